This is an optimization exercise on Yosys and OpenROAD, whose aim is small area and a short achievable clock period, not a production implementation.
Where RTL was checked, it was by simulation tests only, not by an equivalence proof against the original.
The runs stand in the order in which they began. Some may have run side by side, so a run need not build on the results above it, and the first need not be the original design.
Some runs may be left out. An edit can pass the tests and still lose a function that they never use.
Only the layout flow was run in runs 3 to 8 and 10 to 13; the RTL was not checked for function there.
Power and IR drop assume default switching activity.

==> design.v <==
module alu_top (
    input             clk,
    input      [15:0] a,
    input      [15:0] b,
    input      [2:0]  opcode,
    input      [1:0]  mode,
    output reg [31:0] result,
    output reg        eq
);
    reg [15:0] a_q;
    reg [15:0] b_q;
    reg [2:0]  opcode_q;
    reg [1:0]  mode_q;
    wire [31:0] alu_out;
    wire        alu_eq;
    ALU u_alu (.a(a_q), .b(b_q), .opcode(opcode_q), .mode(mode_q),
               .outALU(alu_out), .eq(alu_eq));
    always @(posedge clk) begin
        a_q      <= a;
        b_q      <= b;
        opcode_q <= opcode;
        mode_q   <= mode;
        result   <= alu_out;
        eq       <= alu_eq;
    end
endmodule

`timescale 1ns / 1ps
module logic_unit(a,b,opcode,outlu,eq);
input [15:0] a;
input [15:0] b;
input [2:0] opcode;
output [31:0] outlu;
output eq;
reg [31:0] outlu;
reg eq;
always@(a,b,opcode)
begin
	case(opcode)
	3'b000: outlu = {16'h0000, (a & b)};
	3'b001: outlu = {16'h0000, (a | b)};
	3'b010: outlu = {16'h0000, (a ^ b)};
	3'b011: outlu = {16'h0000, (~ a)};	
	default outlu = 32'h00000000;
	endcase
end
always@(a,b)
begin
	if( a == b) begin
	eq = 1;
	end
	else begin
	eq = 0;
	end
end
endmodule
`timescale 1ns / 1ps
module arith(a,b,opcode,outau);
input [15:0] a;
input [15:0] b;
input [2:0] opcode;
output [31:0] outau;
reg [31:0] outau;
always@(a,b,opcode)
begin
	case(opcode)
	3'b000: outau = {16'h0000, a + b};
	3'b001: outau = a * b;
	3'b010: if (a > b) begin
		outau = a - b;
		end
		else begin
		outau = b - a;
		end
	3'b011: if (a > b) begin
		outau = (b == 16'h0000) ? 32'hFFFFFFFF : a / b;
		end
		else begin
		outau = (a == 16'h0000) ? 32'hFFFFFFFF : b / a;
		end
	3'b100: outau = a + 1;
	3'b101: outau = a - 1;
	default outau = 32'h00000000;
	endcase
end
endmodule
`timescale 1ns / 1ps
module crypto(a,opcode,outcu);
input [15:0] a;
input [2:0] opcode;
output reg [31:0] outcu;
integer i;
always@(a,opcode)
begin
	outcu = 32'h00000000;
	case(opcode)
    3'b000: outcu = (a>>1) ^ a;
    3'b001: begin
        for (i=0; i<16; i=i+1) begin
        outcu[i] = ^(a>>i);  
    end
    end
	default outcu = 32'h00000000;
	endcase
end   
endmodule
`timescale 1ns / 1ps
module ALU( a, b, opcode, mode, outALU, eq);
input [15:0] a;
input [15:0] b;
input [2:0] opcode;
input [1:0] mode;
output [31:0] outALU;
output  eq;
reg [31:0] outALU;
reg eq;
wire [31:0] outau;
wire [31:0] outlu;
wire [31:0] outcu;
wire teq;
arith a1 (.a(a), .b(b), .opcode(opcode), .outau(outau));
logic_unit l1 (.a(a), .b(b), .opcode(opcode), .outlu(outlu), .eq(teq));
crypto d1 (.a(a),.opcode(opcode), .outcu(outcu));
always@(*)
begin
	if(mode == 2'b00) begin
	outALU = outlu;
	end
	else if (mode == 2'b01) begin
	outALU = outau;
	end
	else if (mode == 2'b10) begin
	outALU = outcu;
	end
	else begin
	outALU = 32'h00000000;
	end
	eq = teq;
end
endmodule
==> run.sh <==
#!/bin/bash
# synth_recipe.tcl (not shown) runs the flow's synth.tcl, then flattens the netlist and writes it again
# the make line also repeats each setting of config.mk as NAME=value (left out here)
make -C /OpenROAD-flow-scripts/flow DESIGN_CONFIG=/design/flow/config.mk WORK_HOME=/design/flow/orfs CLKGATE_MAP_FILE= SYNTH_SCRIPT=/design/flow/synth_recipe.tcl finish
==> config.mk <==
export PLATFORM = sky130hd
export DESIGN_NAME = alu_top
export DESIGN_NICKNAME = alu_top
export VERILOG_FILES = /design/flow/design.v
export SDC_FILE = /design/flow/constraint.sdc
export NUM_CORES = 4
export LEC_CHECK = 0
export CAP_MARGIN = 20
export CORE_MARGIN = 2
export CORE_UTILIZATION = 40
export SLEW_MARGIN = 20
==> constraint.sdc <==
create_clock -name core_clock -period 90.0 [get_ports {clk}]
set_input_delay 18.0000 -clock core_clock [delete_from_list [all_inputs] [get_ports {clk}]]
set_output_delay 18.0000 -clock core_clock [all_outputs]
set_load 0.01 [all_outputs]
==> run_results.csv, run 1 <==
group,metric,value,unit
route,drtPass1Iterations,7,
synthesis,async_reset_ff_share,0,%
placed_design,place.gp.congestion,0.981,
clock_tree,clkLatencyLatePin,0.42,ns
grt,antenna_found_initial,14,
placed_design,hpwl,184000,um
final_layout,final_nets,9917,
final_layout,drive_gt1_share,17.9,%
clock_tree,tritoncts,"built",
clock_tree,cts_max_level,3,
floorplan,dieHeight,386,um
sta,maxSlewHeadroom,37.0,%
clock_tree,ctsHoldBuffers,0,
synthesis,ys_seq_area_share,2.40,%
clock_tree,clock_sinks,70,
route,drc,0,
floorplan,initial_utilization,40.2,%
synthesis,synth_ff_type,"dfxtp_1",
synthesis,yosysTopAreaCellShare,21.3,%
synthesis,ys_top_cells_by_area,"ha_1 21%, fa_1 6.8%, o21a_1 5.5%",
sta,drv_slew,0,
route,via_per_inst,6.11,
floorplan,fp.dieArea,149000,um2
placed_design,dp_cells,10400,
synthesis,ys_warn_count,5,
placed_design,dp_slack,-1.74,ns
final_layout,final_cells,10600,
clock_tree,clkTransAtPathRegs,0.09,ns
placed_design,io_buffers,70,
critical_path,path_max_fanout,14,
route,drt-total-wl,234000,um
route,dr_total_vias,64900,
sta,fmax,0.0117,GHz
critical_path,worstPathArrival,85.50,ns
grt,grt_max_degree,58,
floorplan,row_count,140,
critical_path,path_buf_inv,22,
final_layout,fin_area,68900,um2
sta,period_share,94.7,%
synthesis,syn_inst,8059,
route,drt_first_iter_violations,5202,
clock_tree,cts_made_buffers,9,
grt,overflow,0,
route,routedWlPerCell,22.0,um
critical_path,criticalPathCategory,"flop to flop",
sta,finalCriticalPeriod,85.23,ns
sta,worst_slack,4.77,ns
final_layout,fillers,14600,
critical_path,end_kind,"flop",
placed_design,dpl_cell_area,65400,um2
critical_path,cp_slowest_cell,"ha_1",
critical_path,cp_common_cell,"o21a_1",
synthesis,avgSynthCellArea,7.24,um2
sta,worst_pin_slew,0.938,ns
grt,grt_pass1_wl,354000,um
clock_tree,cts-root-buf,"clkbuf_16",
floorplan,ios,71,
critical_path,worstPathRequired,90.27,ns
hold_path,min_path_type,"flop to flop",
synthesis,synth_cell_type_count,139,
sta,setup_viol,0,
grt,grt_usage,30.0,%
grt,grt_pass1_vias,61300,
outcome,status,"timing/DRC/antenna clean",
sta,hold_viol_final,0,
sta,fin_skew,0.0337,ns
floorplan,die_w,386,um
sta,setup_tns,0,ns
critical_path,max_stage_delay,0.51,ns
synthesis,synth_edf_count,0,
critical_path,startpoint_type,"flop",
run,maxCapViolations,0,
synthesis,syn_area,58300,um2
critical_path,reg2reg_slack,4.77,ns
floorplan,coreArea,145000,um2
route,ant_nets,0,
critical_path,cp_top_family,"compound AO/OA/AOI/OAI gates",
synthesis,synth_top_cell_by_area,"ha_1",
synthesis,ys_ff_latch,70,
final_layout,syn_to_final_growth,18.2,%
clock_tree,clock_path_buffers,2,
[area by class of cell]
class                   instances  area [um2]  share of cell area [%]
multi-input cells            7316       56400                    81.8
repair buffers                855        6750                    9.79
well taps                    1917        2400                    3.48
inverters                     435        1660                    2.40
flip-flops and latches         70        1410                    2.05
clock buffers                   9         225                   0.327
clock inverters                 7        82.6                   0.120
diodes                          9        22.5                  0.0327
[flip-flops by register name (all words and copies together) (netlist names)]
name,cells
result,32
eq,1
b_q,16
a_q,16
mode_q,2
opcode_q,3
[worst reg2reg max path, delay by kind of cell (launching register included)]
kind	cells	cell delay (ns)
adder cells (fa/ha/maj)	32	9.50
AND/OR/NAND/NOR	122	18.30
AO/OA/AOI/OAI	267	50.49
buffers and inverters	22	3.03
flip-flops	1	0.36
multiplexers	12	3.36
[cell usage in the layout (no fill, tap or decap), types with 76 or more instances in the layout]
cell	instances
xor2_1	154
a21oi_1	490
o21a_1	425
a31oi_1	76
o211ai_1	76
o31ai_1	191
fa_1	197
xnor2_1	293
nor2_1	705
inv_1	402
nand4_1	97
nand2_1	777
nand3_1	161
nand2b_1	96
nor3_1	436
a21o_1	166
o21ai_0	280
buf_4	761
or2_2	96
ha_1	974
mux2_2	162
[metal layers]
layer / GRT usage [%] / routed length [um] / vias to the layer above
met5: 0 / 45 / -
met4: 9.33 / 8830 / 6
met3: 4.59 / 17400 / 432
met2: 48.6 / 104000 / 2302
met1: 40.7 / 104000 / 31000
li1: - / - / 31100
[cells in the mapped netlist (all sizes together), types with 18 or more instances]
| cell type | number |
|---|---|
| buf | 76 |
| or2 | 105 |
| o221ai | 31 |
| o31a | 24 |
| fa | 197 |
| a211oi | 53 |
| nor4 | 60 |
| nand2 | 801 |
| o22ai | 36 |
| nor2b | 74 |
| o21bai | 60 |
| a21boi | 40 |
| and3 | 67 |
| a221oi | 21 |
| a31oi | 86 |
| and2 | 81 |
| ha | 995 |
| dfxtp | 70 |
| nand2b | 98 |
| and4 | 24 |
| o31ai | 210 |
| xor2 | 155 |
| clkbuf | 183 |
| o21a | 430 |
| inv | 426 |
| or3 | 66 |
| a211o | 32 |
| mux2i | 80 |
| nor2 | 740 |
| o21ai | 368 |
| o2111ai | 24 |
| o211ai | 78 |
| nand3 | 172 |
| a21oi | 573 |
| nor3 | 464 |
| a21o | 169 |
| a221o | 18 |
| xnor2 | 293 |
| nand4 | 100 |
| mux2 | 164 |
[metrics by stage]
stage | hold slack, ns | util (%)
2_1_floorplan | 0.586 | -
3_3_place_gp | 0.907 | 45.0
3_5_place_dp | 0.908 | 45.1
4_1_cts | 0.944 | 45.4
5_1_grt | 0.989 | 47.5
6_report | 0.956 | 47.5
[timing repair]
| action | 4_1_cts | 5_1_grt |
|---|---|---|
| cloned | 4 | 3 |
| hold endpoints to repair | 0 | 0 |
| pin swaps | 9 | 155 |
| setup buffers | 9 | 151 |
| setup endpoints to repair | 1 | 3 |
| gates resized for setup | 32 | 430 |
[worst paths after layout]
kind | endpoint | startpoint | depth (start not counted)
setup reg to reg | result[0] | a_q[1] | 455
setup / recovery | result[0] | a_q[1] | 455
hold reg to reg | result[1] | mode_q[1] | 3
hold / removal | result[1] | mode_q[1] | 3
[kinds of logic after synthesis]
family / Yosys count / synth area share, %
flip-flops: 70 / 2.40
AO/OA/AOI/OAI: 2468 / 28.9
XOR/XNOR: 449 / 6.77
buffers and inverters: 694 / 4.66
AND/OR/NAND/NOR: 2930 / 24.3
adder cells (fa/ha/maj): 1195 / 28.2
multiplexers: 252 / 4.86
other: 1 / 0.00643
Power of run 1 is not shown: default switching activity piles up to over one toggle a cycle in this logic, so the estimate is an artifact.
==> run 2, diff against run 1 <==
==> design.v (replaced) <==
module alu_top (
    input             clk,
    input      [15:0] a,
    input      [15:0] b,
    input      [2:0]  opcode,
    input      [1:0]  mode,
    output reg [31:0] result,
    output reg        eq
);
    reg [15:0] a_q;
    reg [15:0] b_q;
    reg [2:0]  opcode_q;
    reg [1:0]  mode_q;
    wire [31:0] alu_out;
    wire        alu_eq;
    ALU u_alu (.a(a_q), .b(b_q), .opcode(opcode_q), .mode(mode_q),
               .outALU(alu_out), .eq(alu_eq));
    always @(posedge clk) begin
        a_q      <= a;
        b_q      <= b;
        opcode_q <= opcode;
        mode_q   <= mode;
        result   <= alu_out;
        eq       <= alu_eq;
    end
endmodule

module logic_unit(a, b, opcode, outlu, eq);
input  [15:0] a;
input  [15:0] b;
input  [2:0]  opcode;
output reg [15:0] outlu;
output eq;
wire [15:0] x = a ^ b;
assign eq = ~|x;
always @(*) begin
    case (opcode)
    3'b000:  outlu = a & b;
    3'b001:  outlu = a | b;
    3'b010:  outlu = x;
    3'b011:  outlu = ~a;
    default: outlu = 16'h0000;
    endcase
end
endmodule
module arith(a, b, opcode, outau);
input  [15:0] a;
input  [15:0] b;
input  [2:0]  opcode;
output reg [31:0] outau;
wire gt = a > b;
wire absop = (opcode == 3'b010);
wire inc   = (opcode == 3'b100);
wire dec   = (opcode == 3'b101);
wire [15:0] y = a ^ {16{absop & ~gt}};
wire [15:0] x = (b & {16{~(inc | dec)}}) ^ {16{(absop & gt) | dec}};
wire [16:0] s = y + x + (absop | inc);
wire [31:0] prod = a * b;
wire [15:0] q;
wire dz;
divu dv (.a(a), .b(b), .gt(gt), .q(q), .dz(dz));
always @(*) begin
    case (opcode)
    3'b000:  outau = {16'h0000, s[15:0]};
    3'b001:  outau = prod;
    3'b010:  outau = {16'h0000, s[15:0]};
    3'b011:  outau = {{16{dz}}, q};
    3'b100:  outau = {15'h0000, s[16:0]};
    3'b101:  outau = {{16{~s[16]}}, s[15:0]};
    default: outau = 32'h00000000;
    endcase
end
endmodule
module divu(a, b, gt, q, dz);
input  [15:0] a;
input  [15:0] b;
input  gt;
output [15:0] q;
output dz;
wire [15:0] n = gt ? a : b;
wire [15:0] d = gt ? b : a;
wire [16:0] za, zb;
assign za[16] = 1'b1;
assign zb[16] = 1'b1;
genvar k, j;
generate for (k = 15; k >= 0; k = k - 1) begin : zp
    assign za[k] = za[k+1] & ~a[k];
    assign zb[k] = zb[k+1] & ~b[k];
end endgenerate
wire [16:0] hz = za | zb;
assign dz = hz[0];
wire [15:0] r [0:15];
generate for (j = 0; j < 16; j = j + 1) begin : row
    wire [j:0] t;
    if (j == 0) begin : f
        assign t = n[15];
    end else begin : m
        assign t = {r[j-1][j-1:0], n[15-j]};
    end
    wire [j+1:0] df = {1'b0, t} - {1'b0, d[j:0]};
    wire qb = hz[j+1] & ~df[j+1];
    assign q[15-j] = qb;
    if (j < 15) begin : keep
        assign r[j] = qb ? df[j:0] : t;
    end
end endgenerate
endmodule
module crypto(a, opcode, outcu);
input  [15:0] a;
input  [2:0]  opcode;
output reg [15:0] outcu;
wire [15:0] g2b;
assign g2b[15] = a[15];
genvar i;
generate for (i = 14; i >= 0; i = i - 1) begin : pfx
    assign g2b[i] = g2b[i+1] ^ a[i];
end endgenerate
always @(*) begin
    case (opcode)
    3'b000:  outcu = (a >> 1) ^ a;
    3'b001:  outcu = g2b;
    default: outcu = 16'h0000;
    endcase
end
endmodule
module ALU(a, b, opcode, mode, outALU, eq);
input  [15:0] a;
input  [15:0] b;
input  [2:0]  opcode;
input  [1:0]  mode;
output reg [31:0] outALU;
output eq;
wire [31:0] outau;
wire [15:0] outlu;
wire [15:0] outcu;
arith      a1 (.a(a), .b(b), .opcode(opcode), .outau(outau));
logic_unit l1 (.a(a), .b(b), .opcode(opcode), .outlu(outlu), .eq(eq));
crypto     d1 (.a(a), .opcode(opcode), .outcu(outcu));
always @(*) begin
    case (mode)
    2'b00:   outALU = {16'h0000, outlu};
    2'b01:   outALU = outau;
    2'b10:   outALU = {16'h0000, outcu};
    default: outALU = 32'h00000000;
    endcase
end
endmodule
--- a/config.mk
+++ b/config.mk
@@ -5,7 +5,8 @@
 export SDC_FILE = /design/flow/constraint.sdc
 export NUM_CORES = 4
 export LEC_CHECK = 0
+export ABC_AREA = 1
 export CAP_MARGIN = 20
 export CORE_MARGIN = 2
-export CORE_UTILIZATION = 40
+export CORE_UTILIZATION = 55
 export SLEW_MARGIN = 20
==> run_results.csv, run 2 <==
group,metric,value,unit
final_layout,diodes,0,
clock_tree,cts_resized,0,
route,drt_first_iter_violations,1270,
clock_tree,clock_sinks,70,
final_layout,fin_area,21400,um2
route,drt-total-wl,60400,um
grt,grt_pass1_wl,98200,um
power_and_ir_drop,clockPowerShare,8.0,%
critical_path,path_buf_inv,19,
route,drtPass1Iterations,5,
clock_tree,clkLatencyLatePin,0.37,ns
floorplan,die_w,194,um
grt,antenna_found_initial,1,
critical_path,criticalPathCategory,"flop to flop",
floorplan,initial_utilization,55.8,%
sta,hold_viol_final,0,
critical_path,reg2reg_slack,56.25,ns
power_and_ir_drop,p_leak,12.1,nW
sta,rsz0062_at_grt,"false",
grt,grt_max_degree,41,
placed_design,place.gp.congestion,0.995,
critical_path,cp_slowest_cell,"dfxtp_1",
final_layout,largest-register,"result",
critical_path,reg2reg_to,"result[0]",
hold_path,min_path_type,"flop to flop",
sta,period_share,37.5,%
floorplan,row_count,69,
critical_path,cp.depth,197,
route,via_per_inst,5.52,
synthesis,synth_edf_count,0,
sta,setup_tns,0,ns
floorplan,fp.dieArea,37600,um2
run,maxCapViolations,0,
final_layout,layout_common_cells,"636 x nand2_1, 564 x inv_1, 310 x ha_1, 209 x fa_1, 156 x o21ai_0",
grt,overflow,0,
final_layout,drive_gt1_share,5.16,%
final_layout,largestRegisters,"result (32), a_q (16), b_q (16)",
placed_design,io_buffers,70,
critical_path,end_kind,"flop",
synthesis,ys_top_cells_by_area,"fa_1 21%, ha_1 20%, nand2_1 12%",
synthesis,syn_inst,2776,
floorplan,dieHeight,194,um
synthesis,synth.most_common_cell,"nand2_1",
clock_tree,cts_max_level,3,
synthesis,yosys-top-cells-count,"636 x nand2_1, 564 x inv_1, 310 x ha_1",
clock_tree,clkTransAtPathRegs,0.07,ns
synthesis,async_reset_ff_share,0,%
power_and_ir_drop,max-vdd-ir-drop,0.0572,mV
power_and_ir_drop,power_switching,0.000307,W
power_and_ir_drop,switching_share,55.2,%
critical_path,timing.rr.start,"b_q[15]",
synthesis,syn_area,19900,um2
synthesis,synth_cell_type_count,56,
critical_path,cp_top_family,"compound AO/OA/AOI/OAI gates",
clock_tree,cts_made_buffers,9,
floorplan,coreArea,35600,um2
synthesis,ys_warn_count,6,
power_and_ir_drop,p_per_area,26.0,nW/um2
placed_design,dpl_cell_area,21100,um2
sta,worst_pin_slew,1.14,ns
synthesis,synth_ff_type,"dfxtp_1",
outcome,status,"timing/DRC/antenna clean",
critical_path,cp-startpoint,"b_q[15]",
critical_path,path_max_fanout,40,
critical_path,startpoint_type,"flop",
sta,fmax,0.0296,GHz
clock_tree,cts_setup_buffers,0,
power_and_ir_drop,combPwrFrac,85.5,%
clock_tree,clock_path_buffers,2,
placed_design,hpwl,47500,um
floorplan,ios,71,
critical_path,worstSetupEndpoint,"result[0]",
route,dr_total_vias,18000,
critical_path,rr_worst_depth,197,
sta,drv_slew,0,
sta,finalCriticalPeriod,33.75,ns
route,routedWlPerCell,18.5,um
critical_path,worstPathRequired,90.26,ns
final_layout,largest_reg_flops,32,
clock_tree,tritoncts,"built",
power_and_ir_drop,intPower,0.000250,W
clock_tree,cts-root-buf,"clkbuf_16",
synthesis,synth_top_cell_by_area,"fa_1",
sta,fin_skew,0.0127,ns
final_layout,fillers,3415,
sta,maxSlewHeadroom,23.6,%
critical_path,max_stage_delay,0.92,ns
critical_path,worstPathArrival,34.01,ns
route,drc,0,
synthesis,ys_seq_area_share,7.06,%
critical_path,cp_common_cell,"nand2_1",
synthesis,avgSynthCellArea,7.15,um2
final_layout,final_common_cell,"nand2_1",
grt,grt_pass1_vias,18200,
power_and_ir_drop,p_seq_share,6.5,%
route,ant_nets,0,
synthesis,yosysTopAreaCellShare,21.1,%
grt,grt_usage,33.1,%
clock_tree,ctsHoldBuffers,0,
synthesis,ys_ff_latch,70,
final_layout,syn_to_final_growth,7.80,%
final_layout,final_nets,3360,
sta,setup_viol,0,
## run 2: cell types whose count changed after synthesis, sizes merged, moves of 114 or more
cell,change
ha,-685
nor2,-614
nor3,-455
a21oi,-438
o21a,-428
xnor2,-255
o31ai,-200
o21ai,-167
mux2,-164
a21o,-160
nand2,-145
inv,+141
clkbuf,-114
## run 2: worst min-delay path by stage
| stage | from | end | slack, ns | depth (start not counted) |
|---|---|---|---|---|
| 6_report | mode_q[0] | result[0] | 0.70 | 2 |
| 4_1_cts | mode_q[0] | result[0] | 0.71 | 2 |
| 5_1_grt | mode_q[0] | result[0] | 0.74 | 2 |
| 2_1_floorplan | mode_q[1] | result[0] | 0.52 | 1 |
| 3_3_place_gp | mode_q[0] | result[0] | 0.70 | 2 |
| 3_5_place_dp | mode_q[0] | result[0] | 0.69 | 2 |
## run 2: routing by layer
| layer | wire, um | track usage, % | part of all wire, % |
|---|---|---|---|
| met3 | 3980 | 4.63 | 6.6 |
| met5 | 9 | 0 | 0.015 |
| met4 | 2830 | 14.4 | 4.7 |
| met1 | 26000 | 43.3 | 43 |
| met2 | 27500 | 54.6 | 46 |
## run 2: layout make-up
class | count | area [um2] | share of cell area, %
clock buffer | 9 | 225 | 1.05
clock inverter | 7 | 120 | 0.561
inverter | 572 | 2150 | 10.0
multi-input combinational | 2029 | 15900 | 74.1
sequential | 70 | 1400 | 6.55
tap | 461 | 577 | 2.69
timing repair buffer | 121 | 1080 | 5.06
## run 2: metrics by stage
step / total power (W) / hold WS [ns] / util (%) / worst slack (ns) / std cells
6_report: 0.000557 / 0.704 / 60.2 / 56.25 / 3269
5_1_grt: 0.000636 / 0.738 / 60.2 / 52.40 / 3269
4_1_cts: 0.000560 / 0.713 / 60.2 / 56.41 / 3269
3_3_place_gp: 0.000506 / 0.704 / 59.2 / 57.81 / 3253
2_1_floorplan: 0.000394 / 0.517 / - / 62.57 / 2776
3_5_place_dp: 0.000511 / 0.693 / 59.2 / 56.49 / 3253
## run 2: cells by family after synthesis
kind of cell	Yosys count	share of synthesized area [%]
buf+inv	677	13.2
simple gates	908	19.5
fa+ha+maj	519	40.6
mux	5	0.252
compound gates	453	13.0
xor+xnor	144	6.35
flops	70	7.06
## run 2: worst reg2reg max path, delay by kind of cell (launching register included)
kind,cells,cell delay (ns)
buf+inv,19,2.41
simple gates,78,11.32
compound gates,78,11.54
xor+xnor,1,0.16
mux,4,1.30
fa+ha+maj,17,5.95
flops,1,0.92
## run 2: power by group through the flow
stage          logic [W]  registers, W  clock network [W]
6_report        0.000476     0.0000363          0.0000443
5_1_grt         0.000553     0.0000367          0.0000462
4_1_cts         0.000479     0.0000363          0.0000450
3_5_place_dp    0.000474     0.0000370                  0
3_3_place_gp    0.000469     0.0000370                  0
2_1_floorplan   0.000356     0.0000380                  0
==> run 3, diff against run 2 <==
--- a/design.v
+++ b/design.v
@@ -54,24 +54,41 @@
 wire dec   = (opcode == 3'b101);
 wire [15:0] y = a ^ {16{absop & ~gt}};
 wire [15:0] x = (b & {16{~(inc | dec)}}) ^ {16{(absop & gt) | dec}};
-wire [16:0] s = y + x + (absop | inc);
-wire [31:0] prod = a * b;
+wire [15:0] s;
+wire co;
+add16 ad (.a(y), .b(x), .ci(absop | inc), .s(s), .co(co));
+wire [31:0] prod;
+mul16 mu (.a(a), .b(b), .p(prod));
 wire [15:0] q;
 wire dz;
-divu dv (.a(a), .b(b), .gt(gt), .q(q), .dz(dz));
+div16 dv (.a(a), .b(b), .gt(gt), .q(q), .dz(dz));
 always @(*) begin
     case (opcode)
-    3'b000:  outau = {16'h0000, s[15:0]};
+    3'b000:  outau = {16'h0000, s};
     3'b001:  outau = prod;
-    3'b010:  outau = {16'h0000, s[15:0]};
+    3'b010:  outau = {16'h0000, s};
     3'b011:  outau = {{16{dz}}, q};
-    3'b100:  outau = {15'h0000, s[16:0]};
-    3'b101:  outau = {{16{~s[16]}}, s[15:0]};
+    3'b100:  outau = {15'h0000, co, s};
+    3'b101:  outau = {{16{~co}}, s};
     default: outau = 32'h00000000;
     endcase
 end
 endmodule
-module divu(a, b, gt, q, dz);
+module add16(a, b, ci, s, co);
+input  [15:0] a;
+input  [15:0] b;
+input  ci;
+output [15:0] s;
+output co;
+wire [16:0] c;
+assign c[0] = ci;
+genvar k;
+generate for (k = 0; k < 16; k = k + 1) begin : rb
+    fa u (.x(a[k]), .y(b[k]), .z(c[k]), .c(c[k+1]), .s(s[k]));
+end endgenerate
+assign co = c[16];
+endmodule
+module div16(a, b, gt, q, dz);
 input  [15:0] a;
 input  [15:0] b;
 input  gt;
@@ -89,21 +106,106 @@
 end endgenerate
 wire [16:0] hz = za | zb;
 assign dz = hz[0];
-wire [15:0] r [0:15];
-generate for (j = 0; j < 16; j = j + 1) begin : row
-    wire [j:0] t;
+wire [17:0] d3;
+wire [16:0] c3;
+assign d3[0] = d[0];
+assign c3[1] = 1'b0;
+generate for (k = 1; k < 16; k = k + 1) begin : m3
+    fa u (.x(d[k]), .y(d[k-1]), .z(c3[k]), .c(c3[k+1]), .s(d3[k]));
+end endgenerate
+ha m3h (.x(d[15]), .y(c3[16]), .c(d3[17]), .s(d3[16]));
+wire [15:0] r [0:7];
+generate for (j = 0; j < 8; j = j + 1) begin : st
+    localparam W = 2*j + 2;
+    wire h3 = (a <= ((1 << W) - 1) / 3) | (b <= ((1 << W) - 1) / 3);
+    wire [W-1:0] t;
     if (j == 0) begin : f
-        assign t = n[15];
+        assign t = n[15:14];
     end else begin : m
-        assign t = {r[j-1][j-1:0], n[15-j]};
-    end
-    wire [j+1:0] df = {1'b0, t} - {1'b0, d[j:0]};
-    wire qb = hz[j+1] & ~df[j+1];
-    assign q[15-j] = qb;
-    if (j < 15) begin : keep
-        assign r[j] = qb ? df[j:0] : t;
-    end
-end endgenerate
+        assign t = {r[j-1][W-3:0], n[15-2*j:14-2*j]};
+    end
+    wire [1:0] qq;
+    wire [W-1:0] rr;
+    dstep #(.W(W), .LAST(j == 7)) u (.t(t), .d(d[W-1:0]), .d3(d3[W-1:0]),
+        .h1(hz[W]), .h2(hz[W-1]), .h3(h3), .q(qq), .r(rr));
+    assign q[15-2*j:14-2*j] = qq;
+    assign r[j] = rr;
+end endgenerate
+endmodule
+module dstep #(parameter W = 2, parameter LAST = 0) (t, d, d3, h1, h2, h3, q, r);
+input  [W-1:0] t;
+input  [W-1:0] d;
+input  [W-1:0] d3;
+input  h1, h2, h3;
+output [1:0] q;
+output [W-1:0] r;
+wire [W:0] s1 = {1'b0, t} - {1'b0, d};
+wire [W:0] s2 = {1'b0, t} - {1'b0, d[W-2:0], 1'b0};
+wire [W:0] s3 = {1'b0, t} - {1'b0, d3};
+wire ge1 = h1 & ~s1[W];
+wire ge2 = h2 & ~s2[W];
+wire ge3 = h3 & ~s3[W];
+assign q = {ge2, ge3 | (ge1 & ~ge2)};
+generate if (LAST) begin : l
+    assign r = {W{1'b0}};
+end else begin : n
+    assign r = ge3 ? s3[W-1:0] : ge2 ? s2[W-1:0] : ge1 ? s1[W-1:0] : t;
+end endgenerate
+endmodule
+module mul16(a, b, p);
+input  [15:0] a;
+input  [15:0] b;
+output [31:0] p;
+wire [16:0] s [0:15];
+wire [15:0] c [0:15];
+genvar i, k;
+generate
+for (k = 0; k < 16; k = k + 1) begin : r0
+    assign s[0][k] = a[k] & b[0];
+end
+assign s[0][16] = 1'b0;
+for (i = 1; i < 16; i = i + 1) begin : row
+    for (k = 0; k < 16; k = k + 1) begin : col
+        wire x = a[k] & b[i];
+        if (i == 1 && k == 15) begin : n
+            assign s[i][k] = x;
+            assign c[i][k] = 1'b0;
+        end else if (i == 1) begin : h1
+            ha u (.x(x), .y(s[0][k+1]), .c(c[i][k]), .s(s[i][k]));
+        end else if (k == 15) begin : h2
+            ha u (.x(x), .y(c[i-1][k]), .c(c[i][k]), .s(s[i][k]));
+        end else begin : f
+            fa u (.x(x), .y(s[i-1][k+1]), .z(c[i-1][k]), .c(c[i][k]), .s(s[i][k]));
+        end
+    end
+    assign s[i][16] = 1'b0;
+end
+for (i = 0; i < 16; i = i + 1) begin : lo
+    assign p[i] = s[i][0];
+end
+wire [16:0] rc;
+for (k = 0; k < 16; k = k + 1) begin : fin
+    if (k == 0) begin : h
+        ha u (.x(s[15][1]), .y(c[15][0]), .c(rc[1]), .s(p[16]));
+    end else if (k == 15) begin : t
+        assign p[31] = c[15][15] ^ rc[15];
+    end else begin : f
+        fa u (.x(s[15][k+1]), .y(c[15][k]), .z(rc[k]), .c(rc[k+1]), .s(p[16+k]));
+    end
+end
+endgenerate
+endmodule
+module fa(x, y, z, c, s);
+input x, y, z;
+output c, s;
+assign s = x ^ y ^ z;
+assign c = (x & y) | (x & z) | (y & z);
+endmodule
+module ha(x, y, c, s);
+input x, y;
+output c, s;
+assign s = x ^ y;
+assign c = x & y;
 endmodule
 module crypto(a, opcode, outcu);
 input  [15:0] a;
--- a/config.mk
+++ b/config.mk
@@ -8,5 +8,8 @@
 export ABC_AREA = 1
 export CAP_MARGIN = 20
 export CORE_MARGIN = 2
-export CORE_UTILIZATION = 55
+export CORE_UTILIZATION = 70
+export PLACE_DENSITY = 0.8
 export SLEW_MARGIN = 20
+export SYNTH_HIERARCHICAL = 1
+export SYNTH_MINIMUM_KEEP_SIZE = 0
==> run_results.csv, run 3 <==
group,metric,value,unit
critical_path,path_max_fanout,1,
final_layout,largestRegisters,"result (32), a_q (16), b_q (16)",
clock_tree,clock_sinks,70,
critical_path,cp_slowest_cell,"clkdlybuf4s50_1",
floorplan,row_count,71,
clock_tree,cts_setup_buffers,0,
final_layout,layout_common_cells,"1187 x nand2_1, 801 x inv_1, 312 x nand3_1, 281 x ha_1, 275 x fa_1",
final_layout,fillers,3261,
route,via_per_inst,5.47,
sta,worst_pin_slew,1.22,ns
clock_tree,tritoncts,"built",
final_layout,syn_to_final_growth,2.83,%
critical_path,startpoint_type,"flop",
placed_design,place.gp.congestion,0.977,
synthesis,syn_inst,4010,
sta,finalCriticalPeriod,19.21,ns
hold_path,min_path_type,"flop to flop",
placed_design,dp_slack,71.16,ns
route,routedWlPerCell,16.0,um
grt,grt_max_degree,65,
sta,setup_viol,0,
critical_path,cp_cell_sequence,"clkdlybuf4s50_1",
placed_design,hpwl,56100,um
floorplan,dieHeight,198,um
clock_tree,cts_resized,0,
run,maxCapViolations,0,
grt,grt_pass1_wl,118000,um
clock_tree,clock_path_buffers,2,
final_layout,final_nets,4589,
clock_tree,ctsHoldBuffers,0,
sta,hold_viol_final,0,
route,drtPass1Iterations,6,
sta,worst_slack,70.79,ns
final_layout,largest-register,"result",
floorplan,die_w,198,um
sta,fin_skew,0.00769,ns
synthesis,syn_area,26400,um2
critical_path,worstPathArrival,1.21,ns
floorplan,fp.dieArea,39300,um2
sta,drv_slew,0,
critical_path,cp_top_family,"buffers and inverters",
outcome,status,"timing/DRC/antenna clean",
grt,overflow,0,
grt,antenna_found_initial,0,
grt,grt_usage,37.7,%
clock_tree,cts_max_level,3,
critical_path,criticalPathCategory,"flop to output pin",
placed_design,io_buffers,70,
synthesis,avgSynthCellArea,6.59,um2
critical_path,max_stage_delay,0.56,ns
sta,setup_tns,0,ns
critical_path,path_buf_inv,1,
clock_tree,cts-root-buf,"clkbuf_16",
floorplan,coreArea,37400,um2
route,drt-total-wl,72100,um
route,drt_first_iter_violations,1678,
final_layout,diodes,0,
critical_path,worstPathRequired,72.00,ns
route,drc,0,
sta,rsz0062_at_grt,"false",
floorplan,ios,71,
grt,grt_pass1_vias,23900,
clock_tree,clkTransAtPathRegs,0.06,ns
route,ant_nets,0,
floorplan,initial_utilization,70.7,%
final_layout,final_common_cell,"nand2_1",
sta,maxSlewHeadroom,17.9,%
synthesis,ys_warn_count,13,
critical_path,end_kind,"output pin",
clock_tree,clkLatencyLatePin,0.33,ns
route,dr_total_vias,24700,
clock_tree,cts_made_buffers,9,
sta,fmax,0.0521,GHz
sta,period_share,21.3,%
final_layout,drive_gt1_share,7.40,%
final_layout,largest_reg_flops,32,
run 3: changes by cell type in the layout (fill, tap and decap cells not counted), sizes merged, moves of 54 or more:
cell / delta
nand2: +625
nor2: +123
xor2: -54
inv: +272
nand3: +254
o21ai: -87
fa: +66
run 3: final cells by class:
| type | count | area, um2 | area share, % |
|---|---|---|---|
| inverters | 849 | 3210 | 11.8 |
| clock inverters | 7 | 57.6 | 0.212 |
| flip-flops and latches | 70 | 1400 | 5.16 |
| multi-input cells | 2947 | 20600 | 75.7 |
| clock buffers | 9 | 225 | 0.829 |
| repair buffers | 118 | 1070 | 3.93 |
| well taps | 511 | 639 | 2.35 |
run 3: final timing paths:
kind | from | to | slack [ns] | cells after the start
setup / recovery | result[28] | result[28] | 70.79 | 1
hold reg to reg | mode_q[1] | result[8] | 0.96 | 2
hold / removal | mode_q[1] | result[8] | 0.96 | 2
setup reg to reg | a_q[13] | result[0] | 73.75 | 83
run 3: per-stage QoR:
step | instances | utilization (%) | instance area [um2] | hold WS (ns)
detailed placement | 4494 | 71.9 | 26900 | 0.923
CTS | 4510 | 72.6 | 27200 | 0.927
floorplan | 4010 | - | 26400 | 0.603
finish | 4511 | 72.7 | 27200 | 0.961
global placement | 4494 | 71.9 | 26900 | 0.933
global route | 4511 | 72.7 | 27200 | 0.990
run 3: layer usage:
layer | part of all wire, % | vias up | track usage [%]
met4 | 6.1 | 0 | 20.4
met2 | 47 | 915 | 63.9
met1 | 40 | 11300 | 47.0
met3 | 7.3 | 241 | 4.62
li1 | - | 12200 | -
met5 | 0 | - | 0
Power of run 3 is not shown: the default activity estimate is doubtful for this run.
==> run 4, diff against run 3 <==
--- a/config.mk
+++ b/config.mk
@@ -8,8 +8,7 @@
 export ABC_AREA = 1
 export CAP_MARGIN = 20
 export CORE_MARGIN = 2
-export CORE_UTILIZATION = 70
-export PLACE_DENSITY = 0.8
+export CORE_UTILIZATION = 45
 export SLEW_MARGIN = 20
 export SYNTH_HIERARCHICAL = 1
 export SYNTH_MINIMUM_KEEP_SIZE = 0
==> run_results.csv, run 4 <==
group,metric,value,unit
outcome,status,"timing/DRC/antenna clean",
critical_path,cp_cell_sequence,"clkdlybuf4s50_1",
sta,fin_skew,0.0221,ns
synthesis,avgSynthCellArea,6.59,um2
route,routedWlPerCell,16.9,um
final_layout,syn_to_final_growth,4.39,%
clock_tree,cts_made_buffers,9,
floorplan,ios,71,
critical_path,cp-startpoint,"result[20]",
sta,rsz0062_at_grt,"false",
grt,overflow,0,
route,ant_nets,0,
grt,grt_usage,27.3,%
hold_path,min_from,"mode_q[0]",
placed_design,hpwl,63500,um
final_layout,drive_gt1_share,7.58,%
sta,setup_viol,0,
critical_path,startpoint_type,"flop",
clock_tree,clock_path_buffers,2,
floorplan,fp.dieArea,60700,um2
route,via_per_inst,5.09,
run,maxCapViolations,0,
route,drtPass1Iterations,6,
critical_path,max_stage_delay,0.54,ns
floorplan,dieHeight,246,um
placed_design,io_buffers,70,
final_layout,final_common_cell,"nand2_1",
clock_tree,clkLatencyLatePin,0.37,ns
critical_path,path_max_fanout,1,
grt,grt_pass1_vias,23300,
route,drc,0,
critical_path,end_kind,"output pin",
critical_path,cp_top_family,"buffers and inverters",
final_layout,multi_input_area,20600,um2
sta,period_share,21.4,%
final_layout,layout.area.seq,1400,um2
final_layout,largestRegisters,"result (32), a_q (16), b_q (16)",
clock_tree,cts_max_level,3,
floorplan,coreArea,57900,um2
sta,setup_tns,0,ns
critical_path,path_buf_inv,1,
sta,fmax,0.0520,GHz
clock_tree,cts_resized,0,
clock_tree,clkTransAtPathRegs,0.08,ns
route,drt_first_iter_violations,2049,
grt,grt_pass1_wl,130000,um
critical_path,timing.rr.start,"b_q[2]",
sta,maxSlewHeadroom,31.8,%
clock_tree,cts_setup_buffers,0,
sta,finalCriticalPeriod,19.24,ns
grt,antenna_found_initial,0,
critical_path,reg2reg_to,"result[0]",
floorplan,die_w,246,um
clock_tree,tritoncts,"built",
sta,hold_viol_final,0,
final_layout,largest_reg_flops,32,
route,dr_total_vias,24300,
critical_path,worstPathRequired,72.00,ns
critical_path,rr_worst_depth,91,
placed_design,dpl_cell_area,27300,um2
critical_path,reg2reg_slack,73.69,ns
sta,worst_pin_slew,1.01,ns
clock_tree,cts-root-buf,"clkbuf_16",
final_layout,layout_common_cells,"1187 x nand2_1, 801 x inv_1, 312 x nand3_1, 281 x ha_1, 275 x fa_1",
final_layout,final_nets,4597,
grt,grt_max_degree,65,
hold_path,min_to,"result[5]",
route,drt-total-wl,80800,um
hold_path,holdPathStages,3,
hold_path,min_path_type,"flop to flop",
synthesis,syn_area,26400,um2
critical_path,cp_slowest_cell,"clkdlybuf4s50_1",
clock_tree,clock_sinks,70,
floorplan,row_count,88,
critical_path,worstPathArrival,1.24,ns
placed_design,place.gp.congestion,0.909,
sta,drv_slew,0,
synthesis,ys_warn_count,13,
final_layout,largest-register,"result",
synthesis,syn_inst,4010,
critical_path,criticalPathCategory,"flop to output pin",
clock_tree,ctsHoldBuffers,0,
floorplan,initial_utilization,45.6,%
final_layout,fin_area,27600,um2
final_layout,diodes,0,
final_layout,fillers,6195,
run 4: worst max-delay path by stage:
stage / endpoint / slack (ns) / cells after the start
floorplan: eq / 71.67 / 0
global placement: result[5] / 71.16 / 1
detailed placement: result[25] / 71.16 / 1
CTS: result[20] / 70.75 / 1
global route: result[16] / 70.73 / 1
finish: result[20] / 70.76 / 1
run 4: through the flow:
stage               hold WS (ns)  setup WS, ns  std cells  util [%]
floorplan                  0.603         71.67       4010         -
global placement           0.812         71.16       4757      47.1
detailed placement         0.799         71.16       4757      47.1
CTS                        0.819         70.75       4773      47.6
global route               0.851         70.73       4773      47.6
finish                     0.838         70.76       4773      47.6
run 4: cell type report:
cell class / count / share of cell area, %
Multi-Input combinational cell: 2947 / 74.6
Inverter: 849 / 11.6
Sequential cell: 70 / 5.08
Timing Repair Buffer: 126 / 4.06
Tap cell: 765 / 3.47
Clock buffer: 11 / 0.880
Clock inverter: 5 / 0.299
run 4: layer usage:
metal  GRT usage [%]  share of wire (%)  wire length, um  up-vias
li1                -                  -                -    12200
met1            38.6                 46            37200    11300
met2            44.7                 45            36200      710
met3            2.60                6.2             5040      116
met4            6.70                2.9             2360        0
met5               0                  0                0        -
Power of run 4 is not shown: the default activity estimate is doubtful for this run.
==> run 5, diff against run 4 <==
--- a/design.v
+++ b/design.v
@@ -25,54 +25,29 @@
     end
 endmodule
 
-module logic_unit(a, b, opcode, outlu, eq);
-input  [15:0] a;
-input  [15:0] b;
-input  [2:0]  opcode;
-output reg [15:0] outlu;
+module logic_unit(a, b, x, eq);
+input  [15:0] a;
+input  [15:0] b;
+output [15:0] x;
 output eq;
-wire [15:0] x = a ^ b;
+assign x = a ^ b;
 assign eq = ~|x;
-always @(*) begin
-    case (opcode)
-    3'b000:  outlu = a & b;
-    3'b001:  outlu = a | b;
-    3'b010:  outlu = x;
-    3'b011:  outlu = ~a;
-    default: outlu = 16'h0000;
-    endcase
-end
-endmodule
-module arith(a, b, opcode, outau);
-input  [15:0] a;
-input  [15:0] b;
-input  [2:0]  opcode;
-output reg [31:0] outau;
+endmodule
+module arith(a, b, sub, inc, dec, s, co, p, q, dz);
+input  [15:0] a;
+input  [15:0] b;
+input  sub, inc, dec;
+output [15:0] s;
+output co;
+output [31:0] p;
+output [15:0] q;
+output dz;
 wire gt = a > b;
-wire absop = (opcode == 3'b010);
-wire inc   = (opcode == 3'b100);
-wire dec   = (opcode == 3'b101);
-wire [15:0] y = a ^ {16{absop & ~gt}};
-wire [15:0] x = (b & {16{~(inc | dec)}}) ^ {16{(absop & gt) | dec}};
-wire [15:0] s;
-wire co;
-add16 ad (.a(y), .b(x), .ci(absop | inc), .s(s), .co(co));
-wire [31:0] prod;
-mul16 mu (.a(a), .b(b), .p(prod));
-wire [15:0] q;
-wire dz;
+wire [15:0] y = a ^ {16{sub & ~gt}};
+wire [15:0] x = (b & {16{~(inc | dec)}}) ^ {16{(sub & gt) | dec}};
+add16 ad (.a(y), .b(x), .ci(sub | inc), .s(s), .co(co));
+mul16 mu (.a(a), .b(b), .p(p));
 div16 dv (.a(a), .b(b), .gt(gt), .q(q), .dz(dz));
-always @(*) begin
-    case (opcode)
-    3'b000:  outau = {16'h0000, s};
-    3'b001:  outau = prod;
-    3'b010:  outau = {16'h0000, s};
-    3'b011:  outau = {{16{dz}}, q};
-    3'b100:  outau = {15'h0000, co, s};
-    3'b101:  outau = {{16{~co}}, s};
-    default: outau = 32'h00000000;
-    endcase
-end
 endmodule
 module add16(a, b, ci, s, co);
 input  [15:0] a;
@@ -156,17 +131,20 @@
 input  [15:0] a;
 input  [15:0] b;
 output [31:0] p;
+wire [15:0] an = ~a;
+wire [15:0] bn = ~b;
 wire [16:0] s [0:15];
 wire [15:0] c [0:15];
 genvar i, k;
 generate
 for (k = 0; k < 16; k = k + 1) begin : r0
-    assign s[0][k] = a[k] & b[0];
+    nor2 g (.a(an[k]), .b(bn[0]), .y(s[0][k]));
 end
 assign s[0][16] = 1'b0;
 for (i = 1; i < 16; i = i + 1) begin : row
     for (k = 0; k < 16; k = k + 1) begin : col
-        wire x = a[k] & b[i];
+        wire x;
+        nor2 g (.a(an[k]), .b(bn[i]), .y(x));
         if (i == 1 && k == 15) begin : n
             assign s[i][k] = x;
             assign c[i][k] = 1'b0;
@@ -207,43 +185,66 @@
 assign s = x ^ y;
 assign c = x & y;
 endmodule
-module crypto(a, opcode, outcu);
-input  [15:0] a;
-input  [2:0]  opcode;
-output reg [15:0] outcu;
-wire [15:0] g2b;
+module nor2(a, b, y);
+input a, b;
+output y;
+assign y = ~(a | b);
+endmodule
+module crypto(a, g2b);
+input  [15:0] a;
+output [15:0] g2b;
 assign g2b[15] = a[15];
 genvar i;
 generate for (i = 14; i >= 0; i = i - 1) begin : pfx
     assign g2b[i] = g2b[i+1] ^ a[i];
 end endgenerate
-always @(*) begin
-    case (opcode)
-    3'b000:  outcu = (a >> 1) ^ a;
-    3'b001:  outcu = g2b;
-    default: outcu = 16'h0000;
-    endcase
-end
 endmodule
 module ALU(a, b, opcode, mode, outALU, eq);
 input  [15:0] a;
 input  [15:0] b;
 input  [2:0]  opcode;
 input  [1:0]  mode;
-output reg [31:0] outALU;
+output [31:0] outALU;
 output eq;
-wire [31:0] outau;
-wire [15:0] outlu;
-wire [15:0] outcu;
-arith      a1 (.a(a), .b(b), .opcode(opcode), .outau(outau));
-logic_unit l1 (.a(a), .b(b), .opcode(opcode), .outlu(outlu), .eq(eq));
-crypto     d1 (.a(a), .opcode(opcode), .outcu(outcu));
-always @(*) begin
-    case (mode)
-    2'b00:   outALU = {16'h0000, outlu};
-    2'b01:   outALU = outau;
-    2'b10:   outALU = {16'h0000, outcu};
-    default: outALU = 32'h00000000;
-    endcase
-end
-endmodule
+wire [15:0] x;       
+wire [15:0] g2b;     
+logic_unit l1 (.a(a), .b(b), .x(x), .eq(eq));
+crypto     d1 (.a(a), .g2b(g2b));
+wire m0 = (mode == 2'b00);
+wire m1 = (mode == 2'b01);
+wire m2 = (mode == 2'b10);
+wire op_and = m0 & (opcode == 3'b000);
+wire op_or  = m0 & (opcode == 3'b001);
+wire op_xor = m0 & (opcode == 3'b010);
+wire op_not = m0 & (opcode == 3'b011);
+wire op_add = m1 & (opcode == 3'b000);
+wire op_mul = m1 & (opcode == 3'b001);
+wire op_sub = m1 & (opcode == 3'b010);
+wire op_div = m1 & (opcode == 3'b011);
+wire op_inc = m1 & (opcode == 3'b100);
+wire op_dec = m1 & (opcode == 3'b101);
+wire op_gen = m2 & (opcode == 3'b000);
+wire op_gde = m2 & (opcode == 3'b001);
+wire [15:0] s;       
+wire co;
+wire [31:0] p;       
+wire [15:0] q;       
+wire dz;             
+arith a1 (.a(a), .b(b), .sub(op_sub), .inc(op_inc), .dec(op_dec),
+          .s(s), .co(co), .p(p), .q(q), .dz(dz));
+wire sel_s = op_add | op_sub | op_inc | op_dec;
+wire tt0 = op_not;
+wire tt1 = op_or | op_xor | op_not;
+wire tt2 = op_or | op_xor;
+wire tt3 = op_and | op_or;
+wire [15:0] gen = a ^ {1'b0, a[15:1]};
+genvar i;
+generate for (i = 0; i < 16; i = i + 1) begin : lo
+    wire lg = a[i] ? (b[i] ? tt3 : tt2) : (b[i] ? tt1 : tt0);
+    assign outALU[i] = lg | (sel_s & s[i]) | (op_mul & p[i]) | (op_div & q[i])
+                     | (op_gen & gen[i]) | (op_gde & g2b[i]);
+end endgenerate
+wire hi1 = (op_div & dz) | (op_dec & ~co);
+assign outALU[16] = (op_mul & p[16]) | hi1 | (op_inc & co);
+assign outALU[31:17] = ({15{op_mul}} & p[31:17]) | {15{hi1}};
+endmodule
--- a/config.mk
+++ b/config.mk
@@ -5,10 +5,12 @@
 export SDC_FILE = /design/flow/constraint.sdc
 export NUM_CORES = 4
 export LEC_CHECK = 0
-export ABC_AREA = 1
+export ABC_AREA = 0
+export ABC_CLOCK_PERIOD_IN_PS = 20000
 export CAP_MARGIN = 20
 export CORE_MARGIN = 2
-export CORE_UTILIZATION = 45
+export CORE_UTILIZATION = 70
+export PLACE_DENSITY = 0.8
 export SLEW_MARGIN = 20
 export SYNTH_HIERARCHICAL = 1
 export SYNTH_MINIMUM_KEEP_SIZE = 0
==> run_results.csv, run 5 <==
group,metric,value,unit
final_layout,largest_reg_flops,32,
grt,grt_pass1_vias,20100,
floorplan,coreArea,30600,um2
sta,period_share,22.8,%
placed_design,place.gp.congestion,0.964,
route,drtPass1Iterations,6,
route,routedWlPerCell,22.0,um
floorplan,dieHeight,180,um
critical_path,end_kind,"flop",
sta,setup_tns,0,ns
final_layout,largest-register,"result",
route,via_per_inst,6.73,
sta,worst_pin_slew,1.11,ns
clock_tree,cts_max_level,3,
grt,antenna_found_initial,1,
clock_tree,clkTransAtPathRegs,0.06,ns
critical_path,path_max_fanout,33,
synthesis,ys_warn_count,9,
synthesis,avgSynthCellArea,8.70,um2
sta,setup_viol,0,
grt,overflow,0,
route,drt-total-wl,64500,um
clock_tree,clock_path_buffers,2,
clock_tree,ctsHoldBuffers,0,
synthesis,syn_area,21700,um2
clock_tree,clkLatencyLatePin,0.35,ns
clock_tree,cts_made_buffers,9,
grt,grt_max_degree,55,
critical_path,startpoint_type,"flop",
final_layout,final_nets,3090,
final_layout,largestRegisters,"result (32), a_q (16), b_q (16)",
sta,maxSlewHeadroom,25.8,%
sta,hold_viol_final,0,
floorplan,initial_utilization,71.1,%
run,maxCapViolations,0,
sta,fin_skew,0.0103,ns
floorplan,row_count,64,
critical_path,worstPathArrival,20.72,ns
hold_path,min_path_type,"flop to flop",
clock_tree,cts-root-buf,"clkbuf_16",
final_layout,syn_to_final_growth,5.91,%
critical_path,reg2reg_slack,69.50,ns
placed_design,io_buffers,70,
final_layout,diodes,0,
route,drt_first_iter_violations,1544,
clock_tree,clock_sinks,70,
route,ant_nets,0,
grt,grt_usage,40.1,%
placed_design,hpwl,49800,um
final_layout,drive_gt1_share,6.28,%
clock_tree,cts_resized,0,
critical_path,criticalPathCategory,"flop to flop",
sta,finalCriticalPeriod,20.50,ns
floorplan,ios,71,
clock_tree,tritoncts,"built",
floorplan,fp.dieArea,32500,um2
sta,drv_slew,0,
route,drc,0,
floorplan,die_w,180,um
critical_path,cp_common_cell,"ha_1",
critical_path,max_stage_delay,0.94,ns
sta,fmax,0.0488,GHz
critical_path,cp_slowest_cell,"nor4_1",
grt,grt_pass1_wl,105000,um
clock_tree,cts_setup_buffers,0,
sta,rsz0062_at_grt,"false",
critical_path,worstPathRequired,90.23,ns
outcome,status,"timing/DRC/antenna clean",
final_layout,layout_common_cells,"358 x nor2_1, 275 x fa_1, 249 x ha_1, 219 x inv_1, 118 x a21oi_1",
route,dr_total_vias,19700,
synthesis,syn_inst,2498,
final_layout,final_common_cell,"nor2_1",
[run 5: per-layer routing]
layer	up-vias	share of wire, %	GRT usage [%]
li1	8865	-	-
met2	987	48	68.3
met3	261	8.6	6.87
met4	0	5.7	22.2
met1	9607	37	48.5
met5	-	0	0
[run 5: worst max-delay path: cells and delay by family (launching register included)]
family | cells | cell delay, ns
and+or+nand+nor | 16 | 4.12
DFF | 1 | 0.76
adders and majority gates | 10 | 3.99
AOI/OAI and AO/OA | 27 | 7.13
muxes | 8 | 3.17
buffers and inverters | 5 | 1.13
[run 5: metrics by stage]
step / worst slack [ns] / hold slack [ns] / instances / instance area [um2] / utilization (%)
finish: 69.50 / 0.824 / 2928 / 23000 / 75.3
global route: 68.56 / 0.877 / 2928 / 23000 / 75.3
CTS: 69.63 / 0.818 / 2928 / 23000 / 75.2
detailed placement: 69.76 / 0.799 / 2913 / 22700 / 74.2
global placement: 70.18 / 0.815 / 2912 / 22700 / 74.1
floorplan: 71.67 / 0.744 / 2498 / 21700 / -
[run 5: layout make-up]
cell class	instances	area (um2)
fill	2225	7570
sequential	70	1400
timing repair buffer	100	933
multi-input combinational	2126	19000
inverter	221	830
tap	396	495
clock buffer	9	225
clock inverter	6	86.3
[run 5: path summary, 6_finish.rpt]
path,startpoint,to,depth (start not counted)
worst min-delay path,a_q[3],result[2],4
worst max-delay path,b_q[15],result[0],66
worst min register to register,a_q[3],result[2],4
worst max register to register,b_q[15],result[0],66
Power of run 5 is left out: the tool's default activity adds up to more than one toggle a clock period on the data nets, which glitch-free logic cannot reach.
==> run 6, diff against run 5 <==
==> flow/run.sh (new file) <==
#!/bin/bash
# Standard layout, with the resizer's setup repair aimed at a period close to
# what the design's I/O paths allow (the clock and constraints are unchanged).
set -euo pipefail
export SETUP_SLACK_MARGIN=70.6
bash standard.sh > standard_flow.log 2>&1
==> standard.sh (new file) <==
#!/bin/bash
# synth_recipe.tcl (not shown) runs the flow's synth.tcl, then flattens the netlist and writes it again
# the make line also repeats each setting of config.mk as NAME=value (left out here)
make -C /OpenROAD-flow-scripts/flow DESIGN_CONFIG=/design/flow/config.mk WORK_HOME=/design/flow/orfs CLKGATE_MAP_FILE= SYNTH_SCRIPT=/design/flow/synth_recipe.tcl "${@:-finish}"
removed: run.sh
==> run_results.csv, run 6 <==
group,metric,value,unit
route,ant_nets,0,
route,drtPass1Iterations,5,
clock_tree,cts-root-buf,"clkbuf_16",
route,via_per_inst,6.75,
floorplan,fp.dieArea,32500,um2
placed_design,dp_slack,69.76,ns
critical_path,startpoint_type,"flop",
critical_path,cp_slowest_cell,"clkdlybuf4s50_1",
clock_tree,cts_made_buffers,9,
clock_tree,clkTransAtPathRegs,0.06,ns
floorplan,dieHeight,180,um
sta,setup_viol,0,
synthesis,avgSynthCellArea,8.70,um2
hold_path,min_path_type,"flop to flop",
sta,worst_slack,70.77,ns
critical_path,rr_worst_depth,66,
sta,fin_skew,0.00975,ns
critical_path,reg2reg_slack,71.46,ns
grt,grt_max_degree,55,
sta,drv_slew,0,
floorplan,ios,71,
critical_path,worstPathRequired,72.00,ns
floorplan,die_w,180,um
synthesis,ys_warn_count,9,
critical_path,worstPathArrival,1.23,ns
route,drc,0,
clock_tree,clock_sinks,70,
route,routedWlPerCell,22.2,um
sta,setup_tns,0,ns
critical_path,cp_top_family,"buffers and inverters",
hold_path,holdPathStages,4,
sta,worst_pin_slew,1.13,ns
clock_tree,tritoncts,"built",
grt,antenna_found_initial,1,
critical_path,worstSetupEndpoint,"result[12]",
run,maxCapViolations,0,
final_layout,post-route-util,76.1,%
sta,rsz0062_at_grt,"false",
critical_path,cp-startpoint,"result[12]",
critical_path,path_buf_inv,1,
sta,hold_viol_final,0,
final_layout,largest_reg_flops,32,
floorplan,row_count,64,
sta,finalCriticalPeriod,19.23,ns
final_layout,final_common_cell,"nor2_1",
placed_design,dp_cells,2913,
critical_path,reg2reg_to,"result[0]",
final_layout,final_nets,3106,
clock_tree,ctsHoldBuffers,0,
final_layout,diodes,0,
synthesis,syn_area,21700,um2
clock_tree,cts_max_level,3,
critical_path,timing.rr.start,"b_q[15]",
final_layout,layout_common_cells,"358 x nor2_1, 274 x fa_1, 249 x ha_1, 218 x inv_1, 118 x a21oi_1",
placed_design,hpwl,49800,um
placed_design,io_buffers,70,
floorplan,initial_utilization,71.1,%
critical_path,cp_cell_sequence,"clkdlybuf4s50_1",
critical_path,path_max_fanout,1,
sta,period_share,21.4,%
final_layout,final_cells,2944,
route,drt_first_iter_violations,1472,
grt,grt_pass1_wl,105000,um
final_layout,largestRegisters,"result (32), a_q (16), b_q (16)",
synthesis,syn_inst,2498,
final_layout,syn_to_final_growth,7.07,%
critical_path,end_kind,"output pin",
route,dr_total_vias,19900,
floorplan,coreArea,30600,um2
final_layout,largest-register,"result",
final_layout,drive_gt1_share,7.81,%
sta,fmax,0.0520,GHz
grt,grt_usage,40.2,%
outcome,status,"timing/DRC/antenna clean",
critical_path,cp.depth,1,
clock_tree,clock_path_buffers,2,
critical_path,criticalPathCategory,"flop to output pin",
placed_design,place.gp.congestion,0.964,
clock_tree,clkLatencyLatePin,0.35,ns
sta,maxSlewHeadroom,25.0,%
grt,grt_pass1_vias,20100,
grt,overflow,0,
critical_path,max_stage_delay,0.55,ns
route,drt-total-wl,65300,um
-- run 6: worst min-delay path by stage --
stage / startpoint / endpoint / slack (ns)
2_1_floorplan: a_q[8] / result[7] / 0.74
3_3_place_gp: a_q[1] / result[0] / 0.82
3_5_place_dp: a_q[3] / result[2] / 0.80
4_1_cts: a_q[3] / result[2] / 0.82
5_1_grt: a_q[0] / result[0] / 0.86
6_report: a_q[3] / result[2] / 0.83
-- run 6: area by class of cell --
type,instances,area [um2]
tap,396,495
timing repair buffer,115,1050
fill,2211,7320
sequential,70,1420
inverter,221,833
clock buffer,9,225
clock inverter,6,86.3
multi-input combinational,2127,19200
-- run 6: metal layers --
metal / GRT usage [%] / wire length (um) / share of wire [%] / vias to the layer above
met1: 48.5 / 24300 / 37 / 9688
li1: - / - / - / 8905
met5: 0 / 0 / 0 / -
met2: 68.3 / 31500 / 48 / 993
met4: 22.5 / 4020 / 6.2 / 0
met3: 6.83 / 5520 / 8.4 / 283
-- run 6: repair_timing --
action | CTS | global route
endpoints found under the setup margin | 2 | 2
pin swaps | 0 | 4
cloned | 0 | 1
setup buffers | 0 | 15
gates resized for setup | 14 | 22
hold endpoints to repair | 0 | 0
-- run 6: through the flow --
step / cell area, um2 / hold WS (ns)
floorplan: 21700 / 0.744
global placement: 22700 / 0.815
detailed placement: 22700 / 0.799
CTS: 23000 / 0.818
global route: 23300 / 0.859
finish: 23300 / 0.826
Power of run 6 is not shown: the default activity estimate is doubtful for this run.
==> run 7, diff against run 6 <==
==> run.sh (new file) <==
#!/bin/bash
# synth_recipe.tcl (not shown) runs the flow's synth.tcl, then flattens the netlist and writes it again
# the make line also repeats each setting of config.mk as NAME=value (left out here)
make -C /OpenROAD-flow-scripts/flow DESIGN_CONFIG=/design/flow/config.mk WORK_HOME=/design/flow/orfs CLKGATE_MAP_FILE= SYNTH_SCRIPT=/design/flow/synth_recipe.tcl finish
--- a/config.mk
+++ b/config.mk
@@ -7,10 +7,10 @@
 export LEC_CHECK = 0
 export ABC_AREA = 0
 export ABC_CLOCK_PERIOD_IN_PS = 20000
-export CAP_MARGIN = 20
+export CAP_MARGIN = 60
 export CORE_MARGIN = 2
 export CORE_UTILIZATION = 70
 export PLACE_DENSITY = 0.8
-export SLEW_MARGIN = 20
+export SLEW_MARGIN = 70
 export SYNTH_HIERARCHICAL = 1
 export SYNTH_MINIMUM_KEEP_SIZE = 0
removed: flow/run.sh
removed: standard.sh
==> run_results.csv, run 7 <==
group,metric,value,unit
outcome,status,"timing/DRC/antenna clean",
grt,grt_usage,40.9,%
clock_tree,cts_max_level,3,
critical_path,path_max_fanout,1,
critical_path,cp_slowest_cell,"clkdlybuf4s50_1",
run,maxCapViolations,0,
critical_path,path_buf_inv,1,
synthesis,ys_warn_count,9,
floorplan,ios,71,
final_layout,diodes,0,
critical_path,max_stage_delay,0.57,ns
final_layout,largestRegisters,"result (32), a_q (16), b_q (16)",
hold_path,min_path_type,"flop to flop",
hold_path,min_from,"a_q[3]",
sta,fin_skew,0.00988,ns
sta,period_share,21.4,%
sta,maxSlewHeadroom,67.5,%
clock_tree,tritoncts,"built",
critical_path,cp_cell_sequence,"clkdlybuf4s50_1",
clock_tree,cts-root-buf,"clkbuf_16",
synthesis,syn_inst,2498,
placed_design,dp_cells,2928,
clock_tree,cts_setup_buffers,0,
placed_design,place.gp.congestion,0.964,
critical_path,timing.rr.start,"b_q[11]",
grt,grt_pass1_wl,107000,um
route,ant_nets,0,
sta,drv_slew,0,
clock_tree,cts_made_buffers,9,
floorplan,dieHeight,180,um
sta,worst_pin_slew,0.482,ns
critical_path,end_kind,"output pin",
hold_path,holdPathStages,4,
clock_tree,clock_sinks,70,
grt,grt_max_degree,55,
floorplan,row_count,64,
critical_path,cp_top_family,"buffers and inverters",
critical_path,reg2reg_slack,70.90,ns
sta,finalCriticalPeriod,19.24,ns
synthesis,avgSynthCellArea,8.70,um2
critical_path,criticalPathCategory,"flop to output pin",
route,drt_first_iter_violations,1574,
route,via_per_inst,6.76,
critical_path,reg2reg_to,"result[0]",
critical_path,worstPathArrival,1.24,ns
final_layout,layout_common_cells,"356 x nor2_1, 269 x fa_1, 249 x ha_1, 188 x inv_1, 118 x a21oi_1",
final_layout,final_nets,3110,
critical_path,rr_worst_depth,70,
sta,hold_viol_final,0,
clock_tree,clkTransAtPathRegs,0.06,ns
route,drt-total-wl,66000,um
hold_path,min_to,"result[2]",
route,routedWlPerCell,22.4,um
route,drtPass1Iterations,5,
floorplan,fp.dieArea,32500,um2
route,drc,0,
sta,rsz0062_at_grt,"false",
route,dr_total_vias,19900,
grt,antenna_found_initial,2,
clock_tree,clock_path_buffers,2,
placed_design,io_buffers,70,
final_layout,final_cells,2948,
grt,grt_pass1_vias,20500,
synthesis,syn_area,21700,um2
final_layout,fillers,2108,
final_layout,largest_reg_flops,32,
sta,fmax,0.0520,GHz
sta,timing.hold.ws,0.821,ns
clock_tree,ctsHoldBuffers,0,
floorplan,initial_utilization,71.1,%
placed_design,hpwl,50700,um
final_layout,syn_to_final_growth,8.47,%
critical_path,startpoint_type,"flop",
final_layout,largest-register,"result",
critical_path,worstPathRequired,72.00,ns
final_layout,drive_gt1_share,10.7,%
sta,setup_tns,0,ns
sta,setup_viol,0,
floorplan,coreArea,30600,um2
final_layout,post-route-util,77.1,%
grt,overflow,0,
final_layout,final_common_cell,"nor2_1",
clock_tree,clkLatencyLatePin,0.35,ns
clock_tree,cts_resized,0,
floorplan,die_w,180,um
-- run 7: cell types whose count changed in the layout (fill, tap and decap cells not counted), moves of 8 or more --
cell / delta
inv_2: +31
inv_1: -30
buf_4: -10
o21ai_0: -8
-- run 7: final cells by class --
class / count / area (um2) / area share [%]
well taps: 396 / 495 / 2.10
clock inverters: 6 / 87.6 / 0.371
inverters: 221 / 831 / 3.52
flip-flops and latches: 70 / 1420 / 6.03
repair buffers: 120 / 1060 / 4.51
clock buffers: 9 / 225 / 0.955
multi-input cells: 2126 / 19500 / 82.5
-- run 7: worst max-delay path by stage --
stage | from | endpoint | slack, ns | depth (start not counted)
3_3_place_gp | b_q[11] | result[0] | 70.18 | 65
5_1_grt | b_q[11] | result[0] | 70.24 | 70
4_1_cts | result[12] | result[12] | 70.76 | 1
6_report | result[12] | result[12] | 70.76 | 1
2_1_floorplan | eq | eq | 71.67 | 0
3_5_place_dp | b_q[15] | result[0] | 71.03 | 68
-- run 7: metal layers --
layer | routed length [um] | vias up | global-route usage [%] | share of wire, %
met4 | 3760 | 4 | 20.9 | 5.7
li1 | - | 8915 | - | -
met3 | 5240 | 280 | 6.69 | 7.9
met1 | 24900 | 9747 | 49.4 | 38
met5 | 26 | - | 0 | 0.039
met2 | 32100 | 997 | 70.6 | 49
-- run 7: metrics by stage --
step	cell area (um2)	worst slack [ns]
global placement	22700	70.18
global route	23600	70.24
detailed placement	23100	71.03
CTS	23400	70.76
finish	23600	70.76
floorplan	21700	71.67
Power of run 7 is not shown: the default activity estimate is doubtful for this run.
==> run 8, diff against run 7 <==
==> flow/run.sh (new file) <==
#!/bin/bash
# Standard layout with two changes in how it is made (clock and constraints unchanged):
#  - ports are buffered with the smallest buffer, which the resizer upsizes where needed;
#  - the resizer's setup repair aims at a period close to what the I/O paths allow.
set -euo pipefail
export SETUP_SLACK_MARGIN=71.1
export BUFFER_PORTS_ARGS="-buffer_cell sky130_fd_sc_hd__buf_1"
bash standard.sh > standard_flow.log 2>&1
==> standard.sh (new file) <==
#!/bin/bash
# synth_recipe.tcl (not shown) runs the flow's synth.tcl, then flattens the netlist and writes it again
# the make line also repeats each setting of config.mk as NAME=value (left out here)
make -C /OpenROAD-flow-scripts/flow DESIGN_CONFIG=/design/flow/config.mk WORK_HOME=/design/flow/orfs CLKGATE_MAP_FILE= SYNTH_SCRIPT=/design/flow/synth_recipe.tcl "${@:-finish}"
--- a/config.mk
+++ b/config.mk
@@ -7,10 +7,10 @@
 export LEC_CHECK = 0
 export ABC_AREA = 0
 export ABC_CLOCK_PERIOD_IN_PS = 20000
-export CAP_MARGIN = 60
+export CAP_MARGIN = 20
 export CORE_MARGIN = 2
 export CORE_UTILIZATION = 70
 export PLACE_DENSITY = 0.8
-export SLEW_MARGIN = 70
+export SLEW_MARGIN = 20
 export SYNTH_HIERARCHICAL = 1
 export SYNTH_MINIMUM_KEEP_SIZE = 0
removed: run.sh
==> run_results.csv, run 8 <==
group,metric,value,unit
synthesis,avgSynthCellArea,8.70,um2
floorplan,fp.dieArea,32500,um2
synthesis,syn_inst,2498,
floorplan,initial_utilization,71.1,%
route,drc,0,
clock_tree,clkLatencyLatePin,0.37,ns
critical_path,cp_cell_sequence,"buf_1",
sta,drv_slew,0,
critical_path,criticalPathCategory,"flop to output pin",
route,routedWlPerCell,22.2,um
route,via_per_inst,6.72,
grt,antenna_found_initial,3,
final_layout,final_nets,3101,
placed_design,dpl_cell_area,22200,um2
final_layout,layout.area.seq,1420,um2
sta,maxSlewHeadroom,24.3,%
route,ant_nets,0,
critical_path,cp_top_family,"flip-flops",
floorplan,ios,71,
critical_path,worstPathArrival,0.85,ns
clock_tree,clock_sinks,70,
outcome,status,"timing/DRC/antenna clean",
clock_tree,cts_max_level,3,
floorplan,row_count,64,
grt,grt_max_degree,55,
clock_tree,cts_made_buffers,9,
critical_path,cp_slowest_cell,"dfxtp_1",
clock_tree,clkTransAtPathRegs,0.07,ns
grt,grt_usage,40.6,%
clock_tree,tritoncts,"built",
sta,worst_pin_slew,1.13,ns
hold_path,min_path_type,"flop to flop",
route,drt_first_iter_violations,1506,
final_layout,final_common_cell,"nor2_1",
placed_design,place.gp.congestion,0.985,
synthesis,syn_area,21700,um2
floorplan,coreArea,30600,um2
placed_design,hpwl,50500,um
grt,grt_pass1_wl,106000,um
final_layout,largestRegisters,"result (32), a_q (16), b_q (16)",
final_layout,largest-register,"result",
critical_path,max_stage_delay,0.31,ns
sta,finalCriticalPeriod,18.85,ns
critical_path,startpoint_type,"flop",
clock_tree,clock_path_buffers,2,
final_layout,layout_common_cells,"357 x nor2_1, 274 x fa_1, 249 x ha_1, 218 x inv_1, 118 x a21oi_1",
grt,grt_pass1_vias,20300,
clock_tree,cts-root-buf,"clkbuf_16",
floorplan,dieHeight,180,um
sta,fin_skew,0.0233,ns
sta,hold_viol_final,0,
final_layout,largest_reg_flops,32,
final_layout,drive_gt1_share,7.98,%
placed_design,io_buffers,70,
critical_path,worstPathRequired,72.00,ns
synthesis,ys_warn_count,9,
sta,setup_tns,0,ns
route,dr_total_vias,19800,
run,maxCapViolations,0,
sta,period_share,20.9,%
sta,rsz0062_at_grt,"false",
route,drt-total-wl,65300,um
sta,setup_viol,0,
final_layout,fillers,2309,
final_layout,syn_to_final_growth,4.92,%
final_layout,multi_input_area,19200,um2
sta,fmax,0.0530,GHz
route,drtPass1Iterations,8,
critical_path,path_max_fanout,1,
grt,overflow,0,
sta,timing.hold.ws,0.828,ns
critical_path,end_kind,"output pin",
critical_path,path_buf_inv,1,
floorplan,die_w,180,um
final_layout,fin_area,22800,um2
[run 8: worst paths after layout]
path	start	end	slack (ns)	cells past startpoint
max	result[14]	result[14]	71.15	1
min	a_q[15]	result[15]	0.83	3
max reg2reg	b_q[7]	result[0]	71.77	67
min reg2reg	a_q[15]	result[15]	0.83	3
[run 8: repair_timing]
action | 4_1_cts | 5_1_grt
buffers inserted | 0 | 12
hold buffers | 0 | 0
gates cloned | 0 | 1
resized for setup | 25 | 19
pin swaps | 0 | 5
endpoints found under the setup margin | 2 | 3
[run 8: cell type report]
| type | count | share of cell area [%] |
|---|---|---|
| antenna | 1 | 0.0110 |
| clock buffer | 9 | 0.988 |
| clock inverter | 7 | 0.252 |
| inverter | 221 | 3.65 |
| multi-input combinational | 2127 | 84.1 |
| sequential | 70 | 6.24 |
| tap | 396 | 2.17 |
| timing repair buffer | 110 | 2.56 |
[run 8: worst min-delay path: stages, from the launching register on]
cell	delay, ns
dfxtp_1	0.30
buf_4	0.28
a22oi_1	0.14
nand4_1	0.08
[run 8: per-stage QoR]
step	utilization, %	instances	worst slack [ns]
5_1_grt	74.6	2941	71.09
3_3_place_gp	72.7	2911	70.73
2_1_floorplan	-	2498	71.67
4_1_cts	73.8	2927	71.11
3_5_place_dp	72.7	2911	70.09
6_report	74.6	2941	71.15
[run 8: per-layer routing]
metal / part of all wire [%] / global-route usage (%) / up-vias
met1: 38 / 49.4 / 9634
met2: 48 / 69.4 / 961
met3: 7.5 / 5.98 / 254
met5: 0.041 / 0 / -
li1: - / - / 8904
met4: 6.2 / 22.5 / 4
Power of run 8 is not shown: the default activity estimate is doubtful for this run.
==> run 9, diff against run 8 <==
--- a/design.v
+++ b/design.v
@@ -114,12 +114,42 @@
 input  h1, h2, h3;
 output [1:0] q;
 output [W-1:0] r;
-wire [W:0] s1 = {1'b0, t} - {1'b0, d};
-wire [W:0] s2 = {1'b0, t} - {1'b0, d[W-2:0], 1'b0};
-wire [W:0] s3 = {1'b0, t} - {1'b0, d3};
-wire ge1 = h1 & ~s1[W];
-wire ge2 = h2 & ~s2[W];
-wire ge3 = h3 & ~s3[W];
+function [W:0] subbk;
+    input [W-1:0] t;
+    input [W-1:0] d;
+    input integer n;
+    reg [W-1:0] g, p, gg, pp;
+    integer i, l;
+    begin
+        g = t & ~d;
+        p = ~(t ^ d);
+        g[0] = g[0] | p[0];
+        gg = g;
+        pp = p;
+        for (l = 1; l < W; l = l * 2)
+            for (i = 2*l - 1; i < n; i = i + 2*l) begin
+                gg[i] = gg[i] | (pp[i] & gg[i-l]);
+                pp[i] = pp[i] & pp[i-l];
+            end
+        for (l = H; l >= 1; l = l / 2)
+            for (i = 3*l - 1; i < n; i = i + 2*l) begin
+                gg[i] = gg[i] | (pp[i] & gg[i-l]);
+                pp[i] = pp[i] & pp[i-l];
+            end
+        subbk[W] = gg[n-1];
+        subbk[0] = ~p[0];
+        for (i = 1; i < W; i = i + 1)
+            subbk[i] = p[i] ^ gg[i-1];
+    end
+endfunction
+localparam H = (W > 8) ? 8 : (W > 4) ? 4 : (W > 2) ? 2 : 1;
+wire [W:0] s1 = subbk(t, d, W);
+wire [W:0] s2x = subbk({1'b0, t[W-1:1]}, {1'b0, d[W-2:0]}, W - 1);
+wire [W:0] s2 = {s2x[W], s2x[W-2:0], t[0]};
+wire [W:0] s3 = subbk(t, d3, W);
+wire ge1 = h1 & s1[W];
+wire ge2 = h2 & s2[W];
+wire ge3 = h3 & s3[W];
 assign q = {ge2, ge3 | (ge1 & ~ge2)};
 generate if (LAST) begin : l
     assign r = {W{1'b0}};
==> run_results.csv, run 9 <==
group,metric,value,unit
grt,antenna_found_initial,2,
floorplan,coreArea,29600,um2
placed_design,io_buffers,70,
clock_tree,ctsHoldBuffers,0,
grt,grt_pass1_wl,99100,um
synthesis,ys_warn_count,17,
sta,fmax,0.0530,GHz
floorplan,dieHeight,177,um
clock_tree,tritoncts,"built",
synthesis,avgSynthCellArea,9.38,um2
final_layout,final_common_cell,"fa_1",
critical_path,end_kind,"output pin",
critical_path,criticalPathCategory,"flop to output pin",
run,maxCapViolations,0,
clock_tree,clkLatencyLatePin,0.34,ns
grt,grt_max_degree,55,
synthesis,syn_inst,2240,
grt,grt_usage,40.8,%
critical_path,path_buf_inv,1,
grt,use_met2,69.0,%
critical_path,worstPathRequired,72.00,ns
critical_path,cp_top_family,"flip-flops",
final_layout,layout_common_cells,"336 x fa_1, 321 x nor2_1, 240 x inv_1, 223 x ha_1, 82 x nand2_1",
final_layout,syn_to_final_growth,8.21,%
route,ant_nets,0,
clock_tree,clkTransAtPathRegs,0.06,ns
floorplan,ios,71,
critical_path,startpoint_type,"flop",
grt,overflow,0,
clock_tree,cts_max_level,3,
route,dr_total_vias,17700,
sta,maxSlewHeadroom,19.9,%
sta,finalCriticalPeriod,18.85,ns
sta,setup_viol,0,
critical_path,cp_cell_sequence,"buf_1",
final_layout,largestRegisters,"result (32), a_q (16), b_q (16)",
sta,drv_slew,0,
sta,fin_skew,0.00569,ns
critical_path,cp_slowest_cell,"dfxtp_1",
final_layout,largest-register,"result",
floorplan,row_count,63,
floorplan,die_w,177,um
critical_path,worstPathArrival,0.85,ns
route,drc,0,
final_layout,largest_reg_flops,32,
route,drt_first_iter_violations,1478,
critical_path,max_stage_delay,0.31,ns
floorplan,fp.dieArea,31400,um2
final_layout,final_nets,2912,
final_layout,fillers,2095,
route,drtPass1Iterations,6,
clock_tree,clock_sinks,70,
sta,setup_tns,0,ns
hold_path,min_path_type,"flop to flop",
clock_tree,cts_made_buffers,9,
critical_path,path_max_fanout,1,
grt,grtUsageMet3,7.97,%
route,via_per_inst,6.53,
sta,period_share,20.9,%
clock_tree,cts-root-buf,"clkbuf_16",
sta,worst_pin_slew,1.19,ns
placed_design,hpwl,47800,um
clock_tree,clock_path_buffers,2,
route,routedWlPerCell,23.0,um
sta,rsz0062_at_grt,"false",
outcome,status,"timing/DRC/antenna clean",
grt,use_met1,49.6,%
sta,hold_viol_final,0,
route,drt-total-wl,62300,um
grt,grt_busiest_layer,"met2",
grt,grt_pass1_vias,18400,
placed_design,place.gp.congestion,0.966,
floorplan,initial_utilization,71.0,%
final_layout,drive_gt1_share,12.8,%
synthesis,syn_area,21000,um2
## run 9: layer usage
metal / vias up / wire length (um)
met1: 8875 / 23200
met5: - / 0
met2: 774 / 30500
met4: 0 / 3680
met3: 224 / 4970
li1: 7821 / -
## run 9: timing repair
item	CTS	global route
resized for setup	43	58
pin swaps	10	18
hold endpoints to repair	0	0
buffers inserted	11	41
gates cloned	2	2
setup endpoints to repair	4	2
## run 9: path summary, 6_finish.rpt
kind / startpoint / endpoint / slack [ns] / cells after the start
setup / recovery: result[14] / result[14] / 71.15 / 1
hold / removal: b_q[15] / result[15] / 0.71 / 3
setup reg to reg: b_q[6] / result[0] / 71.85 / 82
hold reg to reg: b_q[15] / result[15] / 0.71 / 3
## run 9: area by class of cell
cell class              instances  area [um2]  share of cell area, %
clock inverters                 6        92.6                  0.407
clock buffers                  10         229                   1.01
diodes                          2        5.00                 0.0220
repair buffers                142         842                   3.71
inverters                     248         951                   4.18
flip-flops and latches         70        1500                   6.58
repair inverters                1        6.26                 0.0275
well taps                     390         488                   2.15
multi-input cells            1839       18600                   81.9
## run 9: tightest hold or removal path, stage by stage (launching register included)
cell and delay (ns):
dfxtp_4 0.37, maj3_1 0.16, o21ai_0 0.07, nand4_1 0.09
## run 9: per-stage QoR
stage                     cell area, um2  instances  setup slack [ns]  util, %  hold slack, ns
after global routing               22700       2708             71.03     76.9           0.753
after detailed placement           21500       2634             68.69     72.7           0.778
after CTS                          22100       2663             71.12     74.9           0.749
after global placement             21500       2633             69.40     72.7           0.777
final                              22700       2708             71.15     76.9           0.714
after floorplan                    21100       2240             71.10        -           0.680
Power of run 9 is not shown: the default activity estimate is doubtful for this run.
==> run 10, diff against run 9 <==
--- a/design.v
+++ b/design.v
@@ -63,7 +63,7 @@
 end endgenerate
 assign co = c[16];
 endmodule
-module div16(a, b, gt, q, dz);
+module div16 #(parameter [15:0] PLAN = 16'h4155) (a, b, gt, q, dz);
 input  [15:0] a;
 input  [15:0] b;
 input  gt;
@@ -89,22 +89,40 @@
     fa u (.x(d[k]), .y(d[k-1]), .z(c3[k]), .c(c3[k+1]), .s(d3[k]));
 end endgenerate
 ha m3h (.x(d[15]), .y(c3[16]), .c(d3[17]), .s(d3[16]));
-wire [15:0] r [0:7];
-generate for (j = 0; j < 8; j = j + 1) begin : st
-    localparam W = 2*j + 2;
-    wire h3 = (a <= ((1 << W) - 1) / 3) | (b <= ((1 << W) - 1) / 3);
-    wire [W-1:0] t;
-    if (j == 0) begin : f
-        assign t = n[15:14];
-    end else begin : m
-        assign t = {r[j-1][W-3:0], n[15-2*j:14-2*j]};
+localparam [15:0] R4 = PLAN;
+wire [15:0] r [0:15];
+generate for (j = 0; j < 16; j = j + 1) begin : row
+    if (R4[j]) begin : s4
+        localparam W = j + 2;
+        wire h3 = (a <= ((1 << W) - 1) / 3) | (b <= ((1 << W) - 1) / 3);
+        wire [W-1:0] t;
+        if (j == 0) begin : f
+            assign t = n[15:14];
+        end else begin : m
+            assign t = {r[j-1][W-3:0], n[15-j:14-j]};
+        end
+        wire [1:0] qq;
+        wire [W-1:0] rr;
+        dstep #(.W(W), .LAST(j == 14)) u (.t(t), .d(d[W-1:0]), .d3(d3[W-1:0]),
+            .h1(hz[W]), .h2(hz[W-1]), .h3(h3), .q(qq), .r(rr));
+        assign q[15-j:14-j] = qq;
+        assign r[j] = rr;
+    end else if (j > 0 && R4[j-1]) begin : s4b
+        assign r[j] = r[j-1];
+    end else begin : s2
+        localparam W = j + 1;
+        wire [W-1:0] t;
+        if (j == 0) begin : f
+            assign t = n[15];
+        end else begin : m
+            assign t = {r[j-1][W-2:0], n[15-j]};
+        end
+        wire qq;
+        wire [W-1:0] rr;
+        rstep #(.W(W), .LAST(j == 15)) u (.t(t), .d(d[W-1:0]), .h(hz[W]), .q(qq), .r(rr));
+        assign q[15-j] = qq;
+        assign r[j] = rr;
     end
-    wire [1:0] qq;
-    wire [W-1:0] rr;
-    dstep #(.W(W), .LAST(j == 7)) u (.t(t), .d(d[W-1:0]), .d3(d3[W-1:0]),
-        .h1(hz[W]), .h2(hz[W-1]), .h3(h3), .q(qq), .r(rr));
-    assign q[15-2*j:14-2*j] = qq;
-    assign r[j] = rr;
 end endgenerate
 endmodule
 module dstep #(parameter W = 2, parameter LAST = 0) (t, d, d3, h1, h2, h3, q, r);
@@ -220,6 +238,49 @@
 output y;
 assign y = ~(a | b);
 endmodule
+module rstep #(parameter W = 2, parameter LAST = 0) (t, d, h, q, r);
+input  [W-1:0] t;
+input  [W-1:0] d;
+input  h;
+output q;
+output [W-1:0] r;
+function [W:0] subbk;
+    input [W-1:0] t;
+    input [W-1:0] d;
+    input integer n;
+    reg [W-1:0] g, p, gg, pp;
+    integer i, l;
+    begin
+        g = t & ~d;
+        p = ~(t ^ d);
+        g[0] = g[0] | p[0];
+        gg = g;
+        pp = p;
+        for (l = 1; l < W; l = l * 2)
+            for (i = 2*l - 1; i < n; i = i + 2*l) begin
+                gg[i] = gg[i] | (pp[i] & gg[i-l]);
+                pp[i] = pp[i] & pp[i-l];
+            end
+        for (l = H; l >= 1; l = l / 2)
+            for (i = 3*l - 1; i < n; i = i + 2*l) begin
+                gg[i] = gg[i] | (pp[i] & gg[i-l]);
+                pp[i] = pp[i] & pp[i-l];
+            end
+        subbk[W] = gg[n-1];
+        subbk[0] = ~p[0];
+        for (i = 1; i < W; i = i + 1)
+            subbk[i] = p[i] ^ gg[i-1];
+    end
+endfunction
+localparam H = (W > 8) ? 8 : (W > 4) ? 4 : (W > 2) ? 2 : 1;
+wire [W:0] s1 = subbk(t, d, W);
+assign q = h & s1[W];
+generate if (LAST) begin : l
+    assign r = {W{1'b0}};
+end else begin : n
+    assign r = q ? s1[W-1:0] : t;
+end endgenerate
+endmodule
 module crypto(a, g2b);
 input  [15:0] a;
 output [15:0] g2b;
==> run_results.csv, run 10 <==
group,metric,value,unit
critical_path,cp_slowest_cell,"fa_2",
final_layout,multi_input_area,18100,um2
grt,grt_pass1_wl,95500,um
sta,worst_pin_slew,1.00,ns
clock_tree,clkTransAtPathRegs,0.06,ns
clock_tree,cts_max_level,3,
sta,setup_tns,0,ns
critical_path,startpoint_type,"flop",
synthesis,syn_inst,2081,
final_layout,syn_to_final_growth,15.8,%
sta,hold_viol_final,0,
sta,fin_skew,0.00747,ns
grt,grt_usage,42.3,%
outcome,status,"timing/DRC/antenna clean",
hold_path,min_path_type,"flop to flop",
critical_path,cp_common_cell,"fa_2",
final_layout,largest_reg_flops,32,
placed_design,io_buffers,70,
critical_path,worstPathArrival,19.86,ns
floorplan,dieHeight,172,um
floorplan,fp.dieArea,29400,um2
run,maxCapViolations,0,
sta,fmax,0.0509,GHz
route,drtPass1Iterations,6,
route,ant_nets,0,
sta,period_share,21.8,%
route,via_per_inst,6.67,
clock_tree,ctsHoldBuffers,0,
final_layout,final_common_cell,"fa_1",
critical_path,criticalPathCategory,"flop to flop",
floorplan,initial_utilization,71.0,%
grt,overflow,0,
synthesis,avgSynthCellArea,9.45,um2
sta,maxSlewHeadroom,32.5,%
final_layout,final_nets,2794,
route,drt_first_iter_violations,1709,
clock_tree,clock_sinks,70,
final_layout,layout_common_cells,"305 x fa_1, 301 x nor2_1, 214 x inv_1, 163 x ha_1, 131 x buf_4",
placed_design,place.gp.congestion,0.984,
sta,drv_slew,0,
critical_path,max_stage_delay,0.57,ns
critical_path,end_kind,"flop",
grt,antenna_found_initial,1,
grt,grt_pass1_vias,17900,
floorplan,row_count,61,
final_layout,largest-register,"result",
clock_tree,cts-root-buf,"clkbuf_16",
placed_design,hpwl,43100,um
clock_tree,tritoncts,"built",
clock_tree,clkLatencyLatePin,0.35,ns
final_layout,drive_gt1_share,21.9,%
synthesis,syn_area,19700,um2
clock_tree,cts_made_buffers,9,
sta,setup_viol,0,
route,routedWlPerCell,23.9,um
floorplan,coreArea,27700,um2
final_layout,layout.area.seq,1520,um2
clock_tree,clock_path_buffers,2,
floorplan,ios,71,
sta,finalCriticalPeriod,19.64,ns
final_layout,largestRegisters,"result (32), a_q (16), b_q (16)",
route,drc,0,
floorplan,die_w,172,um
final_layout,fillers,1673,
route,drt-total-wl,62500,um
route,dr_total_vias,17400,
critical_path,path_max_fanout,17,
synthesis,ys_warn_count,19,
critical_path,worstPathRequired,90.23,ns
sta,rsz0062_at_grt,"true",
grt,grt_max_degree,55,
==> run 10: cell types whose count changed in the layout (fill, tap and decap cells not counted), sizes merged, moves of 10 or more <==
cell,before,now
o21ai,49,60
mux2i,59,41
inv,248,235
nor2,326,307
a21o,55,44
ha,225,201
a221oi,15,5
fa,338,325
nand2b,24,34
xor2,79,66
mux2,42,71
buf,141,209
nor3,40,26
o221ai,20,7
==> run 10: layout make-up <==
cell class              instances  share of cell area (%)
diodes                          1                  0.0110
clock buffers                   9                   0.989
clock inverters                 7                   0.462
inverters                     234                    3.91
multi-input cells            1704                    79.7
flip-flops and latches         70                    6.67
well taps                     378                    2.08
repair buffers                211                    6.20
==> run 10: layer usage <==
layer | routed length, um | global-route usage [%]
met1 | 22400 | 51.4
met5 | 0 | 0
met3 | 5790 | 8.21
met2 | 29600 | 69.3
met4 | 4750 | 27.1
==> run 10: timing repair <==
item | CTS | global route
pin swaps | 45 | 35
setup buffers | 88 | 34
cloned | 7 | 2
gates resized for setup | 95 | 50
setup endpoints to repair | 3 | 3
==> run 10: worst max-delay path: cells and delay by family (launching register included) <==
| family | cells | cell delay [ns] |
|---|---|---|
| AND/OR/NAND/NOR | 23 | 3.87 |
| AO/OA/AOI/OAI | 33 | 6.31 |
| flip-flops | 1 | 0.42 |
| multiplexers | 4 | 1.17 |
| adder cells (fa/ha/maj) | 19 | 6.10 |
| buffers and inverters | 14 | 1.56 |
==> run 10: path summary, 6_finish.rpt <==
kind	slack, ns	start	end	depth (start not counted)
worst max-delay path	70.36	a_q[6]	result[0]	93
worst min-delay path	0.79	a_q[2]	result[2]	3
worst max register to register	70.36	a_q[6]	result[0]	93
worst min register to register	0.79	a_q[2]	result[2]	3
==> run 10: through the flow <==
stage | cells | instance area, um2 | utilization (%) | hold slack [ns] | setup slack [ns]
2_1_floorplan | 2081 | 20400 | - | 0.674 | 70.74
3_3_place_gp | 2466 | 20700 | 74.6 | 0.773 | 69.00
3_5_place_dp | 2466 | 20700 | 74.6 | 0.767 | 68.39
4_1_cts | 2577 | 22200 | 80.2 | 0.772 | 70.82
5_1_grt | 2614 | 22800 | 82.2 | 0.823 | 69.65
6_report | 2614 | 22800 | 82.2 | 0.788 | 70.36
Power of run 10 is not shown: the default activity estimate is doubtful for this run.
==> run 11, diff against run 10 <==
--- a/design.v
+++ b/design.v
@@ -33,20 +33,20 @@
 assign x = a ^ b;
 assign eq = ~|x;
 endmodule
-module arith(a, b, sub, inc, dec, s, co, p, q, dz);
+module arith(a, b, sub, inc, dec, mul, s, co, p, q, dz);
 input  [15:0] a;
 input  [15:0] b;
-input  sub, inc, dec;
+input  sub, inc, dec, mul;
 output [15:0] s;
 output co;
-output [31:0] p;
+output [31:0] p;       
 output [15:0] q;
 output dz;
 wire gt = a > b;
 wire [15:0] y = a ^ {16{sub & ~gt}};
 wire [15:0] x = (b & {16{~(inc | dec)}}) ^ {16{(sub & gt) | dec}};
 add16 ad (.a(y), .b(x), .ci(sub | inc), .s(s), .co(co));
-mul16 mu (.a(a), .b(b), .p(p));
+mul16 mu (.a(a), .b(b), .en(mul), .p(p));
 div16 dv (.a(a), .b(b), .gt(gt), .q(q), .dz(dz));
 endmodule
 module add16(a, b, ci, s, co);
@@ -63,7 +63,7 @@
 end endgenerate
 assign co = c[16];
 endmodule
-module div16 #(parameter [15:0] PLAN = 16'h4155) (a, b, gt, q, dz);
+module div16 #(parameter [15:0] PLAN = 16'h5555) (a, b, gt, q, dz);
 input  [15:0] a;
 input  [15:0] b;
 input  gt;
@@ -89,12 +89,22 @@
     fa u (.x(d[k]), .y(d[k-1]), .z(c3[k]), .c(c3[k+1]), .s(d3[k]));
 end endgenerate
 ha m3h (.x(d[15]), .y(c3[16]), .c(d3[17]), .s(d3[16]));
+wire [8:0] l3;
+assign l3[0] = 1'b1;
+generate for (k = 1; k <= 8; k = k + 1) begin : l3c
+    assign l3[k] = ~d[2*k-1] & (~d[2*k-2] | l3[k-1]);
+end endgenerate
 localparam [15:0] R4 = PLAN;
 wire [15:0] r [0:15];
 generate for (j = 0; j < 16; j = j + 1) begin : row
     if (R4[j]) begin : s4
         localparam W = j + 2;
-        wire h3 = (a <= ((1 << W) - 1) / 3) | (b <= ((1 << W) - 1) / 3);
+        wire h3;
+        if (W % 2 == 0) begin : e
+            assign h3 = hz[W] & l3[W/2];
+        end else begin : o
+            assign h3 = (a <= ((1 << W) - 1) / 3) | (b <= ((1 << W) - 1) / 3);
+        end
         wire [W-1:0] t;
         if (j == 0) begin : f
             assign t = n[15:14];
@@ -175,12 +185,13 @@
     assign r = ge3 ? s3[W-1:0] : ge2 ? s2[W-1:0] : ge1 ? s1[W-1:0] : t;
 end endgenerate
 endmodule
-module mul16(a, b, p);
+module mul16(a, b, en, p);
 input  [15:0] a;
 input  [15:0] b;
+input  en;
 output [31:0] p;
 wire [15:0] an = ~a;
-wire [15:0] bn = ~b;
+wire [15:0] bn = ~(b & {16{en}});
 wire [16:0] s [0:15];
 wire [15:0] c [0:15];
 genvar i, k;
@@ -321,7 +332,7 @@
 wire [31:0] p;       
 wire [15:0] q;       
 wire dz;             
-arith a1 (.a(a), .b(b), .sub(op_sub), .inc(op_inc), .dec(op_dec),
+arith a1 (.a(a), .b(b), .sub(op_sub), .inc(op_inc), .dec(op_dec), .mul(op_mul),
           .s(s), .co(co), .p(p), .q(q), .dz(dz));
 wire sel_s = op_add | op_sub | op_inc | op_dec;
 wire tt0 = op_not;
@@ -332,10 +343,10 @@
 genvar i;
 generate for (i = 0; i < 16; i = i + 1) begin : lo
     wire lg = a[i] ? (b[i] ? tt3 : tt2) : (b[i] ? tt1 : tt0);
-    assign outALU[i] = lg | (sel_s & s[i]) | (op_mul & p[i]) | (op_div & q[i])
+    assign outALU[i] = lg | (sel_s & s[i]) | p[i] | (op_div & q[i])
                      | (op_gen & gen[i]) | (op_gde & g2b[i]);
 end endgenerate
 wire hi1 = (op_div & dz) | (op_dec & ~co);
-assign outALU[16] = (op_mul & p[16]) | hi1 | (op_inc & co);
-assign outALU[31:17] = ({15{op_mul}} & p[31:17]) | {15{hi1}};
+assign outALU[16] = p[16] | hi1 | (op_inc & co);
+assign outALU[31:17] = p[31:17] | {15{hi1}};
 endmodule
==> run_results.csv, run 11 <==
group,metric,value,unit
outcome,status,"timing/DRC/antenna clean",
power_and_ir_drop,power,0.000380,W
floorplan,ios,71,
floorplan,dieHeight,176,um
power_and_ir_drop,p_per_area,16.9,nW/um2
clock_tree,clkTransAtPathRegs,0.06,ns
grt,grt_max_degree,70,
power_and_ir_drop,p_leak,11.1,nW
route,drc,0,
sta,fin_skew,0.00789,ns
power_and_ir_drop,max-vdd-ir-drop,0.0136,mV
final_layout,layout.area.seq,1500,um2
placed_design,dp_slack,68.48,ns
sta,worst_slack,71.12,ns
critical_path,criticalPathCategory,"flop to output pin",
grt,overflow,0,
placed_design,place.gp.congestion,1.05,
critical_path,cp_cell_sequence,"buf_1",
sta,drv_slew,0,
clock_tree,clkLatencyLatePin,0.34,ns
synthesis,ys_warn_count,17,
floorplan,initial_utilization,71.6,%
final_layout,multi_input_area,18400,um2
grt,grt_usage,39.7,%
sta,setup_viol,0,
floorplan,coreArea,28900,um2
power_and_ir_drop,combPwrFrac,81.4,%
hold_path,min_to,"result[15]",
critical_path,end_kind,"output pin",
clock_tree,cts-root-buf,"clkbuf_16",
synthesis,syn_area,20700,um2
route,drtPass1Iterations,6,
sta,fmax,0.0530,GHz
final_layout,layout_common_cells,"336 x fa_1, 330 x nor2_1, 225 x inv_1, 224 x ha_1",
clock_tree,cts_made_buffers,9,
power_and_ir_drop,switching_share,51.7,%
power_and_ir_drop,clockPowerShare,8.9,%
clock_tree,cts_max_level,3,
sta,rsz0062_at_grt,"false",
clock_tree,tritoncts,"built",
clock_tree,clock_path_buffers,2,
critical_path,worstPathRequired,72.00,ns
sta,period_share,21.0,%
hold_path,holdPathStages,2,
synthesis,avgSynthCellArea,9.37,um2
final_layout,drive_gt1_share,13.9,%
final_layout,largest-register,"result",
final_layout,fillers,1991,
critical_path,cp_slowest_cell,"dfxtp_1",
floorplan,fp.dieArea,30900,um2
critical_path,cp_top_family,"flip-flops",
power_and_ir_drop,intPower,0.000183,W
placed_design,io_buffers,70,
critical_path,reg2reg_slack,71.81,ns
critical_path,startpoint_type,"flop",
run,maxCapViolations,0,
route,via_per_inst,6.57,
floorplan,die_w,176,um
placed_design,hpwl,47500,um
grt,grt_pass1_vias,17900,
route,routedWlPerCell,22.9,um
critical_path,path_buf_inv,1,
critical_path,timing.rr.start,"b_q[1]",
critical_path,rr_worst_depth,83,
synthesis,syn_inst,2207,
hold_path,min_path_type,"flop to flop",
final_layout,largestRegisters,"result (32), a_q (16), b_q (16)",
final_layout,largest_reg_flops,32,
final_layout,final_nets,2896,
route,ant_nets,0,
grt,grt_pass1_wl,95300,um
sta,maxSlewHeadroom,32.1,%
final_layout,syn_to_final_growth,8.67,%
route,dr_total_vias,17600,
final_layout,final_common_cell,"fa_1",
clock_tree,clock_sinks,70,
sta,setup_tns,0,ns
hold_path,min_from,"a_q[15]",
sta,finalCriticalPeriod,18.88,ns
critical_path,path_max_fanout,1,
route,drt-total-wl,61500,um
sta,hold_viol_final,0,
critical_path,max_stage_delay,0.35,ns
grt,antenna_found_initial,1,
route,drt_first_iter_violations,1528,
critical_path,worstPathArrival,0.88,ns
sta,worst_pin_slew,1.02,ns
floorplan,row_count,62,
critical_path,reg2reg_to,"result[0]",
power_and_ir_drop,p_seq_share,9.7,%
power_and_ir_drop,power_switching,0.000196,W
## run 11: cell count changes in the layout (fill, tap and decap cells not counted), sizes merged, moves of 18 or more
| cell | before | now |
|---|---|---|
| a21oi | 83 | 101 |
| a22oi | 33 | 2 |
| nor2 | 307 | 335 |
| xnor2 | 47 | 65 |
| buf | 209 | 152 |
| mux2 | 71 | 46 |
| nand2 | 80 | 98 |
| ha | 201 | 225 |
| a221oi | 5 | 31 |
## run 11: what timing repair did
item	CTS	global route
setup buffers	17	51
hold buffers	0	0
endpoints found under the hold margin	0	0
resized for setup	32	70
endpoints found under the setup margin	4	3
pin swaps	13	17
cloned	2	2
## run 11: per-stage QoR
step                      hold slack, ns  cells  cell area (um2)  utilization, %
final                              0.691   2685            22500            77.9
after detailed placement           0.689   2596            21200            73.5
after global placement             0.669   2596            21200            73.5
after CTS                          0.699   2631            21800            75.4
after floorplan                    0.614   2207            20800               -
after global routing               0.694   2684            22500            77.9
## run 11: power groups by stage
stage	combinational, W	sequential [W]	clock [W]
after global routing	0.000340	0.0000371	0.0000348
after floorplan	0.000213	0.0000379	0
after global placement	0.000275	0.0000380	0
final	0.000309	0.0000369	0.0000337
after detailed placement	0.000283	0.0000381	0
after CTS	0.000291	0.0000375	0.0000337
## run 11: cell type report
| class | instances | area share, % |
|---|---|---|
| inverters | 233 | 3.94 |
| flip-flops and latches | 70 | 6.69 |
| diodes | 1 | 0.0111 |
| repair buffers | 155 | 4.28 |
| clock buffers | 11 | 1.08 |
| multi-input cells | 1826 | 81.7 |
| clock inverters | 5 | 0.145 |
| well taps | 384 | 2.14 |
## run 11: per-layer routing
| metal | GRT usage [%] | up-vias | share of wire (%) |
|---|---|---|---|
| met5 | 0 | - | 0 |
| met4 | 23.3 | 0 | 7.6 |
| met3 | 6.67 | 293 | 8.0 |
| met2 | 66.5 | 879 | 48 |
| met1 | 48.5 | 8752 | 37 |
| li1 | - | 7722 | - |
## run 11: worst max path at each step
stage	cells past startpoint	from	slack, ns	endpoint
CTS	86	b_q[15]	71.10	result[0]
floorplan	93	b_q[1]	71.12	result[0]
finish	1	result[0]	71.12	result[0]
detailed placement	81	a_q[2]	68.48	result[0]
global route	90	b_q[1]	70.98	result[0]
global placement	85	b_q[6]	69.27	result[0]
==> run 12, diff against run 11 <==
--- a/design.v
+++ b/design.v
@@ -335,14 +335,12 @@
 arith a1 (.a(a), .b(b), .sub(op_sub), .inc(op_inc), .dec(op_dec), .mul(op_mul),
           .s(s), .co(co), .p(p), .q(q), .dz(dz));
 wire sel_s = op_add | op_sub | op_inc | op_dec;
-wire tt0 = op_not;
-wire tt1 = op_or | op_xor | op_not;
-wire tt2 = op_or | op_xor;
-wire tt3 = op_and | op_or;
+wire t_ab = op_and | op_or;
+wire t_x  = op_or | op_xor;
 wire [15:0] gen = a ^ {1'b0, a[15:1]};
 genvar i;
 generate for (i = 0; i < 16; i = i + 1) begin : lo
-    wire lg = a[i] ? (b[i] ? tt3 : tt2) : (b[i] ? tt1 : tt0);
+    wire lg = (t_ab & a[i] & b[i]) | (t_x & x[i]) | (op_not & ~a[i]);
     assign outALU[i] = lg | (sel_s & s[i]) | p[i] | (op_div & q[i])
                      | (op_gen & gen[i]) | (op_gde & g2b[i]);
 end endgenerate
==> run_results.csv, run 12 <==
group,metric,value,unit
clock_tree,cts_max_level,3,
grt,overflow,0,
power_and_ir_drop,switching_share,51.7,%
power_and_ir_drop,intPower,0.000178,W
route,dr_total_vias,17400,
power_and_ir_drop,clockPowerShare,10.0,%
placed_design,hpwl,48200,um
critical_path,max_stage_delay,0.37,ns
floorplan,initial_utilization,71.3,%
sta,drv_slew,0,
sta,hold_viol_final,0,
critical_path,end_kind,"output pin",
floorplan,die_w,175,um
clock_tree,ctsHoldBuffers,0,
sta,fmax,0.0530,GHz
sta,finalCriticalPeriod,18.87,ns
critical_path,rr_worst_depth,89,
synthesis,avgSynthCellArea,9.33,um2
outcome,status,"timing/DRC/antenna clean",
power_and_ir_drop,max-vdd-ir-drop,0.0142,mV
sta,worst_pin_slew,1.16,ns
sta,fin_skew,0.0131,ns
critical_path,reg2reg_to,"result[0]",
run,maxCapViolations,0,
power_and_ir_drop,p_leak,11.0,nW
route,drc,0,
final_layout,largestRegisters,"result (32), a_q (16), b_q (16)",
floorplan,dieHeight,175,um
route,ant_nets,0,
critical_path,cp_slowest_cell,"dfxtp_2",
clock_tree,cts_made_buffers,9,
power_and_ir_drop,p_seq_share,10.1,%
clock_tree,clkLatencyLatePin,0.34,ns
power_and_ir_drop,combPwrFrac,79.9,%
sta,setup_viol,0,
hold_path,min_from,"b_q[1]",
final_layout,layout_common_cells,"332 x fa_1, 305 x nor2_1, 225 x inv_1, 224 x ha_1, 126 x nand2_1",
clock_tree,clock_sinks,70,
sta,timing.hold.ws,0.577,ns
power_and_ir_drop,power_switching,0.000191,W
synthesis,ys_warn_count,17,
floorplan,coreArea,28800,um2
clock_tree,tritoncts,"built",
sta,period_share,21.0,%
sta,maxSlewHeadroom,22.1,%
grt,grt_pass1_vias,18200,
clock_tree,clkTransAtPathRegs,0.07,ns
hold_path,holdPathStages,2,
hold_path,min_to,"result[1]",
route,drtPass1Iterations,7,
critical_path,timing.rr.start,"b_q[1]",
final_layout,final_nets,2882,
critical_path,reg2reg_slack,71.50,ns
floorplan,row_count,62,
final_layout,largest_reg_flops,32,
placed_design,dp_slack,68.16,ns
floorplan,ios,71,
route,drt_first_iter_violations,1518,
sta,rsz0062_at_grt,"false",
power_and_ir_drop,power,0.000368,W
critical_path,cp_cell_sequence,"buf_1",
clock_tree,cts-root-buf,"clkbuf_16",
final_layout,drive_gt1_share,14.1,%
critical_path,criticalPathCategory,"flop to output pin",
hold_path,min_path_type,"flop to flop",
power_and_ir_drop,p_per_area,16.5,nW/um2
critical_path,path_max_fanout,1,
final_layout,syn_to_final_growth,9.10,%
floorplan,fp.dieArea,30700,um2
critical_path,cp_top_family,"flip-flops",
synthesis,syn_area,20500,um2
grt,grt_max_degree,39,
route,routedWlPerCell,23.3,um
critical_path,path_buf_inv,1,
grt,grt_usage,40.7,%
grt,grt_pass1_wl,97200,um
clock_tree,clock_path_buffers,2,
route,via_per_inst,6.50,
route,drt-total-wl,62100,um
final_layout,final_common_cell,"fa_1",
critical_path,startpoint_type,"flop",
sta,setup_tns,0,ns
grt,antenna_found_initial,0,
placed_design,place.gp.congestion,1.00,
placed_design,io_buffers,70,
final_layout,largest-register,"result",
critical_path,worstPathArrival,0.87,ns
synthesis,syn_inst,2200,
critical_path,worstPathRequired,72.00,ns
sta,worst_slack,71.13,ns
[run 12: per-layer routing]
layer	wire (um)	track usage, %	vias up
met5	0	0	-
met3	5030	6.40	224
met1	23700	51.9	8636
met4	3230	18.3	0
li1	-	-	7619
met2	30200	68.5	872
[run 12: tightest hold or removal path: stages, from the launching register on]
cell	delay (ns)
dfxtp_4	0.36
a32oi_1	0.10
nand3_1	0.08
[run 12: stage by stage]
stage / std cells / cell area (um2) / util (%)
4_1_cts: 2625 / 21800 / 75.7
3_3_place_gp: 2588 / 21000 / 73.0
5_1_grt: 2670 / 22400 / 77.8
6_report: 2671 / 22400 / 77.8
2_1_floorplan: 2200 / 20700 / -
3_5_place_dp: 2589 / 21000 / 73.0
[run 12: area by class of cell]
class                   count  area (um2)
multi-input cells        1819       18300
fillers                  1959        6390
flip-flops and latches     70        1480
inverters                 236         896
repair buffers            145         876
well taps                 384         480
clock buffers               9         225
clock inverters             7        81.3
diodes                      1        2.50
[run 12: how the worst max path moves through the flow]
stage | from | to | slack [ns] | cells past startpoint
after global routing | b_q[4] | result[0] | 70.85 | 91
after CTS | b_q[1] | result[0] | 71.10 | 89
final | result[0] | result[0] | 71.13 | 1
after floorplan | b_q[1] | result[0] | 71.12 | 96
after detailed placement | b_q[14] | result[0] | 68.16 | 87
after global placement | b_q[14] | result[0] | 68.85 | 85
[run 12: what timing repair did]
action / 4_1_cts / 5_1_grt
pin swaps: 11 / 30
setup endpoints to repair: 5 / 2
resized for setup: 76 / 60
buffers inserted: 18 / 42
cloned: 2 / 1
[run 12: power groups by stage]
| stage | clock, W | sequential (W) | combinational [W] |
|---|---|---|---|
| 6_report | 0.0000368 | 0.0000372 | 0.000294 |
| 5_1_grt | 0.0000381 | 0.0000374 | 0.000322 |
| 4_1_cts | 0.0000367 | 0.0000373 | 0.000277 |
| 3_5_place_dp | 0 | 0.0000380 | 0.000266 |
| 3_3_place_gp | 0 | 0.0000378 | 0.000257 |
| 2_1_floorplan | 0 | 0.0000376 | 0.000198 |
==> run 13, diff against run 12 <==
--- a/design.v
+++ b/design.v
@@ -63,7 +63,7 @@
 end endgenerate
 assign co = c[16];
 endmodule
-module div16 #(parameter [15:0] PLAN = 16'h5555) (a, b, gt, q, dz);
+module div16 #(parameter [15:0] PLAN = 16'h4555) (a, b, gt, q, dz);
 input  [15:0] a;
 input  [15:0] b;
 input  gt;
@@ -71,6 +71,7 @@
 output dz;
 wire [15:0] n = gt ? a : b;
 wire [15:0] d = gt ? b : a;
+wire [15:0] dn = ~d;
 wire [16:0] za, zb;
 assign za[16] = 1'b1;
 assign zb[16] = 1'b1;
@@ -89,6 +90,7 @@
     fa u (.x(d[k]), .y(d[k-1]), .z(c3[k]), .c(c3[k+1]), .s(d3[k]));
 end endgenerate
 ha m3h (.x(d[15]), .y(c3[16]), .c(d3[17]), .s(d3[16]));
+wire [17:0] d3n = ~d3;
 wire [8:0] l3;
 assign l3[0] = 1'b1;
 generate for (k = 1; k <= 8; k = k + 1) begin : l3c
@@ -113,7 +115,7 @@
         end
         wire [1:0] qq;
         wire [W-1:0] rr;
-        dstep #(.W(W), .LAST(j == 14)) u (.t(t), .d(d[W-1:0]), .d3(d3[W-1:0]),
+        dstep #(.W(W), .LAST(j == 14)) u (.t(t), .dn(dn[W-1:0]), .d3n(d3n[W-1:0]),
             .h1(hz[W]), .h2(hz[W-1]), .h3(h3), .q(qq), .r(rr));
         assign q[15-j:14-j] = qq;
         assign r[j] = rr;
@@ -129,28 +131,28 @@
         end
         wire qq;
         wire [W-1:0] rr;
-        rstep #(.W(W), .LAST(j == 15)) u (.t(t), .d(d[W-1:0]), .h(hz[W]), .q(qq), .r(rr));
+        rstep #(.W(W), .LAST(j == 15)) u (.t(t), .dn(dn[W-1:0]), .h(hz[W]), .q(qq), .r(rr));
         assign q[15-j] = qq;
         assign r[j] = rr;
     end
 end endgenerate
 endmodule
-module dstep #(parameter W = 2, parameter LAST = 0) (t, d, d3, h1, h2, h3, q, r);
+module dstep #(parameter W = 2, parameter LAST = 0) (t, dn, d3n, h1, h2, h3, q, r);
 input  [W-1:0] t;
-input  [W-1:0] d;
-input  [W-1:0] d3;
+input  [W-1:0] dn;      
+input  [W-1:0] d3n;     
 input  h1, h2, h3;
 output [1:0] q;
 output [W-1:0] r;
 function [W:0] subbk;
     input [W-1:0] t;
-    input [W-1:0] d;
+    input [W-1:0] dn;
     input integer n;
     reg [W-1:0] g, p, gg, pp;
     integer i, l;
     begin
-        g = t & ~d;
-        p = ~(t ^ d);
+        g = t & dn;
+        p = t ^ dn;
         g[0] = g[0] | p[0];
         gg = g;
         pp = p;
@@ -171,10 +173,10 @@
     end
 endfunction
 localparam H = (W > 8) ? 8 : (W > 4) ? 4 : (W > 2) ? 2 : 1;
-wire [W:0] s1 = subbk(t, d, W);
-wire [W:0] s2x = subbk({1'b0, t[W-1:1]}, {1'b0, d[W-2:0]}, W - 1);
+wire [W:0] s1 = subbk(t, dn, W);
+wire [W:0] s2x = subbk({1'b0, t[W-1:1]}, {1'b1, dn[W-2:0]}, W - 1);
 wire [W:0] s2 = {s2x[W], s2x[W-2:0], t[0]};
-wire [W:0] s3 = subbk(t, d3, W);
+wire [W:0] s3 = subbk(t, d3n, W);
 wire ge1 = h1 & s1[W];
 wire ge2 = h2 & s2[W];
 wire ge3 = h3 & s3[W];
@@ -249,21 +251,21 @@
 output y;
 assign y = ~(a | b);
 endmodule
-module rstep #(parameter W = 2, parameter LAST = 0) (t, d, h, q, r);
+module rstep #(parameter W = 2, parameter LAST = 0) (t, dn, h, q, r);
 input  [W-1:0] t;
-input  [W-1:0] d;
+input  [W-1:0] dn;      
 input  h;
 output q;
 output [W-1:0] r;
 function [W:0] subbk;
     input [W-1:0] t;
-    input [W-1:0] d;
+    input [W-1:0] dn;
     input integer n;
     reg [W-1:0] g, p, gg, pp;
     integer i, l;
     begin
-        g = t & ~d;
-        p = ~(t ^ d);
+        g = t & dn;
+        p = t ^ dn;
         g[0] = g[0] | p[0];
         gg = g;
         pp = p;
@@ -284,7 +286,7 @@
     end
 endfunction
 localparam H = (W > 8) ? 8 : (W > 4) ? 4 : (W > 2) ? 2 : 1;
-wire [W:0] s1 = subbk(t, d, W);
+wire [W:0] s1 = subbk(t, dn, W);
 assign q = h & s1[W];
 generate if (LAST) begin : l
     assign r = {W{1'b0}};
==> run_results.csv, run 13 <==
group,metric,value,unit
route,dr_total_vias,17600,
critical_path,worstSetupEndpoint,"result[21]",
power_and_ir_drop,power_switching,0.000192,W
route,drtPass1Iterations,8,
clock_tree,ctsHoldBuffers,0,
grt,grt_max_degree,39,
hold_path,min_path_type,"flop to flop",
final_layout,largest-register,"result",
critical_path,startpoint_type,"flop",
critical_path,criticalPathCategory,"flop to output pin",
sta,setup_tns,0,ns
critical_path,end_kind,"output pin",
grt,grt_pass1_wl,94400,um
floorplan,coreArea,27900,um2
final_layout,final_nets,2870,
route,ant_nets,0,
hold_path,min_from,"b_q[2]",
final_layout,diodes,0,
final_layout,syn_to_final_growth,13.5,%
final_layout,largest_reg_flops,32,
critical_path,reg2reg_to,"result[0]",
synthesis,syn_inst,2127,
final_layout,drive_gt1_share,20.0,%
route,routedWlPerCell,22.6,um
route,drc,0,
placed_design,place.gp.congestion,1.02,
floorplan,dieHeight,173,um
sta,fin_skew,0.00981,ns
outcome,status,"timing/DRC/antenna clean",
power_and_ir_drop,combPwrFrac,81.7,%
sta,finalCriticalPeriod,18.87,ns
final_layout,layout.area.seq,1520,um2
critical_path,max_stage_delay,0.33,ns
clock_tree,cts_max_level,3,
sta,setup_viol,0,
critical_path,rr_worst_depth,80,
critical_path,worstPathRequired,72.00,ns
critical_path,reg2reg_slack,71.16,ns
floorplan,fp.dieArea,29800,um2
final_layout,fillers,1723,
sta,period_share,21.0,%
critical_path,cp_slowest_cell,"dfxtp_1",
placed_design,dpl_cell_area,20400,um2
final_layout,multi_input_area,18000,um2
grt,grt_usage,39.7,%
final_layout,final_cells,2672,
grt,grt_pass1_vias,18200,
placed_design,io_buffers,70,
power_and_ir_drop,p_leak,10.8,nW
final_layout,layout_common_cells,"315 x fa_1, 287 x nor2_1, 199 x inv_1, 194 x ha_1, 139 x buf_4",
critical_path,cp_top_family,"flip-flops",
clock_tree,cts-root-buf,"clkbuf_16",
final_layout,fin_area,22600,um2
clock_tree,clkTransAtPathRegs,0.06,ns
grt,overflow,0,
final_layout,largestRegisters,"result (32), a_q (16), b_q (16)",
sta,fmax,0.0530,GHz
power_and_ir_drop,intPower,0.000188,W
clock_tree,clock_sinks,70,
synthesis,syn_area,19900,um2
sta,hold_viol_final,0,
clock_tree,cts_made_buffers,9,
sta,maxSlewHeadroom,9.53,%
power_and_ir_drop,clockPowerShare,8.8,%
floorplan,die_w,173,um
sta,rsz0062_at_grt,"true",
power_and_ir_drop,switching_share,50.5,%
synthesis,ys_warn_count,18,
floorplan,ios,71,
clock_tree,tritoncts,"built",
route,drt-total-wl,60300,um
critical_path,cp.depth,1,
final_layout,final_common_cell,"fa_1",
route,via_per_inst,6.60,
critical_path,worstPathArrival,0.87,ns
power_and_ir_drop,p_seq_share,9.5,%
critical_path,cp_cell_sequence,"buf_1",
placed_design,hpwl,43900,um
run,maxCapViolations,0,
critical_path,path_buf_inv,1,
critical_path,cp-startpoint,"result[21]",
floorplan,row_count,61,
placed_design,dp_cells,2522,
route,drt_first_iter_violations,1589,
synthesis,avgSynthCellArea,9.35,um2
power_and_ir_drop,p_per_area,16.8,nW/um2
grt,antenna_found_initial,0,
clock_tree,clock_path_buffers,2,
clock_tree,clkLatencyLatePin,0.34,ns
floorplan,initial_utilization,71.4,%
sta,worst_pin_slew,1.34,ns
critical_path,path_max_fanout,1,
critical_path,timing.rr.start,"b_q[9]",
power_and_ir_drop,max-vdd-ir-drop,0.0170,mV
sta,drv_slew,0,
power_and_ir_drop,power,0.000380,W
[run 13: how the worst min path moves through the flow]
stage / to / slack [ns] / cells after the start
final: result[2] / 0.61 / 2
after global routing: result[2] / 0.62 / 2
after detailed placement: result[5] / 0.65 / 2
after CTS: result[5] / 0.62 / 2
after floorplan: result[5] / 0.56 / 2
after global placement: result[5] / 0.64 / 2
[run 13: through the flow]
stage / hold slack, ns / setup WS (ns) / util, %
floorplan: 0.555 / 71.11 / -
global placement: 0.639 / 69.23 / 73.1
detailed placement: 0.650 / 68.35 / 73.1
CTS: 0.621 / 71.10 / 77.8
global route: 0.616 / 70.60 / 81.0
finish: 0.612 / 71.13 / 81.0
[run 13: power by group through the flow]
stage | clock network [W] | logic [W] | registers (W)
after floorplan | 0 | 0.000196 | 0.0000377
final | 0.0000332 | 0.000310 | 0.0000361
after global placement | 0 | 0.000246 | 0.0000383
after global routing | 0.0000348 | 0.000339 | 0.0000362
after detailed placement | 0 | 0.000255 | 0.0000383
after CTS | 0.0000334 | 0.000279 | 0.0000362
[run 13: layout make-up]
| cell class | instances | area share, % |
|---|---|---|
| Inverter | 210 | 3.57 |
| Sequential cell | 70 | 6.72 |
| Clock buffer | 11 | 1.08 |
| Tap cell | 378 | 2.10 |
| Timing Repair Buffer | 218 | 6.41 |
| Clock inverter | 5 | 0.155 |
| Multi-Input combinational cell | 1780 | 80.0 |
[run 13: repair_timing]
action                     4_1_cts  5_1_grt
cloned                           4        3
setup endpoints to repair        3        2
resized for setup              114       90
pin swaps                       48       72
buffers inserted                73       54
[run 13: per-layer routing]
| metal | vias up | track usage, % | routed length [um] |
|---|---|---|---|
| met4 | 0 | 22.5 | 4250 |
| li1 | 7576 | - | - |
| met1 | 8699 | 48.7 | 22100 |
| met5 | - | 0 | 0 |
| met3 | 316 | 6.27 | 4880 |
| met2 | 1047 | 67.0 | 29100 |
==> run 14, diff against run 13 <==
--- a/design.v
+++ b/design.v
@@ -63,7 +63,7 @@
 end endgenerate
 assign co = c[16];
 endmodule
-module div16 #(parameter [15:0] PLAN = 16'h4555) (a, b, gt, q, dz);
+module div16 #(parameter [15:0] PLAN = 16'h5555) (a, b, gt, q, dz);
 input  [15:0] a;
 input  [15:0] b;
 input  gt;
==> run_results.csv, run 14 <==
group,metric,value,unit
outcome,status,"timing/DRC/antenna clean",
critical_path,cp_slowest_cell,"dfxtp_1",
floorplan,row_count,62,
critical_path,path_max_fanout,1,
route,routedWlPerCell,22.1,um
clock_tree,cts_max_level,3,
sta,worst_pin_slew,1.06,ns
sta,rsz0062_at_grt,"false",
sta,drv_slew,0,
final_layout,diodes,0,
critical_path,cp_cell_sequence,"buf_2",
route,drt_first_iter_violations,1494,
clock_tree,clock_sinks,70,
final_layout,drive_gt1_share,13.9,%
critical_path,startpoint_type,"flop",
critical_path,cp_top_family,"flip-flops",
critical_path,worstPathRequired,72.00,ns
critical_path,criticalPathCategory,"flop to output pin",
floorplan,initial_utilization,70.9,%
synthesis,syn_inst,2162,
clock_tree,ctsHoldBuffers,0,
final_layout,layout_common_cells,"330 x fa_1, 305 x nor2_1, 223 x ha_1, 204 x inv_1, 114 x nand2_1",
sta,period_share,21.0,%
sta,maxSlewHeadroom,28.8,%
clock_tree,tritoncts,"built",
power_and_ir_drop,p_leak,10.7,nW
sta,fin_skew,0.00863,ns
clock_tree,clkLatencyLatePin,0.35,ns
grt,overflow,0,
floorplan,die_w,175,um
route,ant_nets,0,
sta,finalCriticalPeriod,18.88,ns
sta,hold_viol_final,0,
grt,grt_pass1_vias,17600,
final_layout,syn_to_final_growth,8.40,%
route,drt-total-wl,58500,um
final_layout,largestRegisters,"result (32), a_q (16), b_q (16)",
final_layout,final_nets,2860,
route,dr_total_vias,17300,
grt,grt_max_degree,39,
power_and_ir_drop,max-vdd-ir-drop,0.0127,mV
final_layout,final_common_cell,"fa_1",
run,maxCapViolations,0,
synthesis,ys_warn_count,17,
grt,grt_pass1_wl,92800,um
grt,antenna_found_initial,0,
grt,grt_usage,38.6,%
critical_path,worstPathArrival,0.88,ns
final_layout,largest_reg_flops,32,
route,drtPass1Iterations,5,
critical_path,path_buf_inv,1,
route,drc,0,
placed_design,place.gp.congestion,0.972,
power_and_ir_drop,p_per_area,16.7,nW/um2
sta,fmax,0.0530,GHz
floorplan,coreArea,28700,um2
sta,setup_viol,0,
clock_tree,cts-root-buf,"clkbuf_16",
sta,timing.hold.ws,0.637,ns
clock_tree,clkTransAtPathRegs,0.07,ns
sta,setup_tns,0,ns
route,via_per_inst,6.55,
synthesis,avgSynthCellArea,9.42,um2
final_layout,largest-register,"result",
floorplan,fp.dieArea,30500,um2
floorplan,dieHeight,175,um
placed_design,hpwl,44700,um
synthesis,syn_area,20400,um2
floorplan,ios,71,
hold_path,min_path_type,"flop to flop",
clock_tree,clock_path_buffers,2,
placed_design,io_buffers,70,
clock_tree,cts_made_buffers,9,
critical_path,max_stage_delay,0.38,ns
critical_path,end_kind,"output pin",
[run 14: area by class of cell]
class | count | area, um2
Fill cell | 2034 | 6640
Timing Repair Buffer | 156 | 971
Sequential cell | 70 | 1470
Inverter | 212 | 808
Clock inverter | 7 | 106
Clock buffer | 9 | 225
Multi-Input combinational cell | 1810 | 18000
Tap cell | 384 | 480
[run 14: layer usage]
metal | global-route usage (%) | wire (um) | vias to the layer above
met5 | 0 | 0 | -
met4 | 14.5 | 2640 | 0
met3 | 5.49 | 4410 | 212
met2 | 65.1 | 28800 | 841
met1 | 51.0 | 22700 | 8689
li1 | - | - | 7604
[run 14: per-stage QoR]
stage                     std cells  utilization (%)  cell area (um2)  setup WS, ns  total power (W)
after floorplan                2162                -            20400         71.11         0.000238
final                          2648             76.9            22100         71.12         0.000369
after detailed placement       2572             72.5            20800         68.83         0.000303
after global placement         2572             72.5            20800         69.50         0.000295
after global routing           2648             76.9            22100         70.87         0.000400
after CTS                      2605             74.8            21500         71.10         0.000352
[run 14: path summary, 6_finish.rpt]
kind / from / to / slack [ns] / cells after the start
setup / recovery: result[0] / result[0] / 71.12 / 1
hold / removal: b_q[11] / result[11] / 0.64 / 2
hold reg to reg: b_q[11] / result[11] / 0.64 / 2
setup reg to reg: b_q[14] / result[0] / 71.63 / 89
[run 14: repair_timing]
action	4_1_cts	5_1_grt
pin swaps	7	28
endpoints found under the setup margin	5	2
setup buffers	16	43
resized for setup	54	63
cloned	1	0
[run 14: where the power goes]
group | internal (W) | leakage [nW] | switching [W]
clock | 0.0000247 | 0.162 | 0.0000159
sequential | 0.0000334 | 0.588 | 0.00000292
combinational | 0.000122 | 9.98 | 0.000170
[run 14: worst min-delay path, delay by kind of cell (launching register included)]
kind	cells	cell delay (ns)
AOI/OAI and AO/OA	1	0.10
DFF	1	0.38
and+or+nand+nor	1	0.12
==> run 15, diff against run 14 <==
--- a/flow/run.sh
+++ b/flow/run.sh
@@ -3,6 +3,6 @@
 #  - ports are buffered with the smallest buffer, which the resizer upsizes where needed;
 #  - the resizer's setup repair aims at a period close to what the I/O paths allow.
 set -euo pipefail
-export SETUP_SLACK_MARGIN=71.1
+export SETUP_SLACK_MARGIN=71.3
 export BUFFER_PORTS_ARGS="-buffer_cell sky130_fd_sc_hd__buf_1"
 bash standard.sh > standard_flow.log 2>&1
==> run_results.csv, run 15 <==
group,metric,value,unit
route,dr_total_vias,17500,
final_layout,layout_common_cells,"328 x fa_1, 305 x nor2_1, 221 x ha_1, 204 x inv_1, 114 x nand2_1",
critical_path,path_max_fanout,1,
sta,worst_slack,71.16,ns
hold_path,min_from,"a_q[15]",
clock_tree,clkLatencyLatePin,0.35,ns
route,drt-total-wl,60400,um
final_layout,drive_gt1_share,17.1,%
critical_path,reg2reg_slack,71.78,ns
final_layout,largest_reg_flops,32,
floorplan,initial_utilization,70.9,%
synthesis,avgSynthCellArea,9.42,um2
critical_path,end_kind,"output pin",
power_and_ir_drop,p_per_area,16.6,nW/um2
power_and_ir_drop,max-vdd-ir-drop,0.0144,mV
sta,rsz0062_at_grt,"true",
route,ant_nets,0,
critical_path,worstPathArrival,0.84,ns
placed_design,io_buffers,70,
sta,maxSlewHeadroom,19.9,%
clock_tree,clock_sinks,70,
sta,drv_slew,0,
final_layout,syn_to_final_growth,10.1,%
critical_path,rr_worst_depth,90,
critical_path,startpoint_type,"flop",
synthesis,syn_area,20400,um2
outcome,status,"timing/DRC/antenna clean",
critical_path,cp_slowest_cell,"dfxtp_2",
route,drtPass1Iterations,5,
route,via_per_inst,6.58,
power_and_ir_drop,p_leak,10.9,nW
final_layout,fin_area,22400,um2
clock_tree,clkTransAtPathRegs,0.07,ns
critical_path,max_stage_delay,0.37,ns
floorplan,row_count,62,
grt,antenna_found_initial,0,
sta,fin_skew,0.00642,ns
hold_path,min_to,"result[15]",
critical_path,criticalPathCategory,"flop to output pin",
clock_tree,clock_path_buffers,2,
clock_tree,cts-root-buf,"clkbuf_16",
floorplan,fp.dieArea,30500,um2
sta,setup_tns,0,ns
final_layout,diodes,0,
sta,timing.hold.ws,0.553,ns
sta,finalCriticalPeriod,18.84,ns
final_layout,final_nets,2866,
placed_design,dp_slack,69.16,ns
sta,worst_pin_slew,1.19,ns
critical_path,cp_top_family,"flip-flops",
grt,grt_pass1_wl,94800,um
clock_tree,ctsHoldBuffers,0,
placed_design,hpwl,45700,um
final_layout,largestRegisters,"result (32), a_q (16), b_q (16)",
critical_path,path_buf_inv,1,
power_and_ir_drop,power,0.000372,W
clock_tree,cts_max_level,3,
floorplan,coreArea,28700,um2
sta,period_share,20.9,%
route,drt_first_iter_violations,1468,
critical_path,timing.rr.start,"b_q[11]",
sta,fmax,0.0531,GHz
floorplan,ios,71,
placed_design,place.gp.congestion,0.977,
grt,overflow,0,
critical_path,cp_cell_sequence,"buf_6",
sta,setup_viol,0,
clock_tree,tritoncts,"built",
floorplan,die_w,175,um
grt,grt_pass1_vias,17900,
final_layout,largest-register,"result",
critical_path,worstPathRequired,72.00,ns
sta,hold_viol_final,0,
grt,grt_max_degree,39,
synthesis,ys_warn_count,17,
route,routedWlPerCell,22.7,um
critical_path,reg2reg_to,"result[0]",
placed_design,dpl_cell_area,20800,um2
run,maxCapViolations,0,
hold_path,holdPathStages,2,
route,drc,0,
hold_path,min_path_type,"flop to flop",
clock_tree,cts_made_buffers,9,
floorplan,dieHeight,175,um
synthesis,syn_inst,2162,
final_layout,final_common_cell,"fa_1",
grt,grt_usage,39.6,%
[run 15: cell types whose count changed in the layout (fill, tap and decap cells not counted), sizes merged]
cell,delta
buf,+6
inv,+4
bufinv,-2
clkinv,-2
[run 15: power breakdown]
group | total [W] | internal [W] | switching, W
sequential | 0.0000371 | 0.0000335 | 0.00000355
clock | 0.0000365 | 0.0000197 | 0.0000168
combinational | 0.000299 | 0.000126 | 0.000172
[run 15: what timing repair did]
item	4_1_cts	5_1_grt
pin swaps	6	50
setup endpoints to repair	37	36
cloned	1	0
gates resized for setup	94	119
setup buffers	16	51
[run 15: area by class of cell]
cell class / instances / area [um2]
Clock buffer: 9 / 225
Inverter: 212 / 811
Sequential cell: 70 / 1510
Clock inverter: 7 / 71.3
Tap cell: 384 / 480
Fill cell: 1970 / 6290
Timing Repair Buffer: 162 / 1160
Multi-Input combinational cell: 1810 / 18100
[run 15: routing by layer]
metal / global-route usage [%] / wire [um] / vias up
li1: - / - / 7628
met1: 50.8 / 22800 / 8715
met2: 66.2 / 29300 / 871
met3: 6.50 / 5000 / 250
met4: 18.0 / 3300 / 0
met5: 0 / 0 / -
[run 15: through the flow]
stage	cells	util, %
6_report	2654	78.1
3_3_place_gp	2570	72.5
2_1_floorplan	2162	-
5_1_grt	2654	78.1
3_5_place_dp	2570	72.5
4_1_cts	2603	75.1
[run 15: worst max path at each step]
stage | startpoint | to | slack, ns | cells after the start
2_1_floorplan | b_q[13] | result[0] | 71.31 | 96
3_3_place_gp | a_q[10] | result[0] | 69.84 | 91
3_5_place_dp | a_q[11] | result[0] | 69.16 | 91
4_1_cts | result[0] | result[0] | 71.17 | 1
5_1_grt | b_q[14] | result[0] | 70.99 | 91
6_report | result[0] | result[0] | 71.16 | 1
==> run 16, diff against run 15 <==
--- a/flow/run.sh
+++ b/flow/run.sh
@@ -3,6 +3,6 @@
 #  - ports are buffered with the smallest buffer, which the resizer upsizes where needed;
 #  - the resizer's setup repair aims at a period close to what the I/O paths allow.
 set -euo pipefail
-export SETUP_SLACK_MARGIN=71.3
+export SETUP_SLACK_MARGIN=70.9
 export BUFFER_PORTS_ARGS="-buffer_cell sky130_fd_sc_hd__buf_1"
 bash standard.sh > standard_flow.log 2>&1
==> run_results.csv, run 16 <==
group,metric,value,unit
floorplan,coreArea,28700,um2
clock_tree,clock_path_buffers,2,
sta,fmax,0.0529,GHz
grt,grt_pass1_wl,94000,um
placed_design,dpl_cell_area,20800,um2
sta,fin_skew,0.00805,ns
placed_design,dp_cells,2573,
final_layout,final_nets,2848,
critical_path,timing.rr.start,"b_q[14]",
placed_design,hpwl,45000,um
route,ant_nets,0,
synthesis,syn_area,20400,um2
final_layout,largestRegisters,"result (32), a_q (16), b_q (16)",
hold_path,min_from,"b_q[13]",
final_layout,largest-register,"result",
critical_path,criticalPathCategory,"flop to output pin",
route,drt-total-wl,57800,um
floorplan,ios,71,
floorplan,fp.dieArea,30500,um2
clock_tree,cts_max_level,3,
critical_path,end_kind,"output pin",
final_layout,layout_common_cells,"330 x fa_1, 305 x nor2_1, 224 x ha_1, 204 x inv_1, 114 x nand2_1",
final_layout,syn_to_final_growth,7.84,%
floorplan,row_count,62,
critical_path,max_stage_delay,0.37,ns
sta,finalCriticalPeriod,18.89,ns
sta,maxSlewHeadroom,26.7,%
final_layout,post-route-util,76.5,%
placed_design,io_buffers,70,
grt,antenna_found_initial,2,
sta,setup_tns,0,ns
floorplan,initial_utilization,70.9,%
final_layout,largest_reg_flops,32,
run,maxCapViolations,0,
hold_path,min_path_type,"flop to flop",
route,drt_first_iter_violations,1508,
critical_path,cp_slowest_cell,"dfxtp_1",
power_and_ir_drop,max-vdd-ir-drop,0.0131,mV
sta,setup_viol,0,
critical_path,worstPathRequired,72.00,ns
grt,grt_usage,38.9,%
route,via_per_inst,6.53,
critical_path,cp_cell_sequence,"buf_1",
clock_tree,tritoncts,"built",
synthesis,syn_inst,2162,
sta,rsz0062_at_grt,"false",
final_layout,fillers,2036,
sta,timing.hold.ws,0.633,ns
sta,drv_slew,0,
synthesis,avgSynthCellArea,9.42,um2
grt,grt_pass1_vias,17800,
floorplan,die_w,175,um
final_layout,fin_area,22000,um2
critical_path,cp-startpoint,"result[0]",
clock_tree,clkLatencyLatePin,0.35,ns
sta,worst_pin_slew,1.09,ns
critical_path,startpoint_type,"flop",
power_and_ir_drop,p_leak,10.6,nW
clock_tree,cts_made_buffers,9,
outcome,status,"timing/DRC/antenna clean",
critical_path,path_buf_inv,1,
power_and_ir_drop,p_per_area,16.6,nW/um2
route,drc,0,
route,routedWlPerCell,21.9,um
sta,period_share,21.0,%
critical_path,path_max_fanout,1,
sta,hold_viol_final,0,
route,dr_total_vias,17200,
route,drtPass1Iterations,8,
grt,grt_max_degree,39,
synthesis,ys_warn_count,17,
grt,overflow,0,
final_layout,drive_gt1_share,13.4,%
placed_design,place.gp.congestion,0.971,
clock_tree,clkTransAtPathRegs,0.07,ns
clock_tree,ctsHoldBuffers,0,
critical_path,cp_top_family,"flip-flops",
final_layout,final_cells,2638,
floorplan,dieHeight,175,um
clock_tree,cts-root-buf,"clkbuf_16",
clock_tree,clock_sinks,70,
critical_path,worstPathArrival,0.89,ns
final_layout,final_common_cell,"fa_1",
## run 16: timing repair
item,in CTS,in global routing
buffers inserted,16,29
gates cloned,1,1
pin swaps,4,28
gates resized for setup,52,68
setup endpoints to repair,4,2
## run 16: layout make-up
| cell class | count | area, um2 | area share [%] |
|---|---|---|---|
| clock buffer | 9 | 225 | 1.03 |
| timing repair buffer | 143 | 877 | 4.00 |
| inverter | 212 | 811 | 3.69 |
| antenna | 2 | 5.00 | 0.0228 |
| tap | 384 | 480 | 2.19 |
| multi-input combinational | 1811 | 18000 | 82.2 |
| clock inverter | 7 | 61.3 | 0.279 |
| sequential | 70 | 1450 | 6.62 |
## run 16: stage by stage
step	total power, W	worst slack, ns
global route	0.000396	70.68
finish	0.000365	71.11
floorplan	0.000238	70.94
CTS	0.000346	70.92
detailed placement	0.000303	68.47
global placement	0.000293	69.42
## run 16: path summary, 6_finish.rpt
path                                    to  slack, ns  cells after the start
worst min register to register  result[13]       0.63                      2
worst min-delay path            result[13]       0.63                      2
worst max register to register   result[0]      71.40                     92
worst max-delay path             result[0]      71.11                      1
## run 16: layer usage
metal  share of wire, %  vias to the layer above  GRT usage (%)
met5                  0                        -              0
met1                 39                     8588           50.9
met4                5.1                        0           15.7
met2                 48                      816           65.3
met3                8.0                      215           5.71
li1                   -                     7603              -
## run 16: power breakdown
part	total [W]	switching [W]	leakage, nW	internal [W]
logic	0.000294	0.000171	9.92	0.000123
clock network	0.0000349	0.0000157	0.135	0.0000192
registers	0.0000364	0.00000296	0.587	0.0000334
total	0.000365	0.000190	10.6	0.000175
## run 16: worst reg2reg max path, delay by kind of cell, from the launching register on
family	cells	cell delay (ns)
flops	1	0.41
buf+inv	9	0.89
fa+ha+maj	16	5.84
mux	4	1.12
simple gates	24	2.97
compound gates	39	7.24
==> run 17, diff against run 16 <==
--- a/flow/run.sh
+++ b/flow/run.sh
@@ -3,6 +3,6 @@
 #  - ports are buffered with the smallest buffer, which the resizer upsizes where needed;
 #  - the resizer's setup repair aims at a period close to what the I/O paths allow.
 set -euo pipefail
-export SETUP_SLACK_MARGIN=70.9
+export SETUP_SLACK_MARGIN=70.75
 export BUFFER_PORTS_ARGS="-buffer_cell sky130_fd_sc_hd__buf_1"
 bash standard.sh > standard_flow.log 2>&1
==> run_results.csv, run 17 <==
group,metric,value,unit
route,drc,0,
floorplan,ios,71,
final_layout,syn_to_final_growth,7.95,%
critical_path,end_kind,"output pin",
placed_design,place.gp.congestion,0.987,
synthesis,ys_warn_count,17,
critical_path,reg2reg_to,"result[0]",
critical_path,worstPathArrival,0.92,ns
critical_path,startpoint_type,"flop",
outcome,status,"timing/DRC/antenna clean",
clock_tree,cts_max_level,3,
grt,antenna_found_initial,2,
sta,setup_viol,0,
final_layout,layout.area.seq,1460,um2
synthesis,avgSynthCellArea,9.42,um2
final_layout,multi_input_area,18000,um2
floorplan,coreArea,28700,um2
final_layout,final_common_cell,"fa_1",
final_layout,final_nets,2847,
power_and_ir_drop,max-vdd-ir-drop,0.0145,mV
final_layout,largest-register,"result",
critical_path,cp-startpoint,"result[0]",
power_and_ir_drop,p_per_area,16.7,nW/um2
critical_path,timing.rr.start,"b_q[13]",
critical_path,worstSetupEndpoint,"result[0]",
power_and_ir_drop,p_leak,10.7,nW
placed_design,io_buffers,70,
critical_path,criticalPathCategory,"flop to output pin",
clock_tree,clock_sinks,70,
final_layout,drive_gt1_share,13.4,%
route,via_per_inst,6.59,
route,dr_total_vias,17400,
synthesis,syn_inst,2162,
grt,overflow,0,
route,drt_first_iter_violations,1854,
route,routedWlPerCell,22.0,um
critical_path,cp_slowest_cell,"dfxtp_1",
clock_tree,tritoncts,"built",
final_layout,largestRegisters,"result (32), a_q (16), b_q (16)",
sta,fin_skew,0.00853,ns
grt,grt_usage,38.5,%
grt,grt_pass1_wl,93100,um
clock_tree,cts_made_buffers,9,
clock_tree,cts-root-buf,"clkbuf_16",
placed_design,hpwl,44800,um
clock_tree,clock_path_buffers,2,
critical_path,cp_top_family,"flip-flops",
sta,rsz0062_at_grt,"false",
sta,fmax,0.0528,GHz
route,drt-total-wl,57900,um
final_layout,layout_common_cells,"331 x fa_1, 305 x nor2_1, 222 x ha_1, 204 x inv_1, 114 x nand2_1",
critical_path,rr_worst_depth,87,
critical_path,reg2reg_slack,71.29,ns
floorplan,initial_utilization,70.9,%
sta,drv_slew,0,
floorplan,fp.dieArea,30500,um2
clock_tree,clkTransAtPathRegs,0.06,ns
synthesis,syn_area,20400,um2
critical_path,cp.depth,1,
clock_tree,ctsHoldBuffers,0,
grt,grt_max_degree,39,
sta,period_share,21.0,%
critical_path,cp_cell_sequence,"buf_1",
floorplan,row_count,62,
sta,setup_tns,0,ns
critical_path,max_stage_delay,0.39,ns
sta,hold_viol_final,0,
final_layout,largest_reg_flops,32,
final_layout,fillers,2052,
hold_path,min_path_type,"flop to flop",
sta,worst_pin_slew,1.11,ns
route,ant_nets,0,
floorplan,dieHeight,175,um
sta,timing.hold.ws,0.653,ns
floorplan,die_w,175,um
clock_tree,clkLatencyLatePin,0.34,ns
critical_path,path_buf_inv,1,
critical_path,worstPathRequired,72.00,ns
route,drtPass1Iterations,8,
run,maxCapViolations,0,
sta,maxSlewHeadroom,25.7,%
grt,grt_pass1_vias,17800,
sta,finalCriticalPeriod,18.92,ns
critical_path,path_max_fanout,1,
[run 17: repair_timing]
action / CTS / global route
pin swaps: 3 / 23
setup buffers: 10 / 33
cloned: 1 / 1
setup endpoints to repair: 4 / 2
gates resized for setup: 45 / 72
[run 17: cell type report]
class,count,area share (%)
Antenna cell,1,0.0114
Clock buffer,10,1.09
Clock inverter,6,0.427
Inverter,212,3.68
Multi-Input combinational cell,1811,82.0
Sequential cell,70,6.62
Tap cell,384,2.19
Timing Repair Buffer,142,3.96
[run 17: worst min-delay path by stage]
stage,from,to,cells after the start
finish,b_q[13],result[13],2
global route,b_q[1],result[1],2
CTS,b_q[14],result[14],2
detailed placement,a_q[15],result[15],2
global placement,a_q[15],result[15],2
floorplan,b_q[8],result[8],2
[run 17: worst min-delay path: stages, from the launching register on]
cell and delay, ns:
dfxtp_2 0.41, a32oi_1 0.12, nand3_1 0.09
[run 17: power breakdown]
group | switching, W | internal [W]
sequential | 0.00000315 | 0.0000334
clock | 0.0000145 | 0.0000252
combinational | 0.000168 | 0.000122
total | 0.000186 | 0.000180
[run 17: per-stage QoR]
stage	util, %	cells	worst slack [ns]	power, W	area [um2]
5_1_grt	76.6	2635	70.50	0.000397	22000
6_report	76.6	2636	71.08	0.000367	22000
3_3_place_gp	72.5	2574	69.31	0.000292	20800
3_5_place_dp	72.5	2574	68.48	0.000301	20800
2_1_floorplan	-	2162	70.76	0.000237	20400
4_1_cts	74.5	2601	70.76	0.000347	21400
[run 17: routing by layer]
| layer | track usage, % | vias up | wire [um] |
|---|---|---|---|
| met5 | 0 | - | 11 |
| met4 | 14.7 | 2 | 2490 |
| met3 | 6.56 | 214 | 5110 |
| met2 | 65.4 | 869 | 28500 |
| met1 | 49.6 | 8690 | 21700 |
| li1 | - | 7592 | - |
==> run 18, diff against run 17 <==
--- a/flow/run.sh
+++ b/flow/run.sh
@@ -3,6 +3,6 @@
 #  - ports are buffered with the smallest buffer, which the resizer upsizes where needed;
 #  - the resizer's setup repair aims at a period close to what the I/O paths allow.
 set -euo pipefail
-export SETUP_SLACK_MARGIN=70.75
+export SETUP_SLACK_MARGIN=70.6
 export BUFFER_PORTS_ARGS="-buffer_cell sky130_fd_sc_hd__buf_1"
 bash standard.sh > standard_flow.log 2>&1
==> run_results.csv, run 18 <==
group,metric,value,unit
outcome,status,"timing/DRC/antenna clean",
route,via_per_inst,6.55,
grt,antenna_found_initial,0,
critical_path,path_max_fanout,1,
final_layout,post-route-util,75.7,%
final_layout,final_nets,2834,
sta,finalCriticalPeriod,18.96,ns
route,routedWlPerCell,22.2,um
sta,hold_viol_final,0,
placed_design,place.gp.congestion,0.926,
hold_path,min_path_type,"flop to flop",
grt,grt_max_degree,39,
route,dr_total_vias,17200,
sta,fmax,0.0527,GHz
final_layout,final_common_cell,"fa_1",
clock_tree,clock_path_buffers,2,
route,drc,0,
final_layout,layout_common_cells,"331 x fa_1, 305 x nor2_1, 225 x ha_1, 205 x inv_1, 114 x nand2_1",
clock_tree,tritoncts,"built",
clock_tree,ctsHoldBuffers,0,
floorplan,die_w,175,um
floorplan,initial_utilization,70.9,%
grt,grt_busiest_layer,"met2",
route,drt_first_iter_violations,1644,
clock_tree,clkLatencyLatePin,0.36,ns
grt,grtUsageMet3,6.28,%
grt,use_met2,65.1,%
critical_path,cp.depth,1,
critical_path,cp_top_family,"flip-flops",
placed_design,dp_cells,2571,
final_layout,diodes,0,
power_and_ir_drop,p_leak,10.6,nW
critical_path,max_stage_delay,0.43,ns
final_layout,largest_reg_flops,32,
critical_path,worstPathArrival,0.96,ns
floorplan,dieHeight,175,um
sta,setup_tns,0,ns
sta,fin_skew,0.0124,ns
critical_path,cp_cell_sequence,"buf_1",
route,drtPass1Iterations,5,
synthesis,syn_inst,2162,
grt,overflow,0,
critical_path,path_buf_inv,1,
critical_path,end_kind,"output pin",
route,drt-total-wl,58200,um
final_layout,largest-register,"result",
grt,grt_pass1_vias,17600,
grt,grt_usage,39.1,%
floorplan,row_count,62,
critical_path,worstPathRequired,72.00,ns
sta,drv_slew,0,
floorplan,fp.dieArea,30500,um2
sta,rsz0062_at_grt,"false",
critical_path,cp_slowest_cell,"dfxtp_1",
clock_tree,clock_sinks,70,
floorplan,ios,71,
grt,use_met1,51.0,%
sta,setup_viol,0,
synthesis,syn_area,20400,um2
clock_tree,cts_made_buffers,9,
floorplan,coreArea,28700,um2
power_and_ir_drop,max-vdd-ir-drop,0.0146,mV
run,maxCapViolations,0,
clock_tree,cts-root-buf,"clkbuf_16",
final_layout,drive_gt1_share,12.5,%
critical_path,criticalPathCategory,"flop to output pin",
power_and_ir_drop,p_per_area,16.5,nW/um2
grt,grt_pass1_wl,93900,um
placed_design,io_buffers,70,
clock_tree,cts_max_level,3,
final_layout,final_cells,2622,
route,ant_nets,0,
clock_tree,clkTransAtPathRegs,0.07,ns
final_layout,largestRegisters,"result (32), a_q (16), b_q (16)",
synthesis,ys_warn_count,17,
hold_path,holdPathStages,2,
critical_path,rr_worst_depth,91,
sta,maxSlewHeadroom,23.4,%
synthesis,avgSynthCellArea,9.42,um2
sta,worst_pin_slew,1.14,ns
critical_path,startpoint_type,"flop",
final_layout,syn_to_final_growth,6.79,%
sta,period_share,21.1,%
placed_design,hpwl,45100,um
run 18: per-layer routing:
layer	vias to the layer above	part of all wire (%)
met4	0	4.7
met2	805	48
met3	191	8.1
li1	7561	-
met5	-	0
met1	8608	39
run 18: per-stage QoR:
step / hold slack (ns) / setup slack, ns / area [um2] / total power (W)
6_report: 0.619 / 71.04 / 21700 / 0.000360
5_1_grt: 0.649 / 70.45 / 21700 / 0.000390
4_1_cts: 0.641 / 70.63 / 21300 / 0.000345
3_5_place_dp: 0.711 / 68.23 / 20800 / 0.000301
3_3_place_gp: 0.700 / 69.06 / 20800 / 0.000293
2_1_floorplan: 0.595 / 70.63 / 20400 / 0.000237
run 18: final timing paths:
path	start	endpoint	slack (ns)
max	result[0]	result[0]	71.04
min	b_q[13]	result[13]	0.62
max reg2reg	b_q[7]	result[0]	71.25
min reg2reg	b_q[13]	result[13]	0.62
run 18: repair_timing:
item,in CTS,in global routing
setup endpoints to repair,4,2
gates resized for setup,44,59
pin swaps,4,16
setup buffers,12,20
cloned,1,2
run 18: final cells by class:
class	count	area (um2)
clock buffers	9	225
well taps	384	480
clock inverters	7	73.8
flip-flops and latches	70	1460
fillers	2077	6970
repair buffers	128	739
inverters	212	810
multi-input cells	1812	17900
run 18: report_power, final:
group / switching [W] / leakage (nW) / total, W / internal, W
Clock: 0.0000173 / 0.148 / 0.0000370 / 0.0000197
Combinational: 0.000167 / 9.82 / 0.000286 / 0.000119
Sequential: 0.00000329 / 0.588 / 0.0000367 / 0.0000334

## port drivers added, routing unchanged
In the flow no input, the clock included, has a driving cell. The finished layouts below were timed again as built, in two steps.
Step 1 (the two cells are an assumption about what drives the block):
set clk [get_ports {clk}]
set_driving_cell -lib_cell sky130_fd_sc_hd__clkbuf_16 $clk
set_driving_cell -lib_cell sky130_fd_sc_hd__buf_2 [delete_from_list [all_inputs] $clk]
Step 2 times the ports against the registers' clock, not the clock port: input delays grow and output delays shrink by t, the midpoint of the rising clock arrivals with the driver on.
Three values: no drivers, after step 1, after step 2; two values: the first two.
| run | t, ns | setup slack, ns | worst setup path at the end |
|---|---|---|---|
| run 1 | 0.468 | 4.772 / 4.772 / 4.772 | register to register |
| run 2 | 0.418 | 56.255 / 56.255 / 56.255 | register to register |
| run 3 | 0.364 | 70.789 / 70.756 / 71.120 | register to output |
| run 4 | 0.392 | 70.760 / 70.726 / 71.118 | register to output |
| run 5 | 0.388 | 69.503 / 69.503 / 69.503 | register to register |
| run 6 | 0.388 | 70.775 / 70.734 / 71.122 | register to output |
| run 7 | 0.384 | 70.759 / 70.718 / 70.902 | register to register |
| run 8 | 0.403 | 71.146 / 71.098 / 71.501 | register to output |
| run 9 | 0.382 | 71.148 / 71.107 / 71.489 | register to output |
| run 10 | 0.391 | 70.364 / 70.364 / 70.364 | register to register |
| run 11 | 0.380 | 71.117 / 71.076 / 71.456 | register to output |
| run 12 | 0.372 | 71.131 / 71.094 / 71.466 | register to output |
| run 13 | 0.379 | 71.131 / 71.092 / 71.161 | register to register |
| run 14 | 0.386 | 71.118 / 71.080 / 71.466 | register to output |
| run 15 | 0.387 | 71.164 / 71.127 / 71.513 | register to output |
| run 16 | 0.384 | 71.107 / 71.067 / 71.401 | register to register |
| run 17 | 0.381 | 71.077 / 71.037 / 71.287 | register to register |
| run 18 | 0.392 | 71.039 / 71.000 / 71.248 | register to register |
After both steps setup and hold are still met in every run listed.
